This design comes from an exercise in tuning for small area, a short achievable clock period and few clock cycles on the open sky130 flow, not from production work. At most, simulation tests tie the RTL to the original design; equivalence was not proved. Runs are listed by start time; runs that overlapped did not see each other's results, and the first one shown may already differ from the original design. Some runs may be left out. An edit can pass the tests and still lose a function that they never use. No functional check of the RTL was part of run 2. No activity file was given, so power comes from the tool's default toggle rates.

==> design.v <==
module over(a, b, result);
	parameter WIDTH = 12;
	parameter MSB   = WIDTH-1;
	parameter neg 	= {1'b1, {(WIDTH-1){1'b0}}};
	parameter pos 	= {1'b0, {(WIDTH-1){1'b1}}};
	input signed [WIDTH-1:0] a, b;
	output reg signed [WIDTH-1:0] result;
	reg signed [WIDTH-1:0] temp;
	reg overflow, underflow;
	reg extra;
	always @* begin
		{extra, temp} = {a[MSB], a} + {b[MSB], b};
		overflow  = ({extra, temp[MSB]} == 2'b01) ? 1'b1 : 1'b0;
		underflow = ({extra, temp[MSB]} == 2'b10) ? 1'b1 : 1'b0;
		result = 	(overflow) 	? pos : 
					(underflow)	? neg : temp;
	end
endmodule
module Siso(
						 clk_i,
						 reset_n_i,
						 read_en_i,
						 sys_i,
						 enc_i,
						 ext_i,
						 data_o,
						 finish
	);
	parameter data_size  	= 12;                             
	parameter input_size 	= 5;                                 
	parameter extend_size	= 7;                                 
	parameter block_size 	= 21;                                
	parameter neg_inf    	= {1'b1, {(data_size-1){1'b0}}};     
	parameter LLR_size	 	= extend_size*data_size;
	parameter READ_DATA  	= 3'b000;
	parameter BRANCH     	= 3'b001;
	parameter FORWARD    	= 3'b010;
	parameter BACKWARD   	= 3'b011;
	parameter LLR_COMPUTE	= 3'b100;
	input                       clk_i;
	input                       reset_n_i;
	input                       read_en_i;
	input  signed  [28-1:0]     sys_i;
	input  signed  [28-1:0]     enc_i;
	input  signed  [LLR_size-1:0]     ext_i;
	output signed  [LLR_size-1:0]     data_o;
	output                      finish;
	reg					[2:0]						state, state_nxt;
	reg                         done, done_nxt;
	assign finish = done;
	reg signed  [3:0]	        sys                 	[0:extend_size-1];
	reg signed  [3:0]	        sys_nxt                 [0:extend_size-1];
	reg signed  [3:0]	        enc                 	[0:extend_size-1];
	reg signed  [3:0]	        enc_nxt             	[0:extend_size-1];
	reg signed  [data_size-1:0]	ext                 	[0:extend_size-1];
	reg signed  [data_size-1:0]	ext_nxt             	[0:extend_size-1];
	reg signed	[3:0]	        sys_neg               	[0:extend_size-1];
	reg signed	[3:0]	        enc_neg              	[0:extend_size-1];
	reg signed	[data_size-1:0]	ext_neg                 [0:extend_size-1];
	reg signed	[data_size-1:0]	sys_enc                 [0:extend_size-1] [0:3];
	reg signed	[data_size-1:0]	branch_metrics 			[0:extend_size-1] [0:3] [0:3];   
	reg signed	[data_size-1:0]	branch_metrics_nxt		[0:extend_size-1] [0:3] [0:3];   
	reg signed	[data_size-1:0]	forward_metrics 		[0:extend_size  ] [0:3];
	reg signed	[data_size-1:0]	forward_metrics_prev 	[0:extend_size  ] [0:3];
	reg signed	[data_size-1:0]	backward_metrics 		[0:extend_size  ] [0:3];
	reg signed	[data_size-1:0]	backward_metrics_prev	[0:extend_size  ] [0:3];
	reg signed	[data_size-1:0]	LLR             		[0:extend_size-1];
	reg signed	[data_size-1:0]	LLR_nxt             	[0:extend_size-1];
	wire signed	[data_size-1:0]	branch_sum				[0:extend_size-1] [0:3];
	wire signed	[data_size-1:0]	forward_sum				[0:extend_size-1] [0:7];
	wire signed	[data_size-1:0]	backward_sum			[0:extend_size-1] [0:7];
	wire signed	[data_size-1:0]	LLR_sum					[0:extend_size-1] [0:7];
	reg signed  [data_size-1:0] negative            [0:extend_size-1][0:3];    
	reg signed  [data_size-1:0] positive            [0:extend_size-1][0:3];  
	reg signed  [data_size-1:0] max_negative		[0:extend_size-1];
	reg signed  [data_size-1:0] max_negative_neg	[0:extend_size-1];
	reg signed  [data_size-1:0] max_positive		[0:extend_size-1];
	reg signed  [data_size-1:0] temp_positive_1		[0:extend_size-1];
	reg signed  [data_size-1:0] temp_positive_2		[0:extend_size-1];
	reg signed  [data_size-1:0] temp_negative_1		[0:extend_size-1];
	reg signed  [data_size-1:0] temp_negative_2		[0:extend_size-1];
	wire signed [data_size-1:0] LLR_result			[0:extend_size-1];
	integer i, k, n; 
	assign data_o = {LLR[0], LLR[1], LLR[2], LLR[3], LLR[4], LLR[5], LLR[6]};
	always@(*) begin
		for(n=0;n<extend_size;n=n+1) begin
			sys_neg[n] = ~sys[n] + 1;
			enc_neg[n] = ~enc[n] + 1;
			ext_neg[n] = ~ext[n] + 1;
			max_negative_neg[n] = ~max_negative[n] + 1;
			sys_enc[n][0] = sys[n] + enc[n];
			sys_enc[n][1] = sys[n] - enc[n];
			sys_enc[n][2] = -sys[n] + enc[n];
			sys_enc[n][3] = -sys[n] - enc[n];
		end
	end
	genvar j, l, m;
	generate
		for(l=1;l<=extend_size;l=l+1) begin
			over f0(.a(forward_metrics[l-1][0]), .b(branch_metrics[l-1][0][0]), .result(forward_sum[l-1][0]) );
			over f1(.a(forward_metrics[l-1][1]), .b(branch_metrics[l-1][1][0]), .result(forward_sum[l-1][1]) );
			over f2(.a(forward_metrics[l-1][2]), .b(branch_metrics[l-1][2][1]), .result(forward_sum[l-1][2]) );
			over f3(.a(forward_metrics[l-1][3]), .b(branch_metrics[l-1][3][1]), .result(forward_sum[l-1][3]) );
			over f4(.a(forward_metrics[l-1][0]), .b(branch_metrics[l-1][0][2]), .result(forward_sum[l-1][4]) );
			over f5(.a(forward_metrics[l-1][1]), .b(branch_metrics[l-1][1][2]), .result(forward_sum[l-1][5]) );
			over f6(.a(forward_metrics[l-1][2]), .b(branch_metrics[l-1][2][3]), .result(forward_sum[l-1][6]) );
			over f7(.a(forward_metrics[l-1][3]), .b(branch_metrics[l-1][3][3]), .result(forward_sum[l-1][7]) );
			over b0(.a(backward_metrics[l-1][0]), .b(branch_metrics[extend_size-l][0][0]), .result(backward_sum[l-1][0]) );
			over b1(.a(backward_metrics[l-1][2]), .b(branch_metrics[extend_size-l][0][2]), .result(backward_sum[l-1][1]) );
			over b2(.a(backward_metrics[l-1][0]), .b(branch_metrics[extend_size-l][1][0]), .result(backward_sum[l-1][2]) );
			over b3(.a(backward_metrics[l-1][2]), .b(branch_metrics[extend_size-l][1][2]), .result(backward_sum[l-1][3]) );
			over b4(.a(backward_metrics[l-1][1]), .b(branch_metrics[extend_size-l][2][1]), .result(backward_sum[l-1][4]) );
			over b5(.a(backward_metrics[l-1][3]), .b(branch_metrics[extend_size-l][2][3]), .result(backward_sum[l-1][5]) );
			over b6(.a(backward_metrics[l-1][1]), .b(branch_metrics[extend_size-l][3][1]), .result(backward_sum[l-1][6]) );
			over b7(.a(backward_metrics[l-1][3]), .b(branch_metrics[extend_size-l][3][3]), .result(backward_sum[l-1][7]) );
		end
		for(m=0;m<extend_size;m=m+1) begin
			over LLR0(.a(forward_sum[m][0]), .b(backward_metrics[extend_size-m-1][0]), .result(LLR_sum[m][0]) );
			over LLR1(.a(forward_sum[m][5]), .b(backward_metrics[extend_size-m-1][2]), .result(LLR_sum[m][1]) );
			over LLR2(.a(forward_sum[m][2]), .b(backward_metrics[extend_size-m-1][1]), .result(LLR_sum[m][2]) );
			over LLR3(.a(forward_sum[m][7]), .b(backward_metrics[extend_size-m-1][3]), .result(LLR_sum[m][3]) );
			over LLR4(.a(forward_sum[m][4]), .b(backward_metrics[extend_size-m-1][2]), .result(LLR_sum[m][4]) );
			over LLR5(.a(forward_sum[m][1]), .b(backward_metrics[extend_size-m-1][0]), .result(LLR_sum[m][5]) );
			over LLR6(.a(forward_sum[m][6]), .b(backward_metrics[extend_size-m-1][3]), .result(LLR_sum[m][6]) );
			over LLR7(.a(forward_sum[m][3]), .b(backward_metrics[extend_size-m-1][1]), .result(LLR_sum[m][7]) );
			over LLRk(.a(max_positive[m]), .b(max_negative_neg[m]), .result(LLR_result[m]) );
			over Branch0(.a(sys_enc[m][3]), .b(ext_neg[m]), .result(branch_sum[m][0]) );
			over Branch1(.a(sys_enc[m][0]), .b(ext[m]), 	.result(branch_sum[m][1]) );
			over Branch2(.a(sys_enc[m][1]), .b(ext[m]), 	.result(branch_sum[m][2]) );
			over Branch3(.a(sys_enc[m][2]), .b(ext_neg[m]), .result(branch_sum[m][3]) );
		end
	endgenerate
	always @(*) begin
		for(k=0;k<extend_size;k=k+1) begin
			max_negative[k] = {data_size{1'b0}};
			max_positive[k] = {data_size{1'b0}};
			temp_positive_1[k] = {data_size{1'b0}};
			temp_positive_2[k] = {data_size{1'b0}};
			temp_negative_1[k] = {data_size{1'b0}};
			temp_negative_2[k] = {data_size{1'b0}};
			for(n=0;n<4;n=n+1) begin
				negative[k][n] = {data_size{1'b0}};
				positive[k][n] = {data_size{1'b0}};
			end
			sys_nxt[k] = 0;
			enc_nxt[k] = 0;
			ext_nxt[k] = 0;
			branch_metrics_nxt[k][0][0] = branch_metrics[k][0][0];
			branch_metrics_nxt[k][0][2] = branch_metrics[k][0][2];
			branch_metrics_nxt[k][1][0] = branch_metrics[k][1][0];
			branch_metrics_nxt[k][1][2] = branch_metrics[k][1][2];
			branch_metrics_nxt[k][2][1] = branch_metrics[k][2][1];
			branch_metrics_nxt[k][2][3] = branch_metrics[k][2][3];
			branch_metrics_nxt[k][3][1] = branch_metrics[k][3][1];
			branch_metrics_nxt[k][3][3] = branch_metrics[k][3][3];
			forward_metrics[k+1][0] = forward_metrics_prev[k+1][0];
			forward_metrics[k+1][1] = forward_metrics_prev[k+1][1];
			forward_metrics[k+1][2] = forward_metrics_prev[k+1][2];
			forward_metrics[k+1][3] = forward_metrics_prev[k+1][3];
			backward_metrics[k+1][0] = backward_metrics_prev[k+1][0];
			backward_metrics[k+1][1] = backward_metrics_prev[k+1][1];
			backward_metrics[k+1][2] = backward_metrics_prev[k+1][2];
			backward_metrics[k+1][3] = backward_metrics_prev[k+1][3];
			LLR_nxt[k] = LLR[k];
		end
		forward_metrics[0][0] = 0;
		forward_metrics[0][1] = neg_inf;
		forward_metrics[0][2] = neg_inf;
		forward_metrics[0][3] = neg_inf;
		backward_metrics[0][0] = 0;
		backward_metrics[0][1] = neg_inf;
		backward_metrics[0][2] = neg_inf;
		backward_metrics[0][3] = neg_inf;
		done_nxt = 0;
		state_nxt = 3'b0;
		case(state)
			READ_DATA: begin
				if(read_en_i == 1) begin
					sys_nxt[6] = sys_i[3:0];
					sys_nxt[5] = sys_i[7:4];
					sys_nxt[4] = sys_i[11:8];
					sys_nxt[3] = sys_i[15:12];
					sys_nxt[2] = sys_i[19:16];
					sys_nxt[1] = sys_i[23:20];
					sys_nxt[0] = sys_i[27:24];
					enc_nxt[6] = enc_i[3:0];
					enc_nxt[5] = enc_i[7:4];
					enc_nxt[4] = enc_i[11:8];
					enc_nxt[3] = enc_i[15:12];
					enc_nxt[2] = enc_i[19:16];
					enc_nxt[1] = enc_i[23:20];
					enc_nxt[0] = enc_i[27:24];
					ext_nxt[6] = ext_i[LLR_size-1 - 6*data_size -: data_size];
					ext_nxt[5] = ext_i[LLR_size-1 - 5*data_size -: data_size];
					ext_nxt[4] = ext_i[LLR_size-1 - 4*data_size -: data_size];
					ext_nxt[3] = ext_i[LLR_size-1 - 3*data_size -: data_size];
					ext_nxt[2] = ext_i[LLR_size-1 - 2*data_size -: data_size];
					ext_nxt[1] = ext_i[LLR_size-1 - data_size -: data_size];
					ext_nxt[0] = ext_i[LLR_size-1 -: data_size];
					state_nxt = BRANCH;
				end
				else begin
					state_nxt = READ_DATA;
				end
			end
			BRANCH: begin
				for(k=0;k<extend_size;k=k+1) begin
					branch_metrics_nxt[k][0][0] = branch_sum[k][0];  
					branch_metrics_nxt[k][0][2] = branch_sum[k][1];  
					branch_metrics_nxt[k][1][0] = branch_sum[k][2];  
					branch_metrics_nxt[k][1][2] = branch_sum[k][3];  
					branch_metrics_nxt[k][2][1] = branch_sum[k][0];  
					branch_metrics_nxt[k][2][3] = branch_sum[k][1];  
					branch_metrics_nxt[k][3][1] = branch_sum[k][2];  
					branch_metrics_nxt[k][3][3] = branch_sum[k][3];  
				end
				state_nxt = FORWARD;
			end
			FORWARD: begin
				forward_metrics[0][0] = 0;
				forward_metrics[0][1] = neg_inf;
				forward_metrics[0][2] = neg_inf;
				forward_metrics[0][3] = neg_inf;
				for(k=1;k<=extend_size;k=k+1) begin
					forward_metrics[k][0] = (forward_sum[k-1][0] > forward_sum[k-1][1]) ? forward_sum[k-1][0] : forward_sum[k-1][1];
					forward_metrics[k][1] = (forward_sum[k-1][2] > forward_sum[k-1][3]) ? forward_sum[k-1][2] : forward_sum[k-1][3];
					forward_metrics[k][2] = (forward_sum[k-1][4] > forward_sum[k-1][5]) ? forward_sum[k-1][4] : forward_sum[k-1][5];
					forward_metrics[k][3] = (forward_sum[k-1][6] > forward_sum[k-1][7]) ? forward_sum[k-1][6] : forward_sum[k-1][7];
				end
				state_nxt = BACKWARD;
			end
			BACKWARD: begin
				backward_metrics[0][0] = 0;             
				backward_metrics[0][1] = neg_inf;       
				backward_metrics[0][2] = neg_inf;       
				backward_metrics[0][3] = neg_inf;       
				for(k=1;k<=extend_size;k=k+1) begin     
					backward_metrics[k][0] = (backward_sum[k-1][0] > backward_sum[k-1][1]) ? backward_sum[k-1][0] : backward_sum[k-1][1];
					backward_metrics[k][1] = (backward_sum[k-1][2] > backward_sum[k-1][3]) ? backward_sum[k-1][2] : backward_sum[k-1][3];
					backward_metrics[k][2] = (backward_sum[k-1][4] > backward_sum[k-1][5]) ? backward_sum[k-1][4] : backward_sum[k-1][5];
					backward_metrics[k][3] = (backward_sum[k-1][6] > backward_sum[k-1][7]) ? backward_sum[k-1][6] : backward_sum[k-1][7];
				end
				state_nxt = LLR_COMPUTE;
			end
			LLR_COMPUTE: begin
				for(k=0;k<extend_size;k=k+1) begin
					negative[k][0] = LLR_sum[k][0];
					negative[k][1] = LLR_sum[k][1];
					negative[k][2] = LLR_sum[k][2];
					negative[k][3] = LLR_sum[k][3];
					positive[k][0] = LLR_sum[k][4];
					positive[k][1] = LLR_sum[k][5];
					positive[k][2] = LLR_sum[k][6];
					positive[k][3] = LLR_sum[k][7];
					temp_positive_1[k] = (positive[k][0]>positive[k][1]) ? positive[k][0] : positive[k][1];
					temp_positive_2[k] = (positive[k][2]>positive[k][3]) ? positive[k][2] : positive[k][3];
					max_positive[k] = (temp_positive_1[k]>temp_positive_2[k]) ? temp_positive_1[k] : temp_positive_2[k];
					temp_negative_1[k] = (negative[k][0]>negative[k][1]) ? negative[k][0] : negative[k][1];
					temp_negative_2[k] = (negative[k][2]>negative[k][3]) ? negative[k][2] : negative[k][3];
					max_negative[k] = (temp_negative_1[k]>temp_negative_2[k]) ? temp_negative_1[k] : temp_negative_2[k];
					LLR_nxt[k] = LLR_result[k];
				end
				state_nxt = READ_DATA;
				done_nxt  = 1;
			end
		endcase
	end
		always@(posedge clk_i or negedge reset_n_i)
		begin
			if (reset_n_i == 1'b0)begin  
				state <= READ_DATA;
				done  <= 0;
				for(k=0;k<extend_size;k=k+1) begin
					sys[k] <= 0;
					enc[k] <= 0;
					ext[k] <= 0;
					branch_metrics[k][0][0] <= 0;
					branch_metrics[k][0][2] <= 0;
					branch_metrics[k][1][0] <= 0;
					branch_metrics[k][1][2] <= 0;
					branch_metrics[k][2][1] <= 0;
					branch_metrics[k][2][3] <= 0;
					branch_metrics[k][3][1] <= 0;
					branch_metrics[k][3][3] <= 0;
					forward_metrics_prev[k+1][0] <= 0;
					forward_metrics_prev[k+1][1] <= 0;
					forward_metrics_prev[k+1][2] <= 0;
					forward_metrics_prev[k+1][3] <= 0;
					backward_metrics_prev[k+1][0] <= 0;
					backward_metrics_prev[k+1][1] <= 0;
					backward_metrics_prev[k+1][2] <= 0;
					backward_metrics_prev[k+1][3] <= 0;
					LLR[k] <= 0;
				end
			end
			else begin 
				state <= state_nxt;
				done  <= done_nxt;
				for(k=0;k<extend_size;k=k+1) begin
					sys[k] <= sys_nxt[k];
					enc[k] <= enc_nxt[k];
					ext[k] <= ext_nxt[k];
					branch_metrics[k][0][0] <= branch_metrics_nxt[k][0][0];
					branch_metrics[k][0][2] <= branch_metrics_nxt[k][0][2];
					branch_metrics[k][1][0] <= branch_metrics_nxt[k][1][0];
					branch_metrics[k][1][2] <= branch_metrics_nxt[k][1][2];
					branch_metrics[k][2][1] <= branch_metrics_nxt[k][2][1];
					branch_metrics[k][2][3] <= branch_metrics_nxt[k][2][3];
					branch_metrics[k][3][1] <= branch_metrics_nxt[k][3][1];
					branch_metrics[k][3][3] <= branch_metrics_nxt[k][3][3];
					forward_metrics_prev[k+1][0] <= forward_metrics[k+1][0];
					forward_metrics_prev[k+1][1] <= forward_metrics[k+1][1];
					forward_metrics_prev[k+1][2] <= forward_metrics[k+1][2];
					forward_metrics_prev[k+1][3] <= forward_metrics[k+1][3];
					backward_metrics_prev[k+1][0] <= backward_metrics[k+1][0];
					backward_metrics_prev[k+1][1] <= backward_metrics[k+1][1];
					backward_metrics_prev[k+1][2] <= backward_metrics[k+1][2];
					backward_metrics_prev[k+1][3] <= backward_metrics[k+1][3];
					LLR[k] <= LLR_nxt[k];
				end
			end
		end
endmodule
module over1(a, b, result);
	parameter WIDTH = 12;
	parameter MSB   = WIDTH-1;
	parameter neg 	= {1'b1, {(WIDTH-1){1'b0}}};
	parameter pos 	= {1'b0, {(WIDTH-1){1'b1}}};
	input signed [WIDTH-1:0] a, b;
	output reg signed [WIDTH-1:0] result;
	reg signed [WIDTH-1:0] temp;
	reg overflow, underflow;
	reg extra;
    reg signed [WIDTH-1:0] b_com;
	always @* begin
        b_com = ~b + 1;
		{extra, temp} = {a[MSB], a} + {b_com[MSB], b_com};
		overflow  = ({extra, temp[MSB]} == 2'b01) ? 1'b1 : 1'b0;
		underflow = ({extra, temp[MSB]} == 2'b10) ? 1'b1 : 1'b0;
		result = 	(overflow) 	? pos : 
					(underflow)	? neg : temp;
	end
endmodule
module Deco(
             clk_p_i,
             reset_n_i,
             data_i,
             data_o,
             start_i,
             done_o
);
    parameter MAX_ITER          = 10;
    parameter data_size         = 12;
    parameter input_size        = 5;
    parameter extend_size       = 7;                     
    parameter block_size        = 21;                    
    parameter LLR_size          = extend_size*data_size; 
    parameter S_READ            = 2'd0;
    parameter S_DEC1            = 2'd1;
    parameter S_DEC2            = 2'd2;
    parameter S_ITER_FINISH     = 2'd3;
    input                       clk_p_i;
    input                       reset_n_i;
    input   [block_size-1:0]    data_i;        
    output  [input_size-1:0]    data_o;
    input                       start_i;
    output                      done_o;
    reg     [input_size-1:0]                    out_reg; 
    reg     [input_size-1:0]                    LLR1_reg;
    reg     [input_size-1:0]                    LLR2_reg;
    wire    signed [27:0]                       vec0_1D;
    wire    signed [27:0]                       vec1_1D;
    wire    signed [LLR_size-1:0]               vec2_1D;
    wire    signed [LLR_size-1:0]               ext_i;
    reg     signed [27:0]                       sys_reg;
    reg     signed [27:0]                       enc_reg;
    reg     signed [LLR_size-1:0]               ext_reg;
    reg     signed [27:0]                       sys_reg_nxt;
    reg     signed [27:0]                       enc_reg_nxt;
    reg     signed [LLR_size-1:0]               ext_reg_nxt;
    wire    signed [data_size-1:0]              ext_out     [0:input_size-1];
    wire    signed [data_size-1:0]              ext1_out    [0:input_size-1];
    wire    signed [LLR_size-1:0]               siso1_o;
    reg     signed [3:0]                        vec0        [0:extend_size-1];
    reg     signed [3:0]                        vec1        [0:extend_size-1];
    reg     signed [3:0]                        vec2        [0:extend_size-1];
    reg     signed [extend_size-1:0]            vec0_reg;
    reg     signed [extend_size-1:0]            vec1_reg;
    reg     signed [extend_size-1:0]            vec2_reg;
    reg     signed [data_size-1:0]              temp_LLR        [0:extend_size-1];
    reg     signed [data_size-1:0]              temp_LLR_nxt    [0:extend_size-1];
    reg     signed [data_size-1:0]              temp_LLR1       [0:extend_size-1];
    reg     signed [data_size-1:0]              temp_LLR1_nxt   [0:extend_size-1];
    reg     [3:0]               state;
    reg     [3:0]               state_nxt;
    reg     [2:0]               read_counter;     
    reg     [2:0]               read_counter_nxt; 
    reg     [5:0]               iter_counter;
    reg     [5:0]               iter_counter_nxt;
    reg                         dec1_begin;
    reg                         dec1_begin_nxt;
    wire                        dec1_finish;
    reg                         start_reg;
    reg                         done;
    reg                         done_nxt; 
    wire   signed  [LLR_size-1:0]        middle1;
    wire   signed  [LLR_size-1:0]        middle2;
    wire   signed  [LLR_size-1:0]        middle3;
    wire   signed  [LLR_size-1:0]        middle4;
    Siso siso1(
      .clk_i(clk_p_i),
      .reset_n_i(reset_n_i),
      .read_en_i(dec1_begin),
      .sys_i(vec0_1D),
      .enc_i(vec1_1D),
      .ext_i(vec2_1D),
      .data_o(siso1_o),
      .finish(dec1_finish)
    );  
    over1 M111(.a(siso1_o[LLR_size-1 -: data_size]),  .b(temp_LLR[0]),  .result(middle1[LLR_size-1 -: data_size]));
    over1 M121(.a(middle1[LLR_size-1 -: data_size]),  .b({{(data_size-4){vec0[0][3]}}, vec0[0]}),  .result(middle2[LLR_size-1 -: data_size]));
    over1 M131(.a(middle2[LLR_size-1 -: data_size]),  .b({{(data_size-4){vec0[0][3]}}, vec0[0]}),  .result(ext_out[0]));
    over1 M211(.a(siso1_o[LLR_size-1 - 4*data_size -: data_size]),  .b(temp_LLR[4]),  .result(middle1[LLR_size-1 - data_size -: data_size]));
    over1 M221(.a(middle1[LLR_size-1 - data_size -: data_size]),  .b({{(data_size-4){vec0[4][3]}}, vec0[4]}),  .result(middle2[LLR_size-1 - data_size -: data_size]));
    over1 M231(.a(middle2[LLR_size-1 - data_size -: data_size]),  .b({{(data_size-4){vec0[4][3]}}, vec0[4]}),  .result(ext_out[1]));
    over1 M311(.a(siso1_o[LLR_size-1 - 2*data_size -: data_size]),  .b(temp_LLR[2]),  .result(middle1[LLR_size-1 - 2*data_size -: data_size]));
    over1 M321(.a(middle1[LLR_size-1 - 2*data_size -: data_size]),  .b({{(data_size-4){vec0[2][3]}}, vec0[2]}),  .result(middle2[LLR_size-1 - 2*data_size -: data_size]));
    over1 M331(.a(middle2[LLR_size-1 - 2*data_size -: data_size]),  .b({{(data_size-4){vec0[2][3]}}, vec0[2]}),  .result(ext_out[2]));
    over1 M411(.a(siso1_o[LLR_size-1 - data_size -: data_size]),  .b(temp_LLR[1]),  .result(middle1[LLR_size-1 - 3*data_size -: data_size]));
    over1 M421(.a(middle1[LLR_size-1 - 3*data_size -: data_size]),  .b({{(data_size-4){vec0[1][3]}}, vec0[1]}),  .result(middle2[LLR_size-1 - 3*data_size -: data_size]));
    over1 M431(.a(middle2[LLR_size-1 - 3*data_size -: data_size]),  .b({{(data_size-4){vec0[1][3]}}, vec0[1]}),  .result(ext_out[3]));
    over1 M511(.a(siso1_o[LLR_size-1 - 3*data_size -: data_size]),  .b(temp_LLR[3]),  .result(middle1[LLR_size-1 - 4*data_size -: data_size]));
    over1 M521(.a(middle1[LLR_size-1 - 4*data_size -: data_size]),  .b({{(data_size-4){vec0[3][3]}}, vec0[3]}),  .result(middle2[LLR_size-1 - 4*data_size -: data_size]));
    over1 M531(.a(middle2[LLR_size-1 - 4*data_size -: data_size]),  .b({{(data_size-4){vec0[3][3]}}, vec0[3]}),  .result(ext_out[4]));
    over1 M112(.a(siso1_o[LLR_size-1 -: data_size]),  .b(temp_LLR1[0]), .result(middle3[LLR_size-1 -: data_size]));
    over1 M122(.a(middle3[LLR_size-1 -: data_size]),  .b({{(data_size-4){vec0[0][3]}}, vec0[0]}),  .result(middle4[LLR_size-1 -: data_size]));
    over1 M132(.a(middle4[LLR_size-1 -: data_size]),  .b({{(data_size-4){vec0[0][3]}}, vec0[0]}),  .result(ext1_out[0]));
    over1 M212(.a(siso1_o[LLR_size-1 - 3*data_size -: data_size]),  .b(temp_LLR1[3]), .result(middle3[LLR_size-1 - data_size -: data_size]));
    over1 M222(.a(middle3[LLR_size-1 - data_size -: data_size]),  .b({{(data_size-4){vec0[1][3]}}, vec0[1]}),  .result(middle4[LLR_size-1 - data_size -: data_size]));
    over1 M232(.a(middle4[LLR_size-1 - data_size -: data_size]),  .b({{(data_size-4){vec0[1][3]}}, vec0[1]}),  .result(ext1_out[1]));
    over1 M312(.a(siso1_o[LLR_size-1 - 2*data_size -: data_size]),  .b(temp_LLR1[2]), .result(middle3[LLR_size-1 - 2*data_size -: data_size]));
    over1 M322(.a(middle3[LLR_size-1 - 2*data_size -: data_size]),  .b({{(data_size-4){vec0[2][3]}}, vec0[2]}),  .result(middle4[LLR_size-1 - 2*data_size -: data_size]));
    over1 M332(.a(middle4[LLR_size-1 - 2*data_size -: data_size]),  .b({{(data_size-4){vec0[2][3]}}, vec0[2]}),  .result(ext1_out[2]));
    over1 M412(.a(siso1_o[LLR_size-1 - 4*data_size -: data_size]),  .b(temp_LLR1[4]), .result(middle3[LLR_size-1 - 3*data_size -: data_size]));
    over1 M422(.a(middle3[LLR_size-1 - 3*data_size -: data_size]),  .b({{(data_size-4){vec0[3][3]}}, vec0[3]}),  .result(middle4[LLR_size-1 - 3*data_size -: data_size]));
    over1 M432(.a(middle4[LLR_size-1 - 3*data_size -: data_size]),  .b({{(data_size-4){vec0[3][3]}}, vec0[3]}),  .result(ext1_out[3]));
    over1 M512(.a(siso1_o[LLR_size-1 - data_size -: data_size]),  .b(temp_LLR1[1]), .result(middle3[LLR_size-1 - 4*data_size -: data_size]));
    over1 M522(.a(middle3[LLR_size-1 - 4*data_size -: data_size]),  .b({{(data_size-4){vec0[4][3]}}, vec0[4]}),  .result(middle4[LLR_size-1 - 4*data_size -: data_size]));
    over1 M532(.a(middle4[LLR_size-1 - 4*data_size -: data_size]),  .b({{(data_size-4){vec0[4][3]}}, vec0[4]}),  .result(ext1_out[4]));
    assign done_o = done;
    assign vec0_1D = sys_reg;
    assign vec1_1D = enc_reg;
    assign vec2_1D = ext_reg;
    assign data_o = out_reg;
    integer i;
    reg                         vec_we;
    reg                         out_we;
    reg     [input_size-1:0]    out_nxt;
    always @(*) begin
        for(i=0;i<extend_size;i=i+1) begin
            temp_LLR_nxt[i] = temp_LLR[i];
            temp_LLR1_nxt[i] = temp_LLR1[i];
        end
        vec_we = 1'b0;
        out_we = 1'b0;
        out_nxt = out_reg;
        LLR1_reg = {input_size{1'b0}};
        LLR2_reg = {input_size{1'b0}};
        sys_reg_nxt = sys_reg;
        enc_reg_nxt = enc_reg;
        ext_reg_nxt = ext_reg;
        state_nxt = state;
        read_counter_nxt = read_counter;
        iter_counter_nxt = iter_counter;
        dec1_begin_nxt = dec1_begin;
        done_nxt = done;
        case(state) 
            S_READ: begin
                done_nxt = 0;
                if(start_reg == 1) begin
                    if(read_counter < 4) begin
                        vec_we = 1'b1;
                        read_counter_nxt = read_counter + 1;
                        dec1_begin_nxt = 0;
                        state_nxt = S_READ;
                        iter_counter_nxt = iter_counter;
                    end
                    else begin
                        sys_reg_nxt = {vec0[0][3:0], vec0[1][3:0], vec0[2][3:0], vec0[3][3:0], vec0[4][3:0], vec0[5][3:0], vec0[6][3:0]};
                        enc_reg_nxt = {vec1[0][3:0], vec1[1][3:0], vec1[2][3:0], vec1[3][3:0], vec1[4][3:0], vec1[5][3:0], vec1[6][3:0]};
                        ext_reg_nxt = {temp_LLR[0], temp_LLR[1], temp_LLR[2], temp_LLR[3], temp_LLR[4], temp_LLR[5], temp_LLR[6]};
                        read_counter_nxt = 0;
                        dec1_begin_nxt = 1;
                        state_nxt = S_DEC1;
                    end
                end
                else begin
                    read_counter_nxt = 0;
                    dec1_begin_nxt = 0;
                    state_nxt = S_READ;
                    iter_counter_nxt = iter_counter;
                end
            end 
            S_DEC1: begin
                if(dec1_finish == 1) begin
                    sys_reg_nxt  = {vec0[0][3:0], vec0[4][3:0], vec0[2][3:0], vec0[1][3:0], vec0[3][3:0], 4'b0, 4'b0};
                    enc_reg_nxt  = {vec2[0][3:0], vec2[1][3:0], vec2[2][3:0], vec2[3][3:0], vec2[4][3:0], vec2[5][3:0], vec2[6][3:0]};
                    temp_LLR1_nxt[0] = ext_out[0];
                    temp_LLR1_nxt[1] = ext_out[1];
                    temp_LLR1_nxt[2] = ext_out[2];
                    temp_LLR1_nxt[3] = ext_out[3];
                    temp_LLR1_nxt[4] = ext_out[4];
                    temp_LLR1_nxt[5] = {(data_size){1'b0}};
                    temp_LLR1_nxt[6] = {(data_size){1'b0}};
                    ext_reg_nxt  = {temp_LLR1_nxt[0], temp_LLR1_nxt[1], temp_LLR1_nxt[2], temp_LLR1_nxt[3], temp_LLR1_nxt[4], temp_LLR1_nxt[5], temp_LLR1_nxt[6]};
                    read_counter_nxt = 0;
                    dec1_begin_nxt = 1;
                    state_nxt = S_DEC2;
                    iter_counter_nxt = iter_counter;
                end
                else begin
                    read_counter_nxt = 0;
                    dec1_begin_nxt = 0;
                    state_nxt = S_DEC1;
                    iter_counter_nxt = iter_counter;
                end
            end
            S_DEC2: begin
                if(dec1_finish == 1) begin
                    sys_reg_nxt = {vec0[0][3:0], vec0[1][3:0], vec0[2][3:0], vec0[3][3:0], vec0[4][3:0], vec0[5][3:0], vec0[6][3:0]};
                    enc_reg_nxt = {vec1[0][3:0], vec1[1][3:0], vec1[2][3:0], vec1[3][3:0], vec1[4][3:0], vec1[5][3:0], vec1[6][3:0]};
                    temp_LLR_nxt[0] = ext1_out[0];
                    temp_LLR_nxt[1] = ext1_out[1];
                    temp_LLR_nxt[2] = ext1_out[2];
                    temp_LLR_nxt[3] = ext1_out[3];
                    temp_LLR_nxt[4] = ext1_out[4];
                    temp_LLR_nxt[5] = {(data_size){1'b0}};
                    temp_LLR_nxt[6] = {(data_size){1'b0}};
                    ext_reg_nxt  = {temp_LLR_nxt[0], temp_LLR_nxt[1], temp_LLR_nxt[2], temp_LLR_nxt[3], temp_LLR_nxt[4], temp_LLR_nxt[5], temp_LLR_nxt[6]};
                    read_counter_nxt = 0;
                    LLR1_reg[4] = temp_LLR1_nxt[0][data_size-1] == 1 ? 0 : 1;
                    LLR1_reg[3] = temp_LLR1_nxt[3][data_size-1] == 1 ? 0 : 1;
                    LLR1_reg[2] = temp_LLR1_nxt[2][data_size-1] == 1 ? 0 : 1;
                    LLR1_reg[1] = temp_LLR1_nxt[4][data_size-1] == 1 ? 0 : 1;
                    LLR1_reg[0] = temp_LLR1_nxt[1][data_size-1] == 1 ? 0 : 1;
                    LLR2_reg[4] = temp_LLR_nxt[0][data_size-1] == 1 ? 0 : 1;
                    LLR2_reg[3] = temp_LLR_nxt[1][data_size-1] == 1 ? 0 : 1;
                    LLR2_reg[2] = temp_LLR_nxt[2][data_size-1] == 1 ? 0 : 1;
                    LLR2_reg[1] = temp_LLR_nxt[3][data_size-1] == 1 ? 0 : 1;
                    LLR2_reg[0] = temp_LLR_nxt[4][data_size-1] == 1 ? 0 : 1;
                    if(LLR1_reg == LLR2_reg) begin
                        state_nxt = S_ITER_FINISH;
                        dec1_begin_nxt = 0;
                        iter_counter_nxt = 0;
                        out_we = 1'b1;
                        out_nxt = LLR2_reg;
                    end
                    else begin
                        if(iter_counter != MAX_ITER-1) begin
                            state_nxt = S_DEC1;
                            dec1_begin_nxt = 1;
                            iter_counter_nxt = iter_counter + 1;
                        end
                        else begin
                            state_nxt = S_ITER_FINISH;
                            dec1_begin_nxt = 0;
                            iter_counter_nxt = 0;
                            out_we = 1'b1;
                            out_nxt[4] = temp_LLR_nxt[0][data_size-1] == 1 ? 0 : 1;
                            out_nxt[3] = temp_LLR_nxt[1][data_size-1] == 1 ? 0 : 1;
                            out_nxt[2] = temp_LLR_nxt[2][data_size-1] == 1 ? 0 : 1;
                            out_nxt[1] = temp_LLR_nxt[3][data_size-1] == 1 ? 0 : 1;
                            out_nxt[0] = temp_LLR_nxt[4][data_size-1] == 1 ? 0 : 1;
                        end
                    end
                end
                else begin
                    read_counter_nxt = 0;
                    dec1_begin_nxt = 0;
                    state_nxt = S_DEC2;
                    iter_counter_nxt = iter_counter;
                end
            end
            S_ITER_FINISH: begin
                read_counter_nxt = 0;
                dec1_begin_nxt = 0;
                state_nxt = S_READ;
                iter_counter_nxt = 0;
                done_nxt = 1;
                for (i=0;i<extend_size;i=i+1) begin
                    temp_LLR_nxt[i] = {data_size{1'b0}};
                    temp_LLR1_nxt[i] = {data_size{1'b0}};
                end
            end
            default: begin
                state_nxt = state;
            end
        endcase
    end
    always@(posedge clk_p_i or negedge reset_n_i) begin
        if (reset_n_i == 1'b0) begin  
            state <= S_READ;
            done  <= 0;
            vec0_reg <= 7'b0;
            vec1_reg <= 7'b0;
            vec2_reg <= 7'b0;
            sys_reg  <= 27'b0;
            enc_reg  <= 27'b0;
            ext_reg  <= {LLR_size{1'b0}};
            for (i=0;i<extend_size;i=i+1) begin
                temp_LLR[i] <= {data_size{1'b0}};
                temp_LLR1[i] <= {data_size{1'b0}};
            end
            iter_counter <= 0;
            read_counter <= 0;
            dec1_begin <= 0;
            start_reg <= 0;
        end
        else begin 
            state <= state_nxt;
            done  <= done_nxt;
            vec0_reg <= data_i[20:14];
            vec1_reg <= data_i[13:7];
            vec2_reg <= data_i[6:0];
            sys_reg  <= sys_reg_nxt;
            enc_reg  <= enc_reg_nxt;
            ext_reg  <= ext_reg_nxt;
            for (i=0;i<extend_size;i=i+1) begin
                temp_LLR[i] <= temp_LLR_nxt[i];
                temp_LLR1[i] <= temp_LLR1_nxt[i];
            end
            iter_counter <= iter_counter_nxt;
            read_counter <= read_counter_nxt;
            dec1_begin <= dec1_begin_nxt;
            start_reg <= start_i;
        end
	end
    always@(posedge clk_p_i or negedge reset_n_i) begin
        if (reset_n_i == 1'b0) begin
            out_reg <= {input_size{1'b0}};
            for (i=0;i<extend_size;i=i+1) begin
                vec0[i] <= 4'b0;
                vec1[i] <= 4'b0;
                vec2[i] <= 4'b0;
            end
        end
        else begin
            if (out_we)
                out_reg <= out_nxt;
            if (vec_we) begin
                for (i=0;i<extend_size;i=i+1) begin
                    vec0[i][read_counter[1:0]] <= vec0_reg[6-i];
                    vec1[i][read_counter[1:0]] <= vec1_reg[6-i];
                    vec2[i][read_counter[1:0]] <= vec2_reg[6-i];
                end
            end
        end
	end
endmodule
==> run.sh <==
#!/bin/bash
# synth_recipe.tcl (not shown) runs the flow's synth.tcl, then flattens the netlist and writes it again
# the make line also repeats each setting of config.mk as NAME=value (left out here)
make -C /OpenROAD-flow-scripts/flow DESIGN_CONFIG=/design/flow/config.mk WORK_HOME=/design/flow/orfs CLKGATE_MAP_FILE= SYNTH_SCRIPT=/design/flow/synth_recipe.tcl finish
==> config.mk <==
export PLATFORM = sky130hd
export DESIGN_NAME = Deco
export DESIGN_NICKNAME = Deco
export VERILOG_FILES = /design/flow/design.v
export SDC_FILE = /design/flow/constraint.sdc
export NUM_CORES = 4
export LEC_CHECK = 0
export CAP_MARGIN = 20
export CORE_MARGIN = 2
export CORE_UTILIZATION = 40
export SLEW_MARGIN = 20
==> constraint.sdc <==
create_clock -name core_clock -period 44.0 [get_ports {clk_p_i}]
set_input_delay 8.8000 -clock core_clock [delete_from_list [all_inputs] [get_ports {clk_p_i}]]
set_output_delay 8.8000 -clock core_clock [all_outputs]
set_load 0.01 [all_outputs]
==> reports/qor.yml, run 1 <==
largest_register_ffs: 334
postCtsHoldBufs: 0
critPathLaunchType: "register"
synth_area_leaders: "ha_1 (21%), dfrtp_1 (19%), xnor2_1 (6.3%)"
groute.usage.overall: 0.318
hp-start: "sys_reg[4]"
min_period_ns: 40.89
max_stage_delay_ns: 0.50
setup.worst_path.start: "siso1.branch_metrics[98][11]"
crit_slowest_cell: "dfrtp_1"
synth.distinct_cells: 129
syn_nets: 26199
critPathCaptureType: "register"
layout_commonest_cell: "ha_1"
hold_viol_final: 0
std_cell_rows: 248
numPortBuffers: 29
regToRegEndpoint: "siso1.LLR[0][8]"
clkSinkCount: 1354
synth_top_area_cell: "ha_1"
min_path_type: "register to register"
dpl.hpwl_mm: 637
grt_overflow: 0
reg.largest.list: "siso1.branch_metrics x334, siso1.backward_metrics_prev x288, siso1.forward_metrics_prev x192"
start_util: 0.401
drc: 0
outcome: "finished clean"
rrSetupSlack_ns: 3.11
relSlewSlack: 0.189
grt_max_degree: 134
yosysSeqAreaShare: 0.185
drive_above_1_share: 0.0661
worstSetupPathType: "register to register"
holdPathEnd: "sys_reg[4]"
yosysWarnings: 72
gp_congestion: 1.05
final_cell_mix: "ha_1 (3040), a21oi_1 (2172), inv_1 (2002), nand2_1 (1737), nor2_1 (1693)"
dr.pass1.iters: 6
top_register: "siso1.branch_metrics"
setup_viol: 0
die_h_um: 680
timing.max_cap.violations: 0
synth_top_area_share: 0.208
ys_async_sr_fraction: 1.00
cts_made_buffers: 185
placedCellCount: 28740
synth_enable_flop_cells: 0
wl_mm: 760
clockBufferDepth: 4
clock_latency_ns: 0.97
yosys_most_used_dff: "dfrtp_1"
area_growth_pct: 9.82
ioPinCount: 30
viasPerCell: 5.86
netlist_instances: 22822
cts_max_level: 4
finalNonFillerCells: 29132
grt_pass1_wl_mm: 1090
drt-initial-drc-count: 18153
crit_fanout: 19
grt_pass1_vias: 158710
clockRootBuffer: "clkbuf_16"
worstPathRequired_ns: 44.81
dieWidth_um: 680
cts_tree: "yes"
yosys_register_bits: 1354
cpMostUsedCell: "a21oi_1"
arrival_ns: 41.70
rr_worst_depth: 217
clkTransAtPathRegs_ns: 0.07
nets: 26323
worstMarginPinSlew_ns: 1.20
r2r-start: "siso1.branch_metrics[98][11]"
ant_nets: 0
core_mm2: 0.456
wire_per_inst_um: 26.1
die_area_mm2: 0.463
fmax_ghz: 0.0245
hold_depth: 2
fin_skew_ns: 0.102
avgSynthCellArea_um2: 8.01
vias: 170734
grt_antenna_before_repair: 107
final_max_slew_viol_count: 0
synth.cell_area_mm2: 0.183
finalCritPeriodShare: 0.929
## how the worst max path moves through the flow
stage,depth (start not counted),endpoint
after floorplan,214,siso1.LLR[0][10]
final,217,siso1.LLR[0][8]
after global placement,207,siso1.LLR[0][10]
after CTS,215,siso1.LLR[0][8]
after global routing,228,siso1.LLR[0][2]
after detailed placement,210,siso1.LLR[0][4]
## through the flow
stage	setup TNS (ns)	util	cell area, µm²	hold WS, ns	setup WS, ns
2_1_floorplan	0	-	183000	0.430	6.01
3_3_place_gp	-13.48	0.423	193000	0.444	-1.19
3_5_place_dp	-6.26	0.423	193000	0.452	-0.578
4_1_cts	0	0.437	199000	0.444	0.149
5_1_grt	-1.60	0.440	201000	0.462	-0.177
6_report	0	0.440	201000	0.457	3.11
## cells in the mapped netlist (31+ instances only)
| cell | number |
|---|---|
| nand2b_1 | 291 |
| fa_1 | 310 |
| o21bai_1 | 492 |
| inv_1 | 2003 |
| o211ai_1 | 90 |
| or3_1 | 116 |
| o31ai_1 | 237 |
| a21oi_1 | 2216 |
| or2_2 | 98 |
| o22ai_1 | 45 |
| nor2b_1 | 530 |
| nor2_1 | 1723 |
| nor3_1 | 308 |
| mux2i_1 | 346 |
| a221oi_1 | 31 |
| xor2_1 | 469 |
| a21boi_0 | 120 |
| o21ai_1 | 91 |
| and2_1 | 240 |
| a31o_2 | 33 |
| a221o_1 | 50 |
| xnor2_1 | 1308 |
| o41ai_1 | 65 |
| nand4_1 | 170 |
| a211oi_1 | 87 |
| dfrtp_1 | 1354 |
| o21a_1 | 631 |
| clkbuf_1 | 670 |
| nand3_1 | 241 |
| a21boi_1 | 39 |
| and3_1 | 51 |
| nor3b_1 | 33 |
| o221ai_1 | 182 |
| mux2_2 | 102 |
| a21o_1 | 669 |
| a22oi_1 | 38 |
| nand2_1 | 1757 |
| buf_1 | 40 |
| a22o_1 | 104 |
| o21ai_0 | 1596 |
| maj3_1 | 92 |
| a31oi_1 | 156 |
| nor4_1 | 82 |
| ha_1 | 3043 |
## layer usage
metal  global-route usage  up-vias  routed length, µm
met3               0.0607      933              71000
met5                    0        -                246
met4               0.0899       32              24700
met2                0.445     6359             297000
met1                0.486    82231             367000
li1                     -    81179                  -
## critical path: cells and delay by family (launching register included)
| kind | cells | cell delay, ns |
|---|---|---|
| AOI/OAI and AO/OA | 128 | 23.66 |
| buffers and inverters | 13 | 2.34 |
| adders and majority gates | 20 | 6.22 |
| DFF | 1 | 0.50 |
| and+or+nand+nor | 53 | 7.26 |
| muxes | 3 | 0.66 |
## final cells by class
type / count / area, µm²
diodes: 31 / 77.6
clock buffers: 234 / 5130
clock inverters: 108 / 1450
fillers: 45270 / 255000
inverters: 2018 / 7580
multi-input cells: 18728 / 140000
flip-flops and latches: 1354 / 33900
well taps: 6000 / 7510
repair buffers: 659 / 5110
## cell families after synthesis
| group | share of synthesized area |
|---|---|
| AOI/OAI and AO/OA | 0.253 |
| and+or+nand+nor | 0.147 |
| adders and majority gates | 0.247 |
| buffers and inverters | 0.0564 |
| xor gates and xnor gates | 0.0852 |
| DFF | 0.185 |
| muxes | 0.0257 |
## repair_timing
action,CTS,global route
pin swaps,0,12
gates resized for setup,8,241
buffers inserted,0,17
cloned,0,1
setup endpoints to repair,12,12
Testbench counts, summed over its fixed seeds: cycles 14,068.
Power of run 1 is not shown: default switching activity piles up to over one toggle a cycle in this logic, so the estimate is an artifact.
==> inputs of run 2 (changes only) <==
==> design.v (replaced) <==
module SatAdd(a, b, y);
    input  signed [11:0] a, b;
    output signed [11:0] y;
    wire   signed [12:0] s = a + b;
    assign y = (s[12:11] == 2'b01) ? 12'sh7ff :
               (s[12:11] == 2'b10) ? 12'sh800 : s[11:0];
endmodule
module Clamp13(s, y);
    input  signed [12:0] s;
    output signed [11:0] y;
    assign y = (s[12:11] == 2'b01) ? 12'sh7ff :
               (s[12:11] == 2'b10) ? 12'sh800 : s[11:0];
endmodule
module Gamma(s, e, x, g0, g1, g2, g3);
    input  signed [3:0]  s, e;
    input  signed [11:0] x;
    output signed [11:0] g0, g1, g2, g3;
    wire signed [11:0] se = s, ee = e;
    wire signed [11:0] xn = ~x + 12'd1;
    SatAdd a0(-se - ee, xn, g0);
    SatAdd a1( se + ee, x,  g1);
    SatAdd a2( se - ee, x,  g2);
    SatAdd a3(-se + ee, xn, g3);
endmodule
module AcsF(a0, a1, a2, a3, g0, g1, g2, g3, n0, n1, n2, n3,
            f0, f1, f2, f3, f4, f5, f6, f7);
    input  signed [11:0] a0, a1, a2, a3, g0, g1, g2, g3;
    output signed [11:0] n0, n1, n2, n3;
    output signed [11:0] f0, f1, f2, f3, f4, f5, f6, f7;
    wire signed [12:0] s0 = a0 + g0, s1 = a1 + g2, s2 = a2 + g0, s3 = a3 + g2;
    wire signed [12:0] s4 = a0 + g1, s5 = a1 + g3, s6 = a2 + g1, s7 = a3 + g3;
    Clamp13 c0(s0, f0); Clamp13 c1(s1, f1); Clamp13 c2(s2, f2); Clamp13 c3(s3, f3);
    Clamp13 c4(s4, f4); Clamp13 c5(s5, f5); Clamp13 c6(s6, f6); Clamp13 c7(s7, f7);
    Clamp13 m0(s0 > s1 ? s0 : s1, n0);
    Clamp13 m1(s2 > s3 ? s2 : s3, n1);
    Clamp13 m2(s4 > s5 ? s4 : s5, n2);
    Clamp13 m3(s6 > s7 ? s6 : s7, n3);
endmodule
module AcsB(b0, b1, b2, b3, g0, g1, g2, g3, n0, n1, n2, n3);
    input  signed [11:0] b0, b1, b2, b3, g0, g1, g2, g3;
    output signed [11:0] n0, n1, n2, n3;
    wire signed [12:0] s0 = b0 + g0, s1 = b2 + g1, s2 = b0 + g2, s3 = b2 + g3;
    wire signed [12:0] s4 = b1 + g0, s5 = b3 + g1, s6 = b1 + g2, s7 = b3 + g3;
    Clamp13 m0(s0 > s1 ? s0 : s1, n0);
    Clamp13 m1(s2 > s3 ? s2 : s3, n1);
    Clamp13 m2(s4 > s5 ? s4 : s5, n2);
    Clamp13 m3(s6 > s7 ? s6 : s7, n3);
endmodule
module LlrMax(f0, f1, f2, f3, f4, f5, f6, f7, b0, b1, b2, b3, mp, mn);
    input  signed [11:0] f0, f1, f2, f3, f4, f5, f6, f7, b0, b1, b2, b3;
    output signed [11:0] mp, mn;
    wire signed [12:0] n0 = f0 + b0, n1 = f5 + b2, n2 = f2 + b1, n3 = f7 + b3;
    wire signed [12:0] p0 = f4 + b2, p1 = f1 + b0, p2 = f6 + b3, p3 = f3 + b1;
    wire signed [12:0] n01 = n0 > n1 ? n0 : n1, n23 = n2 > n3 ? n2 : n3;
    wire signed [12:0] p01 = p0 > p1 ? p0 : p1, p23 = p2 > p3 ? p2 : p3;
    Clamp13 cn(n01 > n23 ? n01 : n23, mn);
    Clamp13 cp(p01 > p23 ? p01 : p23, mp);
endmodule
module LlrExt(mp, mn, x, s, ext);
    input  signed [11:0] mp, mn, x;
    input  signed [3:0]  s;
    output signed [11:0] ext;
    wire signed [11:0] mnn = ~mn + 12'd1;
    wire signed [11:0] xn  = ~x + 12'd1;
    wire signed [11:0] llr, t;
    wire signed [12:0] u = t - $signed({s, 1'b0});
    SatAdd a0(mp, mnn, llr);
    SatAdd a1(llr, xn, t);
    Clamp13 c0(u, ext);
endmodule
module Deco(
             clk_p_i,
             reset_n_i,
             data_i,
             data_o,
             start_i,
             done_o
);
    input           clk_p_i;
    input           reset_n_i;
    input   [20:0]  data_i;
    output  [4:0]   data_o;
    input           start_i;
    output          done_o;
    localparam signed [11:0] NINF = 12'sh800;
    reg  signed [3:0]  vr [0:20];           
    reg  [1:0]         rc;                  
    reg                busy, dec, done;
    reg  [2:0]         ph;
    reg  [3:0]         iter;
    reg  [4:0]         out_reg;
    reg  signed [11:0] EA [0:4];            
    reg  signed [11:0] EB [0:4];            
    reg  signed [11:0] al [0:3];            
    reg  signed [11:0] be [0:3];            
    reg  signed [11:0] b3s [0:3];           
    reg  signed [11:0] fs1r [0:7];          
    reg  signed [11:0] mpP, mnP, mpQ, mnQ;  
    reg  [2:0]         tPm, tQm;            
    reg                tPd, tQd;            
    reg                tPv, tQv;            
    assign data_o = out_reg;
    assign done_o = done;
    function signed [3:0] sysv(input d, input [2:0] m);
        begin
            case (m)
                3'd0: sysv = vr[0];
                3'd1: sysv = d ? vr[4] : vr[1];
                3'd2: sysv = vr[2];
                3'd3: sysv = d ? vr[1] : vr[3];
                default: sysv = d ? vr[3] : vr[4];
            endcase
        end
    endfunction
    function signed [3:0] encv(input d, input [2:0] m);
        begin
            case (m)
                3'd0: encv = d ? vr[14] : vr[7];
                3'd1: encv = d ? vr[15] : vr[8];
                3'd2: encv = d ? vr[16] : vr[9];
                3'd3: encv = d ? vr[17] : vr[10];
                default: encv = d ? vr[18] : vr[11];
            endcase
        end
    endfunction
    function signed [11:0] extv(input d, input [2:0] m);
        begin
            case (m)
                3'd0: extv = d ? EB[0] : EA[0];
                3'd1: extv = d ? EB[1] : EA[1];
                3'd2: extv = d ? EB[2] : EA[2];
                3'd3: extv = d ? EB[3] : EA[3];
                default: extv = d ? EB[4] : EA[4];
            endcase
        end
    endfunction
    function signed [11:0] cN(input signed [11:0] g);
        cN = g[11] ? NINF : {1'b1, g[10:0]};
    endfunction
    function signed [11:0] smax(input signed [11:0] a, input signed [11:0] b);
        smax = (a > b) ? a : b;
    endfunction
    wire signed [5:0] A5 = vr[5] + vr[12], B5 = vr[5] - vr[12];
    wire signed [5:0] A6 = vr[6] + vr[13], B6 = vr[6] - vr[13];
    wire signed [6:0] t1_0 = -A6 - A5, t1_1 = B5 - A6, t1_2 = B6 - A5, t1_3 = B6 + B5;
    wire signed [6:0] t2_0 = -(vr[19] + vr[20]);
    wire signed [11:0] b2_0 = dec ? t2_0 : t1_0;
    wire signed [11:0] b2_1 = dec ? t2_0 : t1_1;
    wire signed [11:0] b2_2 = dec ? t2_0 : t1_2;
    wire signed [11:0] b2_3 = dec ? t2_0 : t1_3;
    wire [2:0] stF = ph - 3'd1;             
    wire [2:0] stB = 3'd5 - ph;             
    wire signed [11:0] gF0, gF1, gF2, gF3, gB0, gB1, gB2, gB3, gZ0, gZ1, gZ2, gZ3;
    Gamma uGF(sysv(dec, stF), encv(dec, stF), extv(dec, stF), gF0, gF1, gF2, gF3);
    Gamma uGB(sysv(dec, stB), encv(dec, stB), extv(dec, stB), gB0, gB1, gB2, gB3);
    Gamma uGZ(vr[0], dec ? vr[14] : vr[7], dec ? EB[0] : EA[0], gZ0, gZ1, gZ2, gZ3);
    wire signed [11:0] a1_0 = smax(gZ0, cN(gZ2));
    wire signed [11:0] a1_1 = smax(cN(gZ0), cN(gZ2));
    wire signed [11:0] a1_2 = smax(gZ1, cN(gZ3));
    wire signed [11:0] a1_3 = smax(cN(gZ1), cN(gZ3));
    wire fa1 = (ph == 3'd2);
    wire signed [11:0] aN0, aN1, aN2, aN3;
    wire signed [11:0] f0, f1, f2, f3, f4, f5, f6, f7;
    AcsF uF(fa1 ? a1_0 : al[0], fa1 ? a1_1 : al[1], fa1 ? a1_2 : al[2], fa1 ? a1_3 : al[3],
            gF0, gF1, gF2, gF3, aN0, aN1, aN2, aN3, f0, f1, f2, f3, f4, f5, f6, f7);
    wire fb2 = (ph == 3'd1);
    wire signed [11:0] bN0, bN1, bN2, bN3;
    AcsB uB(fb2 ? b2_0 : be[0], fb2 ? b2_1 : be[1], fb2 ? b2_2 : be[2], fb2 ? b2_3 : be[3],
            gB0, gB1, gB2, gB3, bN0, bN1, bN2, bN3);
    wire signed [11:0] pb0 = (ph == 3'd3) ? be[0] : (ph == 3'd4) ? b3s[0] : b2_0;
    wire signed [11:0] pb1 = (ph == 3'd3) ? be[1] : (ph == 3'd4) ? b3s[1] : b2_1;
    wire signed [11:0] pb2 = (ph == 3'd3) ? be[2] : (ph == 3'd4) ? b3s[2] : b2_2;
    wire signed [11:0] pb3 = (ph == 3'd3) ? be[3] : (ph == 3'd4) ? b3s[3] : b2_3;
    wire signed [11:0] mpPn, mnPn;
    LlrMax uP(f0, f1, f2, f3, f4, f5, f6, f7, pb0, pb1, pb2, pb3, mpPn, mnPn);
    wire q0 = (ph == 3'd5);
    wire signed [11:0] mpQn, mnQn;
    LlrMax uQ(q0 ? gZ0 : fs1r[0], q0 ? cN(gZ2) : fs1r[1], q0 ? cN(gZ0) : fs1r[2], q0 ? cN(gZ2) : fs1r[3],
              q0 ? gZ1 : fs1r[4], q0 ? cN(gZ3) : fs1r[5], q0 ? cN(gZ1) : fs1r[6], q0 ? cN(gZ3) : fs1r[7],
              be[0], be[1], be[2], be[3], mpQn, mnQn);
    wire signed [11:0] xP, xQ;
    LlrExt uXP(mpP, mnP, extv(tPd, tPm), sysv(tPd, tPm), xP);
    LlrExt uXQ(mpQ, mnQ, extv(tQd, tQm), sysv(tQd, tQm), xQ);
    function [2:0] dst(input d, input [2:0] m);
        begin
            if (!d)
                case (m) 3'd0: dst = 3'd0; 3'd1: dst = 3'd3; 3'd2: dst = 3'd2; 3'd3: dst = 3'd4; default: dst = 3'd1; endcase
            else
                case (m) 3'd0: dst = 3'd0; 3'd1: dst = 3'd4; 3'd2: dst = 3'd2; 3'd3: dst = 3'd1; default: dst = 3'd3; endcase
        end
    endfunction
    wire [2:0] dP = dst(tPd, tPm), dQ = dst(tQd, tQm);
    reg signed [11:0] EAn [0:4];
    reg signed [11:0] EBn [0:4];
    integer i;
    always @(*) begin
        for (i = 0; i < 5; i = i + 1) begin
            EAn[i] = EA[i];
            EBn[i] = EB[i];
            if (tPv && dP == i) begin if (tPd) EAn[i] = xP; else EBn[i] = xP; end
            if (tQv && dQ == i) begin if (tQd) EAn[i] = xQ; else EBn[i] = xQ; end
        end
    end
    wire fin = busy && tPv && tPd && (tPm == 3'd4);
    wire [4:0] h2 = {~EAn[0][11], ~EAn[1][11], ~EAn[2][11], ~EAn[3][11], ~EAn[4][11]};
    wire [4:0] h1 = {~EB[0][11], ~EB[3][11], ~EB[2][11], ~EB[4][11], ~EB[1][11]};
    wire stop = fin && ((h1 == h2) || (iter == 4'd9));
    always @(posedge clk_p_i or negedge reset_n_i) begin
        if (!reset_n_i) begin
            rc <= 2'd0; busy <= 1'b0; dec <= 1'b0; ph <= 3'd1; iter <= 4'd0;
            done <= 1'b0; out_reg <= 5'd0; tPv <= 1'b0; tQv <= 1'b0;
        end else begin
            done <= stop;
            if (stop) out_reg <= h2;
            tPv <= busy && (ph == 3'd3 || ph == 3'd4 || ph == 3'd5);
            tQv <= busy && (ph == 3'd4 || ph == 3'd5);
            if (!busy) begin
                ph <= 3'd1; dec <= 1'b0; iter <= 4'd0;
                if (start_i) begin
                    rc <= rc + 2'd1;
                    if (rc == 2'd3) busy <= 1'b1;
                end else
                    rc <= 2'd0;
            end else begin
                rc <= 2'd0;
                if (ph == 3'd5) begin ph <= 3'd1; dec <= ~dec; end
                else ph <= ph + 3'd1;
                if (fin) iter <= iter + 4'd1;
                if (stop) busy <= 1'b0;
            end
        end
    end
    always @(posedge clk_p_i) begin
        tPm <= ph - 3'd1;                   
        tPd <= dec;
        tQm <= 3'd5 - ph;                   
        tQd <= dec;
        mpP <= mpPn; mnP <= mnPn;
        mpQ <= mpQn; mnQ <= mnQn;
        if (!busy && start_i && rc != 2'd3 || !busy && start_i && rc == 2'd3) begin
            for (i = 0; i < 21; i = i + 1)
                vr[i] <= {data_i[20 - i], vr[i][3:1]};
        end
        for (i = 0; i < 5; i = i + 1) begin
            EA[i] <= busy ? EAn[i] : 12'sd0;
            EB[i] <= EBn[i];
        end
        if (ph == 3'd2 || ph == 3'd3 || ph == 3'd4) begin
            al[0] <= aN0; al[1] <= aN1; al[2] <= aN2; al[3] <= aN3;
        end
        if (ph != 3'd5) begin
            be[0] <= bN0; be[1] <= bN1; be[2] <= bN2; be[3] <= bN3;
        end
        if (ph == 3'd1) begin
            b3s[0] <= bN0; b3s[1] <= bN1; b3s[2] <= bN2; b3s[3] <= bN3;
        end
        if (ph == 3'd2) begin
            fs1r[0] <= f0; fs1r[1] <= f1; fs1r[2] <= f2; fs1r[3] <= f3;
            fs1r[4] <= f4; fs1r[5] <= f5; fs1r[6] <= f6; fs1r[7] <= f7;
        end
    end
endmodule
==> run 2 against run 1 <==
Still clean on timing, DRC and antenna. Sequential share of layout area grew 1.8 points. Utilization shrank 0.63 points. Worst setup slack gained 22 ns. Critical path depth shrank 148. Die area shrank 61%. Wire length shrank 60%. Critical path type unchanged. Critical endpoint is now mpP[6]. Largest cell class unchanged. Highest routed layer unchanged.
==> reports/qor.yml, run 2 <==
ioPinCount: 30  # unchanged
std_cell_rows: 154  # -38%
worstMarginPinSlew_ns: 1.36  # +0.156 ns
start_util: 0.402  # +0.00121
critPathCaptureType: "register"
vias: 66860  # -61%
min_path_type: "register to register"
postCtsSetupBuffers: 0  # unchanged
setup.worst_path.end: "mpP[6]"
min_period_ns: 18.66  # -22.23 ns
ys_async_sr_fraction: 0.0368  # -0.963
crit_slowest_cell: "dfrtp_4"
rrSetupSlack_ns: 25.34  # +22.23 ns
grt_max_degree: 130  # -3.0%
nets: 9721  # -63%
core_mm2: 0.176  # -61%
regToRegEndpoint: "mpP[6]"
tns_ns: 0  # unchanged
final_max_slew_viol_count: 0  # unchanged
fin_skew_ns: 0.0406  # -0.0613 ns
layout_commonest_cell: "ha_1"
post-place-ws_ns: 25.62  # +26.20 ns
crit_fanout: 34  # +15
die_h_um: 425  # -38%
cts_max_level: 3  # -1
finalNonFillerCells: 10949  # -62%
worstPathRequired_ns: 44.57  # -0.24 ns
outcome: "finished clean"
grt_overflow: 0  # unchanged
yosys_register_bits: 517  # -62%
clkTransAtPathRegs_ns: 0.06  # about the same
synth_top_area_share: 0.180  # -0.0278
wl_mm: 303  # -60%
fmax_ghz: 0.0536  # +120%
viasPerCell: 6.11  # +4.2%
dr.pass1.iters: 6  # unchanged
critPathLaunchType: "register"
dpl.hpwl_mm: 251  # -61%
setup.worst_path.start: "dec"
muxShareOfSynthArea: 0.0459  # +0.0202
groute.usage.overall: 0.326  # +0.00846
drt-initial-drc-count: 7445  # -59%
timing.max_cap.violations: 0  # unchanged
area_growth_pct: 7.92
grt_pass1_wl_mm: 431  # -61%
yosys_most_used_dff: "edfxtp_1"
design_area_mm2: 0.0765  # -62%
setup_viol: 0  # unchanged
clockBufferDepth: 3  # -1
die_area_mm2: 0.181  # -61%
wire_per_inst_um: 27.7  # +6.1%
drc: 0  # unchanged
r2r-start: "dec"
arrival_ns: 19.22  # -22.48 ns
rr_worst_depth: 69  # -68%
worstSetupPathType: "register to register"
final_cell_mix: "ha_1 (1021), a21oi_1 (792), inv_1 (708), nand2_1 (663), nor2_1 (617)"
cts_resized: 0  # -8
clock_latency_ns: 0.72  # -0.25 ns
yosysWarnings: 19  # -74%
clkSinkCount: 517  # -62%
synth_top_area_cell: "ha_1"
synth-compound-area-share: 0.239  # -0.0136
max_stage_delay_ns: 0.85  # +0.35 ns
placedCellCount: 10811  # -62%
drive_above_1_share: 0.0528  # -0.0133
hold_viol_final: 0  # unchanged
syn_nets: 9788  # -63%
synth_simple_gate_area_frac: 0.137  # -0.00964
yosysSeqAreaShare: 0.202  # +0.0164
rsz0062_at_grt: "no"
synth-xor-area-share: 0.0757  # -0.00956
synth_area_leaders: "ha_1 (18%), edfxtp_1 (16%), a21oi_1 (5.6%)"
postCtsHoldBufs: 0  # unchanged
synth.cell_area_mm2: 0.0709  # -61%
fin_ws_ns: 25.34  # +22.23 ns
synthAdderAreaFrac: 0.245  # -0.00290
synth.distinct_cells: 105  # -19%
cp.buffers_inverters: 5  # -8
dieWidth_um: 425  # -38%
clockRootBuffer: "clkbuf_16"
cts_tree: "yes"
cpMostUsedCell: "o21ai_0"
yosysMostFrequentCell: "ha_1"
grt_antenna_before_repair: 20  # -81%
worst-path-stages: 69  # -68%
cts_made_buffers: 67  # -64%
post_dp_cell_area_mm2: 0.0742  # -62%
synth_enable_flop_cells: 384  # +384
grt_pass1_vias: 63289  # -60%
finalCritPeriodShare: 0.424  # -0.505
synth_common_cells: "ha_1 (1022), a21oi_1 (793), inv_1 (708)"
gp_congestion: 1.08  # +3.5%
crit_family: "compound AO/OA/AOI/OAI gates"
avgSynthCellArea_um2: 8.23  # +2.7%
netlist_instances: 8608  # -62%
fillers: 17599  # -61%
synth_top_family_by_area: "adder cells"
relSlewSlack: 0.0888  # -0.100
ant_nets: 0  # unchanged
numPortBuffers: 29  # unchanged
-- run 2: cell type report --
type / count / area [µm²] / share of cell area
clock inverter: 40 / 410 / 0.00537
antenna: 13 / 32.5 / 0.000425
sequential: 517 / 14300 / 0.187
timing repair buffer: 182 / 1440 / 0.0188
inverter: 721 / 2710 / 0.0355
multi-input combinational: 7052 / 52800 / 0.691
clock buffer: 84 / 1800 / 0.0236
tap: 2340 / 2930 / 0.0383
-- run 2: metal layers --
| layer | up-vias | part of all wire | GRT usage |
|---|---|---|---|
| met5 | - | 0.00019 | 0 |
| met4 | 8 | 0.082 | 0.229 |
| li1 | 31116 | - | - |
| met3 | 784 | 0.095 | 0.0743 |
| met2 | 3174 | 0.43 | 0.499 |
| met1 | 31778 | 0.40 | 0.406 |
-- run 2: stage by stage --
step           hold slack, ns  utilization
6_report                0.437        0.434
3_3_place_gp            0.419        0.421
3_5_place_dp            0.430        0.421
2_1_floorplan           0.345            -
4_1_cts                 0.435        0.434
5_1_grt                 0.445        0.434
-- run 2: worst min path at each step --
| stage | end | slack (ns) | cells past startpoint | start |
|---|---|---|---|---|
| 3_3_place_gp | rc[0] | 0.42 | 1 | rc[0] |
| 3_5_place_dp | rc[0] | 0.43 | 1 | rc[0] |
| 5_1_grt | vr[10][0] | 0.45 | 0 | vr[10][1] |
| 2_1_floorplan | tQd | 0.35 | 0 | dec |
| 6_report | rc[0] | 0.44 | 1 | rc[0] |
| 4_1_cts | vr[10][0] | 0.44 | 0 | vr[10][1] |
-- run 2: cell families after synthesis --
family	after synthesis
DFF	517
buffers and inverters	1039
muxes	312
AOI/OAI and AO/OA	2688
xor gates and xnor gates	612
and+or+nand+nor	2099
adders and majority gates	1341
-- run 2: worst register-to-register path: cells and delay by family (launching register included) --
kind                       cells  cell delay [ns]
AOI/OAI and AO/OA             37            10.20
xor gates and xnor gates       1             0.18
adders and majority gates     11             3.58
buffers and inverters          5             0.99
DFF                            1             0.85
muxes                          2             0.98
and+or+nand+nor               13             1.75
Power of run 2 is not shown: the default activity estimate is doubtful for this run.
==> inputs of run 3 (changes only) <==
==> design.v (replaced) <==
module Clamp13(s, y);
    input  signed [12:0] s;
    output signed [11:0] y;
    assign y = (s[12:11] == 2'b01) ? 12'sh7ff :
               (s[12:11] == 2'b10) ? 12'sh800 : s[11:0];
endmodule
module SatAdd(a, b, y);
    input  signed [11:0] a, b;
    output signed [11:0] y;
    wire   signed [12:0] s = a + b;
    Clamp13 c(s, y);
endmodule
module SatAddS(x, k, y);
    input  signed [11:0] x;
    input  signed [5:0]  k;
    output signed [11:0] y;
    wire [5:0] lo = {1'b0, x[4:0]} + {1'b0, k[4:0]};
    wire [6:0] xh = x[11:5];
    wire [6:0] xi = xh + 7'd1;
    wire [6:0] xd = xh - 7'd1;
    wire up = lo[5] & ~k[5];
    wire dn = ~lo[5] & k[5];
    wire pov = up & (xh == 7'b0111111);
    wire nov = dn & (xh == 7'b1000000);
    wire [6:0] yh = up ? xi : dn ? xd : xh;
    assign y = pov ? 12'sh7ff : nov ? 12'sh800 : {yh, lo[4:0]};
endmodule
module Gamma(A, B, x, g0, g1, g2, g3);
    input  signed [5:0]  A, B;
    input  signed [11:0] x;
    output signed [11:0] g0, g1, g2, g3;
    wire signed [11:0] xc = ~x;
    wire signed [11:0] y0, y3;
    SatAddS u1(x, A, g1);
    SatAddS u2(x, B, g2);
    SatAddS u0(xc, 6'sd1 - A, y0);
    SatAddS u3(xc, 6'sd1 - B, y3);
    wire xmin = (x == 12'sh800);
    wire signed [11:0] n0 = A[5] ? {1'b1, 6'b0, -A[4:0]} : 12'sh800;
    wire signed [11:0] n3 = B[5] ? {1'b1, 6'b0, -B[4:0]} : 12'sh800;
    assign g0 = xmin ? n0 : y0;
    assign g3 = xmin ? n3 : y3;
endmodule
module AcsF(a0, a1, a2, a3, g0, g1, g2, g3, n0, n1, n2, n3,
            f0, f1, f2, f3, f4, f5, f6, f7);
    input  signed [11:0] a0, a1, a2, a3, g0, g1, g2, g3;
    output signed [11:0] n0, n1, n2, n3;
    output signed [11:0] f0, f1, f2, f3, f4, f5, f6, f7;
    wire signed [12:0] s0 = a0 + g0, s1 = a1 + g2, s2 = a2 + g0, s3 = a3 + g2;
    wire signed [12:0] s4 = a0 + g1, s5 = a1 + g3, s6 = a2 + g1, s7 = a3 + g3;
    Clamp13 c0(s0, f0); Clamp13 c1(s1, f1); Clamp13 c2(s2, f2); Clamp13 c3(s3, f3);
    Clamp13 c4(s4, f4); Clamp13 c5(s5, f5); Clamp13 c6(s6, f6); Clamp13 c7(s7, f7);
    Clamp13 m0(s0 > s1 ? s0 : s1, n0);
    Clamp13 m1(s2 > s3 ? s2 : s3, n1);
    Clamp13 m2(s4 > s5 ? s4 : s5, n2);
    Clamp13 m3(s6 > s7 ? s6 : s7, n3);
endmodule
module FwdSums(a0, a1, a2, a3, g0, g1, g2, g3, f0, f1, f2, f3, f4, f5, f6, f7);
    input  signed [11:0] a0, a1, a2, a3, g0, g1, g2, g3;
    output signed [11:0] f0, f1, f2, f3, f4, f5, f6, f7;
    SatAdd u0(a0, g0, f0); SatAdd u1(a1, g2, f1); SatAdd u2(a2, g0, f2); SatAdd u3(a3, g2, f3);
    SatAdd u4(a0, g1, f4); SatAdd u5(a1, g3, f5); SatAdd u6(a2, g1, f6); SatAdd u7(a3, g3, f7);
endmodule
module AcsB(b0, b1, b2, b3, g0, g1, g2, g3, n0, n1, n2, n3);
    input  signed [11:0] b0, b1, b2, b3, g0, g1, g2, g3;
    output signed [11:0] n0, n1, n2, n3;
    wire signed [12:0] s0 = b0 + g0, s1 = b2 + g1, s2 = b0 + g2, s3 = b2 + g3;
    wire signed [12:0] s4 = b1 + g0, s5 = b3 + g1, s6 = b1 + g2, s7 = b3 + g3;
    Clamp13 m0(s0 > s1 ? s0 : s1, n0);
    Clamp13 m1(s2 > s3 ? s2 : s3, n1);
    Clamp13 m2(s4 > s5 ? s4 : s5, n2);
    Clamp13 m3(s6 > s7 ? s6 : s7, n3);
endmodule
module LlrMax(f0, f1, f2, f3, f4, f5, f6, f7, b0, b1, b2, b3, mp, mn);
    input  signed [11:0] f0, f1, f2, f3, f4, f5, f6, f7, b0, b1, b2, b3;
    output signed [11:0] mp, mn;
    wire signed [12:0] n0 = f0 + b0, n1 = f5 + b2, n2 = f2 + b1, n3 = f7 + b3;
    wire signed [12:0] p0 = f4 + b2, p1 = f1 + b0, p2 = f6 + b3, p3 = f3 + b1;
    wire signed [12:0] n01 = n0 > n1 ? n0 : n1, n23 = n2 > n3 ? n2 : n3;
    wire signed [12:0] p01 = p0 > p1 ? p0 : p1, p23 = p2 > p3 ? p2 : p3;
    Clamp13 cn(n01 > n23 ? n01 : n23, mn);
    Clamp13 cp(p01 > p23 ? p01 : p23, mp);
endmodule
module ExtPrep(x, s, wx, d, wd);
    input  signed [11:0] x;
    input  signed [3:0]  s;
    output signed [11:0] wx;
    output signed [5:0]  d;
    output signed [12:0] wd;
    assign wx = ~x + 12'd1;
    assign d  = -{s[3], s, 1'b0};
    assign wd = wx + d;
endmodule
module LlrExt(mp, mn, wx, d, wd, ext);
    input  signed [11:0] mp, mn, wx;
    input  signed [5:0]  d;
    input  signed [12:0] wd;
    output signed [11:0] ext;
    wire signed [12:0] df = mp - mn;
    wire signed [11:0] lc, cn;
    Clamp13 c0(df, lc);
    assign cn = mp[11] ? 12'sh800 : {1'b1, mp[10:0]};
    wire signed [11:0] llr = (mn == 12'sh800) ? cn : lc;
    wire signed [12:0] u = llr + wx;
    wire signed [13:0] y = llr + wd;
    wire signed [11:0] yc = (y > 14'sd2047) ? 12'sh7ff : (y < -14'sd2048) ? 12'sh800 : y[11:0];
    wire signed [11:0] khi = d[5] ? 12'sh7ff + d : 12'sh7ff;
    wire signed [11:0] klo = d[5] ? 12'sh800 : 12'sh800 + d;
    assign ext = (u[12:11] == 2'b01) ? khi : (u[12:11] == 2'b10) ? klo : yc;
endmodule
module Deco(
             clk_p_i,
             reset_n_i,
             data_i,
             data_o,
             start_i,
             done_o
);
    input           clk_p_i;
    input           reset_n_i;
    input   [20:0]  data_i;
    output  [4:0]   data_o;
    input           start_i;
    output          done_o;
    localparam signed [11:0] NINF = 12'sh800;
    reg  signed [3:0]  vr [0:20];           
    reg  [1:0]         rc;                  
    reg                busy, done;
    reg                d1, d2;              
    reg                p1, p2, p3, p4, p5;  
    reg  [3:0]         iter;
    reg  [4:0]         out_reg;
    reg  [4:0]         h1r;                 
    reg  signed [11:0] EC [0:4];            
    reg  signed [11:0] EN2;                 
    reg  signed [11:0] xFr, xBr;            
    reg  signed [5:0]  AZr, BZr;            
    reg  signed [5:0]  AFr, BFr, ABr, BBr;  
    reg                fst;                 
    reg  signed [11:0] GF0, GF1, GF2, GF3;  
    reg  signed [11:0] GZ0, GZ1, GZ2, GZ3;  
    reg  signed [11:0] al [0:3];            
    reg  signed [11:0] be [0:3];            
    reg  signed [11:0] b3s [0:3];           
    reg  signed [11:0] fs1r [0:7];          
    reg  signed [11:0] mpP, mnP, mpQ, mnQ;  
    reg  signed [11:0] wxP, wxQ;            
    reg  signed [5:0]  dP, dQ;
    reg  signed [12:0] wdP, wdQ;
    reg                tP2, tP3, tP4, tQ1, tQ0;  
    assign data_o = out_reg;
    assign done_o = done;
    wire signed [3:0] sy0 = vr[0];
    wire signed [3:0] sy1 = d2 ? vr[4] : vr[1];
    wire signed [3:0] sy2 = vr[2];
    wire signed [3:0] sy3 = d2 ? vr[1] : vr[3];
    wire signed [3:0] sy4 = d2 ? vr[3] : vr[4];
    wire signed [3:0] en0 = d2 ? vr[14] : vr[7];
    wire signed [3:0] en1 = d2 ? vr[15] : vr[8];
    wire signed [3:0] en2 = d2 ? vr[16] : vr[9];
    wire signed [3:0] en3 = d2 ? vr[17] : vr[10];
    wire signed [3:0] en4 = d2 ? vr[18] : vr[11];
    function signed [11:0] cN(input signed [11:0] g);
        cN = g[11] ? NINF : {1'b1, g[10:0]};
    endfunction
    wire signed [5:0] A5 = vr[5] + vr[12], B5 = vr[5] - vr[12];
    wire signed [5:0] A6 = vr[6] + vr[13], B6 = vr[6] - vr[13];
    wire signed [6:0] t1_0 = -A6 - A5, t1_1 = B5 - A6, t1_2 = B6 - A5, t1_3 = B6 + B5;
    wire signed [6:0] t2_0 = -(vr[19] + vr[20]);
    wire signed [11:0] b2_0 = d2 ? t2_0 : t1_0;
    wire signed [11:0] b2_1 = d2 ? t2_0 : t1_1;
    wire signed [11:0] b2_2 = d2 ? t2_0 : t1_2;
    wire signed [11:0] b2_3 = d2 ? t2_0 : t1_3;
    function signed [11:0] ops(input n2, input [2:0] m);
        reg signed [5:0] s, e;
        begin
            case (m)
                3'd1: begin s = n2 ? vr[4] : vr[1]; e = n2 ? vr[15] : vr[8];  end
                3'd2: begin s = vr[2];              e = n2 ? vr[16] : vr[9];  end
                3'd3: begin s = n2 ? vr[1] : vr[3]; e = n2 ? vr[17] : vr[10]; end
                default: begin s = n2 ? vr[3] : vr[4]; e = n2 ? vr[18] : vr[11]; end
            endcase
            ops = {s + e, s - e};
        end
    endfunction
    wire signed [11:0] opF = fst ? ops(1'b0, 3'd2) : {AFr, BFr};
    wire signed [11:0] opB = fst ? ops(1'b0, 3'd4) : {ABr, BBr};
    wire signed [5:0]  AF = opF[11:6], BF = opF[5:0], AB = opB[11:6], BB = opB[5:0];
    wire signed [11:0] gF0, gF1, gF2, gF3, gB0, gB1, gB2, gB3, gZ0, gZ1, gZ2, gZ3;
    Gamma uGF(AF, BF, xFr, gF0, gF1, gF2, gF3);
    Gamma uGB(AB, BB, xBr, gB0, gB1, gB2, gB3);
    Gamma uGZ(AZr, BZr, EC[0], gZ0, gZ1, gZ2, gZ3);
    wire signed [12:0] x0 = EC[0];
    wire signed [12:0] s0 = sy0;
    wire c0 = x0 < 13'sd1024 - s0;          
    wire c2 = (x0 > -13'sd1024 - s0) || (EC[0] == NINF);  
    wire c1 = x0 < -s0;                     
    wire c3 = x0 > -s0;                     
    wire signed [11:0] a1_0 = c0 ? gZ0 : cN(gZ2);
    wire signed [11:0] a1_1 = cN(c1 ? gZ0 : gZ2);
    wire signed [11:0] a1_2 = c2 ? gZ1 : cN(gZ3);
    wire signed [11:0] a1_3 = cN(c3 ? gZ1 : gZ3);
    wire signed [11:0] aN0, aN1, aN2, aN3;
    wire signed [11:0] f0, f1, f2, f3, f4, f5, f6, f7;
    AcsF uF(p2 ? a1_0 : al[0], p2 ? a1_1 : al[1], p2 ? a1_2 : al[2], p2 ? a1_3 : al[3],
            p2 ? gF0 : GF0, p2 ? gF1 : GF1, p2 ? gF2 : GF2, p2 ? gF3 : GF3,
            aN0, aN1, aN2, aN3, f0, f1, f2, f3, f4, f5, f6, f7);
    wire signed [11:0] bN0, bN1, bN2, bN3;
    AcsB uB(p1 ? b2_0 : be[0], p1 ? b2_1 : be[1], p1 ? b2_2 : be[2], p1 ? b2_3 : be[3],
            gB0, gB1, gB2, gB3, bN0, bN1, bN2, bN3);
    wire signed [11:0] pb0 = p3 ? be[0] : p4 ? b3s[0] : b2_0;
    wire signed [11:0] pb1 = p3 ? be[1] : p4 ? b3s[1] : b2_1;
    wire signed [11:0] pb2 = p3 ? be[2] : p4 ? b3s[2] : b2_2;
    wire signed [11:0] pb3 = p3 ? be[3] : p4 ? b3s[3] : b2_3;
    wire signed [11:0] e0, e1, e2, e3, e4, e5, e6, e7;
    FwdSums uPF(al[0], al[1], al[2], al[3], GF0, GF1, GF2, GF3, e0, e1, e2, e3, e4, e5, e6, e7);
    wire signed [11:0] mpPn, mnPn;
    LlrMax uP(e0, e1, e2, e3, e4, e5, e6, e7, pb0, pb1, pb2, pb3, mpPn, mnPn);
    wire signed [11:0] mpQn, mnQn;
    LlrMax uQ(p5 ? GZ0 : fs1r[0], p5 ? cN(GZ2) : fs1r[1], p5 ? cN(GZ0) : fs1r[2], p5 ? cN(GZ2) : fs1r[3],
              p5 ? GZ1 : fs1r[4], p5 ? cN(GZ3) : fs1r[5], p5 ? cN(GZ1) : fs1r[6], p5 ? cN(GZ3) : fs1r[7],
              be[0], be[1], be[2], be[3], mpQn, mnQn);
    wire signed [11:0] wxPn, wxQn;
    wire signed [5:0]  dPn, dQn;
    wire signed [12:0] wdPn, wdQn;
    ExtPrep uEP(p3 ? EC[2] : p4 ? EC[3] : EC[4], p3 ? sy2 : p4 ? sy3 : sy4, wxPn, dPn, wdPn);
    ExtPrep uEQ(p4 ? EC[1] : EC[0], p4 ? sy1 : sy0, wxQn, dQn, wdQn);
    wire signed [11:0] xP, xQ;
    LlrExt uXP(mpP, mnP, wxP, dP, wdP, xP);
    LlrExt uXQ(mpQ, mnQ, wxQ, dQ, wdQ, xQ);
    reg signed [11:0] ECn [0:4];
    integer i;
    always @(*) begin
        for (i = 0; i < 5; i = i + 1) ECn[i] = EC[i];
        if (tP3) begin if (d1) ECn[4] = xP; else ECn[1] = xP; end
        if (tQ1) begin if (d1) ECn[3] = xQ; else ECn[4] = xQ; end
        if (p5) ECn[2] = EN2;
        if (tP4) begin if (d2) ECn[1] = xP; else ECn[3] = xP; end
        if (tQ0) ECn[0] = xQ;
    end
    wire fin = busy && tP4 && d1;
    wire [4:0] h2 = {~ECn[0][11], ~ECn[1][11], ~ECn[2][11], ~ECn[3][11], ~ECn[4][11]};
    wire stop = fin && ((h1r == h2) || (iter == 4'd9));
    always @(posedge clk_p_i or negedge reset_n_i) begin
        if (!reset_n_i) begin
            rc <= 2'd0; busy <= 1'b0; d1 <= 1'b1; d2 <= 1'b0;
            p1 <= 1'b1; p2 <= 1'b0; p3 <= 1'b0; p4 <= 1'b0; p5 <= 1'b0;
            iter <= 4'd0; done <= 1'b0; out_reg <= 5'd0; fst <= 1'b0;
            tP2 <= 1'b0; tP3 <= 1'b0; tP4 <= 1'b0; tQ1 <= 1'b0; tQ0 <= 1'b0;
        end else begin
            done <= stop;
            if (stop) out_reg <= h2;
            fst <= !busy && start_i && (rc == 2'd3);
            tP2 <= busy && p3; tP3 <= busy && p4; tP4 <= busy && p5;
            tQ1 <= busy && p4; tQ0 <= busy && p5;
            if (!busy) begin
                p1 <= 1'b1; p2 <= 1'b0; p3 <= 1'b0; p4 <= 1'b0; p5 <= 1'b0;
                d1 <= 1'b1; d2 <= 1'b0; iter <= 4'd0;
                if (start_i) begin
                    rc <= rc + 2'd1;
                    if (rc == 2'd3) busy <= 1'b1;
                end else
                    rc <= 2'd0;
            end else begin
                rc <= 2'd0;
                p1 <= p5; p2 <= p1; p3 <= p2; p4 <= p3; p5 <= p4;
                if (p5) begin d1 <= ~d1; d2 <= ~d2; end
                if (fin) iter <= iter + 4'd1;
                if (stop) busy <= 1'b0;
            end
        end
    end
    always @(posedge clk_p_i) begin
        mpP <= mpPn; mnP <= mnPn; wxP <= wxPn; dP <= dPn; wdP <= wdPn;
        mpQ <= mpQn; mnQ <= mnQn; wxQ <= wxQn; dQ <= dQn; wdQ <= wdQn;
        if (!busy) begin
            for (i = 0; i < 21; i = i + 1)
                vr[i] <= {data_i[20 - i], vr[i][3:1]};
        end
        for (i = 0; i < 5; i = i + 1)
            EC[i] <= busy ? ECn[i] : 12'sd0;
        if (tP2) EN2 <= xP;
        if (d2 && p5) h1r <= {~EC[0][11], ~EC[3][11], ~EC[2][11], ~EC[4][11], ~EC[1][11]};
        xFr <= !busy ? 12'sd0 : p5 ? ECn[2] : p1 ? ECn[1] : p2 ? EC[3] : EC[4];
        xBr <= !busy ? 12'sd0 : p5 ? ECn[4] : p1 ? ECn[3] : p2 ? EC[2] : EC[1];
        if (p1) begin AZr <= sy0 + en0; BZr <= sy0 - en0; end
        {AFr, BFr} <= p5 ? ops(d1, 3'd2) : p1 ? ops(d2, 3'd1) : p2 ? ops(d2, 3'd3) : ops(d2, 3'd4);
        {ABr, BBr} <= p5 ? ops(d1, 3'd4) : p1 ? ops(d2, 3'd3) : p2 ? ops(d2, 3'd2) : ops(d2, 3'd1);
        if (p2) begin GZ0 <= gZ0; GZ1 <= gZ1; GZ2 <= gZ2; GZ3 <= gZ3; end
        if (!p2 && !p5) begin
            GF0 <= gF0; GF1 <= gF1; GF2 <= gF2; GF3 <= gF3;
        end
        al[0] <= aN0; al[1] <= aN1; al[2] <= aN2; al[3] <= aN3;
        be[0] <= bN0; be[1] <= bN1; be[2] <= bN2; be[3] <= bN3;
        if (p1) begin
            b3s[0] <= bN0; b3s[1] <= bN1; b3s[2] <= bN2; b3s[3] <= bN3;
        end
        if (p2) begin
            fs1r[0] <= f0; fs1r[1] <= f1; fs1r[2] <= f2; fs1r[3] <= f3;
            fs1r[4] <= f4; fs1r[5] <= f5; fs1r[6] <= f6; fs1r[7] <= f7;
        end
    end
endmodule
--- a/config.mk
+++ b/config.mk
@@ -9,3 +9,4 @@
 export CORE_MARGIN = 2
-export CORE_UTILIZATION = 40
+export CORE_UTILIZATION = 65
+export PLACE_DENSITY = 0.75
 export SLEW_MARGIN = 20
==> run 3 against run 2 <==
Still clean on timing, DRC and antenna. Hold slack better by 0.011 ns. Non-clock buffer count fell by 63. Wire length shrank 11%. Critical path depth is 68 lower. Register-to-register slack gained 8.3 ns. Flip-flop and latch count rose by 159. Final area is essentially flat.
==> reports/qor.yml, run 3 <==
outcome: "finished clean"
max_stage_delay_ns: 0.55  # -0.30 ns
crit_chain: "clkdlybuf4s50_1"
finalCritPeriodShare: 0.237  # -0.187
crit_family: "buffers and inverters"
ioPinCount: 30  # unchanged
dr.pass1.iters: 9  # +3
std_cell_rows: 122  # -21%
synth_common_cells: "ha_1 (1055), inv_1 (821), nor2_1 (750)"
grt_pass1_wl_mm: 390  # -9.4%
clkTransAtPathRegs_ns: 0.06  # about the same
drive_above_1_share: 0.0605  # +0.00769
gp_congestion: 1.14  # +4.8%
syn_nets: 9688  # -1.0%
synth_top_area_cell: "ha_1"
synth.cell_area_mm2: 0.0719  # +1.5%
grt_pass1_vias: 62005  # -2.0%
grt_antenna_before_repair: 26  # +30%
postCtsHoldBufs: 0  # unchanged
clockBufferDepth: 3  # unchanged
worstMarginPinSlew_ns: 1.28  # -0.0775 ns
synth_enable_flop_cells: 350  # -8.9%
crit_slowest_cell: "clkdlybuf4s50_1"
viasPerCell: 6.70  # +9.7%
setup_viol: 0  # unchanged
rsz0062_at_grt: "no"
top_register: "fs1r"
worstSetupPathType: "register to output pin"
avgSynthCellArea_um2: 8.43  # +2.5%
drt-initial-drc-count: 8385  # +13%
postCtsSetupBuffers: 0  # unchanged
yosysMostFrequentCell: "ha_1"
core_mm2: 0.110  # -37%
critPathLaunchType: "register"
fin_skew_ns: 0.0584  # +0.0178 ns
worstPathRequired_ns: 35.20  # -9.37 ns
netlist_instances: 8524  # -0.98%
grt_overflow: 0  # unchanged
ys_async_sr_fraction: 0.0325  # -0.00421
layout_commonest_cell: "ha_1"
yosys_register_bits: 676  # +31%
cp.buffers_inverters: 1  # -4
ant_nets: 0  # unchanged
clkSinkCount: 676  # +31%
final_cell_mix: "ha_1 (1055), inv_1 (820), nor2_1 (749), a21oi_1 (676), o21ai_0 (604)"
final_max_slew_viol_count: 0  # unchanged
cts_tree: "yes"
vias: 66939  # +0.12%
dpl.hpwl_mm: 223  # -11%
min_period_ns: 10.41  # -8.25 ns
arrival_ns: 1.61  # -17.61 ns
yosysSeqAreaShare: 0.239  # +0.0369
reg.largest.list: "fs1r x96, vr x84, EC x60"
yosys_most_used_dff: "edfxtp_1"
hold_viol_final: 0  # unchanged
timing.max_cap.violations: 0  # unchanged
area_growth_pct: 6.33
largest_register_ffs: 96
yosysWarnings: 15  # -4
drc: 0  # unchanged
synth_area_leaders: "ha_1 (18%), edfxtp_1 (15%), dfxtp_1 (8.5%)"
crit_fanout: 2  # -94%
critPathCaptureType: "output pin"
die_h_um: 337  # -21%
dieWidth_um: 337  # -21%
clockRootBuffer: "clkbuf_16"
groute.usage.overall: 0.464  # +0.138
grt_max_degree: 103  # -21%
relSlewSlack: 0.136  # +0.0468
die_area_mm2: 0.113  # -37%
numPortBuffers: 29  # unchanged
synth_top_area_share: 0.184  # +0.00315
min_path_type: "register to register"
start_util: 0.652  # +0.250
nets: 9595  # -1.3%
wire_per_inst_um: 27.1  # -2.2%
cts_resized: 0  # unchanged
wl_mm: 271  # -11%
fmax_ghz: 0.0961  # +79%
synth.distinct_cells: 108  # +2.9%
cts_max_level: 3  # unchanged
cts_made_buffers: 76  # +13%
tns_ns: 0  # unchanged
clock_latency_ns: 0.71  # about the same
-- run 3: cell count changes after synthesis, moves of 52 or more --
| cell | before | now |
|---|---|---|
| a31oi_1 | 41 | 97 |
| dfxtp_1 | 114 | 304 |
| a21o_1 | 245 | 179 |
| nor2_1 | 617 | 750 |
| o21bai_1 | 122 | 70 |
| a21oi_1 | 793 | 677 |
| inv_1 | 708 | 821 |
| o22ai_1 | 154 | 35 |
| nand2_1 | 665 | 472 |
| mux2_2 | 63 | 177 |
-- run 3: worst reg2reg max path, delay by kind of cell (launching register included) --
family	cells	cell delay [ns]
AOI/OAI and AO/OA	19	5.11
xor gates and xnor gates	2	0.33
adders and majority gates	6	2.07
buffers and inverters	2	0.16
DFF	1	0.39
muxes	3	0.96
and+or+nand+nor	5	1.13
-- run 3: routing by layer --
metal	vias to the layer above	track usage	part of all wire
met2	4078	0.669	0.40
li1	30433	-	-
met5	-	0	0.00099
met3	1032	0.162	0.13
met4	26	0.315	0.083
met1	31370	0.583	0.38
-- run 3: worst paths after layout --
kind / startpoint / to / slack (ns) / cells after the start
setup / recovery: out_reg[0] / data_o[0] / 33.59 / 1
hold / removal: vr[20][2] / vr[20][1] / 0.45 / 0
setup reg to reg: vr[5][0] / mpP[4] / 33.65 / 37
hold reg to reg: vr[20][2] / vr[20][1] / 0.45 / 0
max in group asynchronous: reset_n_i / p5 / 34.69 / 1
min in group asynchronous: reset_n_i / out_reg[2] / 8.62 / 1
-- run 3: area by class of cell --
class,count,area (µm²)
Fill cell,8892,33800
Clock inverter,35,410
Inverter,826,3110
Clock buffer,107,2270
Timing Repair Buffer,119,978
Sequential cell,676,17200
Multi-Input combinational cell,6732,50600
Tap cell,1488,1860
Antenna cell,13,32.5
-- run 3: cell families after synthesis --
group,share of synthesized area
fa+ha+maj,0.230
xor+xnor,0.0679
compound gates,0.211
buf+inv,0.0584
mux,0.0588
simple gates,0.136
flops,0.239
-- run 3: stage by stage --
step / cell area, µm² / worst slack (ns) / hold slack (ns) / utilization / cells
global route: 76400 / 33.09 / 0.452 / 0.693 / 9983
detailed placement: 73700 / 33.91 / 0.433 / 0.669 / 9839
finish: 76400 / 33.59 / 0.448 / 0.694 / 9996
global placement: 73700 / 33.93 / 0.423 / 0.669 / 9839
CTS: 76400 / 33.56 / 0.444 / 0.693 / 9981
floorplan: 71900 / 34.36 / 0.409 / - / 8524
Testbench counts for the RTL of run 3, summed over its fixed seeds: cycles 11,298.
Power of run 3 is left out: the tool's default activity adds up to more than one toggle a clock period on the data nets, which glitch-free logic cannot reach.
==> inputs of run 4 (changes only) <==
==> flow/run.sh (new file) <==
#!/bin/bash
set -euo pipefail
bash standard.sh SETUP_SLACK_MARGIN=33.8 "BUFFER_PORTS_ARGS=-buffer_cell sky130_fd_sc_hd__buf_2" finish > standard.log 2>&1
==> standard.sh (new file) <==
#!/bin/bash
# synth_recipe.tcl (not shown) runs the flow's synth.tcl, then flattens the netlist and writes it again
# the make line also repeats each setting of config.mk as NAME=value (left out here)
make -C /OpenROAD-flow-scripts/flow DESIGN_CONFIG=/design/flow/config.mk WORK_HOME=/design/flow/orfs CLKGATE_MAP_FILE= SYNTH_SCRIPT=/design/flow/synth_recipe.tcl "${@:-finish}"
removed: run.sh
==> run 4 against run 3 <==
Clock-buffer cell count down 3. Critical path depth unchanged. Clock skew down 0.013 ns. Worst setup slack better by 0.41 ns. Sequential share of layout area about the same. Maximum frequency up 4.1%. Largest cell class unchanged.
==> reports/qor.yml, run 4 <==
synth_common_cells: "ha_1 (1055), inv_1 (821), nor2_1 (750)"
clock_latency_ns: 0.69  # -0.02 ns
grt_overflow: 0  # unchanged
fmax_ghz: 0.100  # +4.1%
die_area_mm2: 0.113  # unchanged
crit_chain: "buf_2"
rrSetupSlack_ns: 34.23  # +0.58 ns
vias: 67357  # +0.62%
clockBufferDepth: 3  # unchanged
crit_slowest_cell: "dfrtp_1"
nets: 9603  # +0.083%
wl_mm: 275  # +1.5%
final_max_slew_viol_count: 0  # unchanged
gp_congestion: 1.15  # +1.6%
cts_tree: "yes"
cts_max_level: 3  # unchanged
crit_fanout: 2  # unchanged
relSlewSlack: 0.127  # -0.00905
hold_viol_final: 0  # unchanged
final_cell_mix: "ha_1 (1055), inv_1 (820), nor2_1 (748), a21oi_1 (672), o21ai_0 (603)"
grt_pass1_vias: 62106  # +0.16%
wire_per_inst_um: 27.5  # +1.4%
timing.max_cap.violations: 0  # unchanged
dieWidth_um: 337  # unchanged
clkSinkCount: 676  # unchanged
min_path_type: "register to register"
outcome: "finished clean"
groute.usage.overall: 0.469  # +0.00512
yosysSeqAreaShare: 0.239  # unchanged
synth_top_area_share: 0.184  # unchanged
std_cell_rows: 122  # unchanged
fin_skew_ns: 0.0449  # -0.0134 ns
tns_ns: 0  # unchanged
yosys_register_bits: 676  # unchanged
netlist_instances: 8524  # unchanged
grt_antenna_before_repair: 25  # -3.8%
start_util: 0.652  # unchanged
clockRootBuffer: "clkbuf_16"
grt_max_degree: 95  # -7.8%
reg.largest.list: "fs1r x96, vr x84, EC x60"
dr.pass1.iters: 8  # -1
cts_made_buffers: 76  # unchanged
numPortBuffers: 29  # unchanged
crit_family: "flip-flops"
min_period_ns: 10.0  # -0.414 ns
area_growth_pct: 6.16
rsz0062_at_grt: "yes"
cp.buffers_inverters: 1  # unchanged
synth_top_area_cell: "ha_1"
critPathLaunchType: "register"
grt_pass1_wl_mm: 394  # +0.96%
die_h_um: 337  # unchanged
worstSetupPathType: "register to output pin"
max_stage_delay_ns: 0.37  # -0.18 ns
avgSynthCellArea_um2: 8.43  # unchanged
setup.worst_path.start: "out_reg[3]"
syn_nets: 9688  # unchanged
viasPerCell: 6.73  # +0.54%
arrival_ns: 1.20  # -0.41 ns
yosysMostFrequentCell: "ha_1"
synth_area_leaders: "ha_1 (18%), edfxtp_1 (15%), dfxtp_1 (8.5%)"
ant_nets: 0  # unchanged
r2r-start: "vr[2][1]"
core_mm2: 0.110  # unchanged
drive_above_1_share: 0.0654  # +0.00491
ioPinCount: 30  # unchanged
worstPathRequired_ns: 35.20  # about the same
synth.cell_area_mm2: 0.0719  # unchanged
largest_register_ffs: 96  # unchanged
layout_commonest_cell: "ha_1"
drc: 0  # unchanged
top_register: "fs1r"
critPathCaptureType: "output pin"
clkTransAtPathRegs_ns: 0.06  # about the same
hp-start: "vr[8][3]"
yosys_most_used_dff: "edfxtp_1"
finalCritPeriodShare: 0.227  # -0.00942
setup_viol: 0  # unchanged
dpl.hpwl_mm: 226  # +1.4%
synth.distinct_cells: 108  # unchanged
drt-initial-drc-count: 9020  # +7.6%
synth_enable_flop_cells: 350  # unchanged
worstMarginPinSlew_ns: 1.30  # +0.0134 ns
ys_async_sr_fraction: 0.0325  # unchanged
yosysWarnings: 15  # unchanged
run 4: cell counts after synthesis:
Identical to the previous run, type by type.
run 4: area by class of cell:
cell class                      instances  area (µm²)
Fill cell                            8767       33900
Clock inverter                         35         400
Multi-Input combinational cell       6732       50700
Inverter                              826        3110
Sequential cell                       676       17200
Clock buffer                          104        2130
Antenna cell                           16        40.0
Timing Repair Buffer                  127         872
Tap cell                             1488        1860
run 4: path summary, 6_finish.rpt:
| check | endpoint | depth (start not counted) |
|---|---|---|
| setup / recovery | data_o[3] | 1 |
| hold / removal | vr[8][2] | 0 |
| setup reg to reg | al[3][1] | 36 |
| hold reg to reg | vr[8][2] | 0 |
| max in group asynchronous | p2 | 1 |
| min in group asynchronous | out_reg[0] | 1 |
run 4: kinds of logic after synthesis:
group | after synthesis | share of synthesized area
compound gates | 2386 | 0.211
simple gates | 2090 | 0.136
fa+ha+maj | 1301 | 0.230
buf+inv | 1116 | 0.0584
flops | 676 | 0.239
xor+xnor | 557 | 0.0679
mux | 398 | 0.0588
run 4: stage by stage:
step,hold WS [ns],std cells,setup WS [ns],util,instance area [µm²]
after CTS,0.449,9974,33.98,0.690,76000
after floorplan,0.409,8524,34.36,-,71900
final,0.451,10004,34.00,0.692,76300
after detailed placement,0.431,9835,33.96,0.667,73500
after global routing,0.459,9988,33.70,0.692,76300
after global placement,0.418,9834,34.22,0.667,73500
run 4: layer usage:
| layer | GRT usage | vias to the layer above | share of wire | wire length, µm |
|---|---|---|---|---|
| li1 | - | 30461 | - | - |
| met1 | 0.582 | 31463 | 0.37 | 103000 |
| met2 | 0.681 | 4375 | 0.40 | 111000 |
| met3 | 0.168 | 1032 | 0.14 | 37700 |
| met4 | 0.316 | 26 | 0.082 | 22500 |
| met5 | 0.00979 | - | 0.0013 | 355 |
run 4: timing repair:
action | 4_1_cts | 5_1_grt
hold buffers | 0 | 0
buffers inserted | 0 | 9
setup endpoints to repair | 0 | 66
resized for setup | 0 | 26
Power of run 4 is left out for the same reason.
==> inputs of run 5 (changes only) <==
--- a/design.v
+++ b/design.v
@@ -83,2 +83,45 @@
 endmodule
+module RGt(a, b, gt);
+    input  [12:0] a, b;
+    output        gt;
+    wire   [13:0] c;
+    assign c[0] = 1'b1;
+    genvar k;
+    generate for (k = 0; k < 13; k = k + 1) begin : g
+        assign c[k+1] = (b[k] & ~a[k]) | (b[k] & c[k]) | (~a[k] & c[k]);
+    end endgenerate
+    assign gt = b[12] ^ ~a[12] ^ c[13];      
+endmodule
+module RAdd(a, b, s);
+    parameter W = 13;
+    input  [W-1:0] a, b;
+    output [W-1:0] s;
+    wire   [W:0]   c;
+    assign c[0] = 1'b0;
+    genvar k;
+    generate for (k = 0; k < W; k = k + 1) begin : g
+        assign s[k]   = a[k] ^ b[k] ^ c[k];
+        assign c[k+1] = (a[k] & b[k]) | (a[k] & c[k]) | (b[k] & c[k]);
+    end endgenerate
+endmodule
+module LlrMaxR(f0, f1, f2, f3, f4, f5, f6, f7, b0, b1, b2, b3, mp, mn);
+    input  signed [11:0] f0, f1, f2, f3, f4, f5, f6, f7, b0, b1, b2, b3;
+    output signed [11:0] mp, mn;
+    wire signed [12:0] n0, n1, n2, n3, p0, p1, p2, p3;
+    RAdd #(13) s0({f0[11], f0}, {b0[11], b0}, n0);
+    RAdd #(13) s1({f5[11], f5}, {b2[11], b2}, n1);
+    RAdd #(13) s2({f2[11], f2}, {b1[11], b1}, n2);
+    RAdd #(13) s3({f7[11], f7}, {b3[11], b3}, n3);
+    RAdd #(13) s4({f4[11], f4}, {b2[11], b2}, p0);
+    RAdd #(13) s5({f1[11], f1}, {b0[11], b0}, p1);
+    RAdd #(13) s6({f6[11], f6}, {b3[11], b3}, p2);
+    RAdd #(13) s7({f3[11], f3}, {b1[11], b1}, p3);
+    wire g0, g1, g2, g3, g4, g5;
+    RGt c0(n0, n1, g0); RGt c1(n2, n3, g1); RGt c2(p0, p1, g2); RGt c3(p2, p3, g3);
+    wire signed [12:0] n01 = g0 ? n0 : n1, n23 = g1 ? n2 : n3;
+    wire signed [12:0] p01 = g2 ? p0 : p1, p23 = g3 ? p2 : p3;
+    RGt c4(n01, n23, g4); RGt c5(p01, p23, g5);
+    Clamp13 cn(g4 ? n01 : n23, mn);
+    Clamp13 cp(g5 ? p01 : p23, mp);
+endmodule
 module ExtPrep(x, s, wx, d, wd);
@@ -134,3 +177,2 @@
     reg  signed [11:0] EC [0:4];            
-    reg  signed [11:0] EN2;                 
     reg  signed [11:0] xFr, xBr;            
@@ -140,3 +182,2 @@
     reg  signed [11:0] GF0, GF1, GF2, GF3;  
-    reg  signed [11:0] GZ0, GZ1, GZ2, GZ3;  
     reg  signed [11:0] al [0:3];            
@@ -146,5 +187,4 @@
     reg  signed [11:0] mpP, mnP, mpQ, mnQ;  
-    reg  signed [11:0] wxP, wxQ;            
-    reg  signed [5:0]  dP, dQ;
-    reg  signed [12:0] wdP, wdQ;
+    reg  signed [11:0] xPr, xQr;            
+    reg  signed [3:0]  sPr, sQr;            
     reg                tP2, tP3, tP4, tQ1, tQ0;  
@@ -219,10 +259,9 @@
     wire signed [11:0] mpQn, mnQn;
-    LlrMax uQ(p5 ? GZ0 : fs1r[0], p5 ? cN(GZ2) : fs1r[1], p5 ? cN(GZ0) : fs1r[2], p5 ? cN(GZ2) : fs1r[3],
-              p5 ? GZ1 : fs1r[4], p5 ? cN(GZ3) : fs1r[5], p5 ? cN(GZ1) : fs1r[6], p5 ? cN(GZ3) : fs1r[7],
-              be[0], be[1], be[2], be[3], mpQn, mnQn);
-    wire signed [11:0] wxPn, wxQn;
-    wire signed [5:0]  dPn, dQn;
-    wire signed [12:0] wdPn, wdQn;
-    ExtPrep uEP(p3 ? EC[2] : p4 ? EC[3] : EC[4], p3 ? sy2 : p4 ? sy3 : sy4, wxPn, dPn, wdPn);
-    ExtPrep uEQ(p4 ? EC[1] : EC[0], p4 ? sy1 : sy0, wxQn, dQn, wdQn);
+    LlrMaxR uQ(fs1r[0], fs1r[1], fs1r[2], fs1r[3], fs1r[4], fs1r[5], fs1r[6], fs1r[7],
+               be[0], be[1], be[2], be[3], mpQn, mnQn);
+    wire signed [11:0] wxP, wxQ;
+    wire signed [5:0]  dP, dQ;
+    wire signed [12:0] wdP, wdQ;
+    ExtPrep uEP(xPr, sPr, wxP, dP, wdP);
+    ExtPrep uEQ(xQr, sQr, wxQ, dQ, wdQ);
     wire signed [11:0] xP, xQ;
@@ -236,3 +275,3 @@
         if (tQ1) begin if (d1) ECn[3] = xQ; else ECn[4] = xQ; end
-        if (p5) ECn[2] = EN2;
+        if (tP2) ECn[2] = xP;
         if (tP4) begin if (d2) ECn[1] = xP; else ECn[3] = xP; end
@@ -273,4 +312,7 @@
     always @(posedge clk_p_i) begin
-        mpP <= mpPn; mnP <= mnPn; wxP <= wxPn; dP <= dPn; wdP <= wdPn;
-        mpQ <= mpQn; mnQ <= mnQn; wxQ <= wxQn; dQ <= dQn; wdQ <= wdQn;
+        mpP <= mpPn; mnP <= mnPn; mpQ <= mpQn; mnQ <= mnQn;
+        xPr <= p3 ? EC[2] : p4 ? EC[3] : EC[4];
+        sPr <= p3 ? sy2 : p4 ? sy3 : sy4;
+        xQr <= p4 ? EC[1] : EC[0];
+        sQr <= p4 ? sy1 : sy0;
         if (!busy) begin
@@ -281,4 +323,3 @@
             EC[i] <= busy ? ECn[i] : 12'sd0;
-        if (tP2) EN2 <= xP;
-        if (d2 && p5) h1r <= {~EC[0][11], ~EC[3][11], ~EC[2][11], ~EC[4][11], ~EC[1][11]};
+        if (d2 && p2) h1r <= {~EC[0][11], ~EC[3][11], ~EC[2][11], ~EC[4][11], ~EC[1][11]};
         xFr <= !busy ? 12'sd0 : p5 ? ECn[2] : p1 ? ECn[1] : p2 ? EC[3] : EC[4];
@@ -288,3 +329,2 @@
         {ABr, BBr} <= p5 ? ops(d1, 3'd4) : p1 ? ops(d2, 3'd3) : p2 ? ops(d2, 3'd2) : ops(d2, 3'd1);
-        if (p2) begin GZ0 <= gZ0; GZ1 <= gZ1; GZ2 <= gZ2; GZ3 <= gZ3; end
         if (!p2 && !p5) begin
@@ -301,2 +341,6 @@
         end
+        if (p4) begin    
+            fs1r[0] <= gZ0;     fs1r[1] <= cN(gZ2); fs1r[2] <= cN(gZ0); fs1r[3] <= cN(gZ2);
+            fs1r[4] <= gZ1;     fs1r[5] <= cN(gZ3); fs1r[6] <= cN(gZ1); fs1r[7] <= cN(gZ3);
+        end
     end
==> flow/run.sh (replaced) <==
#!/bin/bash
# The standard layout, with faster port buffers: the ports' delays are fixed,
# so their buffers' delay adds straight to the achieved period.
set -euo pipefail
bash standard.sh "BUFFER_PORTS_ARGS=-buffer_cell sky130_fd_sc_hd__buf_2" finish > standard.log 2>&1
--- a/config.mk
+++ b/config.mk
@@ -7,2 +7,3 @@
 export LEC_CHECK = 0
+export ABC_AREA = 1
 export CAP_MARGIN = 20
==> run 5 against run 4 <==
Cell count up 2.8%. Flip-flop and latch count down 86. Via count down 2.3%. Hold slack worse by 0.021 ns. Non-clock buffer count down 54. Clock-buffer cell count down 8. Worst setup slack worse by 0.36 ns. Final area down 10%. Area after synthesis down 9.6%. First-iteration DRC count up 2.2%.
==> reports/qor.yml, run 5 <==
outcome: "finished clean"
gp_congestion: 1.19  # +2.9%
cts_max_level: 3  # unchanged
yosys_most_used_dff: "edfxtp_1"
dr.pass1.iters: 10  # +2
grt_overflow: 0  # unchanged
grtUsageMet3: 0.180  # +0.0117
synth.distinct_cells: 63  # -42%
postCtsSetupBuffers: 0  # unchanged
wl_mm: 263  # -4.2%
die_h_um: 320  # -4.9%
tns_ns: 0  # unchanged
postCtsHoldBufs: 0  # unchanged
core_mm2: 0.0987  # -10%
dieWidth_um: 320  # -4.9%
relSlewSlack: 0.0685  # -0.0581
crit_family: "simple AND/OR/NAND/NOR gates"
synth.cell_area_mm2: 0.0650  # -9.6%
critPathCaptureType: "register"
cts_made_buffers: 72  # -5.3%
grt_max_degree: 97  # +2.1%
synth_top_area_cell: "ha_1"
start_util: 0.658  # +0.00617
std_cell_rows: 115  # -5.7%
ys_async_sr_fraction: 0.0373  # +0.00474
layout_commonest_cell: "nand2_1"
cts_resized: 0  # unchanged
synth_common_cells: "nand2_1 (1803), inv_1 (1499), o21ai_0 (934)"
fillers: 8063  # -8.0%
crit_fanout: 23  # +21
timing.max_cap.violations: 0  # unchanged
final_max_slew_viol_count: 0  # unchanged
grt_antenna_before_repair: 17  # -32%
drive_above_1_share: 0.0355  # -0.0299
yosysWarnings: 15  # unchanged
grt_pass1_vias: 61023  # -1.7%
rsz0062_at_grt: "no"
grt.met1_usage: 0.606  # +0.0236
cp.buffers_inverters: 6  # +5
grt_pass1_wl_mm: 380  # -3.4%
top_usage_layer: "met2"
area_growth_pct: 5.61
clkTransAtPathRegs_ns: 0.06  # about the same
arrival_ns: 10.72  # +9.52 ns
nets: 10025  # +4.4%
final_cell_mix: "nand2_1 (1802), inv_1 (1497), o21ai_0 (920), ha_1 (882), a21oi_1 (787)"
ant_nets: 0  # unchanged
ioPinCount: 30  # unchanged
synth_top_area_share: 0.170  # -0.0138
fmax_ghz: 0.0966  # -3.5%
viasPerCell: 6.40  # -4.9%
min_path_type: "register to register"
worstPathRequired_ns: 44.36  # +9.16 ns
avgSynthCellArea_um2: 7.19  # -15%
clock_latency_ns: 0.69  # about the same
groute.usage.overall: 0.502  # +0.0323
clockBufferDepth: 3  # unchanged
cts_tree: "yes"
worstMarginPinSlew_ns: 1.40  # +0.101 ns
worstSetupPathType: "register to register"
clkSinkCount: 590  # -13%
numPortBuffers: 29  # unchanged
largest_register_ffs: 96  # unchanged
dpl.hpwl_mm: 214  # -5.2%
yosys_register_bits: 590  # -13%
use_met2: 0.715  # +0.0340
wire_per_inst_um: 25.6  # -6.8%
drc: 0  # unchanged
cpMostUsedCell: "nor2_1"
hold_viol_final: 0  # unchanged
top_register: "fs1r"
syn_nets: 10132  # +4.6%
synth_area_leaders: "ha_1 (17%), edfxtp_1 (13%), nand2_1 (10%)"
min_period_ns: 10.36  # +0.360 ns
fin_skew_ns: 0.0339  # -0.0110 ns
netlist_instances: 9037  # +6.0%
setup_viol: 0  # unchanged
finalCritPeriodShare: 0.235  # +0.00818
yosysSeqAreaShare: 0.228  # -0.0104
synth_enable_flop_cells: 290  # -17%
critPathLaunchType: "register"
drt-initial-drc-count: 9221  # +2.2%
crit_slowest_cell: "nor2_1"
vias: 65826  # -2.3%
reg.largest.list: "fs1r x96, vr x84, EC x60"
clockRootBuffer: "clkbuf_16"
die_area_mm2: 0.103  # -9.5%
yosysMostFrequentCell: "nand2_1"
max_stage_delay_ns: 0.83  # +0.46 ns
[run 5: changes by cell type after synthesis, moves of 142 or more]
cell     previous run  this run
a21o_1            179        37
ha_1             1055       882
inv_1             821      1499
maj3_1            161         0
mux2_2            177         0
mux2i_1           219         2
nand2_1           472      1803
nor2_1            750       504
nor2b_1           147         0
o21ai_0           613       934
xnor2_1           366       108
[run 5: final cells by class]
class | instances | area (µm²) | area share
multi-input combinational | 6679 | 43500 | 0.634
timing repair buffer | 73 | 479 | 0.00698
antenna | 7 | 17.5 | 0.000255
tap | 1287 | 1610 | 0.0235
clock inverter | 38 | 488 | 0.00711
sequential | 590 | 14800 | 0.216
inverter | 1514 | 5690 | 0.0829
clock buffer | 96 | 2030 | 0.0295
[run 5: worst reg2reg max path, delay by kind of cell, from the launching register on]
family / cells / cell delay [ns]
AND/OR/NAND/NOR: 19 / 3.62
AO/OA/AOI/OAI: 13 / 2.67
adder cells (fa/ha/maj): 6 / 2.24
buffers and inverters: 6 / 0.97
flip-flops: 1 / 0.42
XOR/XNOR: 1 / 0.10
[run 5: logic make-up (layout without fill, tap and decap cells)]
| group | after synthesis | in the layout | share of synthesized area |
|---|---|---|---|
| AND/OR/NAND/NOR | 2817 | 2817 | 0.177 |
| AO/OA/AOI/OAI | 2352 | 2352 | 0.204 |
| buffers and inverters | 1768 | 1721 | 0.103 |
| adder cells (fa/ha/maj) | 1071 | 1071 | 0.228 |
| flip-flops | 590 | 590 | 0.228 |
| XOR/XNOR | 437 | 437 | 0.0589 |
| multiplexers | 2 | 2 | 0.000308 |
| other | 0 | 7 | 0 |
[run 5: through the flow]
step | cell area, µm² | util | setup slack, ns | hold slack [ns] | std cells
after floorplan | 65000 | - | 34.82 | 0.407 | 9037
after global placement | 66100 | 0.669 | 34.41 | 0.420 | 10142
after detailed placement | 66100 | 0.670 | 34.22 | 0.424 | 10143
after CTS | 68600 | 0.695 | 33.95 | 0.432 | 10277
after global routing | 68600 | 0.695 | 33.09 | 0.444 | 10278
final | 68600 | 0.695 | 33.64 | 0.431 | 10284
[run 5: worst paths after layout]
path	start	endpoint	slack, ns	depth (start not counted)
setup / recovery	vr[4][0]	b3s[0][10]	33.64	45
hold / removal	rc[0]	rc[0]	0.43	1
setup reg to reg	vr[4][0]	b3s[0][10]	33.64	45
hold reg to reg	rc[0]	rc[0]	0.43	1
max in group asynchronous	reset_n_i	p2	35.56	1
min in group asynchronous	reset_n_i	out_reg[4]	8.07	1
[run 5: per-layer routing]
metal,up-vias,routed length [µm]
li1,29808,-
met1,29927,94300
met2,4804,103000
met3,1263,38100
met4,24,27300
met5,-,186
Testbench counts for the RTL of run 5, summed over its fixed seeds: cycles 11,298.
Power of run 5 is not shown: the default activity estimate is doubtful for this run.
==> inputs of run 6 (changes only) <==
--- a/config.mk
+++ b/config.mk
@@ -10,4 +10,4 @@
 export CORE_MARGIN = 2
-export CORE_UTILIZATION = 65
-export PLACE_DENSITY = 0.75
+export CORE_UTILIZATION = 75
+export PLACE_DENSITY = 0.85
 export SLEW_MARGIN = 20
==> run 6 against run 5 <==
Still clean on timing, DRC and antenna. Global-route usage grew 6.7 points. Worst setup slack lost 0.044 ns. Hold slack gained 0.010 ns. Sequential share of layout area grew 0.15 points. Area after synthesis is the same. Utilization grew 10 points. Cell count shrank 1.5%. Critical path depth grew 11. Maximum frequency shrank 0.42%. Non-clock buffer count shrank 11. Die area shrank 13%. Critical endpoint is now mnP[6]. Highest routed layer unchanged.
==> reports/qor.yml, run 6 <==
final_cell_mix: "nand2_1 (1802), inv_1 (1497), o21ai_0 (925), ha_1 (882), a21oi_1 (787)"
synth_common_cells: "nand2_1 (1803), inv_1 (1499), o21ai_0 (934)"
arrival_ns: 11.01  # +0.29 ns
dieWidth_um: 298  # -6.8%
clock_latency_ns: 0.72  # +0.03 ns
finalCritPeriodShare: 0.236  # +0.000991
cpMostUsedCell: "nand2_1"
layout_commonest_cell: "nand2_1"
grt_overflow: 0  # unchanged
die_h_um: 298  # -6.8%
reg.largest.list: "fs1r x96, vr x84, EC x60"
hold_viol_final: 0  # unchanged
dpl.hpwl_mm: 206  # -3.7%
cts_resized: 0  # unchanged
wl_mm: 259  # -1.6%
synth.distinct_cells: 63  # unchanged
relSlewSlack: 0.104  # +0.0353
cts_max_level: 3  # unchanged
crit_fanout: 26  # +13%
yosys_register_bits: 590  # unchanged
viasPerCell: 6.72  # +5.0%
critPathCaptureType: "register"
outcome: "finished clean"
grt_pass1_wl_mm: 382  # +0.44%
ioPinCount: 30  # unchanged
postCtsSetupBuffers: 0  # unchanged
drt-initial-drc-count: 12456  # +35%
avgSynthCellArea_um2: 7.19  # unchanged
dr.pass1.iters: 14  # +4
std_cell_rows: 107  # -7.0%
worstMarginPinSlew_ns: 1.33  # -0.0670 ns
synth_enable_flop_cells: 290  # unchanged
yosysWarnings: 15  # unchanged
netlist_instances: 9037  # unchanged
critPathLaunchType: "register"
clockBufferDepth: 3  # unchanged
postCtsHoldBufs: 0  # unchanged
grt_max_degree: 80  # -18%
top_register: "fs1r"
timing.max_cap.violations: 0  # unchanged
synth_top_area_share: 0.170  # unchanged
fmax_ghz: 0.0962  # -0.42%
tns_ns: 0  # unchanged
synth_area_leaders: "ha_1 (17%), edfxtp_1 (13%), nand2_1 (10%)"
yosys_most_used_dff: "edfxtp_1"
core_mm2: 0.0855  # -13%
grt_antenna_before_repair: 20  # +3
drive_above_1_share: 0.0337  # -0.00182
drc: 0  # unchanged
clockRootBuffer: "clkbuf_16"
crit_slowest_cell: "o31ai_1"
clkSinkCount: 590  # unchanged
min_path_type: "register to register"
synth.cell_area_mm2: 0.0650  # unchanged
synth_top_area_cell: "ha_1"
largest_register_ffs: 96  # unchanged
fin_skew_ns: 0.0367  # +0.00282 ns
syn_nets: 10132  # unchanged
final_max_slew_viol_count: 0  # unchanged
worstPathRequired_ns: 44.61  # +0.25 ns
max_stage_delay_ns: 0.56  # -0.27 ns
ant_nets: 0  # unchanged
numPortBuffers: 29  # unchanged
rr_worst_depth: 56  # +24%
rsz0062_at_grt: "no"
setup_viol: 0  # unchanged
vias: 68114  # +3.5%
gp_congestion: 1.30  # +9.4%
area_growth_pct: 4.89
yosysSeqAreaShare: 0.228  # unchanged
grt_pass1_vias: 63813  # +4.6%
groute.usage.overall: 0.569  # +0.0673
start_util: 0.760  # +0.101
cts_tree: "yes"
worstSetupPathType: "register to register"
clkTransAtPathRegs_ns: 0.08  # +0.02 ns
hold_depth: 1  # unchanged
wire_per_inst_um: 25.6  # -0.13%
die_area_mm2: 0.0890  # -13%
yosysMostFrequentCell: "nand2_1"
nets: 10010  # -0.15%
cts_made_buffers: 68  # -5.6%
min_period_ns: 10.40  # +0.0436 ns
ys_async_sr_fraction: 0.0373  # unchanged
## run 6: cell count changes in the layout (fill, tap and decap cells not counted), moves of 3 or more
cell,before,now
o21ai_0,920,925
clkbuf_16,76,70
clkbuf_8,5,1
clkbuf_1,15,11
inv_8,5,0
buf_4,43,33
o21ai_1,50,47
inv_6,3,11
diode_2,7,17
clkinv_16,4,1
## run 6: per-stage QoR
step | area (µm²) | hold WS, ns | cells | util | setup WS, ns
final | 68200 | 0.441 | 10132 | 0.797 | 33.60
after global routing | 68100 | 0.458 | 10118 | 0.796 | 33.08
after CTS | 68100 | 0.438 | 10115 | 0.796 | 33.97
after detailed placement | 65800 | 0.429 | 9989 | 0.770 | 34.33
after global placement | 65800 | 0.421 | 9989 | 0.769 | 34.71
after floorplan | 65000 | 0.407 | 9037 | - | 34.82
## run 6: kinds of logic (layout without fill, tap and decap cells)
group,count (synthesis),in the layout,share of synthesized area
AOI/OAI and AO/OA,2352,2352,0.204
xor gates and xnor gates,437,437,0.0589
adders and majority gates,1071,1071,0.228
buffers and inverters,1768,1702,0.103
DFF,590,590,0.228
muxes,2,2,0.000308
other,0,17,0
and+or+nand+nor,2817,2817,0.177
## run 6: path summary, 6_finish.rpt
path / from / endpoint / slack, ns
hold / removal: rc[0] / rc[0] / 0.44
setup / recovery: al[1][0] / mnP[6] / 33.60
min in group asynchronous: reset_n_i / iter[2] / 8.06
setup reg to reg: al[1][0] / mnP[6] / 33.60
hold reg to reg: rc[0] / rc[0] / 0.44
max in group asynchronous: reset_n_i / p2 / 35.58
## run 6: worst max-delay path: cells and delay by family (launching register included)
family          cells  cell delay, ns
xor+xnor            3            0.39
compound gates     23            4.20
buf+inv             5            0.87
fa+ha+maj           5            1.58
flops               1            0.51
simple gates       20            2.75
## run 6: per-layer routing
metal / share of wire / vias to the layer above / global-route usage
li1: - / 29802 / -
met3: 0.17 / 1873 / 0.247
met1: 0.32 / 30586 / 0.647
met4: 0.12 / 24 / 0.514
met5: 0.0015 / - / 0.0243
met2: 0.39 / 5829 / 0.805
## run 6: area by class of cell
cell class | count | area (µm²)
diodes | 17 | 42.5
inverters | 1514 | 5690
flip-flops and latches | 590 | 14800
multi-input cells | 6679 | 43500
well taps | 1144 | 1430
clock buffers | 82 | 1810
repair buffers | 62 | 393
fillers | 6024 | 17400
clock inverters | 44 | 472
Power of run 6 is not shown: the default activity estimate is doubtful for this run.
==> inputs of run 7 (changes only) <==
--- a/config.mk
+++ b/config.mk
@@ -7,7 +7,6 @@
 export LEC_CHECK = 0
-export ABC_AREA = 1
 export CAP_MARGIN = 20
 export CORE_MARGIN = 2
-export CORE_UTILIZATION = 75
-export PLACE_DENSITY = 0.85
+export CORE_UTILIZATION = 65
+export PLACE_DENSITY = 0.75
 export SLEW_MARGIN = 20
==> run 7 against run 6 <==
Still clean on timing, DRC and antenna. Wire length fell by 0.11%. Critical path depth down 7. Synthesized cell count shrank 11%. Sequential share of layout area decreased by 0.88 points. Critical endpoint is now mpP[6].
==> reports/qor.yml, run 7 <==
setup.worst_path.start: "GF2[0]"
cts_made_buffers: 67  # -1.5%
nets: 8992  # -10%
top_register: "fs1r"
core_mm2: 0.102  # +19%
viasPerCell: 6.67  # -0.74%
timing.max_cap.violations: 0  # unchanged
utilization: 0.696  # -0.101
setup.worst_path.end: "mpP[6]"
largest_register_ffs: 96  # unchanged
clockRootBuffer: "clkbuf_16"
fmax_ghz: 0.0799  # -17%
tns_ns: 0  # unchanged
die_h_um: 326  # +9.1%
min_period_ns: 12.52  # +2.12 ns
drive_above_1_share: 0.0614  # +0.0277
clkSinkCount: 590  # unchanged
vias: 62247  # -8.6%
m1WireLength_mm: 97.1  # +16%
ioPinCount: 30  # unchanged
drc: 0  # unchanged
postCtsSetupBuffers: 0  # unchanged
grt_overflow: 0  # unchanged
cts_max_level: 3  # unchanged
dr_wl_met3_mm: 35.0  # -19%
groute.usage.overall: 0.472  # -0.0966
std_cell_rows: 117  # +9.3%
ant_nets: 0  # unchanged
area_growth_pct: 5.74
clockBufferDepth: 3  # unchanged
cpMostUsedCell: "a21oi_1"
outcome: "finished clean"
multi_input_area_mm2: 0.0478  # +10%
max_stage_delay_ns: 0.93  # +0.37 ns
placedCellCount: 9195  # -7.9%
clkTransAtPathRegs_ns: 0.06  # -0.02 ns
reg.largest.list: "fs1r x96, vr x84, EC x60"
gp_congestion: 1.15  # -12%
setup_viol: 0  # unchanged
dieWidth_um: 326  # +9.1%
critPathLaunchType: "register"
synth_enable_flop_cells: 290  # unchanged
die_area_mm2: 0.106  # +19%
relSlewSlack: 0.115  # +0.0107
yosysWarnings: 15  # unchanged
final_max_slew_viol_count: 0  # unchanged
dpl.hpwl_mm: 214  # +3.7%
crit_slowest_cell: "mux2i_1"
finalNonFillerCells: 9328  # -7.9%
drt-initial-drc-count: 8653  # -31%
synth_common_cells: "inv_1 (911), ha_1 (881), a21oi_1 (681)"
final_cell_mix: "inv_1 (911), ha_1 (881), a21oi_1 (680), nor2_1 (674), o21ai_0 (471)"
numPortBuffers: 29  # unchanged
fillers: 8161  # +35%
yosys_most_used_dff: "edfxtp_1"
r2r-start: "GF2[0]"
synth_top_area_share: 0.164  # -0.00581
rr_worst_depth: 49  # -13%
synth_area_leaders: "ha_1 (16%), edfxtp_1 (13%), dfxtp_1 (8.3%)"
worstMarginPinSlew_ns: 1.31  # -0.0159 ns
arrival_ns: 13.14  # +2.13 ns
rsz0062_at_grt: "no"
hold_viol_final: 0  # unchanged
postCtsHoldBufs: 0  # unchanged
cts_resized: 0  # unchanged
regToRegEndpoint: "mpP[6]"
fin_skew_ns: 0.0802  # +0.0435 ns
cts_tree: "yes"
layout_commonest_cell: "inv_1"
worstPathRequired_ns: 44.62  # about the same
layout.area.seq_mm2: 0.0148  # about the same
grt_pass1_wl_mm: 372  # -2.7%
clock_latency_ns: 0.70  # -0.02 ns
finalCritPeriodShare: 0.284  # +0.0481
rrSetupSlack_ns: 31.48  # -2.12 ns
yosys_register_bits: 590  # unchanged
netlist_instances: 8014  # -11%
grt_max_degree: 87  # +8.8%
whs_ns: 0.449  # +0.00868 ns
crit_fanout: 13  # -50%
route.met2.wl_mm: 103  # +2.5%
critPathCaptureType: "register"
yosysMostFrequentCell: "inv_1"
start_util: 0.658  # -0.102
worstSetupPathType: "register to register"
top_layer: "met5"
dr.pass1.iters: 9  # -5
wire_per_inst_um: 27.7  # +8.5%
grt_pass1_vias: 58242  # -8.7%
ys_async_sr_fraction: 0.0373  # unchanged
yosysSeqAreaShare: 0.221  # -0.00756
synth_top_area_cell: "ha_1"
min_path_type: "register to register"
avgSynthCellArea_um2: 8.39  # +17%
syn_nets: 9108  # -10%
synth.cell_area_mm2: 0.0672  # +3.4%
wl_mm: 259  # -0.11%
grt_antenna_before_repair: 23  # +15%
synth.distinct_cells: 114  # +81%
==> run 7: area by class of cell <==
| class | instances | share of cell area |
|---|---|---|
| Inverter | 923 | 0.0488 |
| Clock buffer | 81 | 0.0255 |
| Multi-Input combinational cell | 6202 | 0.673 |
| Timing Repair Buffer | 114 | 0.0109 |
| Clock inverter | 41 | 0.00863 |
| Tap cell | 1368 | 0.0241 |
| Antenna cell | 9 | 0.000317 |
| Sequential cell | 590 | 0.209 |
==> run 7: cell families (layout without fill, tap and decap cells) <==
group | Yosys count | after routing | share of synthesized area
compound gates | 2277 | 2277 | 0.215
xor+xnor | 506 | 506 | 0.0662
fa+ha+maj | 1206 | 1206 | 0.241
buf+inv | 1222 | 1159 | 0.0692
flops | 590 | 590 | 0.221
mux | 407 | 407 | 0.0641
other cells | 0 | 9 | 0
simple gates | 1806 | 1806 | 0.124
==> run 7: how the worst min path moves through the flow <==
stage | start | end | slack [ns] | depth (start not counted)
6_report | rc[0] | rc[0] | 0.45 | 1
5_1_grt | rc[0] | rc[0] | 0.46 | 1
4_1_cts | vr[8][1] | vr[8][0] | 0.44 | 0
3_5_place_dp | vr[8][1] | vr[8][0] | 0.44 | 0
3_3_place_gp | rc[0] | rc[0] | 0.42 | 1
2_1_floorplan | rc[0] | rc[0] | 0.41 | 1
==> run 7: stage by stage <==
stage / cell area (µm²) / setup slack (ns)
detailed placement: 68600 / 32.08
floorplan: 67200 / 34.15
global placement: 68600 / 32.64
finish: 71100 / 31.48
CTS: 71000 / 32.01
global route: 71100 / 30.89
==> run 7: metal layers <==
layer / GRT usage / vias to the layer above
li1: - / 27998
met1: 0.591 / 29317
met2: 0.666 / 4006
met3: 0.164 / 902
met4: 0.358 / 24
met5: 0.0146 / -
==> run 7: critical path: cells and delay by family, from the launching register on <==
kind	cells	cell delay, ns
compound gates	28	6.36
fa+ha+maj	7	2.31
simple gates	11	1.67
mux	2	1.56
flops	1	0.44
buf+inv	1	0.10
Power of run 7 is not shown: default switching activity piles up to over one toggle a cycle in this logic, so the estimate is an artifact.
==> inputs of run 8 (changes only) <==
--- a/design.v
+++ b/design.v
@@ -180,3 +180,3 @@
     reg  signed [5:0]  AFr, BFr, ABr, BBr;  
-    reg                fst;                 
+    reg  signed [6:0]  b2r [0:3];           
     reg  signed [11:0] GF0, GF1, GF2, GF3;  
@@ -209,21 +209,20 @@
     wire signed [6:0] t2_0 = -(vr[19] + vr[20]);
-    wire signed [11:0] b2_0 = d2 ? t2_0 : t1_0;
-    wire signed [11:0] b2_1 = d2 ? t2_0 : t1_1;
-    wire signed [11:0] b2_2 = d2 ? t2_0 : t1_2;
-    wire signed [11:0] b2_3 = d2 ? t2_0 : t1_3;
-    function signed [11:0] ops(input n2, input [2:0] m);
-        reg signed [5:0] s, e;
-        begin
-            case (m)
-                3'd1: begin s = n2 ? vr[4] : vr[1]; e = n2 ? vr[15] : vr[8];  end
-                3'd2: begin s = vr[2];              e = n2 ? vr[16] : vr[9];  end
-                3'd3: begin s = n2 ? vr[1] : vr[3]; e = n2 ? vr[17] : vr[10]; end
-                default: begin s = n2 ? vr[3] : vr[4]; e = n2 ? vr[18] : vr[11]; end
-            endcase
-            ops = {s + e, s - e};
-        end
-    endfunction
-    wire signed [11:0] opF = fst ? ops(1'b0, 3'd2) : {AFr, BFr};
-    wire signed [11:0] opB = fst ? ops(1'b0, 3'd4) : {ABr, BBr};
-    wire signed [5:0]  AF = opF[11:6], BF = opF[5:0], AB = opB[11:6], BB = opB[5:0];
+    wire signed [6:0] L5 = {4'b0, vr[5][3:1]},  L12 = {4'b0, vr[12][3:1]};
+    wire signed [6:0] L6 = {4'b0, vr[6][3:1]},  L13 = {4'b0, vr[13][3:1]};
+    wire signed [3:0] m5 = {3'b0, data_i[15]},  m12 = {3'b0, data_i[8]};
+    wire signed [3:0] m6 = {3'b0, data_i[14]},  m13 = {3'b0, data_i[7]};
+    wire signed [3:0] k0 = m6 + m13 + m5 + m12, k1 = m5 - m12 - m6 - m13;
+    wire signed [3:0] k2 = m6 - m13 - m5 - m12, k3 = m6 - m13 + m5 - m12;
+    wire signed [6:0] f1_0 = -(L6 + L13 + L5 + L12) + {k0, 3'b0};
+    wire signed [6:0] f1_1 = (L5 - L12 - L6 - L13) - {k1, 3'b0};
+    wire signed [6:0] f1_2 = (L6 - L13 - L5 - L12) - {k2, 3'b0};
+    wire signed [6:0] f1_3 = (L6 - L13 + L5 - L12) - {k3, 3'b0};
+    wire signed [11:0] b2_0 = b2r[0], b2_1 = b2r[1], b2_2 = b2r[2], b2_3 = b2r[3];
+    wire ld = !busy && (rc == 2'd3);
+    wire signed [3:0] nsF = ld ? {data_i[18], vr[2][3:1]} : p5 ? vr[2] : p1 ? sy1 : p2 ? sy3 : sy4;
+    wire signed [3:0] neF = ld ? {data_i[11], vr[9][3:1]} : p5 ? (d1 ? vr[16] : vr[9]) : p1 ? en1 : p2 ? en3 : en4;
+    wire signed [3:0] nsB = ld ? {data_i[16], vr[4][3:1]} : p5 ? (d1 ? vr[3] : vr[4]) : p1 ? sy3 : p2 ? sy2 : sy1;
+    wire signed [3:0] neB = ld ? {data_i[9], vr[11][3:1]} : p5 ? (d1 ? vr[18] : vr[11]) : p1 ? en3 : p2 ? en2 : en1;
+    wire signed [5:0] nsF6 = nsF, neF6 = neF, nsB6 = nsB, neB6 = neB;
+    wire signed [5:0]  AF = AFr, BF = BFr, AB = ABr, BB = BBr;
     wire signed [11:0] gF0, gF1, gF2, gF3, gB0, gB1, gB2, gB3, gZ0, gZ1, gZ2, gZ3;
@@ -286,3 +285,3 @@
             p1 <= 1'b1; p2 <= 1'b0; p3 <= 1'b0; p4 <= 1'b0; p5 <= 1'b0;
-            iter <= 4'd0; done <= 1'b0; out_reg <= 5'd0; fst <= 1'b0;
+            iter <= 4'd0; done <= 1'b0; out_reg <= 5'd0;
             tP2 <= 1'b0; tP3 <= 1'b0; tP4 <= 1'b0; tQ1 <= 1'b0; tQ0 <= 1'b0;
@@ -291,3 +290,2 @@
             if (stop) out_reg <= h2;
-            fst <= !busy && start_i && (rc == 2'd3);
             tP2 <= busy && p3; tP3 <= busy && p4; tP4 <= busy && p5;
@@ -327,4 +325,10 @@
         if (p1) begin AZr <= sy0 + en0; BZr <= sy0 - en0; end
-        {AFr, BFr} <= p5 ? ops(d1, 3'd2) : p1 ? ops(d2, 3'd1) : p2 ? ops(d2, 3'd3) : ops(d2, 3'd4);
-        {ABr, BBr} <= p5 ? ops(d1, 3'd4) : p1 ? ops(d2, 3'd3) : p2 ? ops(d2, 3'd2) : ops(d2, 3'd1);
+        AFr <= nsF6 + neF6; BFr <= nsF6 - neF6;
+        ABr <= nsB6 + neB6; BBr <= nsB6 - neB6;
+        if (ld) begin
+            b2r[0] <= f1_0; b2r[1] <= f1_1; b2r[2] <= f1_2; b2r[3] <= f1_3;
+        end else if (p5) begin
+            b2r[0] <= d1 ? t2_0 : t1_0; b2r[1] <= d1 ? t2_0 : t1_1;
+            b2r[2] <= d1 ? t2_0 : t1_2; b2r[3] <= d1 ? t2_0 : t1_3;
+        end
         if (!p2 && !p5) begin
--- a/config.mk
+++ b/config.mk
@@ -7,2 +7,3 @@
 export LEC_CHECK = 0
+export ABC_AREA = 1
 export CAP_MARGIN = 20
==> run 8 against run 7 <==
Maximum frequency up 12%. Clock skew is 0.044 ns lower. Non-clock buffer count shrank 47. Cell count is 11% higher. Wire length up 2.5%. Utilization fell by 0.29 points. Synthesized cell count is 13% higher. Global-route usage is 2.6 points higher. Flip-flop and latch count rose by 27. Final area decreased by 2.3%.
==> reports/qor.yml, run 8 <==
ant_nets: 0  # unchanged
irDropWorstVdd_uv: 166
min_path_type: "register to register"
powerDensity_mw_per_mm2: 65.9
worstSetupPathType: "primary input to register"
viasPerCell: 6.38  # -4.4%
min_period_ns: 11.15  # -1.37 ns
layout_commonest_cell: "nand2_1"
clkTransAtPathRegs_ns: 0.07  # about the same
yosys_register_bits: 617  # +4.6%
die_h_um: 322  # -1.0%
synth_area_leaders: "ha_1 (17%), edfxtp_1 (15%), nand2_1 (9.8%)"
tns_ns: 0  # unchanged
seqPwrFrac: 0.173
clockBufferDepth: 3  # unchanged
wire_per_inst_um: 25.7  # -7.5%
drive_above_1_share: 0.0351  # -0.0263
dr.pass1.iters: 17  # +8
worstPathRequired_ns: 44.40  # -0.22 ns
leakage_nw: 34.6
core_mm2: 0.100  # -1.8%
clkSinkCount: 617  # +4.6%
switching_power_w: 0.00255
drc: 0  # unchanged
yosysSeqAreaShare: 0.238  # +0.0170
ys_async_sr_fraction: 0.0340  # -0.00325
nets: 10011  # +11%
wl_mm: 265  # +2.5%
netlist_instances: 9026  # +13%
rsz0062_at_grt: "no"
grt_overflow: 0  # unchanged
postCtsHoldBufs: 0  # unchanged
arrival_ns: 11.55  # -1.59 ns
outcome: "finished clean"
utilization: 0.693  # -0.00286
die_area_mm2: 0.104  # -2.0%
cts_max_level: 3  # unchanged
avgSynthCellArea_um2: 7.30  # -13%
synth_common_cells: "nand2_1 (1722), inv_1 (1501), ha_1 (874)"
area_growth_pct: 5.51
setup_viol: 0  # unchanged
synth_top_area_share: 0.166  # +0.00209
dpl.hpwl_mm: 214  # +0.35%
grt_max_degree: 95  # +9.2%
synth_enable_flop_cells: 318  # +9.7%
dieWidth_um: 322  # -1.0%
yosysMostFrequentCell: "nand2_1"
grt_pass1_vias: 60647  # +4.1%
ioPinCount: 30  # unchanged
crit_chain: "buf_2, inv_1, fa_1, inv_1, ha_1, fa_1, ha_1, nand2_1, o21ai_0, nand2_1, nand2_1, a21oi_1, xnor2_1, o21ai_0"
placedCellCount: 10193  # +11%
syn_nets: 10126  # +11%
numPortBuffers: 29  # unchanged
hold_depth: 2  # +1
reg.largest.list: "fs1r x96, vr x84, EC x60"
worstMarginPinSlew_ns: 1.22  # -0.0938 ns
design_area_mm2: 0.0695  # -2.3%
intPower_w: 0.00202
switching_share: 0.558
groute.usage.overall: 0.498  # +0.0259
fin_skew_ns: 0.0366  # -0.0436 ns
finalCritPeriodShare: 0.253  # -0.0312
critPathCaptureType: "register"
final_cell_mix: "nand2_1 (1721), inv_1 (1497), ha_1 (874), o21ai_0 (844), a21oi_1 (832)"
post_dp_cell_area_mm2: 0.0670  # -2.4%
max_stage_delay_ns: 0.55  # -0.38 ns
yosysWarnings: 17  # +2
clockPowerShare: 0.140
synth.cell_area_mm2: 0.0658  # -2.0%
grt_pass1_wl_mm: 381  # +2.4%
start_util: 0.657  # -0.00129
finalNonFillerCells: 10336  # +11%
cts_tree: "yes"
cts_made_buffers: 71  # +6.0%
fin_ws_ns: 32.85  # +1.37 ns
final_max_slew_viol_count: 0  # unchanged
hold_viol_final: 0  # unchanged
synth_top_area_cell: "ha_1"
critPathLaunchType: "primary input"
clockRootBuffer: "clkbuf_16"
largest_register_ffs: 96  # unchanged
drt-initial-drc-count: 9910  # +15%
cts_resized: 0  # unchanged
crit_slowest_cell: "fa_1"
yosys_most_used_dff: "edfxtp_1"
relSlewSlack: 0.178  # +0.0632
power_frac_comb: 0.687
top_register: "fs1r"
grt_antenna_before_repair: 20  # -13%
clock_latency_ns: 0.68  # -0.02 ns
rr_worst_depth: 45  # -8.2%
fmax_ghz: 0.0897  # +12%
gp_congestion: 1.15  # about the same
synth.distinct_cells: 63  # -45%
post-place-ws_ns: 32.18  # +0.0987 ns
std_cell_rows: 116  # -0.85%
timing.max_cap.violations: 0  # unchanged
vias: 65921  # +5.9%
crit_fanout: 4  # -9
cpMostUsedCell: "nand2_1"
postCtsSetupBuffers: 0  # unchanged
==> run 8: stage by stage <==
| step | hold slack (ns) | total power (W) |
|---|---|---|
| 2_1_floorplan | 0.413 | 0.00286 |
| 3_3_place_gp | 0.426 | 0.00365 |
| 3_5_place_dp | 0.436 | 0.00373 |
| 4_1_cts | 0.452 | 0.00438 |
| 5_1_grt | 0.454 | 0.00483 |
| 6_report | 0.457 | 0.00458 |
==> run 8: power groups by stage <==
stage / Combinational, W / Sequential (W) / Clock, W
finish: 0.00314 / 0.000790 / 0.000642
global route: 0.00338 / 0.000790 / 0.000655
CTS: 0.00297 / 0.000784 / 0.000634
detailed placement: 0.00293 / 0.000795 / 0
global placement: 0.00285 / 0.000795 / 0
floorplan: 0.00208 / 0.000772 / 0
==> run 8: logic make-up (layout without fill, tap and decap cells) <==
group / count (synthesis) / after routing / synth area share
muxes: 1 / 1 / 0.000152
and+or+nand+nor: 2751 / 2751 / 0.172
buffers and inverters: 1791 / 1733 / 0.103
AOI/OAI and AO/OA: 2343 / 2343 / 0.201
other: 0 / 11 / 0
adders and majority gates: 1076 / 1076 / 0.227
xor gates and xnor gates: 447 / 447 / 0.0595
DFF: 617 / 617 / 0.238
==> run 8: worst paths after layout <==
check	to	slack [ns]	from
max	b2r[2][6]	32.85	data_i[7]
min	xQr[3]	0.46	EC[1][3]
max reg2reg	al[3][0]	33.32	vr[0][1]
min reg2reg	xQr[3]	0.46	EC[1][3]
max in group asynchronous	p2	35.52	reset_n_i
min in group asynchronous	out_reg[0]	8.09	reset_n_i
==> run 8: area by class of cell <==
cell class | instances | area [µm²]
multi-input combinational | 6618 | 43400
fill | 8118 | 30800
sequential | 617 | 15700
inverter | 1536 | 5770
clock buffer | 80 | 1850
tap | 1357 | 1700
clock inverter | 50 | 596
timing repair buffer | 67 | 432
antenna | 11 | 27.5
==> run 8: metal layers <==
| metal | global-route usage | share of wire | vias to the layer above |
|---|---|---|---|
| met5 | 0 | 0.00032 | - |
| met2 | 0.722 | 0.40 | 4685 |
| met1 | 0.613 | 0.36 | 30288 |
| met3 | 0.172 | 0.14 | 1155 |
| met4 | 0.368 | 0.095 | 12 |
| li1 | - | - | 29781 |
==> run 8: worst max-delay path: cells and delay by family <==
family	cells	cell delay, ns
AO/OA/AOI/OAI	3	0.45
XOR/XNOR	1	0.14
buffers and inverters	3	0.28
AND/OR/NAND/NOR	3	0.22
adder cells (fa/ha/maj)	4	1.65
Testbench counts for the RTL of run 8, summed over its fixed seeds: cycles 11,298.
==> inputs of run 9 (changes only) <==
--- a/design.v
+++ b/design.v
@@ -126,2 +126,12 @@
 endmodule
+module LlrMax2(f0, f1, f2, f3, f4, f5, f6, f7, b0, b1, b2, b3, pa, pb, na, nb);
+    input  signed [11:0] f0, f1, f2, f3, f4, f5, f6, f7, b0, b1, b2, b3;
+    output signed [11:0] pa, pb, na, nb;
+    wire signed [12:0] n0 = f0 + b0, n1 = f5 + b2, n2 = f2 + b1, n3 = f7 + b3;
+    wire signed [12:0] p0 = f4 + b2, p1 = f1 + b0, p2 = f6 + b3, p3 = f3 + b1;
+    Clamp13 c0(n0 > n1 ? n0 : n1, na);
+    Clamp13 c1(n2 > n3 ? n2 : n3, nb);
+    Clamp13 c2(p0 > p1 ? p0 : p1, pa);
+    Clamp13 c3(p2 > p3 ? p2 : p3, pb);
+endmodule
 module ExtPrep(x, s, wx, d, wd);
@@ -186,3 +196,4 @@
     reg  signed [11:0] fs1r [0:7];          
-    reg  signed [11:0] mpP, mnP, mpQ, mnQ;  
+    reg  signed [11:0] paP, pbP, naP, nbP;  
+    reg  signed [11:0] mpQ, mnQ;
     reg  signed [11:0] xPr, xQr;            
@@ -255,4 +266,4 @@
     FwdSums uPF(al[0], al[1], al[2], al[3], GF0, GF1, GF2, GF3, e0, e1, e2, e3, e4, e5, e6, e7);
-    wire signed [11:0] mpPn, mnPn;
-    LlrMax uP(e0, e1, e2, e3, e4, e5, e6, e7, pb0, pb1, pb2, pb3, mpPn, mnPn);
+    wire signed [11:0] paPn, pbPn, naPn, nbPn;
+    LlrMax2 uP(e0, e1, e2, e3, e4, e5, e6, e7, pb0, pb1, pb2, pb3, paPn, pbPn, naPn, nbPn);
     wire signed [11:0] mpQn, mnQn;
@@ -266,2 +277,4 @@
     wire signed [11:0] xP, xQ;
+    wire signed [11:0] mpP = (paP > pbP) ? paP : pbP;
+    wire signed [11:0] mnP = (naP > nbP) ? naP : nbP;
     LlrExt uXP(mpP, mnP, wxP, dP, wdP, xP);
@@ -310,3 +323,4 @@
     always @(posedge clk_p_i) begin
-        mpP <= mpPn; mnP <= mnPn; mpQ <= mpQn; mnQ <= mnQn;
+        paP <= paPn; pbP <= pbPn; naP <= naPn; nbP <= nbPn;
+        mpQ <= mpQn; mnQ <= mnQn;
         xPr <= p3 ? EC[2] : p4 ? EC[3] : EC[4];
==> run 9 against run 8 <==
Maximum frequency is essentially flat. Register-to-register slack better by 0.38 ns. Flip-flop and latch count up 24. Combinational power rose by 15%. Sequential power grew 1%. Synthesized cell count rose by 0.59%. Largest cell class unchanged. Largest power group unchanged.
==> reports/qor.yml, run 9 <==
worstPathRequired_ns: 44.42  # +0.02 ns
clkSinkCount: 641  # +3.9%
std_cell_rows: 117  # +0.86%
cts_max_level: 3  # unchanged
fillers: 8259  # +1.7%
finalCritPeriodShare: 0.253  # about the same
leakage_nw: 35.2  # +1.7%
dr.pass1.iters: 9  # -8
final_max_slew_viol_count: 0  # unchanged
die_area_mm2: 0.105  # +1.0%
avgSynthCellArea_um2: 7.33  # +0.43%
synth_area_leaders: "ha_1 (16%), edfxtp_1 (14%), nand2_1 (9.6%)"
grt_pass1_wl_mm: 388  # +1.9%
min_path_type: "register to register"
gp_congestion: 1.17  # +1.9%
worstMarginPinSlew_ns: 1.24  # +0.0148 ns
netlist_instances: 9079  # +0.59%
clockBufferDepth: 3  # unchanged
grt_overflow: 0  # unchanged
fin_skew_ns: 0.0410  # +0.00435 ns
cts_resized: 0  # unchanged
final_cell_mix: "nand2_1 (1696), inv_1 (1551), ha_1 (872), a21oi_1 (832), o21ai_0 (825)"
timing.max_cap.violations: 0  # unchanged
postCtsSetupBuffers: 0  # unchanged
fin_ws_ns: 32.85  # -0.00440 ns
cts_tree: "yes"
largest_register_ffs: 96  # unchanged
cts_made_buffers: 75  # +5.6%
viasPerCell: 6.41  # +0.50%
groute.usage.overall: 0.506  # +0.00751
wl_mm: 270  # +1.9%
grt_pass1_vias: 61573  # +1.5%
post_dp_cell_area_mm2: 0.0677  # +1.1%
area_growth_pct: 5.75
outcome: "finished clean"
ant_nets: 0  # unchanged
start_util: 0.655  # -0.00181
fmax_ghz: 0.0897  # about the same
rsz0062_at_grt: "no"
ys_async_sr_fraction: 0.0328  # -0.00127
synth.cell_area_mm2: 0.0665  # +1.0%
numPortBuffers: 29  # unchanged
post-place-ws_ns: 32.15  # -0.0240 ns
drc: 0  # unchanged
hold_viol_final: 0  # unchanged
synth.distinct_cells: 66  # +4.8%
ioPinCount: 30  # unchanged
wire_per_inst_um: 25.9  # +1.2%
syn_nets: 10177  # +0.50%
worstSetupPathType: "primary input to register"
grt_max_degree: 88  # -7.4%
crit_fanout: 4  # unchanged
yosysMostFrequentCell: "nand2_1"
core_mm2: 0.102  # +1.3%
clockRootBuffer: "clkbuf_16"
relSlewSlack: 0.168  # -0.00994
top_register: "fs1r"
arrival_ns: 11.57  # +0.02 ns
utilization: 0.692  # about the same
irDropWorstVdd_uv: 464  # +180%
grt_antenna_before_repair: 21  # +5.0%
clock_latency_ns: 0.70  # +0.02 ns
nets: 10071  # +0.60%
reg.largest.list: "fs1r x96, vr x84, EC x60"
die_h_um: 324  # +0.50%
clkTransAtPathRegs_ns: 0.06  # about the same
setup_viol: 0  # unchanged
yosys_register_bits: 641  # +3.9%
dieWidth_um: 324  # +0.50%
synth_top_area_share: 0.164  # -0.00205
postCtsHoldBufs: 0  # unchanged
min_period_ns: 11.15  # +0.00440 ns
synth_common_cells: "nand2_1 (1697), inv_1 (1556), ha_1 (872)"
drive_above_1_share: 0.0366  # +0.00151
yosysWarnings: 17  # unchanged
layout_commonest_cell: "nand2_1"
critPathCaptureType: "register"
drt-initial-drc-count: 9589  # -3.2%
dpl.hpwl_mm: 220  # +2.7%
yosys_most_used_dff: "edfxtp_1"
tns_ns: 0  # unchanged
powerDensity_mw_per_mm2: 72.0  # +9.4%
vias: 66736  # +1.2%
synth_top_area_cell: "ha_1"
critPathLaunchType: "primary input"
design_area_mm2: 0.0703  # +1.3%
yosysSeqAreaShare: 0.242  # +0.00482
synth_enable_flop_cells: 318  # unchanged
run 9: final timing paths:
kind	from	to	slack, ns	cells past startpoint
setup / recovery	data_i[7]	b2r[2][6]	32.85	14
hold / removal	vr[7][1]	vr[7][0]	0.45	0
setup reg to reg	vr[0][1]	al[0][3]	33.70	39
hold reg to reg	vr[7][1]	vr[7][0]	0.45	0
max in group asynchronous	reset_n_i	p4	35.52	1
min in group asynchronous	reset_n_i	rc[1]	8.07	1
run 9: critical path, stage by stage:
cell and delay [ns]:
buf_2 0.11, inv_1 0.11, fa_1 0.56, inv_1 0.05
ha_1 0.31, fa_1 0.47, ha_1 0.36, a21oi_1 0.15
o21ai_0 0.14, nand2_1 0.09, nand2_1 0.05, a21oi_1 0.16
xnor2_1 0.13, o21ai_0 0.09
run 9: per-layer routing:
metal / global-route usage / wire (µm)
met3: 0.162 / 38400
met5: 0.00324 / 314
met2: 0.727 / 109000
met4: 0.415 / 27100
met1: 0.618 / 95700
run 9: area by class of cell:
type | count | area (µm²) | area share
well taps | 1368 | 1710 | 0.0243
clock inverters | 46 | 579 | 0.00823
inverters | 1578 | 5930 | 0.0842
multi-input cells | 6603 | 43500 | 0.618
flip-flops and latches | 641 | 16100 | 0.229
clock buffers | 93 | 2000 | 0.0285
diodes | 9 | 22.5 | 0.000320
repair buffers | 74 | 503 | 0.00715
run 9: power breakdown:
part	internal [W]	leakage [nW]	switching, W
Combinational	0.000954	28.3	0.00265
Sequential	0.000765	5.68	0.0000357
Clock	0.000377	1.24	0.000287
Total	0.00210	35.2	0.00297
run 9: cells by family after synthesis:
| group | synth area share |
|---|---|
| compound gates | 0.199 |
| mux | 0.000451 |
| xor+xnor | 0.0585 |
| simple gates | 0.171 |
| fa+ha+maj | 0.225 |
| flops | 0.242 |
| buf+inv | 0.105 |
run 9: per-stage QoR:
step / hold WS (ns) / instances / power, W
2_1_floorplan: 0.412 / 9079 / 0.00293
3_5_place_dp: 0.430 / 10264 / 0.00408
5_1_grt: 0.462 / 10404 / 0.00526
3_3_place_gp: 0.421 / 10263 / 0.00398
4_1_cts: 0.449 / 10403 / 0.00476
6_report: 0.448 / 10412 / 0.00507
Testbench counts for the RTL of run 9, summed over its fixed seeds: cycles 11,298.
==> inputs of run 10 (changes only) <==
--- a/design.v
+++ b/design.v
@@ -126,12 +126,2 @@
 endmodule
-module LlrMax2(f0, f1, f2, f3, f4, f5, f6, f7, b0, b1, b2, b3, pa, pb, na, nb);
-    input  signed [11:0] f0, f1, f2, f3, f4, f5, f6, f7, b0, b1, b2, b3;
-    output signed [11:0] pa, pb, na, nb;
-    wire signed [12:0] n0 = f0 + b0, n1 = f5 + b2, n2 = f2 + b1, n3 = f7 + b3;
-    wire signed [12:0] p0 = f4 + b2, p1 = f1 + b0, p2 = f6 + b3, p3 = f3 + b1;
-    Clamp13 c0(n0 > n1 ? n0 : n1, na);
-    Clamp13 c1(n2 > n3 ? n2 : n3, nb);
-    Clamp13 c2(p0 > p1 ? p0 : p1, pa);
-    Clamp13 c3(p2 > p3 ? p2 : p3, pb);
-endmodule
 module ExtPrep(x, s, wx, d, wd);
@@ -190,3 +180,3 @@
     reg  signed [5:0]  AFr, BFr, ABr, BBr;  
-    reg  signed [6:0]  b2r [0:3];           
+    reg                fst;                 
     reg  signed [11:0] GF0, GF1, GF2, GF3;  
@@ -196,4 +186,3 @@
     reg  signed [11:0] fs1r [0:7];          
-    reg  signed [11:0] paP, pbP, naP, nbP;  
-    reg  signed [11:0] mpQ, mnQ;
+    reg  signed [11:0] mpP, mnP, mpQ, mnQ;  
     reg  signed [11:0] xPr, xQr;            
@@ -220,20 +209,26 @@
     wire signed [6:0] t2_0 = -(vr[19] + vr[20]);
-    wire signed [6:0] L5 = {4'b0, vr[5][3:1]},  L12 = {4'b0, vr[12][3:1]};
-    wire signed [6:0] L6 = {4'b0, vr[6][3:1]},  L13 = {4'b0, vr[13][3:1]};
-    wire signed [3:0] m5 = {3'b0, data_i[15]},  m12 = {3'b0, data_i[8]};
-    wire signed [3:0] m6 = {3'b0, data_i[14]},  m13 = {3'b0, data_i[7]};
-    wire signed [3:0] k0 = m6 + m13 + m5 + m12, k1 = m5 - m12 - m6 - m13;
-    wire signed [3:0] k2 = m6 - m13 - m5 - m12, k3 = m6 - m13 + m5 - m12;
-    wire signed [6:0] f1_0 = -(L6 + L13 + L5 + L12) + {k0, 3'b0};
-    wire signed [6:0] f1_1 = (L5 - L12 - L6 - L13) - {k1, 3'b0};
-    wire signed [6:0] f1_2 = (L6 - L13 - L5 - L12) - {k2, 3'b0};
-    wire signed [6:0] f1_3 = (L6 - L13 + L5 - L12) - {k3, 3'b0};
-    wire signed [11:0] b2_0 = b2r[0], b2_1 = b2r[1], b2_2 = b2r[2], b2_3 = b2r[3];
-    wire ld = !busy && (rc == 2'd3);
-    wire signed [3:0] nsF = ld ? {data_i[18], vr[2][3:1]} : p5 ? vr[2] : p1 ? sy1 : p2 ? sy3 : sy4;
-    wire signed [3:0] neF = ld ? {data_i[11], vr[9][3:1]} : p5 ? (d1 ? vr[16] : vr[9]) : p1 ? en1 : p2 ? en3 : en4;
-    wire signed [3:0] nsB = ld ? {data_i[16], vr[4][3:1]} : p5 ? (d1 ? vr[3] : vr[4]) : p1 ? sy3 : p2 ? sy2 : sy1;
-    wire signed [3:0] neB = ld ? {data_i[9], vr[11][3:1]} : p5 ? (d1 ? vr[18] : vr[11]) : p1 ? en3 : p2 ? en2 : en1;
+    wire signed [11:0] b2_0 = d2 ? t2_0 : t1_0;
+    wire signed [11:0] b2_1 = d2 ? t2_0 : t1_1;
+    wire signed [11:0] b2_2 = d2 ? t2_0 : t1_2;
+    wire signed [11:0] b2_3 = d2 ? t2_0 : t1_3;
+    function signed [11:0] ops(input n2, input [2:0] m);
+        reg signed [5:0] s, e;
+        begin
+            case (m)
+                3'd1: begin s = n2 ? vr[4] : vr[1]; e = n2 ? vr[15] : vr[8];  end
+                3'd2: begin s = vr[2];              e = n2 ? vr[16] : vr[9];  end
+                3'd3: begin s = n2 ? vr[1] : vr[3]; e = n2 ? vr[17] : vr[10]; end
+                default: begin s = n2 ? vr[3] : vr[4]; e = n2 ? vr[18] : vr[11]; end
+            endcase
+            ops = {s + e, s - e};
+        end
+    endfunction
+    wire signed [3:0] nsF = p5 ? vr[2] : p1 ? sy1 : p2 ? sy3 : sy4;
+    wire signed [3:0] neF = p5 ? (d1 ? vr[16] : vr[9]) : p1 ? en1 : p2 ? en3 : en4;
+    wire signed [3:0] nsB = p5 ? (d1 ? vr[3] : vr[4]) : p1 ? sy3 : p2 ? sy2 : sy1;
+    wire signed [3:0] neB = p5 ? (d1 ? vr[18] : vr[11]) : p1 ? en3 : p2 ? en2 : en1;
     wire signed [5:0] nsF6 = nsF, neF6 = neF, nsB6 = nsB, neB6 = neB;
-    wire signed [5:0]  AF = AFr, BF = BFr, AB = ABr, BB = BBr;
+    wire signed [11:0] opF = fst ? ops(1'b0, 3'd2) : {AFr, BFr};
+    wire signed [11:0] opB = fst ? ops(1'b0, 3'd4) : {ABr, BBr};
+    wire signed [5:0]  AF = opF[11:6], BF = opF[5:0], AB = opB[11:6], BB = opB[5:0];
     wire signed [11:0] gF0, gF1, gF2, gF3, gB0, gB1, gB2, gB3, gZ0, gZ1, gZ2, gZ3;
@@ -266,4 +261,4 @@
     FwdSums uPF(al[0], al[1], al[2], al[3], GF0, GF1, GF2, GF3, e0, e1, e2, e3, e4, e5, e6, e7);
-    wire signed [11:0] paPn, pbPn, naPn, nbPn;
-    LlrMax2 uP(e0, e1, e2, e3, e4, e5, e6, e7, pb0, pb1, pb2, pb3, paPn, pbPn, naPn, nbPn);
+    wire signed [11:0] mpPn, mnPn;
+    LlrMax uP(e0, e1, e2, e3, e4, e5, e6, e7, pb0, pb1, pb2, pb3, mpPn, mnPn);
     wire signed [11:0] mpQn, mnQn;
@@ -277,4 +272,2 @@
     wire signed [11:0] xP, xQ;
-    wire signed [11:0] mpP = (paP > pbP) ? paP : pbP;
-    wire signed [11:0] mnP = (naP > nbP) ? naP : nbP;
     LlrExt uXP(mpP, mnP, wxP, dP, wdP, xP);
@@ -298,3 +291,3 @@
             p1 <= 1'b1; p2 <= 1'b0; p3 <= 1'b0; p4 <= 1'b0; p5 <= 1'b0;
-            iter <= 4'd0; done <= 1'b0; out_reg <= 5'd0;
+            iter <= 4'd0; done <= 1'b0; out_reg <= 5'd0; fst <= 1'b0;
             tP2 <= 1'b0; tP3 <= 1'b0; tP4 <= 1'b0; tQ1 <= 1'b0; tQ0 <= 1'b0;
@@ -303,2 +296,3 @@
             if (stop) out_reg <= h2;
+            fst <= !busy && start_i && (rc == 2'd3);
             tP2 <= busy && p3; tP3 <= busy && p4; tP4 <= busy && p5;
@@ -323,4 +317,3 @@
     always @(posedge clk_p_i) begin
-        paP <= paPn; pbP <= pbPn; naP <= naPn; nbP <= nbPn;
-        mpQ <= mpQn; mnQ <= mnQn;
+        mpP <= mpPn; mnP <= mnPn; mpQ <= mpQn; mnQ <= mnQn;
         xPr <= p3 ? EC[2] : p4 ? EC[3] : EC[4];
@@ -341,8 +334,2 @@
         ABr <= nsB6 + neB6; BBr <= nsB6 - neB6;
-        if (ld) begin
-            b2r[0] <= f1_0; b2r[1] <= f1_1; b2r[2] <= f1_2; b2r[3] <= f1_3;
-        end else if (p5) begin
-            b2r[0] <= d1 ? t2_0 : t1_0; b2r[1] <= d1 ? t2_0 : t1_1;
-            b2r[2] <= d1 ? t2_0 : t1_2; b2r[3] <= d1 ? t2_0 : t1_3;
-        end
         if (!p2 && !p5) begin
==> run 10 against run 9 <==
Still clean on timing, DRC and antenna. Worst setup slack gained 0.67 ns. Area after synthesis shrank 3.7%. Non-clock buffer count grew 6. Flip-flop and latch count shrank 51. Clock skew shrank 0.0094 ns. Clock-buffer cell count is the same. Global-route usage shrank 0.84 points. Wire length shrank 4.9%. Via count shrank 3.1%. Highest routed layer unchanged.
==> reports/qor.yml, run 10 <==
postCtsHoldBufs: 0  # unchanged
grt_max_degree: 84  # -4.5%
arrival_ns: 11.02  # -0.55 ns
fillers: 8167  # -1.1%
clock_latency_ns: 0.70  # about the same
setup_viol: 0  # unchanged
wl_mm: 257  # -4.9%
outcome: "finished clean"
final_cell_mix: "nand2_1 (1714), inv_1 (1448), o21ai_0 (853), ha_1 (847), a21oi_1 (771)"
postCtsSetupBuffers: 0  # unchanged
yosysWarnings: 15  # -2
crit_slowest_cell: "nor2_1"
top_usage_layer: "met2"
yosysSeqAreaShare: 0.231  # -0.0110
drive_above_1_share: 0.0417  # +0.00507
drc: 0  # unchanged
hold_depth: 1  # +1
tns_ns: 0  # unchanged
dpl.hpwl_mm: 211  # -4.1%
cts_tree: "yes"
cts_resized: 0  # unchanged
gp_congestion: 1.19  # +1.7%
min_path_type: "register to register"
timing.max_cap.violations: 0  # unchanged
dr.pass1.iters: 7  # -2
cts_made_buffers: 71  # -5.3%
synth.cell_area_mm2: 0.0641  # -3.7%
avgSynthCellArea_um2: 7.23  # -1.4%
vias: 64678  # -3.1%
drt-initial-drc-count: 9252  # -3.5%
yosysMostFrequentCell: "nand2_1"
holdPathEnd: "rc[0]"
largest_register_ffs: 96  # unchanged
syn_nets: 9917  # -2.6%
reg.largest.list: "fs1r x96, vr x84, EC x60"
rrSetupSlack_ns: 33.51  # -0.19 ns
synth_enable_flop_cells: 290  # -8.8%
whs_ns: 0.438  # -0.0106 ns
clockRootBuffer: "clkbuf_16"
layout_commonest_cell: "nand2_1"
die_h_um: 318  # -1.8%
critPathLaunchType: "register"
min_period_ns: 10.49  # -0.666 ns
synth_area_leaders: "ha_1 (17%), edfxtp_1 (14%), nand2_1 (10%)"
crit_fanout: 18  # +14
core_mm2: 0.0980  # -3.6%
area_growth_pct: 5.52
netlist_instances: 8865  # -2.4%
use_met2: 0.701  # -0.0257
max_stage_delay_ns: 0.62  # +0.06 ns
wire_per_inst_um: 25.4  # -2.1%
synth.distinct_cells: 69  # +4.5%
nets: 9817  # -2.5%
std_cell_rows: 115  # -1.7%
grt_pass1_wl_mm: 376  # -3.1%
hold_viol_final: 0  # unchanged
grt_pass1_vias: 60673  # -1.5%
finalCritPeriodShare: 0.238  # -0.0151
dieWidth_um: 318  # -1.8%
clkTransAtPathRegs_ns: 0.06  # about the same
synth_top_area_share: 0.165  # +0.00140
cpMostUsedCell: "nand2_1"
groute.usage.overall: 0.497  # -0.00841
cts_max_level: 3  # unchanged
r2r-start: "vr[0][1]"
worstSetupPathType: "register to register"
critPathCaptureType: "register"
yosys_most_used_dff: "edfxtp_1"
clkSinkCount: 590  # -8.0%
die_area_mm2: 0.101  # -3.6%
viasPerCell: 6.39  # -0.23%
ys_async_sr_fraction: 0.0373  # +0.00453
rsz0062_at_grt: "no"
numPortBuffers: 29  # unchanged
ant_nets: 0  # unchanged
fin_skew_ns: 0.0316  # -0.00939 ns
grt.met1_usage: 0.621  # +0.00304
worstMarginPinSlew_ns: 1.26  # +0.0228 ns
clockBufferDepth: 3  # unchanged
yosys_register_bits: 590  # -8.0%
fmax_ghz: 0.0954  # +6.4%
synth_top_area_cell: "ha_1"
grtUsageMet3: 0.165  # +0.00300
grt_overflow: 0  # unchanged
ioPinCount: 30  # unchanged
regToRegEndpoint: "al[1][4]"
synth_common_cells: "nand2_1 (1715), inv_1 (1451), o21ai_0 (866)"
grt_antenna_before_repair: 11  # -48%
final_max_slew_viol_count: 0  # unchanged
hp-start: "rc[0]"
rr_worst_depth: 48  # +23%
top_register: "fs1r"
worstPathRequired_ns: 44.53  # +0.11 ns
relSlewSlack: 0.152  # -0.0154
start_util: 0.654  # -0.000923
==> run 10: through the flow <==
stage / utilization / cells / area [µm²] / worst slack (ns)
final: 0.690 / 10114 / 67600 / 33.51
after global routing: 0.690 / 10111 / 67600 / 32.95
after CTS: 0.690 / 10109 / 67600 / 33.92
after detailed placement: 0.665 / 9977 / 65200 / 34.00
after global placement: 0.665 / 9977 / 65200 / 34.26
after floorplan: - / 8865 / 64100 / 34.82
==> run 10: layout make-up <==
class | instances | area, µm² | share of cell area
clock inverters | 39 | 449 | 0.00664
clock buffers | 93 | 1940 | 0.0287
repair buffers | 80 | 526 | 0.00777
flip-flops and latches | 590 | 14800 | 0.220
inverters | 1489 | 5590 | 0.0827
diodes | 3 | 7.51 | 0.000111
multi-input cells | 6533 | 42600 | 0.631
well taps | 1287 | 1610 | 0.0238
==> run 10: worst max path at each step <==
stage	depth (start not counted)	to	slack, ns	start
after floorplan	0	data_o[0]	34.82	out_reg[0]
after global placement	48	al[1][0]	34.26	vr[0][1]
after detailed placement	48	al[1][4]	34.00	vr[0][1]
after CTS	48	al[1][4]	33.92	vr[0][1]
after global routing	48	al[3][2]	32.95	vr[0][1]
final	48	al[1][4]	33.51	vr[0][1]
==> run 10: worst max-delay path, delay by kind of cell (launching register included) <==
family | cells | cell delay, ns
simple gates | 15 | 2.76
fa+ha+maj | 5 | 1.49
flops | 1 | 0.47
xor+xnor | 3 | 0.94
compound gates | 17 | 3.04
buf+inv | 8 | 1.60
==> run 10: cell families (layout without fill, tap and decap cells) <==
family          after synthesis  after routing  synth area share
compound gates             2302           2302             0.204
xor+xnor                    445            445            0.0609
fa+ha+maj                  1028           1028             0.222
buf+inv                    1742           1701             0.104
flops                       590            590             0.231
mux                           4              4          0.000625
other cells                   0              3                 0
simple gates               2754           2754             0.177
==> run 10: metal layers <==
layer  vias up  wire (µm)
met5         -         27
met4         4      25300
met3      1088      37200
met2      4552     101000
met1     29788      93700
li1      29246          -
Testbench counts for the RTL of run 10, summed over its fixed seeds: cycles 11,298.
Power of run 10 is not shown: the default activity estimate is doubtful for this run.

-- separate check: timing with driven ports --
How much do the figures lean on ideal ports? The routed layouts below were timed once more, with nothing changed but the port constraints.
Step 1: set_driving_cell puts a clkbuf_16 on clk_p_i and a buf_2 on each other input, an assumption about the parent block.
Step 2 also shifts input and output timing later by t, the mid clock arrival at the registers, as if the neighbouring blocks saw the same clock.
a / b / c = ideal / step 1 / step 2; a / b = the first two.
run | t (ns) | setup slack, ns | worst hold slack (ns) | worst setup path after step 2 | worst register clock-pin slew, ns
run 1 | 1.043 | 3.111 / 3.111 / 3.111 | 0.457 / 0.457 / 0.457 | register to register | 0.09 / 0.09
run 2 | 0.778 | 25.344 / 25.344 / 25.344 | 0.437 / 0.437 / 0.437 | register to register | 0.08 / 0.08
run 3 | 0.763 | 33.590 / 33.511 / 33.651 | 0.448 / 0.448 / 0.448 | register to register | 0.07 / 0.07
run 4 | 0.748 | 34.004 / 33.925 / 34.226 | 0.451 / 0.451 / 0.451 | register to register | 0.07 / 0.07
run 5 | 0.755 | 33.644 / 33.644 / 33.644 | 0.431 / 0.431 / 0.431 | register to register | 0.07 / 0.07
run 6 | 0.780 | 33.601 / 33.601 / 33.601 | 0.441 / 0.441 / 0.441 | register to register | 0.08 / 0.08
run 7 | 0.742 | 31.482 / 31.482 / 31.482 | 0.449 / 0.449 / 0.449 | register to register | 0.08 / 0.08
run 8 | 0.748 | 32.853 / 32.899 / 32.151 | 0.457 / 0.457 / 0.457 | input to register | 0.07 / 0.07
run 9 | 0.769 | 32.848 / 32.911 / 32.142 | 0.448 / 0.448 / 0.448 | input to register | 0.07 / 0.07
run 10 | 0.762 | 33.514 / 33.514 / 33.514 | 0.438 / 0.438 / 0.438 | register to register | 0.07 / 0.07
After both steps setup and hold are still met in every run listed. For run 9, which loses most, drivers alone change the setup slack by +0.063 ns; drivers and shift together by -0.706 ns.
